What follows belongs to an exercise in optimizing a design on an open flow for small area; a production flow would make more cautious choices. At most, simulation tests tie the RTL to the original design; equivalence was not proved. Order is by start time. A run may have started before the one above it ended, and the first run may already hold edits. The series may have gaps, and a smaller design here may also do less where the tests do not look. For run 1, only the layout was checked, not whether the RTL still works. Power is estimated from default activity; no workload was simulated.

==> flow/design.v <==
module issue_idffs (
    input   wire            clk,
    input   wire            resetn,
    input   wire            snoop_hit,
    input   wire            bco_valid,
    input   wire [1:0]      i_bp_pattern,
    input   wire            i_bp_taken,
    input   wire            i_bp_hit,
    input   wire [31:0]     i_bp_target,
    input   wire            i_wb_en,
    input   wire [3:0]      i_wb_dst_rob,
    input   wire [31:0]     i_wb_value,
    input   wire            i_wb_lsmiss,
    input   wire            i_valid,
    input   wire [31:0]     i_pc,
    input   wire [3:0]      i_src0_rob,
    input   wire            i_src0_rdy,
    input   wire [31:0]     i_src0_value,
    input   wire [3:0]      i_src1_rob,
    input   wire            i_src1_rdy,
    input   wire [31:0]     i_src1_value,
    input   wire [3:0]      i_dst_rob,
    input   wire [25:0]     i_imm,
    input   wire [7:0]      i_fid,
    input   wire            i_branch,
    input   wire            i_load,
    input   wire            i_store,
    input   wire            i_pipe_alu,
    input   wire            i_pipe_mul,
    input   wire            i_pipe_mem,
    input   wire            i_pipe_bru,
    input   wire [4:0]      i_alu_cmd,
    input   wire [0:0]      i_mul_cmd,
    input   wire [4:0]      i_mem_cmd,
    input   wire [6:0]      i_bru_cmd,
    input   wire [1:0]      i_bagu_cmd,
    output  wire [1:0]      o_bp_pattern,
    output  wire            o_bp_taken,
    output  wire            o_bp_hit,
    output  wire [31:0]     o_bp_target,
    output  wire            o_wb_en,
    output  wire [3:0]      o_wb_dst_rob,
    output  wire [31:0]     o_wb_value,
    output  wire            o_wb_lsmiss,
    output  wire            o_valid,
    output  wire [31:0]     o_pc,
    output  wire [3:0]      o_src0_rob,
    output  wire            o_src0_rdy,
    output  wire [31:0]     o_src0_value,
    output  wire [3:0]      o_src1_rob,
    output  wire            o_src1_rdy,
    output  wire [31:0]     o_src1_value,
    output  wire [3:0]      o_dst_rob,
    output  wire [25:0]     o_imm,
    output  wire [7:0]      o_fid,
    output  wire            o_branch,
    output  wire            o_load,
    output  wire            o_store,
    output  wire            o_pipe_alu,
    output  wire            o_pipe_mul,
    output  wire            o_pipe_mem,
    output  wire            o_pipe_bru,
    output  wire [4:0]      o_alu_cmd,
    output  wire [0:0]      o_mul_cmd,
    output  wire [4:0]      o_mem_cmd,
    output  wire [6:0]      o_bru_cmd,
    output  wire [1:0]      o_bagu_cmd
);
    reg  [1:0]  bp_pattern_R;
    reg         bp_taken_R;
    reg         bp_hit_R;
    reg  [31:0] bp_target_R;
    reg  [31:0] pc_R;
    reg         valid_R;
    reg  [3:0]  src0_rob_R;
    reg         src0_rdy_R;
    reg  [31:0] src0_value_R;
    reg  [3:0]  src1_rob_R;
    reg         src1_rdy_R;
    reg  [31:0] src1_value_R;
    reg  [3:0]  dst_rob_R;
    reg  [25:0] imm_R;
    reg  [7:0]  fid_R;
    reg         branch_R;
    reg         load_R;
    reg         store_R;
    reg         pipe_alu_R;
    reg         pipe_mul_R;
    reg         pipe_mem_R;
    reg         pipe_bru_R;
    reg  [4:0]  alu_cmd_R;
    reg  [0:0]  mul_cmd_R;
    reg  [4:0]  mem_cmd_R;
    reg  [6:0]  bru_cmd_R;
    reg  [1:0]  bagu_cmd_R;
    always @(posedge clk) begin
        if (~resetn) begin
            valid_R         <= 'b0;
        end
        else begin
            if (snoop_hit) begin
                valid_R <= 'b0;
            end
            else if (bco_valid) begin
                valid_R <= 'b0;
            end
            else begin
                valid_R <= i_valid;
            end
        end
        bp_pattern_R    <= i_bp_pattern;
        bp_taken_R      <= i_bp_taken;
        bp_hit_R        <= i_bp_hit;
        bp_target_R     <= i_bp_target;
        pc_R            <= i_pc;
        src0_rob_R      <= i_src0_rob;
        src0_rdy_R      <= i_src0_rdy;
        src0_value_R    <= i_src0_value;
        src1_rob_R      <= i_src1_rob;
        src1_rdy_R      <= i_src1_rdy;
        src1_value_R    <= i_src1_value;
        dst_rob_R       <= i_dst_rob;
        imm_R           <= i_imm;
        fid_R           <= i_fid;
        branch_R        <= i_branch;
        load_R          <= i_load;
        store_R         <= i_store;
        pipe_alu_R      <= i_pipe_alu;
        pipe_mul_R      <= i_pipe_mul;
        pipe_mem_R      <= i_pipe_mem;
        pipe_bru_R      <= i_pipe_bru;
        alu_cmd_R       <= i_alu_cmd;
        mul_cmd_R       <= i_mul_cmd;
        mem_cmd_R       <= i_mem_cmd;
        bru_cmd_R       <= i_bru_cmd;
        bagu_cmd_R      <= i_bagu_cmd;
    end
    assign o_bp_pattern     = bp_pattern_R;
    assign o_bp_taken       = bp_taken_R;
    assign o_bp_hit         = bp_hit_R;
    assign o_bp_target      = bp_target_R;
    assign o_valid      = valid_R;
    assign o_pc         = pc_R;
    assign o_src0_rob   = src0_rob_R;
    assign o_src0_rdy   = src0_rdy_R;
    assign o_src0_value = src0_value_R;
    assign o_src1_rob   = src1_rob_R;
    assign o_src1_rdy   = src1_rdy_R;
    assign o_src1_value = src1_value_R;
    assign o_dst_rob    = dst_rob_R;
    assign o_imm        = imm_R;
    assign o_fid        = fid_R;
    assign o_branch     = branch_R;
    assign o_load       = load_R;
    assign o_store      = store_R;
    assign o_pipe_alu   = pipe_alu_R;
    assign o_pipe_mul   = pipe_mul_R;
    assign o_pipe_mem   = pipe_mem_R;
    assign o_pipe_bru   = pipe_bru_R;
    assign o_alu_cmd    = alu_cmd_R;
    assign o_mul_cmd    = mul_cmd_R;
    assign o_mem_cmd    = mem_cmd_R;
    assign o_bru_cmd    = bru_cmd_R;
    assign o_bagu_cmd   = bagu_cmd_R;
    reg         wb_en_R;
    reg [3:0]   wb_dst_rob_R;
    reg [31:0]  wb_value_R;
    reg         wb_lsmiss_R;
    always @(posedge clk) begin
        if (~resetn) begin
            wb_en_R <= 1'b0;
        end
        else begin
            wb_en_R <= i_wb_en;
        end
        wb_dst_rob_R    <= i_wb_dst_rob;
        wb_value_R      <= i_wb_value;
        wb_lsmiss_R     <= i_wb_lsmiss;
    end
    assign o_wb_en      = wb_en_R;
    assign o_wb_dst_rob = wb_dst_rob_R;
    assign o_wb_value   = wb_value_R;
    assign o_wb_lsmiss  = wb_lsmiss_R;
endmodule
module issue_wht (
    input   wire            clk,
    input   wire            resetn,
    input   wire            wea,
    input   wire [3:0]      dina_rob,
    input   wire [31:0]     dina_value,
    input   wire            web,
    input   wire [3:0]      dinb_rob,
    input   wire [31:0]     dinb_value,
    input   wire [3:0]      qina_rob,
    input   wire            qina_rdy,
    input   wire [31:0]     qina_value,
    output  wire            qouta_rdy,
    output  wire [31:0]     qouta_value,
    input   wire [3:0]      qinb_rob,
    input   wire            qinb_rdy,
    input   wire [31:0]     qinb_value,
    output  wire            qoutb_rdy,
    output  wire [31:0]     qoutb_value
);
    reg         valid_aR;
    reg [3:0]   rob_aR;
    reg [31:0]  value_aR;
    always @(posedge clk) begin
        if (~resetn) begin
            valid_aR <= 'b0;
        end
        else begin
            valid_aR <= wea;
        end
        rob_aR   <= dina_rob;
        value_aR <= dina_value;
    end
    reg         valid_bR;
    reg [3:0]   rob_bR;
    reg [31:0]  value_bR;
    always @(posedge clk) begin
        if (~resetn) begin
            valid_bR <= 'b0;
        end
        else begin
            valid_bR <= web;
        end
        rob_bR   <= dinb_rob;
        value_bR <= dinb_value;
    end
    wire qa_hita;
    wire qa_hitb;
    wire qa_hit;
    wire qb_hita;
    wire qb_hitb;
    wire qb_hit;
    assign qa_hita = valid_aR && (qina_rob == rob_aR);
    assign qa_hitb = valid_bR && (qina_rob == rob_bR);
    assign qa_hit  = qa_hita | qa_hitb;
    assign qb_hita = valid_aR && (qinb_rob == rob_aR);
    assign qb_hitb = valid_bR && (qinb_rob == rob_bR);
    assign qb_hit  = qb_hita | qb_hitb;
    assign qouta_rdy   = qina_rdy ? 1'b1       : qa_hit;
    assign qouta_value = qina_rdy ? qina_value
                       : qa_hita  ? value_aR
                       :            value_bR;
    assign qoutb_rdy   = qinb_rdy ? 1'b1       : qb_hit;
    assign qoutb_value = qinb_rdy ? qinb_value
                       : qb_hita  ? value_aR
                       :            value_bR;
endmodule
module issue_alloc (
    input   wire            clk,
    input   wire            resetn,
    input   wire            snoop_hit,
    input   wire [8:0]      fifo_pr,
    input   wire            i_valid,
    output  wire            o_readyn,
    output  wire            next_wen
);
    wire s_readyn;
    assign s_readyn = fifo_pr[8] | fifo_pr[7] | fifo_pr[6] | fifo_pr[5] | fifo_pr[4] | fifo_pr[3];
    reg s_readyn_dly1_R;
    reg s_readyn_dly2_R;
    reg s_readyn_dly3_R;
    reg s_readyn_dly4_R;
    always @(posedge clk) begin
        if (~resetn) begin
            s_readyn_dly1_R <= 'b0;
            s_readyn_dly2_R <= 'b0;
            s_readyn_dly3_R <= 'b0;
            s_readyn_dly4_R <= 'b0;
        end
        else if (snoop_hit) begin
            s_readyn_dly1_R <= 'b1;
            s_readyn_dly2_R <= 'b1;
            s_readyn_dly3_R <= 'b1;
            s_readyn_dly4_R <= 'b1;
        end
        else begin
            s_readyn_dly1_R <= s_readyn;
            s_readyn_dly2_R <= s_readyn_dly1_R;
            s_readyn_dly3_R <= s_readyn_dly2_R;
            s_readyn_dly4_R <= s_readyn_dly3_R;
        end
    end
    assign next_wen = i_valid & ~s_readyn_dly4_R;
    assign o_readyn = s_readyn;
endmodule
module issue_queue (
    input   wire            clk,
    input   wire            resetn,
    input   wire            snoop_hit,
    input   wire            bco_valid,
    output  wire [8:0]      fifo_pr,
    input   wire            wea,
    input   wire [31:0]     dina_pc,
    input   wire [3:0]      dina_src0_rob,
    input   wire            dina_src0_ready,
    input   wire [31:0]     dina_src0_value,
    input   wire [3:0]      dina_src1_rob,
    input   wire            dina_src1_ready,
    input   wire [31:0]     dina_src1_value,
    input   wire [3:0]      dina_rob,
    input   wire [25:0]     dina_imm,
    input   wire [1:0]      dina_bp_pattern,
    input   wire            dina_bp_taken,
    input   wire            dina_bp_hit,
    input   wire [31:0]     dina_bp_target,
    input   wire [7:0]      dina_fid,
    input   wire            dina_branch,
    input   wire            dina_load,
    input   wire            dina_store,
    input   wire            dina_pipe_alu,
    input   wire            dina_pipe_mul,
    input   wire            dina_pipe_mem,
    input   wire            dina_pipe_bru,
    input   wire [4:0]      dina_alu_cmd,
    input   wire [0:0]      dina_mul_cmd,
    input   wire [4:0]      dina_mem_cmd,
    input   wire [6:0]      dina_bru_cmd,
    input   wire [1:0]      dina_bagu_cmd,
    input   wire            web,
    input   wire [3:0]      dinb_rob,
    input   wire [31:0]     dinb_value,
    input   wire            wec,
    input   wire [3:0]      dinc_rob,
    input   wire [31:0]     dinc_value,
    input   wire [3:0]      wed,                 
    output  wire [3:0]      doutd_valid,
    output  wire [127:0]    doutd_pc,
    output  wire [15:0]     doutd_src0_rob,
    output  wire [3:0]      doutd_src0_rdy,
    output  wire [127:0]    doutd_src0_value,
    output  wire [15:0]     doutd_src1_rob,
    output  wire [3:0]      doutd_src1_rdy,
    output  wire [127:0]    doutd_src1_value,
    output  wire [15:0]     doutd_dst_rob,
    output  wire [103:0]    doutd_imm,
    output  wire [7:0]      doutd_bp_pattern,
    output  wire [3:0]      doutd_bp_taken,
    output  wire [3:0]      doutd_bp_hit,
    output  wire [127:0]    doutd_bp_target,
    output  wire [31:0]     doutd_fid,
    output  wire [3:0]      doutd_branch,
    output  wire [3:0]      doutd_load,
    output  wire [3:0]      doutd_store,
    output  wire [3:0]      doutd_pipe_alu,
    output  wire [3:0]      doutd_pipe_mul,
    output  wire [3:0]      doutd_pipe_mem,
    output  wire [3:0]      doutd_pipe_bru,
    output  wire [19:0]     doutd_alu_cmd,
    output  wire [3:0]      doutd_mul_cmd,
    output  wire [19:0]     doutd_mem_cmd,
    output  wire [27:0]     doutd_bru_cmd,
    output  wire [7:0]      doutd_bagu_cmd
);
    integer i;
    genvar  j;
    wire s_full;
    wire s_empty;
    wire r_pop;    
    wire r_push;   
    wire p_hold;   
    wire p_pop;    
    wire p_push;   
    assign r_pop  = |(wed) & ~s_empty;
    assign r_push =   wea  & ~s_full;
    assign p_hold = r_pop & wea;
    assign p_pop  = ~p_hold & r_pop;
    assign p_push = ~p_hold & r_push;
    wire [7:0]  p_wed;
    assign p_wed  = { 4'b0, wed };
    (*MAX_FANOUT = 8 *) reg  [8:0]  fifo_p;
    assign s_full  = fifo_p[8];
    assign s_empty = fifo_p[0];
    always @(posedge clk) begin
        if (~resetn) begin
            fifo_p <= 9'b1;
        end
        else if (bco_valid) begin
            fifo_p <= 9'b1;
        end
        else if (p_pop) begin
            fifo_p <= { 1'b0, fifo_p[8:1] };
        end
        else if (p_push) begin
            fifo_p <= { fifo_p[7:0], 1'b0 };
        end
    end
    wire [7:0]  p_shr;
    wire [7:0]  p_shr_carrier;
    assign p_shr        [7] = 1'b0;
    assign p_shr_carrier[0] = 1'b0;
    generate
        for (j = 0; j < 7; j = j + 1) begin
            assign p_shr        [j]     = p_wed[j] | p_shr_carrier[j];
            assign p_shr_carrier[j + 1] = p_shr[j];
        end
    endgenerate
    wire [7:0]  p_valid;
    wire [7:0]  p_valid_carrier;
    generate
        for (j = 0; j < 8; j = j + 1) begin
            if (j < 7) begin
                assign p_valid[j]         = fifo_p[j + 1] | p_valid_carrier[j + 1];
                assign p_valid_carrier[j] = p_valid[j];
            end
            else begin
                assign p_valid[j]         = fifo_p[j + 1];
                assign p_valid_carrier[j] = p_valid[j];
            end
        end
    endgenerate
    wire [7:0]  p_fifo_shr;
    wire [7:0]  p_fifo_write;
    generate
        for (j = 0; j < 8; j = j + 1) begin
            assign p_fifo_shr  [j] = p_shr[j];
            assign p_fifo_write[j] = wea 
                                   & (p_shr[j] ? fifo_p[j + 1] : fifo_p[j]) 
                                   & (~bco_valid);
        end
    endgenerate
    reg  [31:0] pc_R        [7:0];
    reg  [3:0]  src0_rob_R  [7:0];
    reg         src0_rdy_R  [7:0];
    reg  [31:0] src0_value_R[7:0];
    reg  [3:0]  src1_rob_R  [7:0];
    reg         src1_rdy_R  [7:0];
    reg  [31:0] src1_value_R[7:0];
    reg  [25:0] imm_R       [7:0];
    reg  [3:0]  dst_rob_R   [7:0];
    always @(posedge clk) begin
        for (i = 0; i < 8; i = i + 1) begin
            if (p_fifo_write[i]) begin
                src0_rob_R  [i] <= dina_src0_rob;
                src0_rdy_R  [i] <= dina_src0_ready 
                                || (web && dinb_rob == dina_src0_rob)
                                || (wec && dinc_rob == dina_src0_rob);
                src0_value_R[i] <= (web && dinb_rob == dina_src0_rob && ~dina_src0_ready) ? dinb_value 
                                 : (wec && dinc_rob == dina_src0_rob && ~dina_src0_ready) ? dinc_value 
                                 : dina_src0_value;
            end
            else if (p_fifo_shr[i]) begin
                if (i < 7) begin
                    src0_rob_R  [i] <= src0_rob_R  [i + 1];
                    if (~src0_rdy_R[i + 1] && web && (dinb_rob == src0_rob_R[i + 1])) begin
                        src0_rdy_R  [i] <= 1'b1;
                        src0_value_R[i] <= dinb_value;
                    end
                    else if (~src0_rdy_R[i + 1] && wec && (dinc_rob == src0_rob_R[i + 1])) begin
                        src0_rdy_R  [i] <= 1'b1;
                        src0_value_R[i] <= dinc_value;
                    end
                    else begin
                        src0_rdy_R  [i] <= src0_rdy_R  [i + 1];
                        src0_value_R[i] <= src0_value_R[i + 1];
                    end
                end
            end
            else if (~src0_rdy_R[i]) begin
                if (web && (dinb_rob == src0_rob_R[i])) begin
                    src0_rdy_R  [i] <= 1'b1;
                    src0_value_R[i] <= dinb_value;
                end
                else if (wec && (dinc_rob == src0_rob_R[i])) begin
                    src0_rdy_R  [i] <= 1'b1;
                    src0_value_R[i] <= dinc_value;
                end
            end
        end
    end
    always @(posedge clk) begin
        for (i = 0; i < 8; i = i + 1) begin
            if (p_fifo_write[i]) begin
                src1_rob_R  [i] <= dina_src1_rob;
                src1_rdy_R  [i] <= dina_src1_ready
                                || (web && dinb_rob == dina_src1_rob)
                                || (wec && dinc_rob == dina_src1_rob);
                src1_value_R[i] <= (web && dinb_rob == dina_src1_rob && ~dina_src1_ready) ? dinb_value
                                 : (wec && dinc_rob == dina_src1_rob && ~dina_src1_ready) ? dinc_value
                                 : dina_src1_value;
            end
            else if (p_fifo_shr[i]) begin
                if (i < 7) begin
                    src1_rob_R  [i] <= src1_rob_R  [i + 1];
                    if (~src1_rdy_R[i + 1] && web && (dinb_rob == src1_rob_R[i + 1])) begin
                        src1_rdy_R  [i] <= 1'b1;
                        src1_value_R[i] <= dinb_value;
                    end
                    else if (~src1_rdy_R[i + 1] && wec && (dinc_rob == src1_rob_R[i + 1])) begin
                        src1_rdy_R  [i] <= 1'b1;
                        src1_value_R[i] <= dinc_value;
                    end
                    else begin
                        src1_rdy_R  [i] <= src1_rdy_R  [i + 1];
                        src1_value_R[i] <= src1_value_R[i + 1];
                    end
                end
            end
            else if (~src1_rdy_R[i]) begin
                if (web && (dinb_rob == src1_rob_R[i])) begin
                    src1_rdy_R  [i] <= 1'b1;
                    src1_value_R[i] <= dinb_value;
                end
                else if (wec && (dinc_rob == src1_rob_R[i])) begin
                    src1_rdy_R  [i] <= 1'b1;
                    src1_value_R[i] <= dinc_value;
                end
            end
        end
    end
    always @(posedge clk) begin
        for (i = 0; i < 8; i = i + 1) begin
            if (p_fifo_write[i]) begin
                pc_R        [i] <= dina_pc;
                imm_R       [i] <= dina_imm;
                dst_rob_R   [i] <= dina_rob;
            end
            else if (p_fifo_shr[i] && i < 7) begin
                pc_R        [i] <= pc_R        [i + 1];
                imm_R       [i] <= imm_R       [i + 1];
                dst_rob_R   [i] <= dst_rob_R   [i + 1];
            end
        end
    end
    reg  [1:0]  bp_pattern_R[7:0];
    reg         bp_taken_R  [7:0];
    reg         bp_hit_R    [7:0];
    reg  [31:0] bp_target_R [7:0];
    always @(posedge clk) begin
        for (i = 0; i < 8; i = i + 1) begin
            if (p_fifo_write[i]) begin
                bp_pattern_R[i] <= dina_bp_pattern;
                bp_taken_R  [i] <= dina_bp_taken;
                bp_hit_R    [i] <= dina_bp_hit;
                bp_target_R [i] <= dina_bp_target;
            end
            else if (p_fifo_shr[i] && i < 7) begin
                bp_pattern_R[i] <= bp_pattern_R [i + 1];
                bp_taken_R  [i] <= bp_taken_R   [i + 1];
                bp_hit_R    [i] <= bp_hit_R     [i + 1];
                bp_target_R [i] <= bp_target_R  [i + 1];
            end
        end
    end
    reg  [7:0]  fid_R       [7:0];
    reg         branch_R    [7:0];
    reg         load_R      [7:0];
    reg         store_R     [7:0];
    always @(posedge clk) begin
        for (i = 0; i < 8; i = i + 1) begin
            if (p_fifo_write[i]) begin
                fid_R       [i] <= dina_fid;
                branch_R    [i] <= dina_branch;
                load_R      [i] <= dina_load;
                store_R     [i] <= dina_store;
            end
            else if (p_fifo_shr[i] && i < 7) begin
                fid_R       [i] <= fid_R        [i + 1];
                branch_R    [i] <= branch_R     [i + 1];
                load_R      [i] <= load_R       [i + 1];
                store_R     [i] <= store_R      [i + 1];
            end
        end
    end
    reg         pipe_alu_R  [7:0];
    reg         pipe_mul_R  [7:0];
    reg         pipe_mem_R  [7:0];
    reg         pipe_bru_R  [7:0];
    always @(posedge clk) begin
        for (i = 0; i < 8; i = i + 1) begin
            if (p_fifo_write[i]) begin
                pipe_alu_R  [i] <= dina_pipe_alu;
                pipe_mul_R  [i] <= dina_pipe_mul;
                pipe_mem_R  [i] <= dina_pipe_mem;
                pipe_bru_R  [i] <= dina_pipe_bru;
            end
            else if (p_fifo_shr[i] && i < 7) begin
                pipe_alu_R  [i] <= pipe_alu_R   [i + 1];
                pipe_mul_R  [i] <= pipe_mul_R   [i + 1];
                pipe_mem_R  [i] <= pipe_mem_R   [i + 1];
                pipe_bru_R  [i] <= pipe_bru_R   [i + 1];
            end
        end
    end
    reg  [4:0]  alu_cmd_R   [7:0];
    reg  [0:0]  mul_cmd_R   [7:0];
    reg  [4:0]  mem_cmd_R   [7:0];
    reg  [6:0]  bru_cmd_R   [7:0];
    reg  [1:0]  bagu_cmd_R  [7:0];
    always @(posedge clk) begin
        for (i = 0; i < 8; i = i + 1) begin
            if (p_fifo_write[i]) begin
                alu_cmd_R   [i] <= dina_alu_cmd;
                mul_cmd_R   [i] <= dina_mul_cmd;
                mem_cmd_R   [i] <= dina_mem_cmd;
                bru_cmd_R   [i] <= dina_bru_cmd;
                bagu_cmd_R  [i] <= dina_bagu_cmd;
            end
            else if (p_fifo_shr[i] && i < 7) begin
                alu_cmd_R   [i] <= alu_cmd_R    [i + 1];
                mul_cmd_R   [i] <= mul_cmd_R    [i + 1];
                mem_cmd_R   [i] <= mem_cmd_R    [i + 1];
                bru_cmd_R   [i] <= bru_cmd_R    [i + 1];
                bagu_cmd_R  [i] <= bagu_cmd_R   [i + 1];
            end
        end
    end
    generate 
        for (j = 0; j < 4; j = j + 1) begin
            assign doutd_valid      [j *  1 +:  1] = p_valid[j] & ~bco_valid;
            assign doutd_pc         [j * 32 +: 32] = pc_R[j];
            assign doutd_src0_rob   [j *  4 +:  4] = src0_rob_R[j]; 
            assign doutd_src0_rdy   [j *  1 +:  1] = src0_rdy_R[j];
            assign doutd_src0_value [j * 32 +: 32] = src0_value_R[j];
            assign doutd_src1_rob   [j *  4 +:  4] = src1_rob_R[j];
            assign doutd_src1_rdy   [j *  1 +:  1] = src1_rdy_R[j];
            assign doutd_src1_value [j * 32 +: 32] = src1_value_R[j];
            assign doutd_dst_rob    [j *  4 +:  4] = dst_rob_R[j];
            assign doutd_imm        [j * 26 +: 26] = imm_R[j];
            assign doutd_bp_pattern [j * 2  +:  2] = bp_pattern_R[j];
            assign doutd_bp_taken   [j * 1  +:  1] = bp_taken_R  [j];
            assign doutd_bp_hit     [j * 1  +:  1] = bp_hit_R    [j];
            assign doutd_bp_target  [j * 32 +: 32] = bp_target_R [j];
            assign doutd_fid        [j *  8 +:  8] = fid_R[j];
            assign doutd_branch     [j *  1 +:  1] = branch_R[j];
            assign doutd_load       [j *  1 +:  1] = load_R[j];
            assign doutd_store      [j *  1 +:  1] = store_R[j];
            assign doutd_pipe_alu   [j *  1 +:  1] = pipe_alu_R[j];
            assign doutd_pipe_mul   [j *  1 +:  1] = pipe_mul_R[j];
            assign doutd_pipe_mem   [j *  1 +:  1] = pipe_mem_R[j];
            assign doutd_pipe_bru   [j *  1 +:  1] = pipe_bru_R[j];
            assign doutd_alu_cmd    [j *  5 +:  5] = alu_cmd_R[j];
            assign doutd_mul_cmd    [j *  1 +:  1] = mul_cmd_R[j];
            assign doutd_mem_cmd    [j *  5 +:  5] = mem_cmd_R[j];
            assign doutd_bru_cmd    [j *  7 +:  7] = bru_cmd_R[j];
            assign doutd_bagu_cmd   [j *  2 +:  2] = bagu_cmd_R[j];
        end
    endgenerate
    assign fifo_pr = fifo_p;
endmodule
module issue_pick_core (
    input   wire            clk,
    input   wire            resetn,
    input   wire            snoop_hit,
    input   wire            bco_valid,
    input   wire [3:0]      i_valid,
    input   wire [15:0]     i_src0_rob,
    input   wire [3:0]      i_src0_rdy,
    input   wire [15:0]     i_src1_rob,
    input   wire [3:0]      i_src1_rdy,
    input   wire [15:0]     i_dst_rob,
    input   wire [3:0]      i_branch,
    input   wire [3:0]      i_load,
    input   wire [3:0]      i_store,
    input   wire [3:0]      i_pipe_alu,
    input   wire [3:0]      i_pipe_mul,
    input   wire [3:0]      i_pipe_mem,
    input   wire [3:0]      i_pipe_bru,
    output  wire [3:0]      o_en,
    output  wire [1:0]      o_pick,
    output  wire [3:0]      o_prepick_forward_src0,
    output  wire [3:0]      o_prepick_forward_src1,
    output  wire            o_valid,
    output  wire [3:0]      o_dst_rob,
    output  wire            o_pipe_alu,
    output  wire            o_pipe_mul,
    output  wire            o_pipe_mem,
    output  wire            o_pipe_bru
);
    integer i;
    genvar  j;
    reg  [3:0]  alu_forward_rob;
    reg         alu_forward_valid;
    wire [3:0]  alu_forward_rob_next;
    wire        alu_forward_valid_next;
    assign alu_forward_rob_next   = o_dst_rob;
    assign alu_forward_valid_next = o_valid & o_pipe_alu;
    always @(posedge clk) begin
        if (~resetn) begin
            alu_forward_valid <= 'b0;
        end
        else if (snoop_hit) begin
            alu_forward_valid <= 'b0;
        end
        else if (bco_valid) begin
            alu_forward_valid <= 'b0;
        end
        else begin
            alu_forward_valid <= alu_forward_valid_next;
        end
    end
    always @(posedge clk) begin
        alu_forward_rob <= alu_forward_rob_next;
    end
    wire [3:0]  fence_normal;
    assign fence_normal = 4'b0000;
    wire [3:0]  fence_b;
    wire [3:0]  fence_b_carrier;
    assign fence_b        [0] = 1'b0;
    assign fence_b_carrier[0] = 1'b0;
    generate
        for (j = 1; j < 4; j = j + 1) begin
            assign fence_b        [j] = i_branch[j]     & fence_b_carrier[j];
            assign fence_b_carrier[j] = i_branch[j - 1] | fence_b_carrier[j - 1];
        end
    endgenerate
    wire [3:0]  fence_ls;
    wire [3:0]  fence_ls_carrier;
    assign fence_ls        [0] = 1'b0;
    assign fence_ls_carrier[0] = 1'b0;
    generate
        for (j = 1; j < 4; j = j + 1) begin
            assign fence_ls        [j] = (i_store[j] | i_load[j]) & fence_ls_carrier[j];
            assign fence_ls_carrier[j] =  i_store[j - 1] | fence_ls_carrier[j - 1];
        end
    endgenerate
    reg  [3:0]  aphd_R,     aphd_next;
    wire [3:0]  aphd_hit;
    always @(posedge clk) begin
        if (~resetn) begin
            aphd_R <= 'b0;
        end
        else begin
            aphd_R <= aphd_next;
        end
    end
    always @(*) begin
        aphd_next = { 1'b0, aphd_R[3:1] };
        if (o_valid) begin
            if (o_pipe_alu) begin
            end
            else if (o_pipe_mul) begin
                aphd_next[3 -2] = 1'b1;
            end
            else if (o_pipe_mem) begin
                aphd_next[3 -2] = 1'b1;
            end
            else if (o_pipe_bru) begin
            end
        end
    end
    generate
        for (j = 0; j < 4; j = j + 1) begin
            assign aphd_hit[j] = i_pipe_alu[j] ? aphd_R[1 -1]
                               : i_pipe_mul[j] ? aphd_R[3 -1]
                               : i_pipe_mem[j] ? aphd_R[3 -1]
                               : i_pipe_bru[j] ? aphd_R[1 -1]
                               : 1'b0;
        end
    endgenerate
    wire [3:0]  prepick_forward_src0;
    wire [3:0]  prepick_forward_src1;
    wire [3:0]  prepick_rdy_src0;
    wire [3:0]  prepick_rdy_src1;
    wire [3:0]  prepick_rdy;
    generate
        for (j = 0; j < 4; j = j + 1) begin
            assign prepick_forward_src0[j] = ~i_src0_rdy[j] & alu_forward_valid & (i_src0_rob[j * 4 +: 4] == alu_forward_rob);
            assign prepick_forward_src1[j] = ~i_src1_rdy[j] & alu_forward_valid & (i_src1_rob[j * 4 +: 4] == alu_forward_rob);
            assign prepick_rdy_src0[j] = i_src0_rdy[j] | prepick_forward_src0[j];
            assign prepick_rdy_src1[j] = i_src1_rdy[j] | prepick_forward_src1[j];
            assign prepick_rdy[j] = i_valid[j] & prepick_rdy_src0[j] & prepick_rdy_src1[j];
        end
    endgenerate
    wire [3:0]  pick_rdy;
    generate
        for (j = 0; j < 4; j = j + 1) begin
            assign pick_rdy[j] = prepick_rdy[j] & ~fence_normal[j] & ~fence_b[j] & ~fence_ls[j] & ~aphd_hit[j];
        end
    endgenerate
    assign o_pick = pick_rdy[0] ? 2'b00
                  : pick_rdy[1] ? 2'b01
                  : pick_rdy[2] ? 2'b10
                  : pick_rdy[3] ? 2'b11
                  :               2'b00;
    assign o_en   = pick_rdy[0] ? 4'b0001
                  : pick_rdy[1] ? 4'b0010
                  : pick_rdy[2] ? 4'b0100
                  : pick_rdy[3] ? 4'b1000
                  :               4'b0000;
    assign o_valid = |(pick_rdy);
    reg  [3:0]  o_src0_rob_comb;
    reg         o_src0_rdy_comb;
    reg  [3:0]  o_src1_rob_comb;
    reg         o_src1_rdy_comb;
    reg  [3:0]  o_dst_rob_comb;
    reg         o_pipe_alu_comb;
    reg         o_pipe_mul_comb;
    reg         o_pipe_mem_comb;
    reg         o_pipe_bru_comb;
    always @(*) begin
        o_src0_rob_comb     = i_src0_rob    [o_pick *  4 +:  4];
        o_src0_rdy_comb     = i_src0_rdy    [o_pick *  1 +:  1];
        o_src1_rob_comb     = i_src1_rob    [o_pick *  4 +:  4];
        o_src1_rdy_comb     = i_src1_rdy    [o_pick *  1 +:  1];
        o_dst_rob_comb      = i_dst_rob     [o_pick *  4 +:  4];
        o_pipe_alu_comb     = i_pipe_alu    [o_pick *  1 +:  1];
        o_pipe_mul_comb     = i_pipe_mul    [o_pick *  1 +:  1];
        o_pipe_mem_comb     = i_pipe_mem    [o_pick *  1 +:  1];
        o_pipe_bru_comb     = i_pipe_bru    [o_pick *  1 +:  1];
    end
    assign o_prepick_forward_src0 = prepick_forward_src0;
    assign o_prepick_forward_src1 = prepick_forward_src1;
    assign o_src0_rob   = o_src0_rob_comb;
    assign o_src0_rdy   = o_src0_rdy_comb;
    assign o_src1_rob   = o_src1_rob_comb;
    assign o_src1_rdy   = o_src1_rdy_comb;
    assign o_dst_rob    = o_dst_rob_comb;
    assign o_pipe_alu   = o_pipe_alu_comb;
    assign o_pipe_mul   = o_pipe_mul_comb;
    assign o_pipe_mem   = o_pipe_mem_comb;
    assign o_pipe_bru   = o_pipe_bru_comb;
endmodule
module issue_pick_mux_ctrl (
    input   wire            clk,
    input   wire            resetn,
    input   wire            snoop_hit,
    input   wire            bco_valid,
    input   wire [3:0]      i_valid,
    input   wire [127:0]    i_pc,
    input   wire [15:0]     i_src0_rob,
    input   wire [3:0]      i_src0_rdy,
    input   wire [15:0]     i_src1_rob,
    input   wire [3:0]      i_src1_rdy,
    input   wire [15:0]     i_dst_rob,
    input   wire [103:0]    i_imm,
    input   wire [31:0]     i_fid,
    input   wire [3:0]      i_branch,
    input   wire [3:0]      i_load,
    input   wire [3:0]      i_store,
    input   wire [3:0]      i_pipe_alu,
    input   wire [3:0]      i_pipe_mul,
    input   wire [3:0]      i_pipe_mem,
    input   wire [3:0]      i_pipe_bru,
    input   wire [19:0]     i_alu_cmd,
    input   wire [3:0]      i_mul_cmd,
    input   wire [19:0]     i_mem_cmd,
    input   wire [27:0]     i_bru_cmd,
    input   wire [7:0]      i_bagu_cmd,
    output  wire [3:0]      o_en,
    output  wire [1:0]      o_pick,
    output  wire            o_valid,
    output  wire [31:0]     o_pc,
    output  wire [3:0]      o_dst_rob,
    output  wire [25:0]     o_imm,
    output  wire [7:0]      o_fid,
    output  wire            o_pipe_alu,
    output  wire            o_pipe_mul,
    output  wire            o_pipe_mem,
    output  wire            o_pipe_bru,
    output  wire [4:0]      o_alu_cmd,
    output  wire [0:0]      o_mul_cmd,
    output  wire [4:0]      o_mem_cmd,
    output  wire [6:0]      o_bru_cmd,
    output  wire [1:0]      o_bagu_cmd
);
    issue_pick_core issue_pick_core_ctrl_INST (
        .clk        (clk),
        .resetn     (resetn),
        .snoop_hit  (snoop_hit),
        .bco_valid  (bco_valid),
        .i_valid    (i_valid),
        .i_src0_rob (i_src0_rob),
        .i_src0_rdy (i_src0_rdy),
        .i_src1_rob (i_src1_rob),
        .i_src1_rdy (i_src1_rdy),
        .i_dst_rob  (i_dst_rob),
        .i_branch   (i_branch),
        .i_load     (i_load),
        .i_store    (i_store),
        .i_pipe_alu (i_pipe_alu),
        .i_pipe_mul (i_pipe_mul),
        .i_pipe_mem (i_pipe_mem),
        .i_pipe_bru (i_pipe_bru),
        .o_en       (o_en),
        .o_pick     (o_pick),
        .o_prepick_forward_src0(),
        .o_prepick_forward_src1(),
        .o_valid    (o_valid),
        .o_dst_rob  (o_dst_rob),
        .o_pipe_alu (o_pipe_alu),
        .o_pipe_mul (o_pipe_mul),
        .o_pipe_mem (o_pipe_mem),
        .o_pipe_bru (o_pipe_bru)
    );
    reg  [31:0] o_pc_comb;
    reg  [3:0]  o_src0_rob_comb;
    reg         o_src0_rdy_comb;
    reg  [3:0]  o_src1_rob_comb;
    reg         o_src1_rdy_comb;
    reg  [25:0] o_imm_comb;
    reg  [7:0]  o_fid_comb;
    reg  [4:0]  o_alu_cmd_comb;
    reg  [0:0]  o_mul_cmd_comb;
    reg  [4:0]  o_mem_cmd_comb;
    reg  [6:0]  o_bru_cmd_comb;
    reg  [1:0]  o_bagu_cmd_comb;
    integer i;
    always @(*) begin
        o_pc_comb           = i_pc          [o_pick * 32 +: 32];
        o_src0_rob_comb     = i_src0_rob    [o_pick *  4 +:  4];
        o_src0_rdy_comb     = i_src0_rdy    [o_pick *  1 +:  1];
        o_src1_rob_comb     = i_src1_rob    [o_pick *  4 +:  4];
        o_src1_rdy_comb     = i_src1_rdy    [o_pick *  1 +:  1];
        o_imm_comb          = i_imm         [o_pick * 26 +: 26];
        o_fid_comb          = i_fid         [o_pick *  8 +:  8];
        o_alu_cmd_comb      = i_alu_cmd     [o_pick *  5 +:  5];
        o_mul_cmd_comb      = i_mul_cmd     [o_pick *  1 +:  1];
        o_mem_cmd_comb      = i_mem_cmd     [o_pick *  5 +:  5];
        o_bru_cmd_comb      = i_bru_cmd     [o_pick *  7 +:  7];
        o_bagu_cmd_comb     = i_bagu_cmd    [o_pick *  2 +:  2];
    end
    assign o_pc         = o_pc_comb;
    assign o_src0_rob   = o_src0_rob_comb;
    assign o_src0_rdy   = o_src0_rdy_comb;
    assign o_src1_rob   = o_src1_rob_comb;
    assign o_src1_rdy   = o_src1_rdy_comb;
    assign o_imm        = o_imm_comb;
    assign o_fid        = o_fid_comb;
    assign o_alu_cmd    = o_alu_cmd_comb;
    assign o_mul_cmd    = o_mul_cmd_comb;
    assign o_mem_cmd    = o_mem_cmd_comb;
    assign o_bru_cmd    = o_bru_cmd_comb;
    assign o_bagu_cmd   = o_bagu_cmd_comb;
endmodule
module issue_pick_mux_data (
    input   wire            clk,
    input   wire            resetn,
    input   wire            snoop_hit,
    input   wire            bco_valid,
    input   wire [3:0]      i_valid,
    input   wire [15:0]     i_src0_rob,
    input   wire [3:0]      i_src0_rdy,
    input   wire [127:0]    i_src0_value,
    input   wire [15:0]     i_src1_rob,
    input   wire [3:0]      i_src1_rdy,
    input   wire [127:0]    i_src1_value,
    input   wire [15:0]     i_dst_rob,
    input   wire [3:0]      i_branch,
    input   wire [3:0]      i_load,
    input   wire [3:0]      i_store,
    input   wire [3:0]      i_pipe_alu,
    input   wire [3:0]      i_pipe_mul,
    input   wire [3:0]      i_pipe_mem,
    input   wire [3:0]      i_pipe_bru,
    input   wire [7:0]      i_bp_pattern,
    input   wire [3:0]      i_bp_taken,
    input   wire [3:0]      i_bp_hit,
    input   wire [127:0]    i_bp_target,
    output  wire [3:0]      o_en,
    output  wire [1:0]      o_pick,
    output  wire            o_valid,
    output  wire [3:0]      o_dst_rob,
    output  wire [1:0]      o_bp_pattern,
    output  wire            o_bp_taken,
    output  wire            o_bp_hit,
    output  wire [31:0]     o_bp_target,
    output  wire [31:0]     o_src0_value,
    output  wire            o_src0_forward_alu,
    output  wire [31:0]     o_src1_value,
    output  wire            o_src1_forward_alu
);
    wire        o_pipe_alu;
    wire        o_pipe_mul;
    wire        o_pipe_mem;
    wire        o_pipe_bru;
    wire [3:0]  prepick_forward_src0;
    wire [3:0]  prepick_forward_src1;
    issue_pick_core issue_pick_core_data0_INST (
        .clk        (clk),
        .resetn     (resetn),
        .snoop_hit  (snoop_hit),
        .bco_valid  (bco_valid),
        .i_valid    (i_valid),
        .i_src0_rob (i_src0_rob),
        .i_src0_rdy (i_src0_rdy),
        .i_src1_rob (i_src1_rob),
        .i_src1_rdy (i_src1_rdy),
        .i_dst_rob  (i_dst_rob),
        .i_branch   (i_branch),
        .i_load     (i_load),
        .i_store    (i_store),
        .i_pipe_alu (i_pipe_alu),
        .i_pipe_mul (i_pipe_mul),
        .i_pipe_mem (i_pipe_mem),
        .i_pipe_bru (i_pipe_bru),
        .o_en       (o_en),
        .o_pick     (o_pick),
        .o_prepick_forward_src0(prepick_forward_src0),
        .o_prepick_forward_src1(prepick_forward_src1),
        .o_valid    (o_valid),
        .o_dst_rob  (o_dst_rob),
        .o_pipe_alu (o_pipe_alu),
        .o_pipe_mul (o_pipe_mul),
        .o_pipe_mem (o_pipe_mem),
        .o_pipe_bru (o_pipe_bru)
    );
    reg  [1:0]  o_bp_pattern_comb;
    reg         o_bp_taken_comb;
    reg         o_bp_hit_comb;
    reg  [31:0] o_bp_target_comb;
    reg  [31:0] o_src0_value_comb;
    reg         o_src0_forward_alu_comb;
    reg  [31:0] o_src1_value_comb;
    reg         o_src1_forward_alu_comb;
    integer i;
    always @(*) begin
        o_bp_pattern_comb       = i_bp_pattern        [o_pick * 2  +:  2];
        o_bp_taken_comb         = i_bp_taken          [o_pick * 1  +:  1];
        o_bp_hit_comb           = i_bp_hit            [o_pick * 1  +:  1];
        o_bp_target_comb        = i_bp_target         [o_pick * 32 +: 32];
        o_src0_value_comb       = i_src0_value        [o_pick * 32 +: 32];
        o_src0_forward_alu_comb = prepick_forward_src0[o_pick];
        o_src1_value_comb       = i_src1_value        [o_pick * 32 +: 32];
        o_src1_forward_alu_comb = prepick_forward_src1[o_pick];
    end
    assign o_bp_pattern       = o_bp_pattern_comb;
    assign o_bp_taken         = o_bp_taken_comb;
    assign o_bp_hit           = o_bp_hit_comb;
    assign o_bp_target        = o_bp_target_comb;
    assign o_src0_value       = o_src0_value_comb;
    assign o_src0_forward_alu = o_src0_forward_alu_comb;
    assign o_src1_value       = o_src1_value_comb;
    assign o_src1_forward_alu = o_src1_forward_alu_comb;
endmodule
module issue_pick (
    input   wire            clk,
    input   wire            resetn,
    input   wire            snoop_hit,
    input   wire            bco_valid,
    input   wire [3:0]      i_valid,
    input   wire [127:0]    i_pc,
    input   wire [15:0]     i_src0_rob,
    input   wire [3:0]      i_src0_rdy,
    input   wire [127:0]    i_src0_value,
    input   wire [15:0]     i_src1_rob,
    input   wire [3:0]      i_src1_rdy,
    input   wire [127:0]    i_src1_value,
    input   wire [15:0]     i_dst_rob,
    input   wire [103:0]    i_imm,
    input   wire [7:0]      i_bp_pattern,
    input   wire [3:0]      i_bp_taken,
    input   wire [3:0]      i_bp_hit,
    input   wire [127:0]    i_bp_target,
    input   wire [31:0]     i_fid,
    input   wire [3:0]      i_branch,
    input   wire [3:0]      i_load,
    input   wire [3:0]      i_store,
    input   wire [3:0]      i_pipe_alu,
    input   wire [3:0]      i_pipe_mul,
    input   wire [3:0]      i_pipe_mem,
    input   wire [3:0]      i_pipe_bru,
    input   wire [19:0]     i_alu_cmd,
    input   wire [3:0]      i_mul_cmd,
    input   wire [19:0]     i_mem_cmd,
    input   wire [27:0]     i_bru_cmd,
    input   wire [7:0]      i_bagu_cmd,
    output  wire [3:0]      o_en,
    output  wire            o_valid,
    output  wire [31:0]     o_pc,
    output  wire [31:0]     o_src0_value,
    output  wire            o_src0_forward_alu,
    output  wire [31:0]     o_src1_value,
    output  wire            o_src1_forward_alu,
    output  wire [3:0]      o_dst_rob,
    output  wire [25:0]     o_imm,
    output  wire [1:0]      o_bp_pattern,
    output  wire            o_bp_taken,
    output  wire            o_bp_hit,
    output  wire [31:0]     o_bp_target,
    output  wire [7:0]      o_fid,
    output  wire            o_pipe_alu,
    output  wire            o_pipe_mul,
    output  wire            o_pipe_mem,
    output  wire            o_pipe_bru,
    output  wire [4:0]      o_alu_cmd,
    output  wire [0:0]      o_mul_cmd,
    output  wire [4:0]      o_mem_cmd,
    output  wire [6:0]      o_bru_cmd,
    output  wire [1:0]      o_bagu_cmd
);
    issue_pick_mux_ctrl issue_pick_mux_ctrl_INST (
        .clk            (clk),
        .resetn         (resetn),
        .snoop_hit      (snoop_hit),
        .bco_valid      (bco_valid),
        .i_valid        (i_valid),
        .i_pc           (i_pc),
        .i_src0_rob     (i_src0_rob),
        .i_src0_rdy     (i_src0_rdy),
        .i_src1_rob     (i_src1_rob),
        .i_src1_rdy     (i_src1_rdy),
        .i_dst_rob      (i_dst_rob),
        .i_imm          (i_imm),
        .i_fid          (i_fid),
        .i_branch       (i_branch),
        .i_load         (i_load),
        .i_store        (i_store),
        .i_pipe_alu     (i_pipe_alu),
        .i_pipe_mul     (i_pipe_mul),
        .i_pipe_mem     (i_pipe_mem),
        .i_pipe_bru     (i_pipe_bru),
        .i_alu_cmd      (i_alu_cmd),
        .i_mul_cmd      (i_mul_cmd),
        .i_mem_cmd      (i_mem_cmd),
        .i_bru_cmd      (i_bru_cmd),
        .i_bagu_cmd     (i_bagu_cmd),
        .o_en           (o_en),
        .o_pick         (),
        .o_valid        (o_valid),
        .o_pc           (o_pc),
        .o_dst_rob      (o_dst_rob),
        .o_imm          (o_imm),
        .o_fid          (o_fid),
        .o_pipe_alu     (o_pipe_alu),
        .o_pipe_mul     (o_pipe_mul),
        .o_pipe_mem     (o_pipe_mem),
        .o_pipe_bru     (o_pipe_bru),
        .o_alu_cmd      (o_alu_cmd),
        .o_mul_cmd      (o_mul_cmd),
        .o_mem_cmd      (o_mem_cmd),
        .o_bru_cmd      (o_bru_cmd),
        .o_bagu_cmd     (o_bagu_cmd)
    );
    issue_pick_mux_data issue_pick_mux_data_INST (
        .clk                (clk),
        .resetn             (resetn),
        .snoop_hit          (snoop_hit),
        .bco_valid          (bco_valid),
        .i_valid            (i_valid),
        .i_src0_rob         (i_src0_rob),
        .i_src0_rdy         (i_src0_rdy),
        .i_src0_value       (i_src0_value),
        .i_src1_rob         (i_src1_rob),
        .i_src1_rdy         (i_src1_rdy),
        .i_src1_value       (i_src1_value),
        .i_dst_rob          (i_dst_rob),
        .i_branch           (i_branch),
        .i_load             (i_load),
        .i_store            (i_store),
        .i_pipe_alu         (i_pipe_alu),
        .i_pipe_mul         (i_pipe_mul),
        .i_pipe_mem         (i_pipe_mem),
        .i_pipe_bru         (i_pipe_bru),
        .i_bp_pattern       (i_bp_pattern),
        .i_bp_taken         (i_bp_taken),
        .i_bp_hit           (i_bp_hit),
        .i_bp_target        (i_bp_target),
        .o_en               (),
        .o_pick             (),
        .o_valid            (),
        .o_dst_rob          (),
        .o_bp_pattern       (o_bp_pattern),
        .o_bp_taken         (o_bp_taken),
        .o_bp_hit           (o_bp_hit),
        .o_bp_target        (o_bp_target),
        .o_src0_value       (o_src0_value),
        .o_src0_forward_alu (o_src0_forward_alu),
        .o_src1_value       (o_src1_value),
        .o_src1_forward_alu (o_src1_forward_alu)
    );
endmodule
module issue (
    input   wire            clk,
    input   wire            resetn,
    input   wire            snoop_hit,
    output  wire            readyn,
    input   wire            bco_valid,
    input   wire [1:0]      bp_pattern,
    input   wire            bp_taken,
    input   wire            bp_hit,
    input   wire [31:0]     bp_target,
    input   wire            wb_en,
    input   wire [3:0]      wb_dst_rob,
    input   wire [31:0]     wb_value,
    input   wire            wb_lsmiss,
    input   wire            nowb_en,
    input   wire [3:0]      nowb_dst_rob,
    input   wire [31:0]     nowb_value,
    input   wire            i_valid,
    input   wire [31:0]     i_pc,
    input   wire [3:0]      i_src0_rob,
    input   wire            i_src0_ready,
    input   wire [31:0]     i_src0_value,
    input   wire [3:0]      i_src1_rob,
    input   wire            i_src1_ready,
    input   wire [31:0]     i_src1_value,
    input   wire [3:0]      i_dst_rob,
    input   wire [25:0]     i_imm,
    input   wire [7:0]      i_fid,
    input   wire            i_branch,
    input   wire            i_load,
    input   wire            i_store,
    input   wire            i_pipe_alu,
    input   wire            i_pipe_mul,
    input   wire            i_pipe_mem,
    input   wire            i_pipe_bru,
    input   wire [4:0]      i_alu_cmd,
    input   wire [0:0]      i_mul_cmd,
    input   wire [4:0]      i_mem_cmd,
    input   wire [6:0]      i_bru_cmd,
    input   wire [1:0]      i_bagu_cmd,
    output  wire            o_valid,
    output  wire [31:0]     o_pc,
    output  wire [31:0]     o_src0_value,
    output  wire            o_src0_forward_alu,
    output  wire [31:0]     o_src1_value,
    output  wire            o_src1_forward_alu,
    output  wire [3:0]      o_dst_rob,
    output  wire [25:0]     o_imm,
    output  wire [7:0]      o_fid,
    output  wire            o_pipe_alu,
    output  wire            o_pipe_mul,
    output  wire            o_pipe_mem,
    output  wire            o_pipe_bru,
    output  wire [4:0]      o_alu_cmd,
    output  wire [0:0]      o_mul_cmd,
    output  wire [4:0]      o_mem_cmd,
    output  wire [6:0]      o_bru_cmd,
    output  wire [1:0]      o_bagu_cmd,
    output  wire [1:0]      o_bp_pattern,
    output  wire            o_bp_taken,
    output  wire            o_bp_hit,
    output  wire [31:0]     o_bp_target
);
    wire [1:0]  idffs_bp_pattern;
    wire        idffs_bp_taken;
    wire        idffs_bp_hit;
    wire [31:0] idffs_bp_target;
    wire        idffs_wb_en;
    wire [3:0]  idffs_wb_dst_rob;
    wire [31:0] idffs_wb_value;
    wire        idffs_wb_lsmiss;
    wire [31:0] idffs_pc;
    wire        idffs_valid;
    wire [3:0]  idffs_src0_rob;
    wire        idffs_src0_rdy;
    wire [31:0] idffs_src0_value;
    wire [3:0]  idffs_src1_rob;
    wire        idffs_src1_rdy;
    wire [31:0] idffs_src1_value;
    wire [3:0]  idffs_dst_rob;
    wire [25:0] idffs_imm;
    wire [7:0]  idffs_fid;
    wire        idffs_branch;
    wire        idffs_load;
    wire        idffs_store;
    wire        idffs_pipe_alu;
    wire        idffs_pipe_mul;
    wire        idffs_pipe_mem;
    wire        idffs_pipe_bru;
    wire [4:0]  idffs_alu_cmd;
    wire [0:0]  idffs_mul_cmd;
    wire [4:0]  idffs_mem_cmd;
    wire [6:0]  idffs_bru_cmd;
    wire [1:0]  idffs_bagu_cmd;
    issue_idffs issue_idffs_INST (
        .clk            (clk),
        .resetn         (resetn),
        .snoop_hit      (snoop_hit),
        .bco_valid      (bco_valid),
        .i_bp_pattern   (bp_pattern),
        .i_bp_taken     (bp_taken),
        .i_bp_hit       (bp_hit),
        .i_bp_target    (bp_target),
        .i_wb_en        (wb_en),
        .i_wb_dst_rob   (wb_dst_rob),
        .i_wb_value     (wb_value),
        .i_wb_lsmiss    (wb_lsmiss),
        .i_pc           (i_pc),
        .i_valid        (i_valid),
        .i_src0_rob     (i_src0_rob),
        .i_src0_rdy     (i_src0_ready),
        .i_src0_value   (i_src0_value),
        .i_src1_rob     (i_src1_rob),
        .i_src1_rdy     (i_src1_ready),
        .i_src1_value   (i_src1_value),
        .i_dst_rob      (i_dst_rob),
        .i_imm          (i_imm),
        .i_fid          (i_fid),
        .i_branch       (i_branch),
        .i_load         (i_load),
        .i_store        (i_store),
        .i_pipe_alu     (i_pipe_alu),
        .i_pipe_mul     (i_pipe_mul),
        .i_pipe_mem     (i_pipe_mem),
        .i_pipe_bru     (i_pipe_bru),
        .i_alu_cmd      (i_alu_cmd),
        .i_mul_cmd      (i_mul_cmd),
        .i_mem_cmd      (i_mem_cmd),
        .i_bru_cmd      (i_bru_cmd),
        .i_bagu_cmd     (i_bagu_cmd),
        .o_bp_pattern   (idffs_bp_pattern),
        .o_bp_taken     (idffs_bp_taken),
        .o_bp_hit       (idffs_bp_hit),
        .o_bp_target    (idffs_bp_target),
        .o_wb_en        (idffs_wb_en),
        .o_wb_dst_rob   (idffs_wb_dst_rob),
        .o_wb_value     (idffs_wb_value),
        .o_wb_lsmiss    (idffs_wb_lsmiss),
        .o_pc           (idffs_pc),
        .o_valid        (idffs_valid),
        .o_src0_rob     (idffs_src0_rob),
        .o_src0_rdy     (idffs_src0_rdy),
        .o_src0_value   (idffs_src0_value),
        .o_src1_rob     (idffs_src1_rob),
        .o_src1_rdy     (idffs_src1_rdy),
        .o_src1_value   (idffs_src1_value),
        .o_dst_rob      (idffs_dst_rob),
        .o_imm          (idffs_imm),
        .o_fid          (idffs_fid),
        .o_branch       (idffs_branch),
        .o_load         (idffs_load),
        .o_store        (idffs_store),
        .o_pipe_alu     (idffs_pipe_alu),
        .o_pipe_mul     (idffs_pipe_mul),
        .o_pipe_mem     (idffs_pipe_mem),
        .o_pipe_bru     (idffs_pipe_bru),
        .o_alu_cmd      (idffs_alu_cmd),
        .o_mul_cmd      (idffs_mul_cmd),
        .o_mem_cmd      (idffs_mem_cmd),
        .o_bru_cmd      (idffs_bru_cmd),
        .o_bagu_cmd     (idffs_bagu_cmd)
    );
    wire        wht_src0_rdy;
    wire [31:0] wht_src0_value;
    wire        wht_src1_rdy;
    wire [31:0] wht_src1_value;
    issue_wht issue_wht_INST (
        .clk            (clk),
        .resetn         (resetn),
        .wea            (idffs_wb_en & ~idffs_wb_lsmiss),
        .dina_rob       (idffs_wb_dst_rob),
        .dina_value     (idffs_wb_value),
        .web            (nowb_en),
        .dinb_rob       (nowb_dst_rob),
        .dinb_value     (nowb_value),
        .qina_rdy       (idffs_src0_rdy),
        .qina_rob       (idffs_src0_rob),
        .qina_value     (idffs_src0_value),
        .qouta_rdy      (wht_src0_rdy),
        .qouta_value    (wht_src0_value),
        .qinb_rdy       (idffs_src1_rdy),
        .qinb_rob       (idffs_src1_rob),
        .qinb_value     (idffs_src1_value),
        .qoutb_rdy      (wht_src1_rdy),
        .qoutb_value    (wht_src1_value)
    );
    wire [8:0]  queue_fifo_pr;
    wire        alloc_next_wen;
    issue_alloc issue_alloc_INST (
        .clk            (clk),
        .resetn         (resetn),
        .snoop_hit      (snoop_hit),
        .fifo_pr        (queue_fifo_pr),
        .i_valid        (idffs_valid),
        .o_readyn       (readyn),
        .next_wen       (alloc_next_wen)
    );
    wire [3:0]      queue_we;
    wire [3:0]      queue_valid;
    wire [127:0]    queue_pc;
    wire [15:0]     queue_src0_rob;
    wire [3:0]      queue_src0_rdy;
    wire [127:0]    queue_src0_value;
    wire [15:0]     queue_src1_rob;
    wire [3:0]      queue_src1_rdy;
    wire [127:0]    queue_src1_value;
    wire [15:0]     queue_dst_rob;
    wire [103:0]    queue_imm;
    wire [7:0]      queue_bp_pattern;
    wire [3:0]      queue_bp_taken;
    wire [3:0]      queue_bp_hit;
    wire [127:0]    queue_bp_target;
    wire [31:0]     queue_fid;
    wire [3:0]      queue_branch;
    wire [3:0]      queue_load;
    wire [3:0]      queue_store;
    wire [3:0]      queue_pipe_alu;
    wire [3:0]      queue_pipe_mul;
    wire [3:0]      queue_pipe_mem;
    wire [3:0]      queue_pipe_bru;
    wire [19:0]     queue_alu_cmd;
    wire [3:0]      queue_mul_cmd;
    wire [19:0]     queue_mem_cmd;
    wire [27:0]     queue_bru_cmd;
    wire [7:0]      queue_bagu_cmd;
    issue_queue issue_queue_INST (
        .clk                (clk),
        .resetn             (resetn),
        .snoop_hit          (snoop_hit),
        .bco_valid          (bco_valid),
        .fifo_pr            (queue_fifo_pr),
        .wea                (alloc_next_wen),
        .dina_pc            (idffs_pc),
        .dina_src0_rob      (idffs_src0_rob),
        .dina_src0_ready    (wht_src0_rdy),
        .dina_src0_value    (wht_src0_value),
        .dina_src1_rob      (idffs_src1_rob),
        .dina_src1_ready    (wht_src1_rdy),
        .dina_src1_value    (wht_src1_value),
        .dina_rob           (idffs_dst_rob),
        .dina_imm           (idffs_imm),
        .dina_fid           (idffs_fid),
        .dina_bp_pattern    (idffs_bp_pattern),
        .dina_bp_taken      (idffs_bp_taken),
        .dina_bp_hit        (idffs_bp_hit),
        .dina_bp_target     (idffs_bp_target),
        .dina_branch        (idffs_branch),
        .dina_load          (idffs_load),
        .dina_store         (idffs_store),
        .dina_pipe_alu      (idffs_pipe_alu),
        .dina_pipe_mul      (idffs_pipe_mul),
        .dina_pipe_mem      (idffs_pipe_mem),
        .dina_pipe_bru      (idffs_pipe_bru),
        .dina_alu_cmd       (idffs_alu_cmd),
        .dina_mul_cmd       (idffs_mul_cmd),
        .dina_mem_cmd       (idffs_mem_cmd),
        .dina_bru_cmd       (idffs_bru_cmd),
        .dina_bagu_cmd      (idffs_bagu_cmd),
        .web                (idffs_wb_en & ~idffs_wb_lsmiss),
        .dinb_rob           (idffs_wb_dst_rob),
        .dinb_value         (idffs_wb_value),
        .wec                (nowb_en),
        .dinc_rob           (nowb_dst_rob),
        .dinc_value         (nowb_value),
        .wed                (queue_we),
        .doutd_valid        (queue_valid),
        .doutd_pc           (queue_pc),
        .doutd_src0_rdy     (queue_src0_rdy),
        .doutd_src0_rob     (queue_src0_rob),
        .doutd_src0_value   (queue_src0_value),
        .doutd_src1_rdy     (queue_src1_rdy),
        .doutd_src1_rob     (queue_src1_rob),
        .doutd_src1_value   (queue_src1_value),
        .doutd_dst_rob      (queue_dst_rob),
        .doutd_imm          (queue_imm),
        .doutd_bp_pattern   (queue_bp_pattern),
        .doutd_bp_taken     (queue_bp_taken),
        .doutd_bp_hit       (queue_bp_hit),
        .doutd_bp_target    (queue_bp_target),
        .doutd_fid          (queue_fid),
        .doutd_branch       (queue_branch),
        .doutd_load         (queue_load),
        .doutd_store        (queue_store),
        .doutd_pipe_alu     (queue_pipe_alu),
        .doutd_pipe_mul     (queue_pipe_mul),
        .doutd_pipe_mem     (queue_pipe_mem),
        .doutd_pipe_bru     (queue_pipe_bru),
        .doutd_alu_cmd      (queue_alu_cmd),
        .doutd_mul_cmd      (queue_mul_cmd),
        .doutd_mem_cmd      (queue_mem_cmd),
        .doutd_bru_cmd      (queue_bru_cmd),
        .doutd_bagu_cmd     (queue_bagu_cmd)
    );
    issue_pick issue_pick_INST (
        .clk                (clk),
        .resetn             (resetn),
        .snoop_hit          (snoop_hit),
        .bco_valid          (bco_valid),
        .i_valid            (queue_valid),
        .i_pc               (queue_pc),
        .i_src0_rob         (queue_src0_rob),
        .i_src0_rdy         (queue_src0_rdy),
        .i_src0_value       (queue_src0_value),
        .i_src1_rob         (queue_src1_rob),
        .i_src1_rdy         (queue_src1_rdy),
        .i_src1_value       (queue_src1_value),
        .i_dst_rob          (queue_dst_rob),
        .i_imm              (queue_imm),
        .i_bp_pattern       (queue_bp_pattern),
        .i_bp_taken         (queue_bp_taken),
        .i_bp_hit           (queue_bp_hit),
        .i_bp_target        (queue_bp_target),
        .i_fid              (queue_fid),
        .i_branch           (queue_branch),
        .i_load             (queue_load),
        .i_store            (queue_store),
        .i_pipe_alu         (queue_pipe_alu),
        .i_pipe_mul         (queue_pipe_mul),
        .i_pipe_mem         (queue_pipe_mem),
        .i_pipe_bru         (queue_pipe_bru),
        .i_alu_cmd          (queue_alu_cmd),
        .i_mul_cmd          (queue_mul_cmd),
        .i_mem_cmd          (queue_mem_cmd),
        .i_bru_cmd          (queue_bru_cmd),
        .i_bagu_cmd         (queue_bagu_cmd),
        .o_en               (queue_we),
        .o_valid            (o_valid),
        .o_pc               (o_pc),
        .o_src0_value       (o_src0_value),
        .o_src0_forward_alu (o_src0_forward_alu),
        .o_src1_value       (o_src1_value),
        .o_src1_forward_alu (o_src1_forward_alu),
        .o_dst_rob          (o_dst_rob),
        .o_imm              (o_imm),
        .o_bp_pattern       (o_bp_pattern),
        .o_bp_taken         (o_bp_taken),
        .o_bp_hit           (o_bp_hit),
        .o_bp_target        (o_bp_target),
        .o_fid              (o_fid),
        .o_pipe_alu         (o_pipe_alu),
        .o_pipe_mul         (o_pipe_mul),
        .o_pipe_mem         (o_pipe_mem),
        .o_pipe_bru         (o_pipe_bru),
        .o_alu_cmd          (o_alu_cmd),
        .o_mul_cmd          (o_mul_cmd),
        .o_mem_cmd          (o_mem_cmd),
        .o_bru_cmd          (o_bru_cmd),
        .o_bagu_cmd         (o_bagu_cmd)
    );
endmodule
==> flow/run.sh <==
#!/bin/bash
# synth_recipe.tcl (not shown) runs the flow's synth.tcl, then flattens the netlist and writes it again
# the make line also repeats each setting of config.mk as NAME=value (left out here)
make -C /OpenROAD-flow-scripts/flow DESIGN_CONFIG=/design/flow/config.mk WORK_HOME=/design/flow/orfs CLKGATE_MAP_FILE= SYNTH_SCRIPT=/design/flow/synth_recipe.tcl finish
==> flow/config.mk <==
export PLATFORM = sky130hd
export DESIGN_NAME = issue
export DESIGN_NICKNAME = issue
export VERILOG_FILES = /design/flow/design.v
export SDC_FILE = /design/flow/constraint.sdc
export NUM_CORES = 4
export LEC_CHECK = 0
export CAP_MARGIN = 20
export CORE_MARGIN = 2
export CORE_UTILIZATION = 40
export SLEW_MARGIN = 20
==> flow/constraint.sdc <==
create_clock -name core_clock -period 7.0 [get_ports {clk}]
set_input_delay 1.4000 -clock core_clock [delete_from_list [all_inputs] [get_ports {clk}]]
set_output_delay 1.4000 -clock core_clock [all_outputs]
set_load 0.01 [all_outputs]
==> results.txt, run 1 <==
# TYPE chip_impl_metric gauge
chip_impl_info{name="run_status",value="complete, no violations"} 1
chip_impl_metric{name="cts_clock_pin_slew_for_the_worst_setup_and_hold_paths",unit="ps"} 60
chip_impl_info{name="dominantRegCellSynth",value="edfxtp_1"} 1
chip_impl_metric{name="design.die.area",unit="mm2"} 0.238
chip_impl_info{name="cell_occurring_most_often_along_the_worst_timing_path",value="buf_12"} 1
chip_impl_metric{name="overflow_left_after_global_routing",unit=""} 0
chip_impl_metric{name="deepest_level_of_the_cts_h_tree",unit=""} 4
chip_impl_metric{name="numPortBuffers",unit=""} 484
chip_impl_metric{name="achievable-frequency",unit="MHz"} 150
chip_impl_metric{name="die_height",unit="um"} 487
chip_impl_metric{name="setup-tns-final",unit="ps"} 0
chip_impl_metric{name="share_of_layout_cells_above_drive_strength_1",unit=""} 0.204
chip_impl_info{name="most-common-layout-cells",value="edfxtp_1, mux2_2, nand2_1, o22ai_1, o21ai_0"} 1
chip_impl_info{name="commonest_non_fill_non_tap_cell_in_the_layout",value="edfxtp_1"} 1
chip_impl_metric{name="seqCellArea",unit="mm2"} 0.0565
chip_impl_metric{name="report.final.setup_viol",unit=""} 0
chip_impl_metric{name="place_hpwl",unit="um"} 183000
chip_impl_metric{name="detailedRoute.firstPassIterationCount",unit=""} 6
chip_impl_metric{name="clk_latency",unit="ps"} 900
chip_impl_metric{name="layout.nets",unit=""} 7970
chip_impl_metric{name="syn_area",unit="mm2"} 0.0935
chip_impl_info{name="netlist.top_cell.by_area",value="edfxtp_1"} 1
chip_impl_metric{name="number_of_nets_still_failing_antenna_checks_after_routing",unit=""} 0
chip_impl_metric{name="yosysSeqAreaShare",unit=""} 0.604
chip_impl_metric{name="post-place-ws",unit="ps"} 579
chip_impl_metric{name="drc_violations",unit=""} 0
chip_impl_metric{name="final_cell_count_no_fill",unit=""} 10900
chip_impl_metric{name="maxCapViolations",unit=""} 0
chip_impl_metric{name="synth-warning-count",unit=""} 41
chip_impl_metric{name="report.final.slew_viol_count",unit=""} 0
chip_impl_metric{name="detail_route.iter0.violations",unit=""} 7882
chip_impl_metric{name="slew_headroom",unit=""} 0.145
chip_impl_info{name="cp_slowest_cell",value="dfxtp_1"} 1
chip_impl_metric{name="avgSynthCellArea",unit="um2"} 12.5
chip_impl_metric{name="grt_antenna_before_repair",unit=""} 15
chip_impl_metric{name="routabilityCongestion",unit=""} 0.869
chip_impl_info{name="timing.critical_path.to_type",value="output port"} 1
chip_impl_metric{name="postCtsHoldBufs",unit=""} 0
chip_impl_metric{name="io-pin-count",unit=""} 485
chip_impl_metric{name="die_w",unit="um"} 487
chip_impl_metric{name="cts-root-to-sink-buffers",unit=""} 3
chip_impl_metric{name="synth_async_sr_flop_share",unit=""} 0
chip_impl_info{name="rsz_0062_raised_after_global_routing",value="false"} 1
chip_impl_metric{name="placeableCoreArea",unit="mm2"} 0.233
chip_impl_info{name="synth.area.top_cells",value="edfxtp_1, mux2_2, dfxtp_1, mux2i_1, o22ai_1"} 1
chip_impl_metric{name="clkSinkCount",unit=""} 2002
chip_impl_metric{name="post_synth_inst_count",unit=""} 7470
chip_impl_info{name="cp-start-kind",value="register"} 1
chip_impl_metric{name="r2r_slack",unit="ps"} 2120
chip_impl_metric{name="area_used_by_multi_input_combinational_logic",unit="mm2"} 0.0345
chip_impl_metric{name="max_slew.worst_pin.slew",unit="ps"} 1270
chip_impl_metric{name="filler_cell_count",unit=""} 20700
chip_impl_metric{name="synth_nets",unit=""} 7757
chip_impl_metric{name="layout_worst_path_cycle_share",unit=""} 0.950
chip_impl_metric{name="drt-wirelength-per-cell",unit="um"} 27.6
chip_impl_info{name="cts_tree",value="yes"} 1
chip_impl_metric{name="timing.critical_path.slowest_cell_delay",unit="ps"} 840
chip_impl_metric{name="seq_cells_post_synth",unit=""} 2002
chip_impl_metric{name="critical_path.max_fanout",unit=""} 30
chip_impl_info{name="ctsRootBufferMaster",value="clkbuf_16"} 1
chip_impl_metric{name="first_global_vias",unit=""} 65200
chip_impl_metric{name="first_pass_grt_wire_length",unit="um"} 443000
chip_impl_metric{name="placed_cells_incl_taps",unit=""} 10500
chip_impl_metric{name="synth_top_area_share",unit=""} 0.527
chip_impl_metric{name="finalWorstSetupSlack",unit="ps"} 352
chip_impl_info{name="cp_cell_sequence",value="o221ai_1 > nor4_1 > a2bb2oi_1 > o211ai_1 > nor2b_1 > o21ai_4 > buf_12 > buf_12 > mux2i_1 > clkdlybuf4s50_1"} 1
chip_impl_metric{name="timing.clock.skew",unit="ps"} 52.3
chip_impl_info{name="hold_path.class",value="register to register"} 1
chip_impl_metric{name="groute.usage.overall",unit=""} 0.246
chip_impl_metric{name="yosysUniqueCellTypes",unit=""} 69
chip_impl_metric{name="row_count",unit=""} 177
chip_impl_metric{name="effective_utilization_at_floorplan",unit=""} 0.402
chip_impl_metric{name="static-leakage-power",unit="uW"} 0.0372
chip_impl_metric{name="minimum_period_implied_by_the_final_worst_setup_slack",unit="ps"} 6650
chip_impl_metric{name="growth_of_design_area_from_synthesis_to_finish",unit="%"} 16.9
chip_impl_metric{name="routed_wl",unit="um"} 301000
chip_impl_metric{name="postCtsSetupRepairBufs",unit=""} 0
chip_impl_metric{name="critical_path_arrival",unit="ps"} 5250
chip_impl_metric{name="vias_per_cell",unit=""} 6.13
chip_impl_info{name="crit_type",value="register to output port"} 1
chip_impl_metric{name="synth_edf_count",unit=""} 1639
chip_impl_metric{name="routed-via-count",unit=""} 66900
chip_impl_metric{name="ctsResizeCount",unit=""} 0
chip_impl_metric{name="timing.final.hold_violations",unit=""} 0
chip_impl_metric{name="critPathRequiredTime",unit="ps"} 5600
chip_impl_metric{name="cts_made_buffers",unit=""} 215
chip_impl_metric{name="ir_worst_vdd",unit="uV"} 215
chip_impl_metric{name="grt_start_max_net_pins",unit=""} 169
chip_impl_metric{name="power_density",unit="mW/mm2"} 258
## metrics by stage
stage                     cell area, um2  total power [uW]  hold slack (ps)   util
after floorplan                    93500             15600              329      -
after global placement            102000             16700              412  0.439
after detailed placement          102000             16800              421  0.439
after CTS                         109000             28300              436  0.470
after global routing              109000             29100              445  0.470
final                             109000             28200              429  0.470
## kinds of logic after synthesis
| group | count (synthesis) | share of synthesized area |
|---|---|---|
| buffers and inverters | 747 | 0.0320 |
| flip-flops | 2002 | 0.604 |
| XOR/XNOR | 200 | 0.0187 |
| AO/OA/AOI/OAI | 1829 | 0.119 |
| multiplexers | 1433 | 0.166 |
| AND/OR/NAND/NOR | 1259 | 0.0596 |
## state kept, by name, summed over array words and instances, names as in the netlist, 40 cells and up, named ones only
register / cells
issue_queue_INST.bp_target_R: 256
issue_queue_INST.pc_R: 256
issue_queue_INST.src0_value_R: 256
issue_queue_INST.src1_value_R: 256
issue_queue_INST.imm_R: 208
issue_queue_INST.fid_R: 64
issue_queue_INST.bru_cmd_R: 56
issue_queue_INST.alu_cmd_R: 40
issue_queue_INST.mem_cmd_R: 40
## path summary, 6_finish.rpt
check	from	to	depth (start not counted)
hold / removal	issue_alloc_INST.s_readyn_dly3_R	issue_alloc_INST.s_readyn_dly4_R	1
hold reg to reg	issue_alloc_INST.s_readyn_dly3_R	issue_alloc_INST.s_readyn_dly4_R	1
setup reg to reg	register	issue_queue_INST.src1_value_R[4][0]	10
setup / recovery	register	o_bp_target[1]	10
## layer usage
metal	routed length, um	vias to the layer above	GRT usage
met5	72	-	0
met4	9220	12	0.0777
met3	29900	566	0.0537
met2	136000	3658	0.383
met1	126000	33800	0.341
li1	-	28900	-
## Yosys cell counts (4+ instances only)
library cell	number
a211oi_1	91
a21o_1	11
a21oi_1	79
a22o_1	6
a31oi_1	139
and2_1	99
and3_1	4
and4_1	6
buf_1	49
buf_2	140
clkbuf_1	527
dfxtp_1	363
edfxtp_1	1639
inv_1	26
mux2_2	934
mux2i_1	498
nand2_1	775
nand2b_1	22
nand3_1	63
nand4_1	7
nand4b_1	4
nor2_1	123
nor2b_1	10
nor3_1	63
nor3b_1	8
nor4_1	20
o211ai_1	7
o21a_1	6
o21ai_0	583
o21ai_1	22
o21bai_1	39
o221ai_1	42
o22a_1	33
o22ai_1	688
o311ai_0	6
o31ai_1	34
o32ai_1	25
or2_2	33
or3_1	7
xnor2_1	91
xor2_1	109
## final cells by class
| class | count | share of cell area |
|---|---|---|
| sequential | 2002 | 0.517 |
| multi-input combinational | 4721 | 0.316 |
| timing repair buffer | 715 | 0.0651 |
| clock buffer | 313 | 0.0562 |
| tap | 3043 | 0.0348 |
| clock inverter | 91 | 0.00955 |
| inverter | 28 | 0.00113 |
| antenna | 3 | 0.0000687 |
## worst max-delay path, delay by kind of cell, from the launching register on
family | cells | cell delay (ps)
compound gates | 4 | 1120
buf+inv | 3 | 1210
flops | 1 | 840
mux | 1 | 250
simple gates | 2 | 880
## power by group
group	leakage (uW)	internal (uW)	switching, uW
clock network	0.00349	6530	5050
registers	0.0179	13600	432
logic	0.0158	1000	1600
==> run 2: changes to the inputs <==
==> flow/design.v (replaced) <==
module issue (
    input   wire            clk,
    input   wire            resetn,
    input   wire            snoop_hit,
    output  wire            readyn,
    input   wire            bco_valid,
    input   wire [1:0]      bp_pattern,
    input   wire            bp_taken,
    input   wire            bp_hit,
    input   wire [31:0]     bp_target,
    input   wire            wb_en,
    input   wire [3:0]      wb_dst_rob,
    input   wire [31:0]     wb_value,
    input   wire            wb_lsmiss,
    input   wire            nowb_en,
    input   wire [3:0]      nowb_dst_rob,
    input   wire [31:0]     nowb_value,
    input   wire            i_valid,
    input   wire [31:0]     i_pc,
    input   wire [3:0]      i_src0_rob,
    input   wire            i_src0_ready,
    input   wire [31:0]     i_src0_value,
    input   wire [3:0]      i_src1_rob,
    input   wire            i_src1_ready,
    input   wire [31:0]     i_src1_value,
    input   wire [3:0]      i_dst_rob,
    input   wire [25:0]     i_imm,
    input   wire [7:0]      i_fid,
    input   wire            i_branch,
    input   wire            i_load,
    input   wire            i_store,
    input   wire            i_pipe_alu,
    input   wire            i_pipe_mul,
    input   wire            i_pipe_mem,
    input   wire            i_pipe_bru,
    input   wire [4:0]      i_alu_cmd,
    input   wire [0:0]      i_mul_cmd,
    input   wire [4:0]      i_mem_cmd,
    input   wire [6:0]      i_bru_cmd,
    input   wire [1:0]      i_bagu_cmd,
    output  wire            o_valid,
    output  wire [31:0]     o_pc,
    output  wire [31:0]     o_src0_value,
    output  wire            o_src0_forward_alu,
    output  wire [31:0]     o_src1_value,
    output  wire            o_src1_forward_alu,
    output  wire [3:0]      o_dst_rob,
    output  wire [25:0]     o_imm,
    output  wire [7:0]      o_fid,
    output  wire            o_pipe_alu,
    output  wire            o_pipe_mul,
    output  wire            o_pipe_mem,
    output  wire            o_pipe_bru,
    output  wire [4:0]      o_alu_cmd,
    output  wire [0:0]      o_mul_cmd,
    output  wire [4:0]      o_mem_cmd,
    output  wire [6:0]      o_bru_cmd,
    output  wire [1:0]      o_bagu_cmd,
    output  wire [1:0]      o_bp_pattern,
    output  wire            o_bp_taken,
    output  wire            o_bp_hit,
    output  wire [31:0]     o_bp_target
);
    localparam NS = 7;           
    localparam DW = 133;         
    integer i;
    genvar  s, p;
    reg         wbr_v;
    reg  [3:0]  wbr_rob;
    reg  [31:0] wbr_val;
    always @(posedge clk) begin
        if (~resetn)
            wbr_v <= 1'b0;
        else
            wbr_v <= wb_en & ~wb_lsmiss;
        wbr_rob <= wb_dst_rob;
        wbr_val <= wb_value;
    end
    reg  [2:0]  cnt;             
    reg         pend;            
    reg         dly1, dly2, dly3;
    wire        s_readyn = cnt[2] | (cnt[1] & cnt[0]);
    assign readyn = s_readyn;
    always @(posedge clk) begin
        if (~resetn) begin
            dly1 <= 1'b0;
            dly2 <= 1'b0;
            dly3 <= 1'b0;
        end
        else if (snoop_hit) begin
            dly1 <= 1'b1;
            dly2 <= 1'b1;
            dly3 <= 1'b1;
        end
        else begin
            dly1 <= s_readyn;
            dly2 <= dly1;
            dly3 <= dly2;
        end
    end
    reg  [DW-1:0] sd      [0:NS-1];
    reg  [3:0]    s0_rob  [0:NS-1];
    reg           s0_rdy  [0:NS-1];
    reg  [31:0]   s0_val  [0:NS-1];
    reg  [3:0]    s1_rob  [0:NS-1];
    reg           s1_rdy  [0:NS-1];
    reg  [31:0]   s1_val  [0:NS-1];
    reg  [2:0]  ord [0:NS-1];
    reg         afv;
    reg  [3:0]  afrob;
    reg         ah1, ah0;
    wire [DW-1:0] din = { i_pc, i_imm, i_fid, i_dst_rob,
                          bp_pattern, bp_taken, bp_hit, bp_target,
                          i_alu_cmd, i_mul_cmd, i_mem_cmd, i_bru_cmd, i_bagu_cmd,
                          i_branch, i_load, i_store,
                          i_pipe_alu, i_pipe_mul, i_pipe_mem, i_pipe_bru };
    wire [NS-1:0] fwd0, fwd1, srdy, sbr, sst, sls;
    generate
        for (s = 0; s < NS; s = s + 1) begin : g_slot
            wire alu = sd[s][3];
            wire mul = sd[s][2];
            wire mem = sd[s][1];
            wire bru = sd[s][0];
            assign fwd0[s] = ~s0_rdy[s] & afv & (s0_rob[s] == afrob);
            assign fwd1[s] = ~s1_rdy[s] & afv & (s1_rob[s] == afrob);
            assign srdy[s] = (s0_rdy[s] | fwd0[s]) & (s1_rdy[s] | fwd1[s])
                           & ~(ah0 & (alu | (~mul & ~mem & bru)));
            assign sbr[s]  = sd[s][6];
            assign sst[s]  = sd[s][4];
            assign sls[s]  = sd[s][5] | sd[s][4];
        end
    endgenerate
    wire [3:0] pv, prdy, pbr, pst, pls;
    generate
        for (p = 0; p < 4; p = p + 1) begin : g_pos
            assign pv[p]   = (cnt > p);
            assign prdy[p] = pv[p] & srdy[ord[p]];
            assign pbr[p]  = sbr[ord[p]];
            assign pst[p]  = sst[ord[p]];
            assign pls[p]  = sls[ord[p]];
        end
    endgenerate
    wire [3:0] pick_rdy;
    assign pick_rdy[0] = prdy[0];
    assign pick_rdy[1] = prdy[1] & ~(pbr[1] & pbr[0])
                                 & ~(pls[1] & pst[0]);
    assign pick_rdy[2] = prdy[2] & ~(pbr[2] & (pbr[0] | pbr[1]))
                                 & ~(pls[2] & (pst[0] | pst[1]));
    assign pick_rdy[3] = prdy[3] & ~(pbr[3] & (pbr[0] | pbr[1] | pbr[2]))
                                 & ~(pls[3] & (pst[0] | pst[1] | pst[2]));
    wire [3:0] pick1h;
    assign pick1h[0] = pick_rdy[0];
    assign pick1h[1] = pick_rdy[1] & ~pick_rdy[0];
    assign pick1h[2] = pick_rdy[2] & ~|pick_rdy[1:0];
    assign pick1h[3] = pick_rdy[3] & ~|pick_rdy[2:0];
    assign o_valid = |pick_rdy & ~bco_valid;
    wire [NS-1:0] psel;
    generate
        for (s = 0; s < NS; s = s + 1) begin : g_psel
            assign psel[s] = (pick1h[0] & (ord[0] == s))
                           | (pick1h[1] & (ord[1] == s))
                           | (pick1h[2] & (ord[2] == s))
                           | (pick1h[3] & (ord[3] == s));
        end
    endgenerate
    reg  [DW-1:0] o_d;
    reg  [31:0]   o_v0, o_v1;
    reg           o_f0, o_f1;
    always @(*) begin
        o_d  = {DW{1'b0}};
        o_v0 = 32'b0;
        o_v1 = 32'b0;
        o_f0 = 1'b0;
        o_f1 = 1'b0;
        for (i = 0; i < NS; i = i + 1) begin
            o_d  = o_d  | ({DW{psel[i]}} & sd[i]);
            o_v0 = o_v0 | ({32{psel[i]}} & ~s0_val[i]);
            o_v1 = o_v1 | ({32{psel[i]}} & ~s1_val[i]);
            o_f0 = o_f0 | (psel[i] & fwd0[i]);
            o_f1 = o_f1 | (psel[i] & fwd1[i]);
        end
    end
    assign { o_pc, o_imm, o_fid, o_dst_rob,
             o_bp_pattern, o_bp_taken, o_bp_hit, o_bp_target,
             o_alu_cmd, o_mul_cmd, o_mem_cmd, o_bru_cmd, o_bagu_cmd } = o_d[DW-1:7];
    assign { o_pipe_alu, o_pipe_mul, o_pipe_mem, o_pipe_bru } = o_d[3:0];
    assign o_src0_value       = o_v0;
    assign o_src0_forward_alu = o_f0;
    assign o_src1_value       = o_v1;
    assign o_src1_forward_alu = o_f1;
    always @(posedge clk) begin
        if (~resetn | snoop_hit | bco_valid)
            afv <= 1'b0;
        else
            afv <= o_valid & o_pipe_alu;
        afrob <= o_dst_rob;
        if (~resetn) begin
            ah1 <= 1'b0;
            ah0 <= 1'b0;
        end
        else begin
            ah1 <= o_valid & ~o_pipe_alu & (o_pipe_mul | o_pipe_mem);
            ah0 <= ah1;
        end
    end
    wire        acc  = pend & ~bco_valid;
    wire        wr   = resetn & i_valid & ~snoop_hit & ~bco_valid & ~dly3;
    wire [3:0]  occ  = cnt + pend;
    wire [2:0]  pick_sid = ({3{pick1h[0]}} & ord[0])
                         | ({3{pick1h[1]}} & ord[1])
                         | ({3{pick1h[2]}} & ord[2])
                         | ({3{pick1h[3]}} & ord[3]);
    reg  [2:0]  wslot;
    always @(*) begin
        wslot = pick_sid;
        for (i = 0; i < NS; i = i + 1)
            if (occ == i)
                wslot = ord[i];
    end
    wire [NS-1:0] shl;           
    generate
        for (p = 0; p < NS; p = p + 1) begin : g_shl
            if (p == 0) begin : g0
                assign shl[p] = pick1h[0];
            end
            else if (p < 4) begin : g1
                assign shl[p] = shl[p-1] | pick1h[p];
            end
            else begin : g2
                assign shl[p] = shl[3];
            end
        end
    endgenerate
    always @(posedge clk) begin
        if (~resetn) begin
            cnt  <= 3'd0;
            pend <= 1'b0;
            for (i = 0; i < NS; i = i + 1)
                ord[i] <= i;
        end
        else begin
            if (bco_valid)
                cnt <= 3'd0;
            else
                cnt <= cnt - o_valid + acc;
            pend <= wr;
            for (i = 0; i < NS; i = i + 1)
                if (shl[i])
                    ord[i] <= (i == NS - 1) ? pick_sid : ord[(i + 1) % NS];
        end
    end
    wire n0_b = wbr_v   & (wbr_rob      == i_src0_rob);
    wire n0_c = nowb_en & (nowb_dst_rob == i_src0_rob);
    wire n1_b = wbr_v   & (wbr_rob      == i_src1_rob);
    wire n1_c = nowb_en & (nowb_dst_rob == i_src1_rob);
    wire n0_rdy = i_src0_ready | n0_b | n0_c;
    wire n1_rdy = i_src1_ready | n1_b | n1_c;
    generate
        for (s = 0; s < NS; s = s + 1) begin : g_wr
            wire we   = wr & (wslot == s);
            wire w0_b = wbr_v   & (wbr_rob      == s0_rob[s]);
            wire w0_c = nowb_en & (nowb_dst_rob == s0_rob[s]);
            wire w1_b = wbr_v   & (wbr_rob      == s1_rob[s]);
            wire w1_c = nowb_en & (nowb_dst_rob == s1_rob[s]);
            wire v0_i = we & i_src0_ready;
            wire v0_b = we ? (~i_src0_ready & n0_b) : (~s0_rdy[s] & w0_b);
            wire v0_c = we ? (~i_src0_ready & ~n0_b) : (~s0_rdy[s] & ~w0_b & w0_c);
            wire v1_i = we & i_src1_ready;
            wire v1_b = we ? (~i_src1_ready & n1_b) : (~s1_rdy[s] & w1_b);
            wire v1_c = we ? (~i_src1_ready & ~n1_b) : (~s1_rdy[s] & ~w1_b & w1_c);
            always @(posedge clk) begin
                if (we) begin
                    sd[s]     <= din;
                    s0_rob[s] <= i_src0_rob;
                    s1_rob[s] <= i_src1_rob;
                end
                if (we)
                    s0_rdy[s] <= n0_rdy;
                else if (w0_b | w0_c)
                    s0_rdy[s] <= 1'b1;
                if (we)
                    s1_rdy[s] <= n1_rdy;
                else if (w1_b | w1_c)
                    s1_rdy[s] <= 1'b1;
                if (v0_i | v0_b | v0_c)
                    s0_val[s] <= ~(({32{v0_i}} & i_src0_value)
                                 | ({32{v0_b}} & wbr_val)
                                 | ({32{v0_c}} & nowb_value));
                if (v1_i | v1_b | v1_c)
                    s1_val[s] <= ~(({32{v1_i}} & i_src1_value)
                                 | ({32{v1_b}} & wbr_val)
                                 | ({32{v1_c}} & nowb_value));
            end
        end
    endgenerate
endmodule
==> run 2 against run 1 <==
Die area down 30%. Register-to-register slack lost 1100 ps. Clock power decreased by 27%. Worst setup slack worse by 230 ps. Largest cell class unchanged.
==> results.txt, run 2 <==
# TYPE chip_impl_metric gauge
chip_impl_info{name="run_status",value="complete, no violations"} 1
chip_impl_info{name="crit_type",value="register to output port"} 1
chip_impl_metric{name="cts_clock_pin_slew_for_the_worst_setup_and_hold_paths",unit="ps"} 50
chip_impl_info{name="commonest_non_fill_non_tap_cell_in_the_layout",value="edfxtp_1"} 1
chip_impl_info{name="dominantRegCellSynth",value="edfxtp_1"} 1
chip_impl_metric{name="worst-path-buf-inv",unit=""} 5
chip_impl_metric{name="first_pass_grt_wire_length",unit="um"} 329000
chip_impl_info{name="synth.area.top_cells",value="edfxtp_1, a222oi_1, a22oi_1, a221oi_1, dfxtp_1"} 1
chip_impl_metric{name="share_of_layout_cells_above_drive_strength_1",unit=""} 0.117
chip_impl_metric{name="place_hpwl",unit="um"} 140000
chip_impl_metric{name="numPortBuffers",unit=""} 484
chip_impl_metric{name="syn_area",unit="mm2"} 0.0648
chip_impl_metric{name="io-pin-count",unit=""} 485
chip_impl_metric{name="vias_per_cell",unit=""} 6.58
chip_impl_info{name="cp-start-kind",value="register"} 1
chip_impl_metric{name="static-leakage-power",unit="uW"} 0.0265
chip_impl_info{name="most-common-layout-cells",value="edfxtp_1, clkdlybuf4s50_1, a222oi_1, a22oi_1, nor2_1"} 1
chip_impl_metric{name="placeableCoreArea",unit="mm2"} 0.161
chip_impl_metric{name="synth_top_area_share",unit=""} 0.671
chip_impl_metric{name="maxCapViolations",unit=""} 0
chip_impl_info{name="min_from",value="dly2"} 1
chip_impl_metric{name="first_global_vias",unit=""} 46100
chip_impl_metric{name="synth-warning-count",unit=""} 9
chip_impl_metric{name="seq_cells_post_synth",unit=""} 1521
chip_impl_metric{name="power_density",unit="mW/mm2"} 241
chip_impl_info{name="critPathLaunch",value="afrob[3]"} 1
chip_impl_info{name="biggest_register",value="sd"} 1
chip_impl_metric{name="largest_register_ffs",unit=""} 931
chip_impl_info{name="cts_tree",value="yes"} 1
chip_impl_info{name="cp_cell_sequence",value="buf_6 > xnor2_1 > nand4_1 > a221o_1 > or2_1 > mux4_2 > o21a_1 > buf_4 > a32o_1 > a221o_4 > buf_12 > buf_12 > a22oi_1 > nand3_1 > clkdlybuf4s50_1"} 1
chip_impl_metric{name="setup-tns-final",unit="ps"} 0
chip_impl_metric{name="synth_edf_count",unit=""} 1449
chip_impl_metric{name="drc_violations",unit=""} 0
chip_impl_metric{name="routed-via-count",unit=""} 47600
chip_impl_info{name="cp_slowest_cell",value="mux4_2"} 1
chip_impl_metric{name="report.final.slew_viol_count",unit=""} 0
chip_impl_info{name="ctsRootBufferMaster",value="clkbuf_16"} 1
chip_impl_metric{name="detailedRoute.firstPassIterationCount",unit=""} 14
chip_impl_info{name="reg.largest.list",value="sd x931, s0_val x224, s1_val x224"} 1
chip_impl_info{name="rsz_0062_raised_after_global_routing",value="false"} 1
chip_impl_metric{name="groute.usage.overall",unit=""} 0.273
chip_impl_info{name="worst_r2r_startpoint",value="afrob[3]"} 1
chip_impl_metric{name="detail_route.iter0.violations",unit=""} 8729
chip_impl_metric{name="drt-wirelength-per-cell",unit="um"} 32.2
chip_impl_metric{name="number_of_nets_still_failing_antenna_checks_after_routing",unit=""} 0
chip_impl_metric{name="post_synth_inst_count",unit=""} 4518
chip_impl_metric{name="layout.nets",unit=""} 5219
chip_impl_metric{name="overflow_left_after_global_routing",unit=""} 0
chip_impl_metric{name="die_height",unit="um"} 406
chip_impl_metric{name="deepest_level_of_the_cts_h_tree",unit=""} 4
chip_impl_metric{name="grt_start_max_net_pins",unit=""} 121
chip_impl_metric{name="report.final.setup_viol",unit=""} 0
chip_impl_info{name="cell_occurring_most_often_along_the_worst_timing_path",value="buf_12"} 1
chip_impl_metric{name="row_count",unit=""} 147
chip_impl_metric{name="achievable-frequency",unit="MHz"} 145
chip_impl_metric{name="slew_headroom",unit=""} 0.173
chip_impl_metric{name="timing.critical_path.slowest_cell_delay",unit="ps"} 560
chip_impl_metric{name="layout_worst_path_cycle_share",unit=""} 0.983
chip_impl_metric{name="routed_wl",unit="um"} 233000
chip_impl_metric{name="yosysSeqAreaShare",unit=""} 0.694
chip_impl_metric{name="avgSynthCellArea",unit="um2"} 14.3
chip_impl_info{name="worst_path_dominant_cell_family",value="compound AO/OA/AOI/OAI gates"} 1
chip_impl_metric{name="grt_antenna_before_repair",unit=""} 39
chip_impl_metric{name="yosysUniqueCellTypes",unit=""} 91
chip_impl_metric{name="critPathRequiredTime",unit="ps"} 5600
chip_impl_metric{name="die_w",unit="um"} 406
chip_impl_info{name="hold_path.class",value="register to register"} 1
chip_impl_metric{name="design.die.area",unit="mm2"} 0.165
chip_impl_metric{name="ir_worst_vdd",unit="uV"} 263
chip_impl_metric{name="synth_async_sr_flop_share",unit=""} 0
chip_impl_metric{name="clkSinkCount",unit=""} 1521
chip_impl_metric{name="timing.final.hold_violations",unit=""} 0
chip_impl_info{name="timing.critical_path.to_type",value="output port"} 1
chip_impl_metric{name="postLayoutCoreUtil",unit=""} 0.494
chip_impl_info{name="synth_most_common_cell",value="edfxtp_1"} 1
chip_impl_metric{name="routabilityCongestion",unit=""} 0.937
chip_impl_metric{name="minimum_period_implied_by_the_final_worst_setup_slack",unit="ps"} 6880
chip_impl_metric{name="postCtsHoldBufs",unit=""} 0
chip_impl_metric{name="cts_made_buffers",unit=""} 164
chip_impl_metric{name="timing.clock.skew",unit="ps"} 77.0
chip_impl_info{name="netlist.top_cell.by_area",value="edfxtp_1"} 1
chip_impl_metric{name="growth_of_design_area_from_synthesis_to_finish",unit="%"} 22.5
chip_impl_metric{name="max_slew.worst_pin.slew",unit="ps"} 1230
chip_impl_metric{name="synth_nets",unit=""} 4814
chip_impl_metric{name="effective_utilization_at_floorplan",unit=""} 0.403
chip_impl_metric{name="critical_path_arrival",unit="ps"} 5480
chip_impl_metric{name="critical_path.max_fanout",unit=""} 23
chip_impl_metric{name="cts-root-to-sink-buffers",unit=""} 3
chip_impl_metric{name="clk_latency",unit="ps"} 830
chip_impl_info{name="synth_top_cells_by_count",value="edfxtp_1, a222oi_1, clkbuf_1"} 1
chip_impl_metric{name="filler_cell_count",unit=""} 13800
==> run 2: changes by cell type after synthesis, sizes merged, moves of 291 or more <==
| cell | before | now |
|---|---|---|
| dfxtp | 363 | 72 |
| a222oi | 2 | 392 |
| mux2i | 499 | 47 |
| nand2 | 775 | 195 |
| o22ai | 688 | 198 |
| o21ai | 605 | 34 |
| mux2 | 934 | 5 |
==> run 2: what timing repair did <==
item                       CTS  global route
hold endpoints to repair     0             0
pin swaps                    2            14
setup endpoints to repair  193           188
gates cloned                 2             3
buffers inserted             2             9
resized for setup           19            81
==> run 2: path summary, 6_finish.rpt <==
check / to / slack, ps / cells after the start
setup reg to reg: s0_val[2][20] / 1010 / 15
hold / removal: dly3 / 420 / 1
setup / recovery: o_bru_cmd[3] / 120 / 15
hold reg to reg: dly3 / 420 / 1
==> run 2: cells by family (layout without fill, tap and decap cells) <==
family          Yosys count  in the layout  synth area share
simple gates            906            906            0.0695
mux                      59             59            0.0107
compound gates         1310           1310             0.167
buf+inv                 532           1068            0.0328
xor+xnor                181            181            0.0245
fa+ha+maj                 9              9           0.00185
flops                  1521           1521             0.694
other cells               0             12                 0
==> run 2: metrics by stage <==
stage | area, um2 | std cells | hold slack (ps) | power [uW] | setup WS, ps
floorplan | 64800 | 4518 | 403 | 10400 | 370
global placement | 73300 | 6894 | 410 | 10800 | 505
detailed placement | 73400 | 6898 | 415 | 10800 | 431
CTS | 78900 | 7199 | 427 | 19200 | 7.64
global route | 79400 | 7218 | 445 | 19600 | 1.15
finish | 79400 | 7226 | 422 | 19100 | 121
==> run 2: layer usage <==
metal  up-vias  part of all wire  track usage
met1     23600              0.37        0.353
li1      19700                 -            -
met5         -            0.0013            0
met3       714              0.13       0.0827
met4        48             0.053        0.135
met2      3469              0.45        0.418
==> run 2: worst reg2reg max path, cell delays in order, from the launching register on <==
cell	delay, ps
dfxtp_1	300
buf_6	170
xnor2_1	270
nand4_1	180
a221o_1	360
or2_1	250
mux4_2	560
o21a_1	240
buf_4	200
mux2i_1	250
o211ai_1	370
a211oi_4	420
nand2_1	630
inv_8	510
buf_12	480
a222oi_1	490
==> run 2: area by class of cell <==
type,count,area (um2),share of cell area
tap,2160,2700,0.0340
sequential,1521,45000,0.566
clock buffer,207,4340,0.0547
antenna,12,30.0,0.000378
clock inverter,90,930,0.0117
inverter,48,230,0.00290
timing repair buffer,723,7770,0.0979
multi-input combinational,2465,18400,0.232
==> run 2: where the power goes <==
group | total (uW) | internal [uW] | switching (uW)
clock | 8500 | 4770 | 3730
sequential | 10100 | 9980 | 69.2
combinational | 591 | 224 | 367
==> run 3: changes to the inputs <==
--- a/flow/design.v
+++ b/flow/design.v
@@ -108,5 +108,5 @@
     reg  [2:0]  ord [0:NS-1];
     reg         afv;
-    reg  [3:0]  afrob;
+    reg  [NS-1:0] fm0, fm1;      
     reg         ah1, ah0;
     wire [DW-1:0] din = { i_pc, i_imm, i_fid, i_dst_rob,
@@ -122,6 +122,6 @@
             wire mem = sd[s][1];
             wire bru = sd[s][0];
-            assign fwd0[s] = ~s0_rdy[s] & afv & (s0_rob[s] == afrob);
-            assign fwd1[s] = ~s1_rdy[s] & afv & (s1_rob[s] == afrob);
+            assign fwd0[s] = ~s0_rdy[s] & afv & fm0[s];
+            assign fwd1[s] = ~s1_rdy[s] & afv & fm1[s];
             assign srdy[s] = (s0_rdy[s] | fwd0[s]) & (s1_rdy[s] | fwd1[s])
                            & ~(ah0 & (alu | (~mul & ~mem & bru)));
@@ -164,21 +164,31 @@
         end
     endgenerate
-    reg  [DW-1:0] o_d;
-    reg  [31:0]   o_v0, o_v1;
-    reg           o_f0, o_f1;
-    always @(*) begin
-        o_d  = {DW{1'b0}};
-        o_v0 = 32'b0;
-        o_v1 = 32'b0;
-        o_f0 = 1'b0;
-        o_f1 = 1'b0;
-        for (i = 0; i < NS; i = i + 1) begin
-            o_d  = o_d  | ({DW{psel[i]}} & sd[i]);
-            o_v0 = o_v0 | ({32{psel[i]}} & ~s0_val[i]);
-            o_v1 = o_v1 | ({32{psel[i]}} & ~s1_val[i]);
-            o_f0 = o_f0 | (psel[i] & fwd0[i]);
-            o_f1 = o_f1 | (psel[i] & fwd1[i]);
+    wire [DW-1:0] o_d;
+    wire [NS-1:0] pseln = ~psel;
+    wire [31:0]   o_v0, o_v1;
+    wire          o_f0, o_f1;
+    generate
+        for (p = 0; p < DW; p = p + 1) begin : g_od
+            issue_omux7 u (
+                .sel (psel),
+                .d   ({sd[6][p], sd[5][p], sd[4][p], sd[3][p], sd[2][p], sd[1][p], sd[0][p]}),
+                .y   (o_d[p])
+            );
         end
-    end
+        for (p = 0; p < 32; p = p + 1) begin : g_ov
+            issue_omux7n u0 (
+                .seln (pseln),
+                .dn   ({s0_val[6][p], s0_val[5][p], s0_val[4][p], s0_val[3][p], s0_val[2][p], s0_val[1][p], s0_val[0][p]}),
+                .y   (o_v0[p])
+            );
+            issue_omux7n u1 (
+                .seln (pseln),
+                .dn   ({s1_val[6][p], s1_val[5][p], s1_val[4][p], s1_val[3][p], s1_val[2][p], s1_val[1][p], s1_val[0][p]}),
+                .y   (o_v1[p])
+            );
+        end
+    endgenerate
+    assign o_f0 = |(psel & fwd0);
+    assign o_f1 = |(psel & fwd1);
     assign { o_pc, o_imm, o_fid, o_dst_rob,
              o_bp_pattern, o_bp_taken, o_bp_hit, o_bp_target,
@@ -194,5 +204,4 @@
         else
             afv <= o_valid & o_pipe_alu;
-        afrob <= o_dst_rob;
         if (~resetn) begin
             ah1 <= 1'b0;
@@ -269,5 +278,12 @@
             wire v1_b = we ? (~i_src1_ready & n1_b) : (~s1_rdy[s] & w1_b);
             wire v1_c = we ? (~i_src1_ready & ~n1_b) : (~s1_rdy[s] & ~w1_b & w1_c);
+            wire [31:0] d0n, d1n;
+            issue_vsel u_d0 (.si(v0_i), .sb(v0_b), .sc(v0_c),
+                             .di(i_src0_value), .db(wbr_val), .dc(nowb_value), .yn(d0n));
+            issue_vsel u_d1 (.si(v1_i), .sb(v1_b), .sc(v1_c),
+                             .di(i_src1_value), .db(wbr_val), .dc(nowb_value), .yn(d1n));
             always @(posedge clk) begin
+                fm0[s] <= we ? (i_src0_rob == o_dst_rob) : (s0_rob[s] == o_dst_rob);
+                fm1[s] <= we ? (i_src1_rob == o_dst_rob) : (s1_rob[s] == o_dst_rob);
                 if (we) begin
                     sd[s]     <= din;
@@ -284,13 +300,69 @@
                     s1_rdy[s] <= 1'b1;
                 if (v0_i | v0_b | v0_c)
-                    s0_val[s] <= ~(({32{v0_i}} & i_src0_value)
-                                 | ({32{v0_b}} & wbr_val)
-                                 | ({32{v0_c}} & nowb_value));
+                    s0_val[s] <= d0n;
                 if (v1_i | v1_b | v1_c)
-                    s1_val[s] <= ~(({32{v1_i}} & i_src1_value)
-                                 | ({32{v1_b}} & wbr_val)
-                                 | ({32{v1_c}} & nowb_value));
+                    s1_val[s] <= d1n;
             end
         end
     endgenerate
 endmodule
+module issue_omux7 (
+    input  wire [6:0] sel,
+    input  wire [6:0] d,
+    output wire       y
+);
+    wire [2:0] g;
+    issue_aoi222 u0 (.a1(sel[0]), .a2(d[0]), .b1(sel[1]), .b2(d[1]), .c1(sel[2]), .c2(d[2]), .y(g[0]));
+    issue_aoi222 u1 (.a1(sel[3]), .a2(d[3]), .b1(sel[4]), .b2(d[4]), .c1(sel[5]), .c2(d[5]), .y(g[1]));
+    assign g[2] = ~(sel[6] & d[6]);
+    assign y    = ~&g;
+endmodule
+module issue_aoi222 (
+    input  wire a1,
+    input  wire a2,
+    input  wire b1,
+    input  wire b2,
+    input  wire c1,
+    input  wire c2,
+    output wire y
+);
+    assign y = ~((a1 & a2) | (b1 & b2) | (c1 & c2));
+endmodule
+module issue_omux7n (
+    input  wire [6:0] seln,
+    input  wire [6:0] dn,
+    output wire       y
+);
+    wire [3:0] g;
+    issue_oai22 u0 (.a1(seln[0]), .a2(dn[0]), .b1(seln[1]), .b2(dn[1]), .y(g[0]));
+    issue_oai22 u1 (.a1(seln[2]), .a2(dn[2]), .b1(seln[3]), .b2(dn[3]), .y(g[1]));
+    issue_oai22 u2 (.a1(seln[4]), .a2(dn[4]), .b1(seln[5]), .b2(dn[5]), .y(g[2]));
+    assign g[3] = ~(seln[6] | dn[6]);
+    issue_or4 u3 (.a(g), .y(y));
+endmodule
+module issue_or4 (
+    input  wire [3:0] a,
+    output wire       y
+);
+    assign y = |a;
+endmodule
+module issue_oai22 (
+    input  wire a1,
+    input  wire a2,
+    input  wire b1,
+    input  wire b2,
+    output wire y
+);
+    assign y = ~((a1 | a2) & (b1 | b2));
+endmodule
+module issue_vsel (
+    input  wire        si,
+    input  wire        sb,
+    input  wire        sc,
+    input  wire [31:0] di,
+    input  wire [31:0] db,
+    input  wire [31:0] dc,
+    output wire [31:0] yn
+);
+    assign yn = ~(({32{si}} & di) | ({32{sb}} & db) | ({32{sc}} & dc));
+endmodule
--- a/flow/config.mk
+++ b/flow/config.mk
@@ -8,4 +8,8 @@
 export CAP_MARGIN = 20
 export CORE_MARGIN = 2
-export CORE_UTILIZATION = 40
+export CORE_UTILIZATION = 45
+export CTS_BUF_LIST = sky130_fd_sc_hd__clkbuf_8
+export CTS_CLUSTER_DIAMETER = 40
+export CTS_CLUSTER_SIZE = 12
 export SLEW_MARGIN = 20
+export SYNTH_HIERARCHICAL = 1
==> run 3 against run 2 <==
Still clean. Worst setup slack improved by 42 ps. Register-to-register slack improved by 450 ps. Sequential share of layout area increased by 3.2 points. Clock power decreased by 11%. Final cell count decreased by 11%. Sequential power about the same. First-iteration DRC count increased by 7.1%.
==> results.txt, run 3 <==
# TYPE chip_impl_metric gauge
chip_impl_info{name="worstReg2RegEnd",value="s0_val[4][30]"} 1
chip_impl_metric{name="power_density",unit="mW/mm2"} 241
chip_impl_info{name="synth.area.top_cells",value="edfxtp_1, a222oi_1, dfxtp_1, o22ai_1, buf_6"} 1
chip_impl_metric{name="report.final.slew_viol_count",unit=""} 0
chip_impl_metric{name="rr_worst_depth",unit=""} 14
chip_impl_metric{name="first_pass_grt_wire_length",unit="um"} 299000
chip_impl_info{name="crit_type",value="register to output port"} 1
chip_impl_info{name="commonest_non_fill_non_tap_cell_in_the_layout",value="edfxtp_1"} 1
chip_impl_metric{name="post_synth_inst_count",unit=""} 3834
chip_impl_metric{name="ir_worst_vdd",unit="uV"} 174
chip_impl_metric{name="seq_cells_post_synth",unit=""} 1531
chip_impl_metric{name="detail_route.iter0.violations",unit=""} 9352
chip_impl_metric{name="static-leakage-power",unit="uW"} 0.0241
chip_impl_metric{name="worst-path-buf-inv",unit=""} 5
chip_impl_metric{name="growth_of_design_area_from_synthesis_to_finish",unit="%"} 20.5
chip_impl_metric{name="critical_path.max_fanout",unit=""} 33
chip_impl_metric{name="area_used_by_multi_input_combinational_logic",unit="mm2"} 0.0166
chip_impl_metric{name="detailedRoute.firstPassIterationCount",unit=""} 17
chip_impl_metric{name="avgSynthCellArea",unit="um2"} 16.3
chip_impl_info{name="run_status",value="complete, no violations"} 1
chip_impl_metric{name="slew_headroom",unit=""} 0.166
chip_impl_metric{name="grt_antenna_before_repair",unit=""} 45
chip_impl_info{name="cell_occurring_most_often_along_the_worst_timing_path",value="buf_4"} 1
chip_impl_info{name="cts_tree",value="yes"} 1
chip_impl_metric{name="drc_violations",unit=""} 0
chip_impl_metric{name="critPathRequiredTime",unit="ps"} 5600
chip_impl_metric{name="numPortBuffers",unit=""} 484
chip_impl_metric{name="report.final.setup_viol",unit=""} 0
chip_impl_metric{name="postCtsHoldBufs",unit=""} 0
chip_impl_info{name="most-common-layout-cells",value="edfxtp_1, a222oi_1, clkdlybuf4s50_1, clkbuf_8, o22ai_1"} 1
chip_impl_metric{name="overflow_left_after_global_routing",unit=""} 0
chip_impl_metric{name="die_w",unit="um"} 377
chip_impl_metric{name="timing.critical_path.slowest_cell_delay",unit="ps"} 660
chip_impl_metric{name="seqCellArea",unit="mm2"} 0.0452
chip_impl_metric{name="design.die.area",unit="mm2"} 0.142
chip_impl_metric{name="deepest_level_of_the_cts_h_tree",unit=""} 4
chip_impl_metric{name="io-pin-count",unit=""} 485
chip_impl_metric{name="place_hpwl",unit="um"} 117000
chip_impl_metric{name="die_height",unit="um"} 377
chip_impl_metric{name="effective_utilization_at_floorplan",unit=""} 0.454
chip_impl_metric{name="filler_cell_count",unit=""} 11100
chip_impl_metric{name="cts-root-to-sink-buffers",unit=""} 3
chip_impl_metric{name="yosysUniqueCellTypes",unit=""} 83
chip_impl_info{name="netlist.top_cell.by_area",value="edfxtp_1"} 1
chip_impl_metric{name="postLayoutCoreUtil",unit=""} 0.547
chip_impl_info{name="hold_path.class",value="register to register"} 1
chip_impl_metric{name="minimum_period_implied_by_the_final_worst_setup_slack",unit="ps"} 6840
chip_impl_metric{name="layout.nets",unit=""} 4782
chip_impl_metric{name="post-place-ws",unit="ps"} 751
chip_impl_metric{name="routed_metal_1_wirelength",unit="um"} 78600
chip_impl_metric{name="drt-wirelength-per-cell",unit="um"} 32.5
chip_impl_metric{name="r2r_slack",unit="ps"} 1460
chip_impl_metric{name="routed_wl",unit="um"} 210000
chip_impl_info{name="cp_cell_sequence",value="nor2b_1 > a22oi_1 > a22oi_1 > a21oi_1 > a2111oi_2 > and3_4 > nor4_4 > buf_4 > buf_4 > a211oi_4 > buf_4 > clkbuf_16 > o22ai_1 > or4_1 > clkdlybuf4s50_1"} 1
chip_impl_info{name="holdPathEnd",value="dly2"} 1
chip_impl_metric{name="synth_edf_count",unit=""} 1449
chip_impl_info{name="worst_path_dominant_cell_family",value="simple AND/OR/NAND/NOR gates"} 1
chip_impl_info{name="dominantRegCellSynth",value="edfxtp_1"} 1
chip_impl_metric{name="timing.clock.skew",unit="ps"} 68.0
chip_impl_metric{name="synth_top_area_share",unit=""} 0.695
chip_impl_metric{name="share_of_layout_cells_above_drive_strength_1",unit=""} 0.129
chip_impl_info{name="biggest_register",value="sd"} 1
chip_impl_metric{name="synth_async_sr_flop_share",unit=""} 0
chip_impl_info{name="worst_r2r_startpoint",value="ord[1][0]"} 1
chip_impl_metric{name="maxCapViolations",unit=""} 0
chip_impl_metric{name="achievable-frequency",unit="MHz"} 146
chip_impl_metric{name="max_slew.worst_pin.slew",unit="ps"} 1220
chip_impl_metric{name="critical_path_arrival",unit="ps"} 5440
chip_impl_info{name="synth_most_common_cell",value="edfxtp_1"} 1
chip_impl_metric{name="met3_wl_post_dr",unit="um"} 27200
chip_impl_metric{name="first_global_vias",unit=""} 42800
chip_impl_metric{name="groute.usage.overall",unit=""} 0.286
chip_impl_info{name="ctsRootBufferMaster",value="clkbuf_8"} 1
chip_impl_metric{name="routabilityCongestion",unit=""} 0.884
chip_impl_metric{name="yosysSeqAreaShare",unit=""} 0.721
chip_impl_info{name="cp-start-kind",value="register"} 1
chip_impl_metric{name="placeableCoreArea",unit="mm2"} 0.138
chip_impl_info{name="cp_slowest_cell",value="or4_1"} 1
chip_impl_metric{name="largest_register_ffs",unit=""} 931
chip_impl_metric{name="number_of_nets_still_failing_antenna_checks_after_routing",unit=""} 0
chip_impl_metric{name="timing.final.hold_violations",unit=""} 0
chip_impl_metric{name="layout_worst_path_cycle_share",unit=""} 0.977
chip_impl_info{name="reg.largest.list",value="sd x931, s0_val x224, s1_val x224"} 1
chip_impl_info{name="timing.critical_path.to_type",value="output port"} 1
chip_impl_metric{name="syn_area",unit="mm2"} 0.0626
chip_impl_metric{name="wl_met2",unit="um"} 95500
chip_impl_metric{name="clk_latency",unit="ps"} 980
chip_impl_metric{name="grt_start_max_net_pins",unit=""} 131
chip_impl_metric{name="routed-via-count",unit=""} 44000
chip_impl_metric{name="finalWorstSetupSlack",unit="ps"} 163
chip_impl_metric{name="synth_nets",unit=""} 4130
chip_impl_info{name="min_from",value="dly1"} 1
chip_impl_metric{name="cts_clock_pin_slew_for_the_worst_setup_and_hold_paths",unit="ps"} 70
chip_impl_info{name="synth_top_cells_by_count",value="edfxtp_1, a222oi_1, o22ai_1"} 1
chip_impl_info{name="rsz_0062_raised_after_global_routing",value="true"} 1
chip_impl_metric{name="min_delay_path_depth",unit=""} 1
chip_impl_metric{name="vias_per_cell",unit=""} 6.81
chip_impl_metric{name="clkSinkCount",unit=""} 1531
chip_impl_metric{name="synth-warning-count",unit=""} 15
chip_impl_info{name="highest_layer",value="met5"} 1
chip_impl_metric{name="row_count",unit=""} 136
chip_impl_metric{name="cts_made_buffers",unit=""} 207
run 3: cell types whose count changed in the layout (fill, tap and decap cells not counted), moves of 23 or more:
cell,change
nor2_1,-109
and2_1,-42
a22oi_1,-267
clkbuf_16,-168
a222oi_1,+316
a221oi_1,-184
clkdlybuf4s50_1,+70
xor2_1,-23
buf_4,-63
xnor2_1,+37
and3_1,-25
dlymetal6s2s_1,-62
clkbuf_1,-38
clkbuf_8,+206
run 3: repair_timing:
item	in CTS	in global routing
gates resized for setup	14	31
gates cloned	3	1
setup endpoints to repair	176	182
setup buffers	5	14
pin swaps	0	12
run 3: modules after synthesis, one instance, submodules excluded:
module | flip-flops and latches | times used | cells inside
issue_vsel | 0 | 14 | 41
issue_or4 | 0 | 64 | 1
issue | 1531 | 1 | 2420
issue_oai22 | 0 | 192 | 1
issue_omux7n | 0 | 64 | 1
issue_aoi222 | 0 | 260 | 1
issue_omux7 | 0 | 130 | 2
run 3: metal layers:
| metal | up-vias | global-route usage |
|---|---|---|
| met3 | 600 | 0.0903 |
| met2 | 3170 | 0.441 |
| li1 | 18400 | - |
| met4 | 56 | 0.108 |
| met1 | 21800 | 0.380 |
| met5 | - | 0 |
run 3: layout make-up:
cell class	instances	area share
well taps	1794	0.0297
repair buffers	638	0.0881
inverters	31	0.00259
clock inverters	166	0.0223
diodes	19	0.000630
flip-flops and latches	1531	0.599
clock buffers	209	0.0381
multi-input cells	2077	0.220
run 3: power by group:
part / total (uW) / internal [uW] / switching, uW
logic: 545 / 213 / 332
clock network: 7530 / 3790 / 3740
registers: 10100 / 10000 / 66.4
total: 18200 / 14000 / 4140
run 3: worst max-delay path by stage:
stage | endpoint | depth (start not counted) | from
after floorplan | o_pipe_alu | 13 | sd[3][0]
after global placement | o_alu_cmd[2] | 13 | ah0
after detailed placement | o_alu_cmd[2] | 13 | ah0
after CTS | o_src0_value[25] | 13 | s1_rdy[1]
after global routing | o_bp_target[10] | 15 | sd[5][4]
final | o_src0_value[29] | 15 | ord[1][0]
run 3: stage by stage:
step	total power (uW)	std cells	setup TNS, ps	cell area (um2)	hold slack [ps]
6_report	18200	6465	0	75500	431
5_1_grt	18700	6457	-291	75400	445
4_1_cts	18300	6429	0	75100	436
3_5_place_dp	10800	6046	0	70300	419
3_3_place_gp	10800	6045	0	70300	409
2_1_floorplan	10400	3834	-31030	62800	405
run 3: cells by family (layout without fill, tap and decap cells):
group / count (synthesis) / after routing / synth area share
flops: 1531 / 1531 / 0.721
xor+xnor: 194 / 194 / 0.0271
other cells: 0 / 19 / 0
compound gates: 1073 / 1073 / 0.153
buf+inv: 226 / 1044 / 0.0252
mux: 79 / 79 / 0.0135
simple gates: 722 / 722 / 0.0585
fa+ha+maj: 9 / 9 / 0.00192
==> run 4: changes to the inputs <==
==> flow/flow/run.sh (new file) <==
#!/bin/bash
# Standard layout flow (standard.sh: ORFS synthesis through finish), with two changes:
#  - ports are buffered with the smallest buffer cell instead of the default pick;
#  - clock tree synthesis uses clkbuf_8 with small sink clusters and adds no dummy loads.
# ORFS writes each tool's log under orfs/logs; the driver's own output goes to flow_run.log.
cp standard.sh standard_sh_copy.log 2>/dev/null
export BUFFER_PORTS_ARGS="-buffer_cell sky130_fd_sc_hd__buf_1"
export CTS_ARGS="-sink_clustering_enable -repair_clock_nets -dont_use_dummy_load -buf_list sky130_fd_sc_hd__clkbuf_8 -sink_clustering_size 12 -sink_clustering_max_diameter 40"
bash standard.sh > flow_run.log 2>&1
==> flow/standard.sh (new file) <==
#!/bin/bash
# synth_recipe.tcl (not shown) runs the flow's synth.tcl, then flattens the netlist and writes it again
# the make line also repeats each setting of config.mk as NAME=value (left out here)
make -C /OpenROAD-flow-scripts/flow DESIGN_CONFIG=/design/flow/config.mk WORK_HOME=/design/flow/orfs CLKGATE_MAP_FILE= SYNTH_SCRIPT=/design/flow/synth_recipe.tcl "${@:-finish}"
--- a/flow/config.mk
+++ b/flow/config.mk
@@ -9,7 +9,4 @@
 export CORE_MARGIN = 2
 export CORE_UTILIZATION = 45
-export CTS_BUF_LIST = sky130_fd_sc_hd__clkbuf_8
-export CTS_CLUSTER_DIAMETER = 40
-export CTS_CLUSTER_SIZE = 12
 export SLEW_MARGIN = 20
 export SYNTH_HIERARCHICAL = 1
removed: flow/run.sh
==> run 4 against run 3 <==
Still clean. Via count down 1.2%. Worst setup slack better by 17 ps. Clock power down 28%. Final area down 7.2%. Synthesized cell count unchanged. Clock skew up 55 ps. Clock-buffer cell count down 13. Sequential share of layout area up 4.6 points. Critical path depth down 2. Critical path type unchanged. Highest routed layer unchanged.
==> results.txt, run 4 <==
# TYPE chip_impl_metric gauge
chip_impl_metric{name="slew_headroom",unit=""} 0.191
chip_impl_metric{name="die_height",unit="um"} 377
chip_impl_metric{name="first_global_vias",unit=""} 42500
chip_impl_metric{name="synth-xor-area-share",unit=""} 0.0271
chip_impl_metric{name="routabilityCongestion",unit=""} 0.889
chip_impl_metric{name="seq_cells_post_synth",unit=""} 1531
chip_impl_info{name="synth_most_common_cell",value="edfxtp_1"} 1
chip_impl_info{name="hold_path.class",value="register to register"} 1
chip_impl_metric{name="power_density",unit="mW/mm2"} 228
chip_impl_metric{name="postCtsHoldBufs",unit=""} 0
chip_impl_metric{name="first_pass_grt_wire_length",unit="um"} 293000
chip_impl_metric{name="r2r_slack",unit="ps"} 1290
chip_impl_metric{name="io-pin-count",unit=""} 485
chip_impl_metric{name="synth_nets",unit=""} 4130
chip_impl_info{name="synth_top_cells_by_count",value="edfxtp_1, a222oi_1, o22ai_1"} 1
chip_impl_metric{name="max_slew.worst_pin.slew",unit="ps"} 1210
chip_impl_metric{name="timing.critical_path.slowest_cell_delay",unit="ps"} 690
chip_impl_metric{name="min_delay_path_depth",unit=""} 1
chip_impl_metric{name="routed_wl",unit="um"} 204000
chip_impl_info{name="ctsRootBufferMaster",value="clkbuf_8"} 1
chip_impl_metric{name="cts_made_buffers",unit=""} 196
chip_impl_metric{name="overflow_left_after_global_routing",unit=""} 0
chip_impl_metric{name="timing.clock.skew",unit="ps"} 123
chip_impl_metric{name="minimum_period_implied_by_the_final_worst_setup_slack",unit="ps"} 6820
chip_impl_metric{name="synth_compound_gate_area_share",unit=""} 0.153
chip_impl_metric{name="achievable-frequency",unit="MHz"} 147
chip_impl_info{name="reg.largest.list",value="sd x931, s0_val x224, s1_val x224"} 1
chip_impl_metric{name="synth_async_sr_flop_share",unit=""} 0
chip_impl_metric{name="cts_clock_pin_slew_for_the_worst_setup_and_hold_paths",unit="ps"} 50
chip_impl_metric{name="timing.final.hold_violations",unit=""} 0
chip_impl_info{name="min_from",value="dly1"} 1
chip_impl_metric{name="largest_register_ffs",unit=""} 931
chip_impl_info{name="dominantRegCellSynth",value="edfxtp_1"} 1
chip_impl_metric{name="post-place-ws",unit="ps"} 943
chip_impl_metric{name="report.final.slew_viol_count",unit=""} 0
chip_impl_metric{name="yosys-mux-area-fraction",unit=""} 0.0135
chip_impl_info{name="run_status",value="complete, no violations"} 1
chip_impl_info{name="holdPathEnd",value="dly2"} 1
chip_impl_info{name="cp_slowest_cell",value="or4_1"} 1
chip_impl_metric{name="ir_worst_vdd",unit="uV"} 203
chip_impl_metric{name="cts-root-to-sink-buffers",unit=""} 3
chip_impl_metric{name="post_synth_and_or_nand_nor_area_fraction",unit=""} 0.0585
chip_impl_metric{name="report.final.setup_viol",unit=""} 0
chip_impl_metric{name="die_w",unit="um"} 377
chip_impl_info{name="crit_type",value="register to output port"} 1
chip_impl_metric{name="layout.nets",unit=""} 4755
chip_impl_metric{name="row_count",unit=""} 136
chip_impl_metric{name="groute.usage.overall",unit=""} 0.279
chip_impl_metric{name="yosysUniqueCellTypes",unit=""} 83
chip_impl_metric{name="synth_fa_ha_area_frac",unit=""} 0.00192
chip_impl_metric{name="synth_edf_count",unit=""} 1449
chip_impl_metric{name="critPathRequiredTime",unit="ps"} 5600
chip_impl_metric{name="design.die.area",unit="mm2"} 0.142
chip_impl_metric{name="rr_worst_depth",unit=""} 13
chip_impl_info{name="cell_occurring_most_often_along_the_worst_timing_path",value="o22ai_1"} 1
chip_impl_metric{name="number_of_nets_still_failing_antenna_checks_after_routing",unit=""} 0
chip_impl_info{name="main_combinational_cell_family_by_area_after_synthesis",value="compound AO/OA/AOI/OAI gates"} 1
chip_impl_info{name="cts_tree",value="yes"} 1
chip_impl_metric{name="synth-warning-count",unit=""} 15
chip_impl_metric{name="critical_path.max_fanout",unit=""} 39
chip_impl_metric{name="deepest_level_of_the_cts_h_tree",unit=""} 4
chip_impl_metric{name="clk_latency",unit="ps"} 970
chip_impl_metric{name="clkSinkCount",unit=""} 1531
chip_impl_info{name="biggest_register",value="sd"} 1
chip_impl_metric{name="critical_path_arrival",unit="ps"} 5420
chip_impl_metric{name="numPortBuffers",unit=""} 484
chip_impl_metric{name="placed_cells_incl_taps",unit=""} 6050
chip_impl_metric{name="static-leakage-power",unit="uW"} 0.0216
chip_impl_info{name="timing.critical_path.to_type",value="output port"} 1
chip_impl_metric{name="maxCapViolations",unit=""} 0
chip_impl_metric{name="share_of_layout_cells_above_drive_strength_1",unit=""} 0.0974
chip_impl_metric{name="layout_worst_path_cycle_share",unit=""} 0.974
chip_impl_metric{name="syn_area",unit="mm2"} 0.0626
chip_impl_metric{name="grt_antenna_before_repair",unit=""} 65
chip_impl_info{name="worstReg2RegEnd",value="s1_val[2][9]"} 1
chip_impl_info{name="worst_r2r_startpoint",value="s0_rdy[1]"} 1
chip_impl_metric{name="place_hpwl",unit="um"} 118000
chip_impl_metric{name="stdcell_area",unit="mm2"} 0.0700
chip_impl_info{name="critPathLaunch",value="s0_rdy[1]"} 1
chip_impl_metric{name="synth_top_area_share",unit=""} 0.695
chip_impl_metric{name="finalWorstSetupSlack",unit="ps"} 180
chip_impl_metric{name="detailedRoute.firstPassIterationCount",unit=""} 17
chip_impl_info{name="cp_cell_sequence",value="o22ai_2 > a2111oi_4 > a22oi_1 > a311o_2 > and2_1 > nand4_1 > o22ai_1 > a31o_2 > a31oi_4 > buf_4 > o22ai_1 > or4_1 > buf_1"} 1
chip_impl_metric{name="avgSynthCellArea",unit="um2"} 16.3
chip_impl_metric{name="detail_route.iter0.violations",unit=""} 8991
chip_impl_metric{name="drt-wirelength-per-cell",unit="um"} 32.5
chip_impl_metric{name="filler_cell_count",unit=""} 11600
chip_impl_info{name="commonest_non_fill_non_tap_cell_in_the_layout",value="edfxtp_1"} 1
chip_impl_info{name="most-common-layout-cells",value="edfxtp_1, a222oi_1, buf_1, o22ai_1, nand2_1"} 1
chip_impl_info{name="cp-start-kind",value="register"} 1
chip_impl_metric{name="drc_violations",unit=""} 0
chip_impl_info{name="netlist.top_cell.by_area",value="edfxtp_1"} 1
chip_impl_metric{name="growth_of_design_area_from_synthesis_to_finish",unit="%"} 11.8
chip_impl_metric{name="placeableCoreArea",unit="mm2"} 0.138
chip_impl_metric{name="postPlaceCellArea",unit="mm2"} 0.0671
chip_impl_metric{name="routed-via-count",unit=""} 43500
chip_impl_metric{name="grt_start_max_net_pins",unit=""} 121
chip_impl_metric{name="effective_utilization_at_floorplan",unit=""} 0.454
chip_impl_metric{name="vias_per_cell",unit=""} 6.93
chip_impl_metric{name="post_synth_inst_count",unit=""} 3834
chip_impl_metric{name="final_cell_count_no_fill",unit=""} 6278
chip_impl_info{name="synth.area.top_cells",value="edfxtp_1, a222oi_1, dfxtp_1, o22ai_1, buf_6"} 1
chip_impl_metric{name="yosysSeqAreaShare",unit=""} 0.721
## run 4: logic make-up (layout without fill, tap and decap cells)
logic type / Yosys count / count (layout)
muxes: 79 / 79
DFF: 1531 / 1531
buffers and inverters: 226 / 849
AOI/OAI and AO/OA: 1073 / 1073
and+or+nand+nor: 722 / 722
xor gates and xnor gates: 194 / 194
adders and majority gates: 9 / 9
other: 0 / 27
## run 4: per-module statistics from Yosys (local to each module, per instance)
module | cells | area [um2] | times used | flops+latches
issue | 2420 | 51300 | 1 | 1531
issue_omux7n | 1 | 3.75 | 64 | 0
issue_aoi222 | 1 | 10.0 | 260 | 0
issue_or4 | 1 | 7.51 | 64 | 0
issue_omux7 | 2 | 8.76 | 130 | 0
issue_vsel | 41 | 403 | 14 | 0
issue_oai22 | 1 | 6.26 | 192 | 0
## run 4: final cells by class
type                    instances  area [um2]  share of cell area
diodes                         27        67.6            0.000965
clock buffers                 196        2700              0.0385
inverters                      31         183             0.00261
multi-input cells            2077       16500               0.235
flip-flops and latches       1531       45200               0.645
well taps                    1794        2240              0.0321
repair buffers                622        3170              0.0453
## run 4: worst max-delay path by stage
stage,end,slack (ps)
final,o_src0_value[29],180
after global routing,o_src0_value[27],-6
after CTS,o_fid[3],1
after detailed placement,o_pc[15],940
after global placement,o_imm[24],1030
after floorplan,o_pipe_alu,-260
## run 4: routing by layer
| metal | vias to the layer above | track usage | wire length (um) |
|---|---|---|---|
| met5 | - | 0 | 425 |
| met4 | 74 | 0.106 | 7020 |
| met2 | 3117 | 0.431 | 93300 |
| met3 | 564 | 0.0953 | 27500 |
| li1 | 18100 | - | - |
| met1 | 21600 | 0.364 | 75500 |
## run 4: through the flow
stage | total power (uW) | TNS [ps] | utilization | hold WS, ps
6_report | 16000 | 0 | 0.508 | 425
5_1_grt | 16400 | -10.1 | 0.508 | 439
4_1_cts | 16100 | 0 | 0.507 | 431
3_5_place_dp | 10700 | 0 | 0.487 | 420
3_3_place_gp | 10700 | 0 | 0.486 | 418
2_1_floorplan | 10400 | -31030 | - | 405
## run 4: worst max-delay path, delay by kind of cell (launching register included)
kind / cells / cell delay [ps]
buf+inv: 2 / 770
simple gates: 3 / 1130
flops: 1 / 520
compound gates: 8 / 2060
## run 4: power breakdown
group          internal, uW  switching, uW  total, uW
registers             10000           68.8      10100
logic                   105            325        429
clock network          2450           3000       5450
total                 12600           3390      16000
## run 4: what timing repair did
| item | in CTS | in global routing |
|---|---|---|
| gates resized for setup | 3 | 9 |
| buffers inserted | 0 | 2 |
| setup endpoints to repair | 55 | 165 |
| pin swaps | 0 | 1 |
==> run 5: changes to the inputs <==
--- a/flow/design.v
+++ b/flow/design.v
@@ -165,5 +165,4 @@
     endgenerate
     wire [DW-1:0] o_d;
-    wire [NS-1:0] pseln = ~psel;
     wire [31:0]   o_v0, o_v1;
     wire          o_f0, o_f1;
@@ -177,12 +176,12 @@
         end
         for (p = 0; p < 32; p = p + 1) begin : g_ov
-            issue_omux7n u0 (
-                .seln (pseln),
-                .dn   ({s0_val[6][p], s0_val[5][p], s0_val[4][p], s0_val[3][p], s0_val[2][p], s0_val[1][p], s0_val[0][p]}),
+            issue_omux7 u0 (
+                .sel  (psel),
+                .d    ({s0_val[6][p], s0_val[5][p], s0_val[4][p], s0_val[3][p], s0_val[2][p], s0_val[1][p], s0_val[0][p]}),
                 .y   (o_v0[p])
             );
-            issue_omux7n u1 (
-                .seln (pseln),
-                .dn   ({s1_val[6][p], s1_val[5][p], s1_val[4][p], s1_val[3][p], s1_val[2][p], s1_val[1][p], s1_val[0][p]}),
+            issue_omux7 u1 (
+                .sel  (psel),
+                .d    ({s1_val[6][p], s1_val[5][p], s1_val[4][p], s1_val[3][p], s1_val[2][p], s1_val[1][p], s1_val[0][p]}),
                 .y   (o_v1[p])
             );
@@ -278,9 +277,9 @@
             wire v1_b = we ? (~i_src1_ready & n1_b) : (~s1_rdy[s] & w1_b);
             wire v1_c = we ? (~i_src1_ready & ~n1_b) : (~s1_rdy[s] & ~w1_b & w1_c);
-            wire [31:0] d0n, d1n;
-            issue_vsel u_d0 (.si(v0_i), .sb(v0_b), .sc(v0_c),
-                             .di(i_src0_value), .db(wbr_val), .dc(nowb_value), .yn(d0n));
-            issue_vsel u_d1 (.si(v1_i), .sb(v1_b), .sc(v1_c),
-                             .di(i_src1_value), .db(wbr_val), .dc(nowb_value), .yn(d1n));
+            wire [31:0] d0, d1;
+            issue_vsel u_d0 (.si(v0_i), .sb(v0_b), .sc(v0_c), .sh(~(v0_i | v0_b | v0_c)),
+                             .di(i_src0_value), .db(wbr_val), .dc(nowb_value), .dh(s0_val[s]), .y(d0));
+            issue_vsel u_d1 (.si(v1_i), .sb(v1_b), .sc(v1_c), .sh(~(v1_i | v1_b | v1_c)),
+                             .di(i_src1_value), .db(wbr_val), .dc(nowb_value), .dh(s1_val[s]), .y(d1));
             always @(posedge clk) begin
                 fm0[s] <= we ? (i_src0_rob == o_dst_rob) : (s0_rob[s] == o_dst_rob);
@@ -299,8 +298,6 @@
                 else if (w1_b | w1_c)
                     s1_rdy[s] <= 1'b1;
-                if (v0_i | v0_b | v0_c)
-                    s0_val[s] <= d0n;
-                if (v1_i | v1_b | v1_c)
-                    s1_val[s] <= d1n;
+                s0_val[s] <= d0;
+                s1_val[s] <= d1;
             end
         end
@@ -329,40 +326,15 @@
     assign y = ~((a1 & a2) | (b1 & b2) | (c1 & c2));
 endmodule
-module issue_omux7n (
-    input  wire [6:0] seln,
-    input  wire [6:0] dn,
-    output wire       y
-);
-    wire [3:0] g;
-    issue_oai22 u0 (.a1(seln[0]), .a2(dn[0]), .b1(seln[1]), .b2(dn[1]), .y(g[0]));
-    issue_oai22 u1 (.a1(seln[2]), .a2(dn[2]), .b1(seln[3]), .b2(dn[3]), .y(g[1]));
-    issue_oai22 u2 (.a1(seln[4]), .a2(dn[4]), .b1(seln[5]), .b2(dn[5]), .y(g[2]));
-    assign g[3] = ~(seln[6] | dn[6]);
-    issue_or4 u3 (.a(g), .y(y));
-endmodule
-module issue_or4 (
-    input  wire [3:0] a,
-    output wire       y
-);
-    assign y = |a;
-endmodule
-module issue_oai22 (
-    input  wire a1,
-    input  wire a2,
-    input  wire b1,
-    input  wire b2,
-    output wire y
-);
-    assign y = ~((a1 | a2) & (b1 | b2));
-endmodule
 module issue_vsel (
     input  wire        si,
     input  wire        sb,
     input  wire        sc,
+    input  wire        sh,
     input  wire [31:0] di,
     input  wire [31:0] db,
     input  wire [31:0] dc,
-    output wire [31:0] yn
+    input  wire [31:0] dh,
+    output wire [31:0] y
 );
-    assign yn = ~(({32{si}} & di) | ({32{sb}} & db) | ({32{sc}} & dc));
+    assign y = ({32{si}} & di) | ({32{sb}} & db) | ({32{sc}} & dc) | ({32{sh}} & dh);
 endmodule
--- a/flow/config.mk
+++ b/flow/config.mk
@@ -9,4 +9,5 @@
 export CORE_MARGIN = 2
 export CORE_UTILIZATION = 45
+export PLACE_DENSITY = 0.45
 export SLEW_MARGIN = 20
 export SYNTH_HIERARCHICAL = 1
==> run 5 against run 4 <==
Non-clock buffer count up 47. Wire length is 11% higher. Power up 9.3%. Sequential power up 5%. Fmax grew 0.95%. Final cell count increased by 15%. Combinational power rose by 130%. Clock power is 7.3% higher. Synthesized cell count is 24% higher. Worst hold slack worse by 2.4 ps. First-iteration DRC count fell by 29%. Sequential share of layout area fell by 6.6 points. Critical endpoint is now o_pc[21]. Largest cell class unchanged. Highest routed layer unchanged.
==> results.txt, run 5 <==
# TYPE chip_impl_metric gauge
chip_impl_metric{name="minimum_period_implied_by_the_final_worst_setup_slack",unit="ps"} 6760
chip_impl_info{name="run_status",value="complete, no violations"} 1
chip_impl_metric{name="layout.nets",unit=""} 5688
chip_impl_metric{name="slew_headroom",unit=""} 0.245
chip_impl_info{name="worst_r2r_startpoint",value="s1_rdy[4]"} 1
chip_impl_info{name="cp-start-kind",value="register"} 1
chip_impl_metric{name="synth_edf_count",unit=""} 1001
chip_impl_info{name="dominantRegCellSynth",value="edfxtp_1"} 1
chip_impl_metric{name="report.final.slew_viol_count",unit=""} 0
chip_impl_info{name="rsz_0062_raised_after_global_routing",value="false"} 1
chip_impl_metric{name="timing.final.hold_violations",unit=""} 0
chip_impl_metric{name="cts_made_buffers",unit=""} 218
chip_impl_info{name="hold_path.class",value="register to register"} 1
chip_impl_info{name="biggest_register",value="sd"} 1
chip_impl_metric{name="synth_nets",unit=""} 5036
chip_impl_info{name="critPathLaunch",value="s1_rdy[4]"} 1
chip_impl_metric{name="report.final.setup_viol",unit=""} 0
chip_impl_metric{name="max_slew.worst_pin.slew",unit="ps"} 1130
chip_impl_metric{name="die_w",unit="um"} 375
chip_impl_info{name="cp_slowest_cell",value="edfxtp_1"} 1
chip_impl_metric{name="synth-xor-area-share",unit=""} 0.0274
chip_impl_info{name="min_from",value="dly1"} 1
chip_impl_metric{name="drt-wirelength-per-cell",unit="um"} 31.5
chip_impl_metric{name="critical_path.max_fanout",unit=""} 66
chip_impl_info{name="worst_path_dominant_cell_family",value="compound AO/OA/AOI/OAI gates"} 1
chip_impl_metric{name="drc_violations",unit=""} 0
chip_impl_metric{name="grt_antenna_before_repair",unit=""} 45
chip_impl_metric{name="power_density",unit="mW/mm2"} 249
chip_impl_metric{name="static-leakage-power",unit="uW"} 0.0246
chip_impl_metric{name="avgSynthCellArea",unit="um2"} 13.1
chip_impl_metric{name="finalHoldWorstSlack",unit="ps"} 423
chip_impl_info{name="ctsRootBufferMaster",value="clkbuf_8"} 1
chip_impl_metric{name="filler_cell_count",unit=""} 12100
chip_impl_metric{name="seq_cells_post_synth",unit=""} 1531
chip_impl_metric{name="place_hpwl",unit="um"} 135000
chip_impl_metric{name="die_height",unit="um"} 375
chip_impl_metric{name="ir_worst_vdd",unit="uV"} 168
chip_impl_metric{name="timing.clock.skew",unit="ps"} 102
chip_impl_metric{name="first_pass_grt_wire_length",unit="um"} 326000
chip_impl_metric{name="groute.usage.overall",unit=""} 0.313
chip_impl_info{name="most-common-layout-cells",value="edfxtp_1, a22oi_1, nand2_1, dfxtp_1, buf_1"} 1
chip_impl_metric{name="overflow_left_after_global_routing",unit=""} 0
chip_impl_metric{name="maxCapViolations",unit=""} 0
chip_impl_info{name="synth.area.top_cells",value="edfxtp_1, dfxtp_1, a22oi_1, a222oi_1, nand2_1"} 1
chip_impl_info{name="netlist.top_cell.by_area",value="edfxtp_1"} 1
chip_impl_info{name="synth_most_common_cell",value="edfxtp_1"} 1
chip_impl_metric{name="synth_compound_gate_area_share",unit=""} 0.190
chip_impl_metric{name="number_of_nets_still_failing_antenna_checks_after_routing",unit=""} 0
chip_impl_metric{name="numPortBuffers",unit=""} 484
chip_impl_metric{name="placeableCoreArea",unit="mm2"} 0.137
chip_impl_metric{name="io-pin-count",unit=""} 485
chip_impl_metric{name="effective_utilization_at_floorplan",unit=""} 0.453
chip_impl_info{name="commonest_non_fill_non_tap_cell_in_the_layout",value="edfxtp_1"} 1
chip_impl_metric{name="syn_area",unit="mm2"} 0.0621
chip_impl_metric{name="clkSinkCount",unit=""} 1531
chip_impl_metric{name="routed_wl",unit="um"} 227000
chip_impl_info{name="reg.largest.list",value="sd x931, s0_val x224, s1_val x224"} 1
chip_impl_metric{name="synth-warning-count",unit=""} 23
chip_impl_metric{name="layout_worst_path_cycle_share",unit=""} 0.965
chip_impl_metric{name="largest_register_ffs",unit=""} 931
chip_impl_metric{name="yosysSeqAreaShare",unit=""} 0.655
chip_impl_metric{name="share_of_layout_cells_above_drive_strength_1",unit=""} 0.0946
chip_impl_metric{name="critPathRequiredTime",unit="ps"} 5600
chip_impl_metric{name="cts-root-to-sink-buffers",unit=""} 3
chip_impl_metric{name="post_synth_inst_count",unit=""} 4740
chip_impl_info{name="crit_type",value="register to output port"} 1
chip_impl_info{name="cts_tree",value="yes"} 1
chip_impl_metric{name="synth_top_area_share",unit=""} 0.484
chip_impl_metric{name="grt_start_max_net_pins",unit=""} 108
chip_impl_metric{name="detail_route.iter0.violations",unit=""} 6403
chip_impl_metric{name="cts_clock_pin_slew_for_the_worst_setup_and_hold_paths",unit="ps"} 50
chip_impl_info{name="synth_top_cells_by_count",value="edfxtp_1, a22oi_1, nand2_1"} 1
chip_impl_metric{name="deepest_level_of_the_cts_h_tree",unit=""} 4
chip_impl_info{name="timing.critical_path.to_type",value="output port"} 1
chip_impl_metric{name="achievable-frequency",unit="MHz"} 148
chip_impl_metric{name="growth_of_design_area_from_synthesis_to_finish",unit="%"} 13.1
chip_impl_metric{name="yosysUniqueCellTypes",unit=""} 81
chip_impl_metric{name="clk_latency",unit="ps"} 960
chip_impl_metric{name="design.die.area",unit="mm2"} 0.141
chip_impl_metric{name="routabilityCongestion",unit=""} 0.899
chip_impl_metric{name="yosys-mux-area-fraction",unit=""} 0.0137
chip_impl_info{name="main_combinational_cell_family_by_area_after_synthesis",value="compound AO/OA/AOI/OAI gates"} 1
chip_impl_metric{name="vias_per_cell",unit=""} 6.61
chip_impl_metric{name="synth_fa_ha_area_frac",unit=""} 0.00193
chip_impl_metric{name="worst-path-buf-inv",unit=""} 4
chip_impl_metric{name="detailedRoute.firstPassIterationCount",unit=""} 10
chip_impl_metric{name="synth_async_sr_flop_share",unit=""} 0
chip_impl_metric{name="first_global_vias",unit=""} 46300
chip_impl_metric{name="routed-via-count",unit=""} 47600
chip_impl_metric{name="row_count",unit=""} 136
chip_impl_info{name="cp_cell_sequence",value="and2_1 > o211ai_1 > o32ai_1 > or2_4 > a211oi_4 > nand4b_1 > buf_4 > o311ai_4 > buf_12 > buf_6 > a222oi_1 > nand3_1 > buf_1"} 1
chip_impl_metric{name="timing.critical_path.slowest_cell_delay",unit="ps"} 580
chip_impl_metric{name="critical_path_arrival",unit="ps"} 5360
chip_impl_metric{name="post_synth_and_or_nand_nor_area_fraction",unit=""} 0.0871
chip_impl_metric{name="setup-tns-final",unit="ps"} 0
run 5: cell types whose count changed in the layout (fill, tap and decap cells not counted), sizes merged, moves of 18 or more:
cell,previous run,this run
a22oi,10,908
nand2,201,711
dfxtp,82,530
edfxtp,1449,1001
a222oi,708,388
o22ai,202,9
or4,67,4
nand3,145,202
buf,622,668
nor2,124,86
clkbuf,196,219
o21ai,11,29
run 5: worst reg2reg max path, cell delays in order (launching register included):
cell      delay [ps]
edfxtp_1         580
and2_1           260
o211ai_1         430
o32ai_1          170
or2_4            310
a211oi_4         420
nand4b_1         150
buf_4            230
o211ai_1         570
nand3_1          460
nor3_4           690
buf_4            470
mux2i_4          290
buf_4            530
a22oi_1          200
nand2_1          100
run 5: layout make-up:
type / instances / area (um2) / area share
Inverter: 21 / 93.8 / 0.00134
Timing Repair Buffer: 669 / 3730 / 0.0532
Multi-Input combinational cell: 2951 / 20400 / 0.291
Clock buffer: 218 / 3000 / 0.0427
Antenna cell: 20 / 50.0 / 0.000713
Sequential cell: 1531 / 40700 / 0.579
Tap cell: 1794 / 2240 / 0.0320
run 5: path summary, 6_finish.rpt:
check / to / depth (start not counted) / slack, ps
setup / recovery: o_pc[21] / 13 / 240
setup reg to reg: s1_val[6][5] / 15 / 1030
hold reg to reg: dly2 / 1 / 420
hold / removal: dly2 / 1 / 420
run 5: power breakdown:
group | switching [uW] | internal [uW] | leakage (uW)
clock | 3140 | 2720 | 0.00157
sequential | 389 | 10200 | 0.0134
combinational | 577 | 425 | 0.00964
run 5: Yosys stat by module, one instance, submodules excluded:
module        times used  cells inside  cell area (um2)  flops+latches
issue_omux7          194             2             8.76              0
issue_vsel            14           108              679              0
issue                  1          2452            47000           1531
issue_aoi222         388             1             10.0              0
run 5: metal layers:
layer | vias up | track usage | wire length (um)
met5 | - | 0 | 328
met4 | 52 | 0.125 | 8580
met3 | 584 | 0.0827 | 22300
met2 | 2577 | 0.488 | 104000
met1 | 23900 | 0.416 | 91700
li1 | 20500 | - | -
run 5: logic make-up after synthesis:
group                      count (synthesis)
buffers and inverters                    260
xor gates and xnor gates                 194
and+or+nand+nor                         1216
adders and majority gates                  9
AOI/OAI and AO/OA                       1453
muxes                                     77
DFF                                     1531
run 5: through the flow:
step / util / instance area (um2) / cells / power [uW] / setup slack [ps]
finish: 0.512 / 70200 / 7204 / 17500 / 244
CTS: 0.510 / 70000 / 7177 / 17600 / 50.0
detailed placement: 0.488 / 67000 / 6958 / 11800 / 883
floorplan: - / 62200 / 4740 / 11300 / -579
global route: 0.512 / 70200 / 7194 / 18100 / 14.2
global placement: 0.488 / 67000 / 6958 / 11800 / 961
run 5: repair_timing:
item / 4_1_cts / 5_1_grt
setup endpoints to repair: 133 / 192
setup buffers: 0 / 5
hold buffers: 0 / 0
pin swaps: 1 / 2
cloned: 1 / 1
gates resized for setup: 5 / 7
==> run 6: changes to the inputs <==
==> flow/flow/run.sh (replaced) <==
#!/bin/bash
# Standard layout flow (standard.sh: ORFS synthesis through finish), with two changes:
#  - ports are buffered with the smallest buffer cell instead of the default pick;
#  - clock tree synthesis uses clkbuf_4/clkbuf_8 with small sink clusters and adds no dummy loads.
# ORFS writes each tool's log under orfs/logs; the driver's own output goes to flow_run.log.
cp standard.sh standard_sh_copy.log 2>/dev/null
export BUFFER_PORTS_ARGS="-buffer_cell sky130_fd_sc_hd__buf_1"
export CTS_ARGS="-sink_clustering_enable -repair_clock_nets -dont_use_dummy_load -buf_list {sky130_fd_sc_hd__clkbuf_4 sky130_fd_sc_hd__clkbuf_8} -sink_clustering_size 12 -sink_clustering_max_diameter 40"
bash standard.sh > flow_run.log 2>&1
--- a/flow/config.mk
+++ b/flow/config.mk
@@ -9,5 +9,4 @@
 export CORE_MARGIN = 2
 export CORE_UTILIZATION = 45
-export PLACE_DENSITY = 0.45
 export SLEW_MARGIN = 20
 export SYNTH_HIERARCHICAL = 1
==> run 6 against run 5 <==
First-iteration DRC count rose by 12%. Critical path depth rose by 2. Final cell count fell by 0.79%. Area after synthesis did not move. Final area fell by 0.69%.
==> results.txt, run 6 <==
# TYPE chip_impl_metric gauge
chip_impl_metric{name="internal_power",unit="uW"} 13200
chip_impl_metric{name="synth_edf_count",unit=""} 1001
chip_impl_metric{name="final_cell_count_no_fill",unit=""} 7147
chip_impl_metric{name="area_used_by_multi_input_combinational_logic",unit="mm2"} 0.0205
chip_impl_info{name="main_combinational_cell_family_by_area_after_synthesis",value="compound AO/OA/AOI/OAI gates"} 1
chip_impl_metric{name="finalWorstSetupSlack",unit="ps"} 330
chip_impl_metric{name="avgSynthCellArea",unit="um2"} 13.1
chip_impl_metric{name="routabilityCongestion",unit=""} 0.907
chip_impl_metric{name="power_frac_comb",unit=""} 0.058
chip_impl_info{name="most-common-layout-cells",value="edfxtp_1, a22oi_1, nand2_1, dfxtp_1, buf_1"} 1
chip_impl_metric{name="routed-via-count",unit=""} 47600
chip_impl_metric{name="synth_top_area_share",unit=""} 0.484
chip_impl_metric{name="p_clk_frac",unit=""} 0.327
chip_impl_metric{name="detailedRoute.firstPassIterationCount",unit=""} 14
chip_impl_metric{name="drc_violations",unit=""} 0
chip_impl_metric{name="post-place-ws",unit="ps"} 883
chip_impl_metric{name="report.final.slew_viol_count",unit=""} 0
chip_impl_metric{name="max_slew.worst_pin.slew",unit="ps"} 1170
chip_impl_info{name="synth_most_common_cell",value="edfxtp_1"} 1
chip_impl_metric{name="die_w",unit="um"} 375
chip_impl_metric{name="filler_cell_count",unit=""} 12000
chip_impl_metric{name="vias_per_cell",unit=""} 6.66
chip_impl_metric{name="power_frac_seq",unit=""} 0.615
chip_impl_metric{name="clkSinkCount",unit=""} 1531
chip_impl_metric{name="min_delay_path_depth",unit=""} 1
chip_impl_metric{name="post_synth_inst_count",unit=""} 4740
chip_impl_metric{name="clk_latency",unit="ps"} 970
chip_impl_info{name="crit_type",value="register to output port"} 1
chip_impl_metric{name="ir_worst_vdd",unit="uV"} 194
chip_impl_metric{name="rr_worst_depth",unit=""} 14
chip_impl_metric{name="grt_start_max_net_pins",unit=""} 117
chip_impl_metric{name="routed_wl",unit="um"} 217000
chip_impl_info{name="hold_path.class",value="register to register"} 1
chip_impl_metric{name="layout_worst_path_cycle_share",unit=""} 0.953
chip_impl_metric{name="finalHoldWorstSlack",unit="ps"} 417
chip_impl_metric{name="layout.nets",unit=""} 5636
chip_impl_info{name="netlist.top_cell.by_area",value="edfxtp_1"} 1
chip_impl_metric{name="power_density",unit="mW/mm2"} 248
chip_impl_metric{name="synth_async_sr_flop_share",unit=""} 0
chip_impl_metric{name="seqCellArea",unit="mm2"} 0.0407
chip_impl_info{name="cp-start-kind",value="register"} 1
chip_impl_metric{name="io-pin-count",unit=""} 485
chip_impl_metric{name="timing.clock.skew",unit="ps"} 109
chip_impl_metric{name="row_count",unit=""} 136
chip_impl_metric{name="critical_path.max_fanout",unit=""} 71
chip_impl_metric{name="first_global_vias",unit=""} 46400
chip_impl_metric{name="numPortBuffers",unit=""} 484
chip_impl_metric{name="slew_headroom",unit=""} 0.215
chip_impl_metric{name="post_synth_and_or_nand_nor_area_fraction",unit=""} 0.0871
chip_impl_metric{name="growth_of_design_area_from_synthesis_to_finish",unit="%"} 12.3
chip_impl_info{name="cts_tree",value="yes"} 1
chip_impl_metric{name="cts_made_buffers",unit=""} 207
chip_impl_metric{name="share_of_layout_cells_above_drive_strength_1",unit=""} 0.0858
chip_impl_metric{name="die_height",unit="um"} 375
chip_impl_metric{name="groute.usage.overall",unit=""} 0.298
chip_impl_metric{name="syn_area",unit="mm2"} 0.0621
chip_impl_metric{name="detail_route.iter0.violations",unit=""} 7197
chip_impl_info{name="reg.largest.list",value="sd x931, s0_val x224, s1_val x224"} 1
chip_impl_metric{name="effective_utilization_at_floorplan",unit=""} 0.453
chip_impl_metric{name="place_hpwl",unit="um"} 125000
chip_impl_info{name="synth.area.top_cells",value="edfxtp_1, dfxtp_1, a22oi_1, a222oi_1, nand2_1"} 1
chip_impl_metric{name="number_of_nets_still_failing_antenna_checks_after_routing",unit=""} 0
chip_impl_metric{name="critPathRequiredTime",unit="ps"} 5600
chip_impl_metric{name="synth-warning-count",unit=""} 23
chip_impl_metric{name="synth-xor-area-share",unit=""} 0.0274
chip_impl_metric{name="postLayoutCoreUtil",unit=""} 0.508
chip_impl_metric{name="power.share.switching",unit=""} 0.233
chip_impl_metric{name="largest_register_ffs",unit=""} 931
chip_impl_metric{name="timing.final.hold_violations",unit=""} 0
chip_impl_metric{name="totalPowerFinal",unit="uW"} 17300
chip_impl_metric{name="cts-root-to-sink-buffers",unit=""} 3
chip_impl_info{name="timing.critical_path.to_type",value="output port"} 1
chip_impl_metric{name="placed_cells_incl_taps",unit=""} 6916
chip_impl_info{name="run_status",value="complete, no violations"} 1
chip_impl_info{name="ctsRootBufferMaster",value="clkbuf_8"} 1
chip_impl_metric{name="minimum_period_implied_by_the_final_worst_setup_slack",unit="ps"} 6670
chip_impl_metric{name="netSwitchingPower",unit="uW"} 4020
chip_impl_info{name="dominantRegCellSynth",value="edfxtp_1"} 1
chip_impl_metric{name="design.die.area",unit="mm2"} 0.141
chip_impl_info{name="biggest_register",value="sd"} 1
chip_impl_metric{name="seq_cells_post_synth",unit=""} 1531
chip_impl_metric{name="overflow_left_after_global_routing",unit=""} 0
chip_impl_metric{name="grt_antenna_before_repair",unit=""} 47
chip_impl_metric{name="first_pass_grt_wire_length",unit="um"} 314000
chip_impl_metric{name="placeableCoreArea",unit="mm2"} 0.137
chip_impl_metric{name="drt-wirelength-per-cell",unit="um"} 30.4
chip_impl_metric{name="static-leakage-power",unit="uW"} 0.0243
chip_impl_info{name="rsz_0062_raised_after_global_routing",value="false"} 1
chip_impl_metric{name="achievable-frequency",unit="MHz"} 150
chip_impl_metric{name="cts_clock_pin_slew_for_the_worst_setup_and_hold_paths",unit="ps"} 50
chip_impl_metric{name="yosysUniqueCellTypes",unit=""} 81
chip_impl_info{name="commonest_non_fill_non_tap_cell_in_the_layout",value="edfxtp_1"} 1
chip_impl_metric{name="yosys-mux-area-fraction",unit=""} 0.0137
chip_impl_metric{name="synth_nets",unit=""} 5036
chip_impl_metric{name="critical_path_arrival",unit="ps"} 5270
chip_impl_metric{name="synth_fa_ha_area_frac",unit=""} 0.00193
chip_impl_metric{name="maxCapViolations",unit=""} 0
chip_impl_metric{name="synth_compound_gate_area_share",unit=""} 0.190
chip_impl_metric{name="postCtsHoldBufs",unit=""} 0
chip_impl_info{name="synth_top_cells_by_count",value="edfxtp_1, a22oi_1, nand2_1"} 1
chip_impl_metric{name="yosysSeqAreaShare",unit=""} 0.655
chip_impl_metric{name="report.final.setup_viol",unit=""} 0
chip_impl_metric{name="deepest_level_of_the_cts_h_tree",unit=""} 4
==> run 6: cell counts after synthesis <==
Identical to the previous run, type by type.
==> run 6: per-module statistics from Yosys, one instance, submodules excluded <==
module	times used	area, um2	flip-flops and latches
issue	1	47000	1531
issue_omux7	194	8.76	0
issue_aoi222	388	10.0	0
issue_vsel	14	679	0
==> run 6: repair_timing <==
item / in CTS / in global routing
setup endpoints to repair: 84 / 193
cloned: 0 / 1
resized for setup: 4 / 17
endpoints found under the hold margin: 0 / 0
setup buffers: 0 / 8
pin swaps: 0 / 4
==> run 6: logic make-up (layout without fill, tap and decap cells) <==
family | Yosys count | count (layout)
XOR/XNOR | 194 | 194
AO/OA/AOI/OAI | 1453 | 1453
multiplexers | 77 | 77
other | 0 | 15
buffers and inverters | 260 | 857
flip-flops | 1531 | 1531
adder cells (fa/ha/maj) | 9 | 9
AND/OR/NAND/NOR | 1216 | 1217
==> run 6: cell type report <==
cell class | count | share of cell area
multi-input cells | 2950 | 0.293
flip-flops and latches | 1531 | 0.583
inverters | 21 | 0.00135
well taps | 1794 | 0.0322
diodes | 15 | 0.000538
repair buffers | 629 | 0.0484
clock buffers | 207 | 0.0409
==> run 6: final timing paths <==
check / from / to / slack [ps]
setup / recovery: ah0 / o_src0_value[29] / 330
hold / removal: dly1 / dly2 / 420
setup reg to reg: ah0 / sd[6][113] / 1390
hold reg to reg: dly1 / dly2 / 420
==> run 6: critical path, stage by stage (launching register included) <==
cell and delay (ps):
dfxtp_2 490, nor4bb_1 350, a2111oi_1 110, buf_4 170, a22oi_1 340, a211oi_4 160, a211oi_4 420, nand4b_1 150
buf_4 190, buf_4 170, o311ai_4 310, buf_4 210, buf_12 360, a222oi_1 200, nand3_1 120, buf_1 450
==> run 6: metal layers <==
layer,up-vias,track usage,share of wire
met5,-,0,0.0021
met4,70,0.115,0.039
met3,671,0.105,0.13
met2,3081,0.459,0.45
met1,23400,0.386,0.38
li1,20400,-,-
==> run 6: power by group through the flow <==
stage	logic, uW	registers (uW)	clock network, uW
after floorplan	639	10700	0
after global placement	935	10800	0
after detailed placement	983	10800	0
after CTS	987	10600	5750
after global routing	1130	10700	6090
final	995	10600	5650
==> run 6: metrics by stage <==
stage               TNS [ps]  cell area, um2
floorplan             -84820           62200
global placement           0           66600
detailed placement         0           66600
CTS                        0           69500
global route               0           69700
finish                     0           69700
==> run 7: changes to the inputs <==
==> flow/flow/run.sh (replaced) <==
#!/bin/bash
# Standard layout flow (standard.sh: ORFS synthesis through finish), with two changes:
#  - ports are buffered with the smallest buffer cell instead of the default pick;
#  - clock tree synthesis uses clkbuf_8 with sink clusters of up to 12 within 60 um and adds no dummy loads.
# ORFS writes each tool's log under orfs/logs; the driver's own output goes to flow_run.log.
cp standard.sh standard_sh_copy.log 2>/dev/null
export BUFFER_PORTS_ARGS="-buffer_cell sky130_fd_sc_hd__buf_1"
export CTS_ARGS="-sink_clustering_enable -repair_clock_nets -dont_use_dummy_load -buf_list sky130_fd_sc_hd__clkbuf_8 -sink_clustering_size 12 -sink_clustering_max_diameter 60"
bash standard.sh > flow_run.log 2>&1
==> run 7 against run 6 <==
Via count decreased by 0.25%. Final area is 1.0% lower. Worst setup slack got worse by 56 ps. Non-clock buffer count stayed put. Critical path depth decreased by 1. Combinational power about the same. Clock-buffer cell count down 50. Power down 4.2%. Die area unchanged. Sequential power is essentially flat. First-iteration DRC count is 5.6% higher. Wire length decreased by 0.22%. Critical endpoint is now o_src1_value[26]. Highest routed layer unchanged.
==> results.txt, run 7 <==
# TYPE chip_impl_metric gauge
chip_impl_info{name="run_status",value="complete, no violations"} 1
chip_impl_metric{name="effective_utilization_at_floorplan",unit=""} 0.453
chip_impl_metric{name="maxCapViolations",unit=""} 0
chip_impl_metric{name="groute.usage.overall",unit=""} 0.298
chip_impl_metric{name="layout.nets",unit=""} 5586
chip_impl_metric{name="drc_violations",unit=""} 0
chip_impl_metric{name="timing.clock.skew",unit="ps"} 130
chip_impl_metric{name="synth_edf_count",unit=""} 1001
chip_impl_info{name="hold_path.class",value="register to register"} 1
chip_impl_info{name="cp_slowest_cell",value="dfxtp_1"} 1
chip_impl_metric{name="avgSynthCellArea",unit="um2"} 13.1
chip_impl_metric{name="clkSinkCount",unit=""} 1531
chip_impl_metric{name="placeableCoreArea",unit="mm2"} 0.137
chip_impl_metric{name="cts_made_buffers",unit=""} 157
chip_impl_metric{name="grt_antenna_before_repair",unit=""} 45
chip_impl_metric{name="layout_worst_path_cycle_share",unit=""} 0.961
chip_impl_metric{name="static-leakage-power",unit="uW"} 0.0240
chip_impl_metric{name="power_frac_seq",unit=""} 0.641
chip_impl_metric{name="cts-root-to-sink-buffers",unit=""} 3
chip_impl_metric{name="place_hpwl",unit="um"} 125000
chip_impl_metric{name="vias_per_cell",unit=""} 6.69
chip_impl_info{name="dominantRegCellSynth",value="edfxtp_1"} 1
chip_impl_metric{name="die_w",unit="um"} 375
chip_impl_metric{name="achievable-frequency",unit="MHz"} 149
chip_impl_metric{name="number_of_nets_still_failing_antenna_checks_after_routing",unit=""} 0
chip_impl_metric{name="design.die.area",unit="mm2"} 0.141
chip_impl_info{name="cell_occurring_most_often_along_the_worst_timing_path",value="buf_4"} 1
chip_impl_metric{name="overflow_left_after_global_routing",unit=""} 0
chip_impl_metric{name="detail_route.iter0.violations",unit=""} 7599
chip_impl_info{name="biggest_register",value="sd"} 1
chip_impl_metric{name="power_density",unit="mW/mm2"} 240
chip_impl_metric{name="minimum_period_implied_by_the_final_worst_setup_slack",unit="ps"} 6730
chip_impl_metric{name="yosysSeqAreaShare",unit=""} 0.655
chip_impl_metric{name="routed_wl",unit="um"} 217000
chip_impl_metric{name="placed_cells_incl_taps",unit=""} 6916
chip_impl_info{name="crit_type",value="register to output port"} 1
chip_impl_metric{name="power_frac_comb",unit=""} 0.060
chip_impl_info{name="synth_top_cells_by_count",value="edfxtp_1, a22oi_1, nand2_1"} 1
chip_impl_metric{name="grt_start_max_net_pins",unit=""} 117
chip_impl_metric{name="yosysUniqueCellTypes",unit=""} 81
chip_impl_metric{name="stdcell_area",unit="mm2"} 0.0690
chip_impl_info{name="rsz_0062_raised_after_global_routing",value="false"} 1
chip_impl_info{name="synth.area.top_cells",value="edfxtp_1, dfxtp_1, a22oi_1, a222oi_1, nand2_1"} 1
chip_impl_metric{name="critical_path_arrival",unit="ps"} 5330
chip_impl_info{name="commonest_non_fill_non_tap_cell_in_the_layout",value="edfxtp_1"} 1
chip_impl_metric{name="detailedRoute.firstPassIterationCount",unit=""} 10
chip_impl_metric{name="numPortBuffers",unit=""} 484
chip_impl_metric{name="largest_register_ffs",unit=""} 931
chip_impl_info{name="cp_cell_sequence",value="nand2b_1 > o221ai_1 > and2_1 > a221oi_2 > a211oi_4 > nand4b_1 > buf_4 > buf_4 > o311ai_4 > buf_4 > buf_12 > a222oi_1 > nand3_1 > buf_1"} 1
chip_impl_metric{name="deepest_level_of_the_cts_h_tree",unit=""} 4
chip_impl_metric{name="timing.critical_path.slowest_cell_delay",unit="ps"} 640
chip_impl_metric{name="routed-via-count",unit=""} 47500
chip_impl_metric{name="synth_async_sr_flop_share",unit=""} 0
chip_impl_metric{name="report.final.setup_viol",unit=""} 0
chip_impl_metric{name="post_synth_inst_count",unit=""} 4740
chip_impl_metric{name="drt-wirelength-per-cell",unit="um"} 30.5
chip_impl_metric{name="final_cell_count_no_fill",unit=""} 7093
chip_impl_metric{name="synth-warning-count",unit=""} 23
chip_impl_metric{name="synth_nets",unit=""} 5036
chip_impl_info{name="most-common-layout-cells",value="edfxtp_1, a22oi_1, nand2_1, dfxtp_1, buf_1"} 1
chip_impl_metric{name="slew_headroom",unit=""} 0.204
chip_impl_metric{name="internal_power",unit="uW"} 12600
chip_impl_info{name="synth_most_common_cell",value="edfxtp_1"} 1
chip_impl_metric{name="growth_of_design_area_from_synthesis_to_finish",unit="%"} 11.1
chip_impl_info{name="timing.critical_path.to_type",value="output port"} 1
chip_impl_metric{name="timing.final.hold_violations",unit=""} 0
chip_impl_metric{name="synth_top_area_share",unit=""} 0.484
chip_impl_metric{name="ir_worst_vdd",unit="uV"} 175
chip_impl_metric{name="io-pin-count",unit=""} 485
chip_impl_metric{name="max_slew.worst_pin.slew",unit="ps"} 1190
chip_impl_metric{name="seq_cells_post_synth",unit=""} 1531
chip_impl_metric{name="syn_area",unit="mm2"} 0.0621
chip_impl_metric{name="netSwitchingPower",unit="uW"} 3900
chip_impl_metric{name="first_pass_grt_wire_length",unit="um"} 314000
chip_impl_metric{name="critPathRequiredTime",unit="ps"} 5600
chip_impl_metric{name="routabilityCongestion",unit=""} 0.907
chip_impl_metric{name="critical_path.max_fanout",unit=""} 71
chip_impl_metric{name="report.final.slew_viol_count",unit=""} 0
chip_impl_info{name="cts_tree",value="yes"} 1
chip_impl_metric{name="row_count",unit=""} 136
chip_impl_metric{name="p_clk_frac",unit=""} 0.299
chip_impl_info{name="reg.largest.list",value="sd x931, s0_val x224, s1_val x224"} 1
chip_impl_info{name="netlist.top_cell.by_area",value="edfxtp_1"} 1
chip_impl_info{name="ctsRootBufferMaster",value="clkbuf_8"} 1
chip_impl_metric{name="share_of_layout_cells_above_drive_strength_1",unit=""} 0.0768
chip_impl_metric{name="postPlaceCellArea",unit="mm2"} 0.0666
chip_impl_metric{name="power.share.switching",unit=""} 0.236
chip_impl_metric{name="clk_latency",unit="ps"} 960
chip_impl_info{name="cp-start-kind",value="register"} 1
chip_impl_metric{name="die_height",unit="um"} 375
chip_impl_metric{name="first_global_vias",unit=""} 46000
chip_impl_metric{name="cts_clock_pin_slew_for_the_worst_setup_and_hold_paths",unit="ps"} 80
==> run 7: cell counts after synthesis <==
No cell type changed its count.
==> run 7: logic make-up after synthesis <==
logic type | synth area share
DFF | 0.655
AOI/OAI and AO/OA | 0.190
and+or+nand+nor | 0.0871
buffers and inverters | 0.0245
xor gates and xnor gates | 0.0274
muxes | 0.0137
adders and majority gates | 0.00193
==> run 7: per-layer routing <==
metal | GRT usage | vias up | part of all wire
li1 | - | 20300 | -
met1 | 0.388 | 23400 | 0.39
met2 | 0.460 | 3026 | 0.45
met3 | 0.102 | 643 | 0.12
met4 | 0.113 | 68 | 0.039
met5 | 0 | - | 0.0020
==> run 7: metrics by stage <==
step / hold WS [ps] / setup slack [ps] / TNS [ps] / utilization / total power, uW
6_report: 432 / 274 / 0 / 0.503 / 16500
4_1_cts: 439 / -51.9 / -51.9 / 0.502 / 16600
3_5_place_dp: 418 / 883 / 0 / 0.486 / 11800
2_1_floorplan: 405 / -579 / -84820 / - / 11300
3_3_place_gp: 411 / 926 / 0 / 0.486 / 11700
5_1_grt: 464 / 8.84 / 0 / 0.503 / 17100
==> run 7: repair_timing <==
action | in CTS | in global routing
cloned | 0 | 1
endpoints found under the setup margin | 86 | 196
resized for setup | 3 | 15
buffers inserted | 0 | 8
pin swaps | 0 | 4
hold buffers | 0 | 0
==> run 7: power by group through the flow <==
| stage | registers, uW | logic [uW] | clock network, uW |
|---|---|---|---|
| finish | 10600 | 994 | 4940 |
| global route | 10700 | 1130 | 5340 |
| CTS | 10600 | 987 | 5040 |
| detailed placement | 10800 | 983 | 0 |
| global placement | 10800 | 935 | 0 |
| floorplan | 10700 | 639 | 0 |
==> run 7: final cells by class <==
| class | count | area, um2 |
|---|---|---|
| flip-flops and latches | 1531 | 40700 |
| diodes | 11 | 27.5 |
| inverters | 21 | 93.8 |
| repair buffers | 629 | 3370 |
| multi-input cells | 2950 | 20400 |
| clock buffers | 157 | 2160 |
| well taps | 1794 | 2240 |
| fillers | 12000 | 68100 |
==> run 7: Yosys stat by module, one instance, submodules excluded <==
module	times used	flip-flops and latches	cell area (um2)
issue_omux7	194	0	8.76
issue_vsel	14	0	679
issue	1	1531	47000
issue_aoi222	388	0	10.0
==> run 7: critical path, delay by kind of cell (launching register included) <==
family	cells	cell delay, ps
AO/OA/AOI/OAI	5	1450
buffers and inverters	5	1340
AND/OR/NAND/NOR	4	930
flip-flops	1	640
==> run 7: final timing paths <==
check	startpoint	end	slack (ps)	depth (start not counted)
setup / recovery	ord[0][0]	o_src1_value[26]	270	14
hold / removal	dly2	dly3	430	1
setup reg to reg	ord[0][0]	s1_val[1][5]	1300	16
hold reg to reg	dly2	dly3	430	1
==> run 8: changes to the inputs <==
==> flow/flow/run.sh (replaced) <==
#!/bin/bash
# Standard layout flow (standard.sh: ORFS synthesis through finish), with two changes:
#  - ports are buffered with the smallest buffer cell instead of the default pick;
#  - clock tree synthesis drives sink clusters of up to 8 with clkbuf_4 and adds no dummy loads.
# ORFS writes each tool's log under orfs/logs; the driver's own output goes to flow_run.log.
cp standard.sh standard_sh_copy.log 2>/dev/null
export BUFFER_PORTS_ARGS="-buffer_cell sky130_fd_sc_hd__buf_1"
export CTS_ARGS="-sink_clustering_enable -repair_clock_nets -dont_use_dummy_load -buf_list {sky130_fd_sc_hd__clkbuf_4 sky130_fd_sc_hd__clkbuf_8} -sink_clustering_buffer sky130_fd_sc_hd__clkbuf_4 -sink_clustering_size 8 -sink_clustering_max_diameter 40"
bash standard.sh > flow_run.log 2>&1
==> run 8 against run 7 <==
Fmax decreased by 0.56%. Sequential share of layout area increased by 0.18 points. Highest routed layer unchanged. Worst hold slack got worse by 22 ps. Critical endpoint unchanged. Largest power group unchanged. Largest cell class unchanged. Final cell count increased by 1.3%. Power decreased by 1.9%. Still clean on timing, DRC and antenna.
==> results.txt, run 8 <==
# TYPE chip_impl_metric gauge
chip_impl_info{name="run_status",value="complete, no violations"} 1
chip_impl_info{name="cp_cell_sequence",value="and4bb_2 > or4_1 > nand3_1 > nand4_1 > a2111oi_4 > nand4b_1 > o31ai_2 > or2_4 > buf_12 > a222oi_1 > nand3_1 > buf_1"} 1
chip_impl_metric{name="critPathRequiredTime",unit="ps"} 5600
chip_impl_metric{name="row_count",unit=""} 136
chip_impl_metric{name="report.final.setup_viol",unit=""} 0
chip_impl_metric{name="number_of_nets_still_failing_antenna_checks_after_routing",unit=""} 0
chip_impl_metric{name="first_pass_grt_wire_length",unit="um"} 315000
chip_impl_metric{name="design.die.area",unit="mm2"} 0.141
chip_impl_info{name="commonest_non_fill_non_tap_cell_in_the_layout",value="edfxtp_1"} 1
chip_impl_metric{name="slew_headroom",unit=""} 0.185
chip_impl_metric{name="synth_edf_count",unit=""} 1001
chip_impl_info{name="hold_path.class",value="register to register"} 1
chip_impl_metric{name="routed_wl",unit="um"} 217000
chip_impl_metric{name="die_height",unit="um"} 375
chip_impl_metric{name="grt_start_max_net_pins",unit=""} 117
chip_impl_metric{name="report.final.slew_viol_count",unit=""} 0
chip_impl_metric{name="synth-warning-count",unit=""} 23
chip_impl_metric{name="post_synth_inst_count",unit=""} 4740
chip_impl_metric{name="filler_cell_count",unit=""} 12100
chip_impl_info{name="synth_most_common_cell",value="edfxtp_1"} 1
chip_impl_metric{name="groute.usage.overall",unit=""} 0.299
chip_impl_metric{name="post-place-ws",unit="ps"} 883
chip_impl_info{name="biggest_register",value="sd"} 1
chip_impl_metric{name="yosys-mux-area-fraction",unit=""} 0.0137
chip_impl_metric{name="layout.nets",unit=""} 5668
chip_impl_metric{name="maxCapViolations",unit=""} 0
chip_impl_metric{name="setup-tns-final",unit="ps"} 0
chip_impl_metric{name="placeableCoreArea",unit="mm2"} 0.137
chip_impl_info{name="cp-start-kind",value="register"} 1
chip_impl_metric{name="synth-xor-area-share",unit=""} 0.0274
chip_impl_metric{name="routabilityCongestion",unit=""} 0.907
chip_impl_metric{name="critical_path_arrival",unit="ps"} 5360
chip_impl_metric{name="achievable-frequency",unit="MHz"} 148
chip_impl_metric{name="io-pin-count",unit=""} 485
chip_impl_metric{name="synth_fa_ha_area_frac",unit=""} 0.00193
chip_impl_metric{name="synth_top_area_share",unit=""} 0.484
chip_impl_metric{name="ir_worst_vdd",unit="uV"} 154
chip_impl_metric{name="routed-via-count",unit=""} 47900
chip_impl_metric{name="numPortBuffers",unit=""} 484
chip_impl_metric{name="postLayoutCoreUtil",unit=""} 0.502
chip_impl_metric{name="cts_made_buffers",unit=""} 239
chip_impl_metric{name="place_hpwl",unit="um"} 125000
chip_impl_metric{name="postPlaceCellArea",unit="mm2"} 0.0666
chip_impl_metric{name="deepest_level_of_the_cts_h_tree",unit=""} 4
chip_impl_info{name="reg.largest.list",value="sd x931, s0_val x224, s1_val x224"} 1
chip_impl_info{name="cts_tree",value="yes"} 1
chip_impl_info{name="timing.critical_path.to_type",value="output port"} 1
chip_impl_metric{name="timing.final.hold_violations",unit=""} 0
chip_impl_metric{name="clk_latency",unit="ps"} 950
chip_impl_metric{name="critical_path.max_fanout",unit=""} 40
chip_impl_metric{name="drt-wirelength-per-cell",unit="um"} 30.3
chip_impl_metric{name="clkSinkCount",unit=""} 1531
chip_impl_info{name="netlist.top_cell.by_area",value="edfxtp_1"} 1
chip_impl_metric{name="synth_async_sr_flop_share",unit=""} 0
chip_impl_info{name="rsz_0062_raised_after_global_routing",value="false"} 1
chip_impl_metric{name="power_density",unit="mW/mm2"} 236
chip_impl_metric{name="post_synth_and_or_nand_nor_area_fraction",unit=""} 0.0871
chip_impl_info{name="ctsRootBufferMaster",value="clkbuf_8"} 1
chip_impl_metric{name="vias_per_cell",unit=""} 6.68
chip_impl_metric{name="layout_worst_path_cycle_share",unit=""} 0.966
chip_impl_metric{name="largest_register_ffs",unit=""} 931
chip_impl_metric{name="yosysSeqAreaShare",unit=""} 0.655
chip_impl_metric{name="max_slew.worst_pin.slew",unit="ps"} 1220
chip_impl_metric{name="growth_of_design_area_from_synthesis_to_finish",unit="%"} 10.8
chip_impl_info{name="cp_slowest_cell",value="or4_1"} 1
chip_impl_info{name="main_combinational_cell_family_by_area_after_synthesis",value="compound AO/OA/AOI/OAI gates"} 1
chip_impl_metric{name="timing.critical_path.slowest_cell_delay",unit="ps"} 600
chip_impl_metric{name="grt_antenna_before_repair",unit=""} 47
chip_impl_metric{name="overflow_left_after_global_routing",unit=""} 0
chip_impl_metric{name="minimum_period_implied_by_the_final_worst_setup_slack",unit="ps"} 6760
chip_impl_metric{name="detailedRoute.firstPassIterationCount",unit=""} 10
chip_impl_metric{name="timing.clock.skew",unit="ps"} 120
chip_impl_metric{name="share_of_layout_cells_above_drive_strength_1",unit=""} 0.0912
chip_impl_metric{name="effective_utilization_at_floorplan",unit=""} 0.453
chip_impl_metric{name="r2r_slack",unit="ps"} 1280
chip_impl_metric{name="stdcell_area",unit="mm2"} 0.0688
chip_impl_info{name="synth.area.top_cells",value="edfxtp_1, dfxtp_1, a22oi_1, a222oi_1, nand2_1"} 1
chip_impl_metric{name="cts-root-to-sink-buffers",unit=""} 3
chip_impl_metric{name="syn_area",unit="mm2"} 0.0621
chip_impl_metric{name="first_global_vias",unit=""} 46600
chip_impl_metric{name="yosysUniqueCellTypes",unit=""} 81
chip_impl_metric{name="finalHoldWorstSlack",unit="ps"} 410
chip_impl_info{name="synth_top_cells_by_count",value="edfxtp_1, a22oi_1, nand2_1"} 1
chip_impl_info{name="crit_type",value="register to output port"} 1
chip_impl_metric{name="detail_route.iter0.violations",unit=""} 7270
chip_impl_metric{name="drc_violations",unit=""} 0
chip_impl_metric{name="die_w",unit="um"} 375
chip_impl_metric{name="synth_compound_gate_area_share",unit=""} 0.190
chip_impl_info{name="dominantRegCellSynth",value="edfxtp_1"} 1
chip_impl_info{name="most-common-layout-cells",value="edfxtp_1, a22oi_1, nand2_1, dfxtp_1, buf_1"} 1
chip_impl_metric{name="cts_clock_pin_slew_for_the_worst_setup_and_hold_paths",unit="ps"} 90
chip_impl_info{name="cell_occurring_most_often_along_the_worst_timing_path",value="nand3_1"} 1
chip_impl_metric{name="finalWorstSetupSlack",unit="ps"} 236
chip_impl_metric{name="seq_cells_post_synth",unit=""} 1531
chip_impl_metric{name="synth_nets",unit=""} 5036
chip_impl_metric{name="avgSynthCellArea",unit="um2"} 13.1
chip_impl_metric{name="static-leakage-power",unit="uW"} 0.0240
run 8: cell counts after synthesis:
Identical to the previous run, type by type.
run 8: path summary, 6_finish.rpt:
| kind | start | endpoint | cells past startpoint |
|---|---|---|---|
| worst max-delay path | ah0 | o_src1_value[26] | 12 |
| worst min register to register | dly1 | dly2 | 1 |
| worst min-delay path | dly1 | dly2 | 1 |
| worst max register to register | ord[0][0] | s1_val[1][0] | 16 |
run 8: per-layer routing:
metal | part of all wire | wire length (um) | track usage | up-vias
met3 | 0.12 | 26100 | 0.106 | 632
met5 | 0.0017 | 377 | 0 | -
met1 | 0.39 | 85200 | 0.386 | 23700
li1 | - | - | - | 20600
met4 | 0.038 | 8280 | 0.119 | 60
met2 | 0.45 | 97300 | 0.460 | 2997
run 8: cell families after synthesis:
logic type / Yosys count
simple gates: 1216
xor+xnor: 194
mux: 77
buf+inv: 260
fa+ha+maj: 9
flops: 1531
compound gates: 1453
run 8: through the flow:
stage | cells | total power [uW]
2_1_floorplan | 4740 | 11300
3_5_place_dp | 6916 | 11800
4_1_cts | 7155 | 16300
6_report | 7182 | 16200
3_3_place_gp | 6915 | 11700
5_1_grt | 7172 | 16900
run 8: timing repair:
item / CTS / global route
cloned: 0 / 1
pin swaps: 0 / 5
hold buffers: 0 / 0
setup buffers: 0 / 8
setup endpoints to repair: 99 / 196
hold endpoints to repair: 0 / 0
resized for setup: 3 / 19
run 8: power breakdown:
| part | internal [uW] | switching (uW) | leakage [uW] | total, uW |
|---|---|---|---|---|
| combinational | 423 | 573 | 0.00942 | 996 |
| clock | 1670 | 2950 | 0.00114 | 4620 |
| sequential | 10200 | 383 | 0.0134 | 10600 |
| total | 12300 | 3900 | 0.0240 | 16200 |
run 8: cell type report:
type	instances	area [um2]	share of cell area
tap	1794	2240	0.0326
multi-input combinational	2950	20500	0.297
sequential	1531	40700	0.591
timing repair buffer	629	3370	0.0490
antenna	18	45.0	0.000655
inverter	21	113	0.00164
clock buffer	239	1900	0.0276
run 8: modules after synthesis, one instance, submodules excluded:
module        cells  cell area [um2]  flip-flops and latches  times used
issue_vsel      108              679                       0          14
issue          2452            47000                    1531           1
issue_aoi222      1             10.0                       0         388
issue_omux7       2             8.76                       0         194
run 8: critical path, delay by kind of cell (launching register included):
| family | cells | cell delay (ps) |
|---|---|---|
| flops | 1 | 410 |
| buf+inv | 2 | 750 |
| compound gates | 3 | 1060 |
| simple gates | 7 | 2160 |
==> run 9: changes to the inputs <==
--- a/flow/config.mk
+++ b/flow/config.mk
@@ -8,5 +8,5 @@
 export CAP_MARGIN = 20
 export CORE_MARGIN = 2
-export CORE_UTILIZATION = 45
+export CORE_UTILIZATION = 55
 export SLEW_MARGIN = 20
 export SYNTH_HIERARCHICAL = 1
==> run 9 against run 8 <==
Still clean on timing, DRC and antenna. Flip-flop and latch count unchanged. Area after synthesis unchanged. Clock-buffer cell count shrank 10. Critical path depth rose by 1. Fmax is 0.45% lower. Power shrank 0.63%. Largest cell class unchanged.
==> results.txt, run 9 <==
# TYPE chip_impl_metric gauge
chip_impl_metric{name="die_w",unit="um"} 340
chip_impl_metric{name="yosysUniqueCellTypes",unit=""} 81
chip_impl_metric{name="filler_cell_count",unit=""} 9108
chip_impl_metric{name="achievable-frequency",unit="MHz"} 147
chip_impl_metric{name="seq_cells_post_synth",unit=""} 1531
chip_impl_metric{name="placeableCoreArea",unit="mm2"} 0.112
chip_impl_info{name="dominantRegCellSynth",value="edfxtp_1"} 1
chip_impl_metric{name="maxCapViolations",unit=""} 0
chip_impl_info{name="cts_tree",value="yes"} 1
chip_impl_metric{name="deepest_level_of_the_cts_h_tree",unit=""} 4
chip_impl_metric{name="syn_area",unit="mm2"} 0.0621
chip_impl_metric{name="ir_worst_vdd",unit="uV"} 176
chip_impl_info{name="netlist.top_cell.by_area",value="edfxtp_1"} 1
chip_impl_metric{name="clk_latency",unit="ps"} 910
chip_impl_metric{name="io-pin-count",unit=""} 485
chip_impl_metric{name="post-place-ws",unit="ps"} 797
chip_impl_info{name="commonest_non_fill_non_tap_cell_in_the_layout",value="edfxtp_1"} 1
chip_impl_info{name="reg.largest.list",value="sd x931, s0_val x224, s1_val x224"} 1
chip_impl_metric{name="effective_utilization_at_floorplan",unit=""} 0.553
chip_impl_metric{name="cts_made_buffers",unit=""} 229
chip_impl_metric{name="first_pass_grt_wire_length",unit="um"} 310000
chip_impl_metric{name="report.final.setup_viol",unit=""} 0
chip_impl_metric{name="row_count",unit=""} 123
chip_impl_metric{name="cts_clock_pin_slew_for_the_worst_setup_and_hold_paths",unit="ps"} 80
chip_impl_metric{name="numPortBuffers",unit=""} 484
chip_impl_metric{name="timing.clock.skew",unit="ps"} 99.5
chip_impl_metric{name="timing.final.hold_violations",unit=""} 0
chip_impl_metric{name="die_height",unit="um"} 340
chip_impl_info{name="hold_path.class",value="register to register"} 1
chip_impl_info{name="crit_type",value="register to output port"} 1
chip_impl_metric{name="power_density",unit="mW/mm2"} 235
chip_impl_metric{name="minimum_period_implied_by_the_final_worst_setup_slack",unit="ps"} 6790
chip_impl_info{name="rsz_0062_raised_after_global_routing",value="false"} 1
chip_impl_metric{name="clkSinkCount",unit=""} 1531
chip_impl_metric{name="growth_of_design_area_from_synthesis_to_finish",unit="%"} 10.4
chip_impl_metric{name="critical_path_arrival",unit="ps"} 5390
chip_impl_info{name="run_status",value="complete, no violations"} 1
chip_impl_info{name="ctsRootBufferMaster",value="clkbuf_8"} 1
chip_impl_metric{name="groute.usage.overall",unit=""} 0.358
chip_impl_metric{name="finalHoldWorstSlack",unit="ps"} 428
chip_impl_info{name="synth_top_cells_by_count",value="edfxtp_1, a22oi_1, nand2_1"} 1
chip_impl_info{name="biggest_register",value="sd"} 1
chip_impl_metric{name="design.die.area",unit="mm2"} 0.116
chip_impl_metric{name="synth_async_sr_flop_share",unit=""} 0
chip_impl_metric{name="cts-root-to-sink-buffers",unit=""} 3
chip_impl_info{name="most-common-layout-cells",value="edfxtp_1, a22oi_1, nand2_1, dfxtp_1, buf_1"} 1
chip_impl_metric{name="slew_headroom",unit=""} 0.213
chip_impl_metric{name="detailedRoute.firstPassIterationCount",unit=""} 12
chip_impl_metric{name="largest_register_ffs",unit=""} 931
chip_impl_metric{name="routed_wl",unit="um"} 213000
chip_impl_info{name="timing.critical_path.to_type",value="output port"} 1
chip_impl_metric{name="routed-via-count",unit=""} 48100
chip_impl_metric{name="first_global_vias",unit=""} 46600
chip_impl_metric{name="avgSynthCellArea",unit="um2"} 13.1
chip_impl_info{name="synth.area.top_cells",value="edfxtp_1, dfxtp_1, a22oi_1, a222oi_1, nand2_1"} 1
chip_impl_metric{name="routabilityCongestion",unit=""} 0.927
chip_impl_metric{name="place_hpwl",unit="um"} 123000
chip_impl_metric{name="synth-warning-count",unit=""} 23
chip_impl_metric{name="postCtsHoldBufs",unit=""} 0
chip_impl_metric{name="vias_per_cell",unit=""} 6.96
chip_impl_metric{name="drt-wirelength-per-cell",unit="um"} 30.9
chip_impl_metric{name="yosysSeqAreaShare",unit=""} 0.655
chip_impl_metric{name="detail_route.iter0.violations",unit=""} 7826
chip_impl_metric{name="layout_worst_path_cycle_share",unit=""} 0.971
chip_impl_metric{name="post_synth_inst_count",unit=""} 4740
chip_impl_metric{name="critical_path.max_fanout",unit=""} 31
chip_impl_info{name="synth_most_common_cell",value="edfxtp_1"} 1
chip_impl_metric{name="overflow_left_after_global_routing",unit=""} 0
chip_impl_metric{name="finalWorstSetupSlack",unit="ps"} 205
chip_impl_metric{name="share_of_layout_cells_above_drive_strength_1",unit=""} 0.0908
chip_impl_info{name="cp-start-kind",value="register"} 1
chip_impl_metric{name="max_slew.worst_pin.slew",unit="ps"} 1180
chip_impl_metric{name="grt_antenna_before_repair",unit=""} 45
chip_impl_metric{name="report.final.slew_viol_count",unit=""} 0
chip_impl_metric{name="synth_nets",unit=""} 5036
chip_impl_metric{name="layout.nets",unit=""} 5683
chip_impl_metric{name="critPathRequiredTime",unit="ps"} 5600
chip_impl_metric{name="synth_top_area_share",unit=""} 0.484
chip_impl_metric{name="number_of_nets_still_failing_antenna_checks_after_routing",unit=""} 0
chip_impl_metric{name="synth_edf_count",unit=""} 1001
chip_impl_metric{name="drc_violations",unit=""} 0
chip_impl_metric{name="static-leakage-power",unit="uW"} 0.0241
chip_impl_metric{name="grt_start_max_net_pins",unit=""} 110
==> run 9: cell counts after synthesis <==
Identical to the previous run, type by type.
==> run 9: Yosys stat by module (local to each module, per instance) <==
| module | flops+latches | times used | area [um2] | cells inside |
|---|---|---|---|---|
| issue | 1531 | 1 | 47000 | 2452 |
| issue_vsel | 0 | 14 | 679 | 108 |
| issue_aoi222 | 0 | 388 | 10.0 | 1 |
| issue_omux7 | 0 | 194 | 8.76 | 2 |
==> run 9: metrics by stage <==
stage | instance area [um2] | instances | setup TNS (ps) | total power [uW] | util
6_report | 68500 | 6910 | 0 | 16100 | 0.611
5_1_grt | 68500 | 6902 | 0 | 16700 | 0.611
4_1_cts | 68400 | 6878 | 0 | 16200 | 0.609
3_5_place_dp | 66500 | 6647 | 0 | 11800 | 0.593
3_3_place_gp | 66500 | 6645 | 0 | 11700 | 0.592
2_1_floorplan | 62200 | 4740 | -84820 | 11300 | -
==> run 9: power by group <==
part / switching [uW] / leakage [uW] / internal [uW]
registers: 382 / 0.0134 / 10200
clock network: 2910 / 0.00110 / 1610
logic: 573 / 0.00956 / 424
total: 3860 / 0.0241 / 12300
==> run 9: cells by family (layout without fill, tap and decap cells) <==
kind of cell | count (synthesis) | count (layout) | share of synthesized area
adders and majority gates | 9 | 9 | 0.00193
AOI/OAI and AO/OA | 1453 | 1453 | 0.190
other | 0 | 25 | 0
DFF | 1531 | 1531 | 0.655
and+or+nand+nor | 1216 | 1218 | 0.0871
muxes | 77 | 77 | 0.0137
xor gates and xnor gates | 194 | 194 | 0.0274
buffers and inverters | 260 | 903 | 0.0245
==> run 9: per-layer routing <==
layer | routed length, um | part of all wire | GRT usage
met1 | 80100 | 0.38 | 0.475
met5 | 280 | 0.0013 | 0
met2 | 97100 | 0.46 | 0.550
met4 | 9650 | 0.045 | 0.167
met3 | 26200 | 0.12 | 0.0998
==> run 9: layout make-up <==
class	instances	area, um2	share of cell area
antenna	25	62.6	0.000913
clock buffer	229	1830	0.0266
inverter	21	98.8	0.00144
multi-input combinational	2951	20400	0.298
sequential	1531	40700	0.593
tap	1500	1880	0.0274
timing repair buffer	653	3610	0.0526
==> run 9: critical path, cell delays in order (launching register included) <==
cell and delay (ps):
dfxtp_1 450, o2bb2ai_2 190, or4_4 590, a221oi_2 290, nand4_1 180, a2111oi_4 510, nand4b_1 350, o221ai_1 410
or2_4 400, buf_12 270, buf_12 270, a222oi_1 90, nand3_1 100, buf_1 340
==> run 9: worst paths after layout <==
path                            startpoint               end  slack [ps]  depth (start not counted)
worst max-delay path                   ah0  o_src1_value[29]         210                         13
worst min-delay path                  dly2              dly3         430                          1
worst max register to register   ord[1][1]         sd[4][54]        1250                         11
worst min register to register        dly2              dly3         430                          1
==> run 9: what timing repair did <==
action	in CTS	in global routing
gates cloned	2	0
buffers inserted	0	7
pin swaps	1	3
endpoints found under the setup margin	153	183
resized for setup	4	6
==> run 10: changes to the inputs <==
--- a/flow/config.mk
+++ b/flow/config.mk
@@ -6,7 +6,7 @@
 export NUM_CORES = 4
 export LEC_CHECK = 0
-export CAP_MARGIN = 20
+export CAP_MARGIN = 10
 export CORE_MARGIN = 2
-export CORE_UTILIZATION = 55
-export SLEW_MARGIN = 20
+export CORE_UTILIZATION = 45
+export SLEW_MARGIN = 10
 export SYNTH_HIERARCHICAL = 1
==> run 10 against run 9 <==
Still clean on timing, DRC and antenna. Clock-buffer cell count grew 9. Global-route usage shrank 6.0 points. Clock skew grew 33 ps. Combinational power is essentially flat. First-iteration DRC count shrank 7.5%. Via count shrank 0.45%. Fmax grew 0.20%. Worst hold slack gained 5.1 ps. Critical endpoint is now o_src1_value[1]. Highest routed layer unchanged.
==> results.txt, run 10 <==
# TYPE chip_impl_metric gauge
chip_impl_metric{name="power.share.switching",unit=""} 0.240
chip_impl_metric{name="overflow_left_after_global_routing",unit=""} 0
chip_impl_metric{name="timing.clock.skew",unit="ps"} 133
chip_impl_info{name="biggest_register",value="sd"} 1
chip_impl_metric{name="synth_edf_count",unit=""} 1001
chip_impl_info{name="hold_path.class",value="register to register"} 1
chip_impl_metric{name="share_of_layout_cells_above_drive_strength_1",unit=""} 0.0897
chip_impl_metric{name="post_synth_inst_count",unit=""} 4740
chip_impl_metric{name="rr_worst_depth",unit=""} 14
chip_impl_info{name="ctsRootBufferMaster",value="clkbuf_8"} 1
chip_impl_metric{name="placeableCoreArea",unit="mm2"} 0.137
chip_impl_info{name="cts_tree",value="yes"} 1
chip_impl_metric{name="power_frac_comb",unit=""} 0.061
chip_impl_metric{name="clk_latency",unit="ps"} 960
chip_impl_metric{name="cts-root-to-sink-buffers",unit=""} 3
chip_impl_metric{name="post_synth_and_or_nand_nor_area_fraction",unit=""} 0.0871
chip_impl_metric{name="cts_made_buffers",unit=""} 238
chip_impl_info{name="cp-start-kind",value="register"} 1
chip_impl_metric{name="maxCapViolations",unit=""} 0
chip_impl_metric{name="layout.nets",unit=""} 5662
chip_impl_info{name="most-common-layout-cells",value="edfxtp_1, a22oi_1, nand2_1, dfxtp_1, buf_1"} 1
chip_impl_metric{name="synth-xor-area-share",unit=""} 0.0274
chip_impl_metric{name="synth-warning-count",unit=""} 23
chip_impl_metric{name="vias_per_cell",unit=""} 6.67
chip_impl_metric{name="largest_register_ffs",unit=""} 931
chip_impl_metric{name="routabilityCongestion",unit=""} 0.907
chip_impl_metric{name="routed-via-count",unit=""} 47900
chip_impl_info{name="critical_path.endpoint",value="o_src1_value[1]"} 1
chip_impl_metric{name="p_clk_frac",unit=""} 0.284
chip_impl_info{name="timing.critical_path.to_type",value="output port"} 1
chip_impl_info{name="worst_r2r_startpoint",value="ord[0][0]"} 1
chip_impl_metric{name="netSwitchingPower",unit="uW"} 3900
chip_impl_metric{name="drt-wirelength-per-cell",unit="um"} 30.2
chip_impl_metric{name="synth_top_area_share",unit=""} 0.484
chip_impl_metric{name="internal_power",unit="uW"} 12300
chip_impl_info{name="netlist.top_cell.by_area",value="edfxtp_1"} 1
chip_impl_info{name="synth_most_common_cell",value="edfxtp_1"} 1
chip_impl_metric{name="avgSynthCellArea",unit="um2"} 13.1
chip_impl_metric{name="detail_route.iter0.violations",unit=""} 7237
chip_impl_metric{name="max_slew.worst_pin.slew",unit="ps"} 1300
chip_impl_metric{name="synth_async_sr_flop_share",unit=""} 0
chip_impl_metric{name="deepest_level_of_the_cts_h_tree",unit=""} 4
chip_impl_metric{name="minimum_period_implied_by_the_final_worst_setup_slack",unit="ps"} 6780
chip_impl_info{name="worst_path_dominant_cell_family",value="compound AO/OA/AOI/OAI gates"} 1
chip_impl_info{name="main_combinational_cell_family_by_area_after_synthesis",value="compound AO/OA/AOI/OAI gates"} 1
chip_impl_metric{name="numPortBuffers",unit=""} 484
chip_impl_metric{name="syn_area",unit="mm2"} 0.0621
chip_impl_metric{name="die_w",unit="um"} 375
chip_impl_metric{name="row_count",unit=""} 136
chip_impl_metric{name="grt_antenna_before_repair",unit=""} 45
chip_impl_metric{name="finalHoldWorstSlack",unit="ps"} 433
chip_impl_metric{name="achievable-frequency",unit="MHz"} 147
chip_impl_metric{name="r2r_slack",unit="ps"} 1150
chip_impl_info{name="synth.area.top_cells",value="edfxtp_1, dfxtp_1, a22oi_1, a222oi_1, nand2_1"} 1
chip_impl_metric{name="number_of_nets_still_failing_antenna_checks_after_routing",unit=""} 0
chip_impl_metric{name="postCtsHoldBufs",unit=""} 0
chip_impl_info{name="dominantRegCellSynth",value="edfxtp_1"} 1
chip_impl_metric{name="timing.final.hold_violations",unit=""} 0
chip_impl_metric{name="report.final.setup_viol",unit=""} 0
chip_impl_metric{name="io-pin-count",unit=""} 485
chip_impl_metric{name="drc_violations",unit=""} 0
chip_impl_metric{name="totalPowerFinal",unit="uW"} 16200
chip_impl_info{name="synth_top_cells_by_count",value="edfxtp_1, a22oi_1, nand2_1"} 1
chip_impl_metric{name="seq_cells_post_synth",unit=""} 1531
chip_impl_metric{name="effective_utilization_at_floorplan",unit=""} 0.453
chip_impl_metric{name="groute.usage.overall",unit=""} 0.299
chip_impl_info{name="commonest_non_fill_non_tap_cell_in_the_layout",value="edfxtp_1"} 1
chip_impl_metric{name="place_hpwl",unit="um"} 125000
chip_impl_metric{name="synth_nets",unit=""} 5036
chip_impl_metric{name="ir_worst_vdd",unit="uV"} 167
chip_impl_metric{name="synth_fa_ha_area_frac",unit=""} 0.00193
chip_impl_metric{name="filler_cell_count",unit=""} 12100
chip_impl_metric{name="first_pass_grt_wire_length",unit="um"} 315000
chip_impl_metric{name="postPlaceCellArea",unit="mm2"} 0.0666
chip_impl_info{name="crit_type",value="register to output port"} 1
chip_impl_metric{name="layout_worst_path_cycle_share",unit=""} 0.969
chip_impl_metric{name="design.die.area",unit="mm2"} 0.141
chip_impl_metric{name="path_depth",unit=""} 13
chip_impl_info{name="critPathLaunch",value="afv"} 1
chip_impl_metric{name="grt_start_max_net_pins",unit=""} 117
chip_impl_metric{name="first_global_vias",unit=""} 46700
chip_impl_metric{name="cts_clock_pin_slew_for_the_worst_setup_and_hold_paths",unit="ps"} 90
chip_impl_metric{name="critical_path_arrival",unit="ps"} 5380
chip_impl_metric{name="power_frac_seq",unit=""} 0.654
chip_impl_metric{name="yosys-mux-area-fraction",unit=""} 0.0137
chip_impl_metric{name="growth_of_design_area_from_synthesis_to_finish",unit="%"} 10.6
chip_impl_info{name="reg.largest.list",value="sd x931, s0_val x224, s1_val x224"} 1
chip_impl_metric{name="static-leakage-power",unit="uW"} 0.0239
chip_impl_metric{name="yosysUniqueCellTypes",unit=""} 81
chip_impl_metric{name="min_delay_path_depth",unit=""} 1
chip_impl_metric{name="stdcell_area",unit="mm2"} 0.0687
chip_impl_metric{name="slew_headroom",unit=""} 0.134
chip_impl_metric{name="timing.critical_path.slowest_cell_delay",unit="ps"} 630
chip_impl_metric{name="synth_compound_gate_area_share",unit=""} 0.190
chip_impl_info{name="cp_slowest_cell",value="a2111oi_0"} 1
chip_impl_metric{name="routed_wl",unit="um"} 217000
chip_impl_metric{name="report.final.slew_viol_count",unit=""} 0
chip_impl_metric{name="critical_path.max_fanout",unit=""} 33
chip_impl_metric{name="clkSinkCount",unit=""} 1531
chip_impl_info{name="cp_cell_sequence",value="o21ai_0 > a2111oi_0 > a221oi_2 > a32oi_1 > nand2_1 > nand4b_1 > o221ai_4 > or2_4 > buf_12 > buf_4 > a222oi_1 > nand3_1 > buf_1"} 1
chip_impl_metric{name="critPathRequiredTime",unit="ps"} 5600
chip_impl_info{name="worstReg2RegEnd",value="s0_val[5][27]"} 1
chip_impl_metric{name="yosysSeqAreaShare",unit=""} 0.655
chip_impl_info{name="run_status",value="complete, no violations"} 1
chip_impl_metric{name="detailedRoute.firstPassIterationCount",unit=""} 13
chip_impl_metric{name="worst-path-buf-inv",unit=""} 3
chip_impl_info{name="min_from",value="dly2"} 1
chip_impl_metric{name="die_height",unit="um"} 375
chip_impl_metric{name="power_density",unit="mW/mm2"} 236
## run 10: how the worst min path moves through the flow
stage | endpoint | slack [ps]
after floorplan | dly2 | 410
after global placement | dly2 | 410
after detailed placement | dly3 | 420
after CTS | dly3 | 440
after global routing | wbr_rob[2] | 460
final | dly3 | 430
## run 10: cell families (layout without fill, tap and decap cells)
kind of cell,after synthesis,count (layout)
buffers and inverters,260,883
multiplexers,77,77
XOR/XNOR,194,194
flip-flops,1531,1531
AND/OR/NAND/NOR,1216,1217
AO/OA/AOI/OAI,1453,1453
adder cells (fa/ha/maj),9,9
other,0,17
## run 10: through the flow
stage	std cells	worst slack (ps)	TNS [ps]	util
final	7175	219	0	0.501
after global routing	7169	-3.90	-5.84	0.501
after CTS	7153	91.2	0	0.500
after detailed placement	6915	842	0	0.486
after global placement	6915	926	0	0.486
after floorplan	4740	-579	-84820	-
## run 10: modules after synthesis, one instance, submodules excluded
module / cell area [um2] / times used / flops+latches
issue_aoi222: 10.0 / 388 / 0
issue: 47000 / 1 / 1531
issue_vsel: 679 / 14 / 0
issue_omux7: 8.76 / 194 / 0
## run 10: what timing repair did
action	CTS	global route
endpoints found under the setup margin	120	193
pin swaps	0	4
cloned	0	1
buffers inserted	0	4
resized for setup	4	12
## run 10: power by group through the flow
stage / combinational (uW) / clock, uW / sequential [uW]
CTS: 988 / 4710 / 10600
global placement: 935 / 0 / 10800
floorplan: 639 / 0 / 10700
detailed placement: 983 / 0 / 10800
finish: 995 / 4610 / 10600
global route: 1130 / 5060 / 10700
## run 10: area by class of cell
class,count,area (um2),share of cell area
repair buffers,624,3290,0.0480
diodes,17,42.5,0.000619
inverters,21,93.8,0.00137
flip-flops and latches,1531,40700,0.592
multi-input cells,2950,20400,0.297
clock buffers,238,1890,0.0276
well taps,1794,2240,0.0327
## run 10: routing by layer
layer  GRT usage  up-vias  routed length [um]
met3       0.101      604               26900
met1       0.391    23600               84300
met4       0.115       62                7900
li1            -    20600                   -
met2       0.458     3041               97100
met5           0        -                 538
==> run 11: changes to the inputs <==
--- a/flow/config.mk
+++ b/flow/config.mk
@@ -6,7 +6,8 @@
 export NUM_CORES = 4
 export LEC_CHECK = 0
-export CAP_MARGIN = 10
+export CAP_MARGIN = 20
 export CORE_MARGIN = 2
 export CORE_UTILIZATION = 45
-export SLEW_MARGIN = 10
+export PLACE_DENSITY = 0.7
+export SLEW_MARGIN = 20
 export SYNTH_HIERARCHICAL = 1
==> run 11 against run 10 <==
Still clean on timing, DRC and antenna. Clock power decreased by 1%. Via count increased by 1.9%. Utilization increased by 0.054 points. Area after synthesis unchanged. Clock skew increased by 8.1 ps. Critical path type unchanged. Critical endpoint is now o_src1_value[0].
==> results.txt, run 11 <==
# TYPE chip_impl_metric gauge
chip_impl_info{name="run_status",value="complete, no violations"} 1
chip_impl_metric{name="totalPowerFinal",unit="uW"} 16100
chip_impl_metric{name="place_hpwl",unit="um"} 123000
chip_impl_metric{name="synth_top_area_share",unit=""} 0.484
chip_impl_metric{name="power.share.switching",unit=""} 0.239
chip_impl_info{name="reg.largest.list",value="sd x931, s0_val x224, s1_val x224"} 1
chip_impl_info{name="cp_slowest_cell",value="dfxtp_1"} 1
chip_impl_metric{name="stdcell_area",unit="mm2"} 0.0687
chip_impl_metric{name="timing.critical_path.slowest_cell_delay",unit="ps"} 910
chip_impl_metric{name="area_used_by_multi_input_combinational_logic",unit="mm2"} 0.0204
chip_impl_metric{name="post_synth_inst_count",unit=""} 4740
chip_impl_metric{name="design.die.area",unit="mm2"} 0.141
chip_impl_info{name="worst_path_dominant_cell_family",value="simple AND/OR/NAND/NOR gates"} 1
chip_impl_metric{name="numPortBuffers",unit=""} 484
chip_impl_metric{name="syn_area",unit="mm2"} 0.0621
chip_impl_metric{name="seq_cells_post_synth",unit=""} 1531
chip_impl_info{name="synth_most_common_cell",value="edfxtp_1"} 1
chip_impl_metric{name="seqCellArea",unit="mm2"} 0.0407
chip_impl_metric{name="layout_worst_path_cycle_share",unit=""} 0.969
chip_impl_metric{name="grt_start_max_net_pins",unit=""} 135
chip_impl_info{name="timing.critical_path.to_type",value="output port"} 1
chip_impl_metric{name="postPlaceCellArea",unit="mm2"} 0.0666
chip_impl_info{name="rsz_0062_raised_after_global_routing",value="false"} 1
chip_impl_metric{name="report.final.setup_viol",unit=""} 0
chip_impl_metric{name="drt-wirelength-per-cell",unit="um"} 29.3
chip_impl_metric{name="clkSinkCount",unit=""} 1531
chip_impl_metric{name="routabilityCongestion",unit=""} 0.928
chip_impl_metric{name="detailedRoute.firstPassIterationCount",unit=""} 11
chip_impl_metric{name="worst-path-buf-inv",unit=""} 3
chip_impl_metric{name="power_frac_seq",unit=""} 0.657
chip_impl_metric{name="clk_latency",unit="ps"} 970
chip_impl_info{name="biggest_register",value="sd"} 1
chip_impl_info{name="commonest_non_fill_non_tap_cell_in_the_layout",value="edfxtp_1"} 1
chip_impl_metric{name="effective_utilization_at_floorplan",unit=""} 0.453
chip_impl_metric{name="filler_cell_count",unit=""} 11900
chip_impl_metric{name="first_pass_grt_wire_length",unit="um"} 305000
chip_impl_metric{name="avgSynthCellArea",unit="um2"} 13.1
chip_impl_info{name="cell_occurring_most_often_along_the_worst_timing_path",value="buf_4"} 1
chip_impl_metric{name="synth_edf_count",unit=""} 1001
chip_impl_metric{name="cts_clock_pin_slew_for_the_worst_setup_and_hold_paths",unit="ps"} 80
chip_impl_metric{name="growth_of_design_area_from_synthesis_to_finish",unit="%"} 10.7
chip_impl_metric{name="cts_made_buffers",unit=""} 234
chip_impl_metric{name="timing.clock.skew",unit="ps"} 141
chip_impl_metric{name="placeableCoreArea",unit="mm2"} 0.137
chip_impl_info{name="synth.area.top_cells",value="edfxtp_1, dfxtp_1, a22oi_1, a222oi_1, nand2_1"} 1
chip_impl_metric{name="largest_register_ffs",unit=""} 931
chip_impl_metric{name="overflow_left_after_global_routing",unit=""} 0
chip_impl_metric{name="routed_wl",unit="um"} 210000
chip_impl_metric{name="routed-via-count",unit=""} 48800
chip_impl_metric{name="met3_wl_post_dr",unit="um"} 28900
chip_impl_metric{name="synth-warning-count",unit=""} 23
chip_impl_metric{name="report.final.slew_viol_count",unit=""} 0
chip_impl_metric{name="slew_headroom",unit=""} 0.152
chip_impl_metric{name="power_density",unit="mW/mm2"} 235
chip_impl_info{name="most-common-layout-cells",value="edfxtp_1, a22oi_1, nand2_1, dfxtp_1, buf_1"} 1
chip_impl_info{name="cp_cell_sequence",value="a21oi_1 > a2111oi_2 > a2111oi_4 > buf_4 > nand4b_1 > buf_4 > nor3_2 > or2_2 > a222oi_1 > nand3_1 > buf_1"} 1
chip_impl_metric{name="deepest_level_of_the_cts_h_tree",unit=""} 4
chip_impl_metric{name="detail_route.iter0.violations",unit=""} 7864
chip_impl_metric{name="minimum_period_implied_by_the_final_worst_setup_slack",unit="ps"} 6780
chip_impl_info{name="synth_top_cells_by_count",value="edfxtp_1, a22oi_1, nand2_1"} 1
chip_impl_metric{name="power_frac_comb",unit=""} 0.062
chip_impl_metric{name="synth_async_sr_flop_share",unit=""} 0
chip_impl_metric{name="first_global_vias",unit=""} 47200
chip_impl_info{name="crit_type",value="register to output port"} 1
chip_impl_info{name="cp-start-kind",value="register"} 1
chip_impl_metric{name="setup-tns-final",unit="ps"} 0
chip_impl_metric{name="share_of_layout_cells_above_drive_strength_1",unit=""} 0.0896
chip_impl_metric{name="row_count",unit=""} 136
chip_impl_metric{name="critical_path.max_fanout",unit=""} 22
chip_impl_metric{name="routed_metal_1_wirelength",unit="um"} 76800
chip_impl_metric{name="achievable-frequency",unit="MHz"} 147
chip_impl_metric{name="finalHoldWorstSlack",unit="ps"} 437
chip_impl_metric{name="yosysSeqAreaShare",unit=""} 0.655
chip_impl_metric{name="critPathRequiredTime",unit="ps"} 5600
chip_impl_metric{name="static-leakage-power",unit="uW"} 0.0240
chip_impl_metric{name="yosysUniqueCellTypes",unit=""} 81
chip_impl_info{name="hold_path.class",value="register to register"} 1
chip_impl_metric{name="io-pin-count",unit=""} 485
chip_impl_metric{name="p_clk_frac",unit=""} 0.282
chip_impl_metric{name="grt_antenna_before_repair",unit=""} 50
chip_impl_metric{name="drc_violations",unit=""} 0
chip_impl_metric{name="postLayoutCoreUtil",unit=""} 0.501
chip_impl_metric{name="wl_met2",unit="um"} 93900
chip_impl_info{name="ctsRootBufferMaster",value="clkbuf_8"} 1
chip_impl_metric{name="synth_nets",unit=""} 5036
chip_impl_metric{name="maxCapViolations",unit=""} 0
chip_impl_metric{name="vias_per_cell",unit=""} 6.79
chip_impl_metric{name="number_of_nets_still_failing_antenna_checks_after_routing",unit=""} 0
chip_impl_metric{name="ir_worst_vdd",unit="uV"} 254
chip_impl_info{name="cts_tree",value="yes"} 1
chip_impl_metric{name="die_w",unit="um"} 375
chip_impl_info{name="highest_layer",value="met5"} 1
chip_impl_metric{name="max_slew.worst_pin.slew",unit="ps"} 1270
chip_impl_metric{name="groute.usage.overall",unit=""} 0.287
chip_impl_metric{name="die_height",unit="um"} 375
chip_impl_metric{name="cts-root-to-sink-buffers",unit=""} 3
chip_impl_info{name="netlist.top_cell.by_area",value="edfxtp_1"} 1
chip_impl_metric{name="timing.final.hold_violations",unit=""} 0
chip_impl_metric{name="netSwitchingPower",unit="uW"} 3850
chip_impl_metric{name="internal_power",unit="uW"} 12300
chip_impl_info{name="dominantRegCellSynth",value="edfxtp_1"} 1
chip_impl_metric{name="layout.nets",unit=""} 5666
chip_impl_metric{name="r2r_slack",unit="ps"} 1400
chip_impl_metric{name="critical_path_arrival",unit="ps"} 5380
## run 11: cell count changes in the layout (fill, tap and decap cells not counted), moves of 4 or more
cell | before | now
and2_1 | 11 | 15
buf_4 | 106 | 110
diode_2 | 17 | 26
clkbuf_4 | 221 | 217
and2_2 | 4 | 0
## run 11: logic make-up after synthesis
family	share of synthesized area
XOR/XNOR	0.0274
AO/OA/AOI/OAI	0.190
adder cells (fa/ha/maj)	0.00193
AND/OR/NAND/NOR	0.0871
flip-flops	0.655
multiplexers	0.0137
buffers and inverters	0.0245
## run 11: power by group through the flow
stage                     Sequential (uW)  Combinational (uW)  Clock, uW
after floorplan                     10700                 639          0
after global placement              10800                 929          0
after detailed placement            10800                 981          0
after CTS                           10600                 985       4630
after global routing                10600                1120       4980
final                               10600                 995       4550
## run 11: routing by layer
metal / track usage / vias to the layer above
met3: 0.0988 / 769
met5: 0 / -
li1: - / 20600
met2: 0.440 / 3704
met1: 0.364 / 23700
met4: 0.136 / 56
## run 11: area by class of cell
type / instances / area share
repair buffers: 631 / 0.0489
flip-flops and latches: 1531 / 0.592
clock buffers: 234 / 0.0271
diodes: 26 / 0.000946
inverters: 21 / 0.00160
well taps: 1794 / 0.0327
multi-input cells: 2951 / 0.297
## run 11: per-module statistics from Yosys, one instance, submodules excluded
module | times used | cells inside | cell area (um2) | flops+latches
issue | 1 | 2452 | 47000 | 1531
issue_omux7 | 194 | 2 | 8.76 | 0
issue_vsel | 14 | 108 | 679 | 0
issue_aoi222 | 388 | 1 | 10.0 | 0
## run 11: stage by stage
step | std cells | setup WS, ps
2_1_floorplan | 4740 | -579
3_5_place_dp | 6915 | 693
6_report | 7188 | 217
3_3_place_gp | 6915 | 723
5_1_grt | 7179 | 33.8
4_1_cts | 7149 | 76.9
## run 11: path summary, 6_finish.rpt
kind,start,end,cells past startpoint
min reg2reg,ah1,ah0,1
min,ah1,ah0,1
max reg2reg,ord[2][2],s0_val[1][29],13
max,ord[2][2],o_src1_value[0],11
## run 11: timing repair
item | 4_1_cts | 5_1_grt
gates resized for setup | 4 | 23
gates cloned | 0 | 2
hold buffers | 0 | 0
pin swaps | 0 | 4
endpoints found under the setup margin | 128 | 192
setup buffers | 0 | 10

## separate check: timing with driven ports
How much do the figures lean on ideal ports? The routed layouts below were timed once more, with nothing changed but the port constraints.
Step 1 sets driving cells, clkbuf_16 on the clock port and buf_2 on the other inputs (assumed; they add their load-dependent delay and slew).
Step 2 times the ports against the registers' clock, not the clock port: input delays grow and output delays shrink by t, the midpoint of the rising clock arrivals with the driver on.
Three values: ideal, step 1, step 2; two values: the first two.
| run | t, ns | setup slack, ns | cell pins on the clock port's net |
|---|---|---|---|
| run 1 | 0.964 | 0.352 / 0.261 / 0.407 | 1 |
| run 2 | 0.875 | 0.121 / 0.041 / 0.915 | 1 |
| run 3 | 1.019 | 0.163 / 0.084 / 1.103 | 1 |
| run 4 | 0.974 | 0.180 / 0.107 / 1.080 | 1 |
| run 5 | 0.984 | 0.244 / 0.164 / 1.034 | 1 |
| run 6 | 0.994 | 0.330 / 0.248 / 1.242 | 1 |
| run 7 | 0.971 | 0.274 / 0.194 / 1.165 | 1 |
| run 8 | 0.976 | 0.236 / 0.155 / 1.131 | 1 |
| run 9 | 0.935 | 0.205 / 0.130 / 1.066 | 1 |
| run 10 | 0.973 | 0.219 / 0.144 / 1.116 | 1 |
| run 11 | 0.964 | 0.217 / 0.150 / 1.113 | 1 |
After both steps setup and hold are still met in every run listed.
